This design comes from an exercise in tuning for small area on the open sky130 flow, not from production work.
At most, simulation tests tie the RTL to the original design; equivalence was not proved.
Order is by start time. A run may have started before the one above it ended, and the first run may already hold edits.
The series may have gaps, and a smaller design here may also do less where the tests do not look.
Only the layout flow was run in runs 3 to 6 and 13 to 15; the RTL was not checked for function there.
In runs 8 to 23 the design's own scripts or RTL, not TritonCTS, make the clock network.
The clock input has no modelled driver; a real chip could not lean on it and would need a root buffer or a full tree.
No activity file was given, so power comes from the tool's default toggle rates.

===== flow/design.v =====
module reset_gen (
    input   wire    i_clk,
    input   wire    i_res_n,
    output  wire    o_res_n
);
    reg r_ff1;
    reg r_ff2;
    always @(posedge i_clk or negedge i_res_n) begin
        if (~i_res_n) begin
            r_ff1 <= 1'b0;
            r_ff2 <= 1'b0;
        end else begin
            r_ff1 <= 1'b1;
            r_ff2 <= r_ff1;
        end
    end
    assign o_res_n = r_ff2;
endmodule
module led_ctrl (
    input   wire            i_clk,
    input   wire            i_res_n,
    input   wire            i_tx_d1,
    input   wire            i_tx_err,
    input   wire            i_rx_d1,
    input   wire            i_rx_err,
    output  wire            o_tx_led_red,
    output  wire            o_tx_led_gr,
    output  wire            o_rx_led_red,
    output  wire            o_rx_led_gr
);
    reg     [19:0]  r_cnt_boot;
    reg     [ 1:0]  r_boot_st;
    wire            w_cnt_max_boot = (r_cnt_boot == 20'd599999);    
    always @(posedge i_clk or negedge i_res_n) begin
        if (~i_res_n) begin
            r_cnt_boot <= 20'd0;
            r_boot_st <= 2'd0;
        end else begin
            if (w_cnt_max_boot) begin
                r_cnt_boot <= 20'd0;
                if (r_boot_st != 2'b11) begin
                    r_boot_st <= r_boot_st + 2'd1;
                end
            end else begin
                r_cnt_boot <= r_cnt_boot + 20'd1;
            end
        end
    end
    reg     [16:0]  r_cnt_flash;
    wire            w_cnt_max_flash = (r_cnt_flash == 17'd119999);   
    reg             r_flash_en;
    always @(posedge i_clk or negedge i_res_n) begin
        if (~i_res_n) begin
            r_cnt_flash <= 17'd0;
            r_flash_en <= 1'b0;
        end else begin
            if (w_cnt_max_flash) begin
                r_cnt_flash <= 17'd0;
                r_flash_en <= ~r_flash_en;
            end else begin
                r_cnt_flash <= r_cnt_flash + 17'd1;
            end
        end
    end
    assign o_tx_led_red =   (r_boot_st == 2'd0) ? 1'b1 :
                            (r_boot_st == 2'd1) ? 1'b0 :
                            (i_tx_err) ? r_flash_en :
                            1'b1;
    assign o_tx_led_gr =    (r_boot_st == 2'd0) ? 1'b1 :
                            (r_boot_st == 2'd1) ? 1'b0 :
                            i_tx_d1;
    assign o_rx_led_red =   (r_boot_st == 2'd0) ? 1'b1 :
                            (r_boot_st == 2'd1) ? 1'b0 :
                            (i_rx_err) ? r_flash_en :
                            1'b1;
    assign o_rx_led_gr =    (r_boot_st == 2'd0) ? 1'b1 :
                            (r_boot_st == 2'd1) ? 1'b0 :
                            i_rx_d1;
endmodule
module cdr (
    input   wire            i_clk,
    input   wire            i_res_n,
    input   wire            i_SerialData,
    output  reg             o_RecoveryData,
    output  reg             o_DataEn
);
    reg     [2:0]   r_syncFF;
    always @(posedge i_clk or negedge i_res_n) begin
        if (~i_res_n) begin
            r_syncFF <= 3'd0;
        end else begin
            r_syncFF <= {r_syncFF[1:0], i_SerialData};
        end
    end
    wire            w_ts = r_syncFF[2] ^ r_syncFF[1];
    reg     [2:0]   r_rcvState;
    always @(posedge i_clk or negedge i_res_n) begin
        if (~i_res_n) begin
            r_rcvState <= 3'b001;
            o_RecoveryData <= 1'b0;
            o_DataEn <= 1'b0;
        end else begin
            if (w_ts) begin
                r_rcvState <= 3'b001;
            end else begin
                r_rcvState <= {r_rcvState[1:0], r_rcvState[2]};
            end
            if (r_rcvState[1]) begin
                o_RecoveryData <= r_syncFF[2];
                o_DataEn <= 1'b1;
            end else begin
                o_DataEn <= 1'b0;
            end
        end
    end
endmodule
module encode_8b10b (datain, dispin, dataout, dispout) ;
  input [8:0]   datain ;
  input 	dispin ;   
  output [9:0]	dataout ;
  output	dispout ;
  wire ai = datain[0] ;
  wire bi = datain[1] ;
  wire ci = datain[2] ;
  wire di = datain[3] ;
  wire ei = datain[4] ;
  wire fi = datain[5] ;
  wire gi = datain[6] ;
  wire hi = datain[7] ;
  wire ki = datain[8] ;
  wire aeqb = (ai & bi) | (!ai & !bi) ;
  wire ceqd = (ci & di) | (!ci & !di) ;
  wire l22 = (ai & bi & !ci & !di) |
	     (ci & di & !ai & !bi) |
	     ( !aeqb & !ceqd) ;
  wire l40 = ai & bi & ci & di ;
  wire l04 = !ai & !bi & !ci & !di ;
  wire l13 = ( !aeqb & !ci & !di) |
	     ( !ceqd & !ai & !bi) ;
  wire l31 = ( !aeqb & ci & di) |
	     ( !ceqd & ai & bi) ;
  wire ao = ai ;
  wire bo = (bi & !l40) | l04 ;
  wire co = l04 | ci | (ei & di & !ci & !bi & !ai) ;
  wire do_ = di & ! (ai & bi & ci) ;
  wire eo = (ei | l13) & ! (ei & di & !ci & !bi & !ai) ;
  wire io = (l22 & !ei) |
	    (ei & !di & !ci & !(ai&bi)) |   
	    (ei & l40) |
	    (ki & ei & di & ci & !bi & !ai) |  
	    (ei & !di & ci & !bi & !ai) ;
  wire pd1s6 = (ei & di & !ci & !bi & !ai) | (!ei & !l22 & !l31) ;
  wire nd1s6 = ki | (ei & !l22 & !l13) | (!ei & !di & ci & bi & ai) ;
  wire ndos6 = pd1s6 ;
  wire pdos6 = ki | (ei & !l22 & !l13) ;
  wire alt7 = fi & gi & hi & (ki | 
			      (dispin ? (!ei & di & l31) : (ei & !di & l13))) ;
  wire fo = fi & ! alt7 ;
  wire go = gi | (!fi & !gi & !hi) ;
  wire ho = hi ;
  wire jo = (!hi & (gi ^ fi)) | alt7 ;
  wire nd1s4 = fi & gi ;
  wire pd1s4 = (!fi & !gi) | (ki & ((fi & !gi) | (!fi & gi))) ;
  wire ndos4 = (!fi & !gi) ;
  wire pdos4 = fi & gi & hi ;
  wire illegalk = ki & 
		  (ai | bi | !ci | !di | !ei) &  
		  (!fi | !gi | !hi | !ei | !l31) ;  
  wire compls6 = (pd1s6 & !dispin) | (nd1s6 & dispin) ;
  wire disp6 = dispin ^ (ndos6 | pdos6) ;
  wire compls4 = (pd1s4 & !disp6) | (nd1s4 & disp6) ;
  assign dispout = disp6 ^ (ndos4 | pdos4) ;
  assign dataout = {(ao ^ compls6), (bo ^ compls6),
		    (co ^ compls6), (do_ ^ compls6),
		    (eo ^ compls6), (io ^ compls6),
		    (fo ^ compls4), (go ^ compls4),
		    (ho ^ compls4), (jo ^ compls4)};
endmodule
module decode_8b10b (datain, dispin, dataout, dispout, code_err, disp_err) ;
  input [9:0]   datain ;
  input		dispin ;
  output [8:0]	dataout ;
  output	dispout ;
  output	code_err ;
  output	disp_err ;
  wire ai = datain[9] ;
  wire bi = datain[8] ;
  wire ci = datain[7] ;
  wire di = datain[6] ;
  wire ei = datain[5] ;
  wire ii = datain[4] ;
  wire fi = datain[3] ;
  wire gi = datain[2] ;
  wire hi = datain[1] ;
  wire ji = datain[0] ;
  wire aeqb = (ai & bi) | (!ai & !bi) ;
  wire ceqd = (ci & di) | (!ci & !di) ;
  wire p22 = (ai & bi & !ci & !di) |
	     (ci & di & !ai & !bi) |
	     ( !aeqb & !ceqd) ;
  wire p13 = ( !aeqb & !ci & !di) |
	     ( !ceqd & !ai & !bi) ;
  wire p31 = ( !aeqb & ci & di) |
	     ( !ceqd & ai & bi) ;
  wire p40 = ai & bi & ci & di ;
  wire p04 = !ai & !bi & !ci & !di ;
  wire disp6a = p31 | (p22 & dispin) ;  
   wire disp6a2 = p31 & dispin ;   
   wire disp6a0 = p13 & ! dispin ;  
  wire disp6b = (((ei & ii & ! disp6a0) | (disp6a & (ei | ii)) | disp6a2 |
		  (ei & ii & di)) & (ei | ii | di)) ;
  wire p22bceeqi = p22 & bi & ci & (ei == ii) ;
  wire p22bncneeqi = p22 & !bi & !ci & (ei == ii) ;
  wire p13in = p13 & !ii ;
  wire p31i = p31 & ii ;
  wire p13dei = p13 & di & ei & ii ;
  wire p22aceeqi = p22 & ai & ci & (ei == ii) ;
  wire p22ancneeqi = p22 & !ai & !ci & (ei == ii) ;
  wire p13en = p13 & !ei ;
  wire anbnenin = !ai & !bi & !ei & !ii ;
  wire abei = ai & bi & ei & ii ;
  wire cdei = ci & di & ei & ii ;
  wire cndnenin = !ci & !di & !ei & !ii ;
  wire p22enin = p22 & !ei & !ii ;
  wire p22ei = p22 & ei & ii ;
  wire p31dnenin = p31 & !di & !ei & !ii ;
  wire p31e = p31 & ei ;
  wire compa = p22bncneeqi | p31i | p13dei | p22ancneeqi | 
		p13en | abei | cndnenin ;
  wire compb = p22bceeqi | p31i | p13dei | p22aceeqi | 
		p13en | abei | cndnenin ;
  wire compc = p22bceeqi | p31i | p13dei | p22ancneeqi | 
		p13en | anbnenin | cndnenin ;
  wire compd = p22bncneeqi | p31i | p13dei | p22aceeqi |
		p13en | abei | cndnenin ;
  wire compe = p22bncneeqi | p13in | p13dei | p22ancneeqi | 
		p13en | anbnenin | cndnenin ;
  wire ao = ai ^ compa ;
  wire bo = bi ^ compb ;
  wire co = ci ^ compc ;
  wire do_ = di ^ compd ;
  wire eo = ei ^ compe ;
  wire feqg = (fi & gi) | (!fi & !gi) ;
  wire heqj = (hi & ji) | (!hi & !ji) ;
  wire fghj22 = (fi & gi & !hi & !ji) |
		(!fi & !gi & hi & ji) |
		( !feqg & !heqj) ;
  wire fghjp13 = ( !feqg & !hi & !ji) |
		 ( !heqj & !fi & !gi) ;
  wire fghjp31 = ( (!feqg) & hi & ji) |
		 ( !heqj & fi & gi) ;
  wire dispout = (fghjp31 | (disp6b & fghj22) | (hi & ji)) & (hi | ji) ;
  wire ko = ( (ci & di & ei & ii) | ( !ci & !di & !ei & !ii) |
		(p13 & !ei & ii & gi & hi & ji) |
		(p31 & ei & !ii & !gi & !hi & !ji)) ;
  wire alt7 =   (fi & !gi & !hi &  
		 ((dispin & ci & di & !ei & !ii) | ko |
		  (dispin & !ci & di & !ei & !ii))) |
		(!fi & gi & hi &  
		 (( !dispin & !ci & !di & ei & ii) | ko |
		  ( !dispin & ci & !di & ei & ii))) ;
  wire k28 = (ci & di & ei & ii) | ! (ci | di | ei | ii) ;
  wire k28p = ! (ci | di | ei | ii) ;
  wire fo = (ji & !fi & (hi | !gi | k28p)) |
	    (fi & !ji & (!hi | gi | !k28p)) |
	    (k28p & gi & hi) |
	    (!k28p & !gi & !hi) ;
  wire go = (ji & !fi & (hi | !gi | !k28p)) |
	    (fi & !ji & (!hi | gi |k28p)) |
	    (!k28p & gi & hi) |
	    (k28p & !gi & !hi) ;
  wire ho = ((ji ^ hi) & ! ((!fi & gi & !hi & ji & !k28p) | (!fi & gi & hi & !ji & k28p) | 
			    (fi & !gi & !hi & ji & !k28p) | (fi & !gi & hi & !ji & k28p))) |
	    (!fi & gi & hi & ji) | (fi & !gi & !hi & !ji) ;
  wire disp6p = (p31 & (ei | ii)) | (p22 & ei & ii) ;
  wire disp6n = (p13 & ! (ei & ii)) | (p22 & !ei & !ii) ;
  wire disp4p = fghjp31 ;
  wire disp4n = fghjp13 ;
  assign code_err = p40 | p04 | (fi & gi & hi & ji) | (!fi & !gi & !hi & !ji) |
		    (p13 & !ei & !ii) | (p31 & ei & ii) | 
		    (ei & ii & fi & gi & hi) | (!ei & !ii & !fi & !gi & !hi) | 
		    (ei & !ii & gi & hi & ji) | (!ei & ii & !gi & !hi & !ji) |
		    (!p31 & ei & !ii & !gi & !hi & !ji) |
		    (!p13 & !ei & ii & gi & hi & ji) |
		    (((ei & ii & !gi & !hi & !ji) | 
		      (!ei & !ii & gi & hi & ji)) &
		     ! ((ci & di & ei) | (!ci & !di & !ei))) |
		    (disp6p & disp4p) | (disp6n & disp4n) |
		    (ai & bi & ci & !ei & !ii & ((!fi & !gi) | fghjp13)) |
		    (!ai & !bi & !ci & ei & ii & ((fi & gi) | fghjp31)) |
		    (fi & gi & !hi & !ji & disp6p) |
		    (!fi & !gi & hi & ji & disp6n) |
		    (ci & di & ei & ii & !fi & !gi & !hi) |
		    (!ci & !di & !ei & !ii & fi & gi & hi) ;
  assign dataout = {ko, ho, go, fo, eo, do_, co, bo, ao} ;
   assign disp_err = ((dispin & disp6p) | (disp6n & !dispin) |
		      (dispin & !disp6n & fi & gi) |
		      (dispin & ai & bi & ci) |
		      (dispin & !disp6n & disp4p) |
		      (!dispin & !disp6p & !fi & !gi) |
		      (!dispin & !ai & !bi & !ci) |
		      (!dispin & !disp6p & disp4n) |
		      (disp6p & disp4p) | (disp6n & disp4n)) ;
endmodule
module serial_tx_master (
    input   wire            i_clk,
    input   wire            i_res_n,
    input   wire            i_sfp_tx_flt,
    input   wire            i_my_lock,   
    input   wire            i_rx_lock,   
    input   wire    [3:0]   i_data,      
    input   wire            i_master,
    output  wire            o_SerialData,
    output  wire            o_drv_en,
    output  wire            o_sfp_tx_dis_n
);
    parameter DEF_SMPL_CNT = 5'd29;  
    wire    w_start = 1'b1;          
    reg             r_my_lock;
    reg             r_rx_lock;
    reg     [3:0]   r_data;
    reg             r_master;
    always @(posedge i_clk or negedge i_res_n) begin
        if (~i_res_n) begin
            r_my_lock <= 1'b0;
            r_rx_lock <= 1'b0;
            r_data <= 4'b0;
            r_master <= 1'b0;
        end else begin
            r_my_lock <= i_my_lock;
            r_rx_lock <= i_rx_lock;
            r_data <= i_data;
            r_master <= i_master;
        end
    end
    wire            w_p1 = w_start ^ r_my_lock ^ r_master ^ r_data[3] ^ r_data[2] ^ r_data[1] ^ r_data[0] ^ 1'b1;
    wire    [7:0]   w_mosi_8b = {w_start, r_my_lock, r_master, r_data[3:0], w_p1};
    reg     [4:0]   r_sample_prsc_cnt;
    wire            w_sample_prsc_en = (r_sample_prsc_cnt == DEF_SMPL_CNT); 
    always @(posedge i_clk or negedge i_res_n) begin
        if (~i_res_n) begin
            r_sample_prsc_cnt <= 5'd0;
        end else if (w_sample_prsc_en) begin
            r_sample_prsc_cnt <= 5'd0;
        end else begin
            r_sample_prsc_cnt <= r_sample_prsc_cnt + 5'd1;
        end
    end
    reg     [7:0]   r_mosi_8b;
    always @(posedge i_clk or negedge i_res_n) begin
        if (~i_res_n) begin
            r_mosi_8b <= 8'd0;
        end else if (w_sample_prsc_en) begin
            r_mosi_8b <= w_mosi_8b;
        end
    end
    reg             r_dispin;
    wire            w_dispout;
    always @(posedge i_clk or negedge i_res_n) begin
        if (~i_res_n) begin
            r_dispin <= 1'b0;
        end else begin
            if (w_sample_prsc_en) begin
                r_dispin <= w_dispout;
            end
        end
    end
    reg             r_k28_5_send_en;
    reg     [3:0]   r_k28_5_send_cnt;
    reg     [1:0]   r_k28_5_send_status;     
    always @(posedge i_clk or negedge i_res_n) begin
        if (~i_res_n) begin
            r_k28_5_send_en <= 1'b0;
            r_k28_5_send_status <= 2'd0;
            r_k28_5_send_cnt <= 4'd0;
        end else begin
            if (w_sample_prsc_en) begin
                case (r_k28_5_send_status[1:0])
                    2'd0: begin
                        if (~r_rx_lock | ~r_my_lock) begin
                            r_k28_5_send_status <= 2'd1;
                            r_k28_5_send_en <= 1'b1;
                            r_k28_5_send_cnt <= 4'd0;
                        end
                    end
                    2'd1: begin
                        if (r_k28_5_send_cnt == 4'd4) begin
                            r_k28_5_send_cnt <= 4'd0;
                            r_k28_5_send_status <= 2'd2;
                            r_k28_5_send_en <= 1'b0;
                        end else begin
                            r_k28_5_send_cnt <= r_k28_5_send_cnt + 4'd1;
                        end
                    end
                    2'd2: begin
                        if (r_k28_5_send_cnt == 4'd4) begin
                            r_k28_5_send_cnt <= 4'd0;
                            r_k28_5_send_status <= 2'd0;
                        end else begin
                            r_k28_5_send_cnt <= r_k28_5_send_cnt + 4'd1;
                        end
                    end
                endcase
            end
        end
    end
    wire    [9:0]   w_data_10b;
    encode_8b10b encode_8b10b_inst (
        .datain ( {r_k28_5_send_en, r_k28_5_send_en ? 8'hbc : r_mosi_8b[7:0]} ),
        .dispin ( r_dispin ),
        .dataout ( w_data_10b ),
        .dispout ( w_dispout )
    );
    reg     [2:0]   r_ser_prsc;
    wire            w_ser_en = r_ser_prsc[0];
    always @(posedge i_clk or negedge i_res_n) begin
        if (~i_res_n) begin
            r_ser_prsc <= 3'b001;
        end else begin
            r_ser_prsc <= {r_ser_prsc[1:0], r_ser_prsc[2]};
        end
    end
    reg             r_sample_prsc_en_ff;
    always @(posedge i_clk or negedge i_res_n) begin
        if (~i_res_n) begin
            r_sample_prsc_en_ff <= 1'b0;
        end else begin
            r_sample_prsc_en_ff <= w_sample_prsc_en;
        end
    end
    reg     [9:0]   r_tx_shiftreg;
    always @(posedge i_clk or negedge i_res_n) begin
        if (~i_res_n) begin
            r_tx_shiftreg <= 10'd0;
        end else if (w_ser_en) begin
            if (r_sample_prsc_en_ff) begin
                r_tx_shiftreg <= w_data_10b;
            end else begin
                r_tx_shiftreg <= {r_tx_shiftreg[8:0], 1'b0};
            end
        end
    end
    reg             r_serialData;
    always @(posedge i_clk or negedge i_res_n) begin
        if (~i_res_n) begin
            r_serialData <= 1'b0;
        end else begin
            r_serialData <= r_tx_shiftreg[9] & ~i_sfp_tx_flt;
        end
    end
    assign o_SerialData = r_serialData;
    assign o_drv_en = ~i_sfp_tx_flt;
    assign o_sfp_tx_dis_n = i_sfp_tx_flt;
endmodule
module serial_rx (
    input   wire            i_clk,
    input   wire            i_res_n,
    input   wire            i_SerialData,
    input   wire            i_sfp_los,
    output  wire            o_rcv_en_n,
    input   wire    [3:0]   i_dip_sel,   
    output  wire            o_my_lock,   
    output  reg             o_rx_lock,   
    output  reg     [3:0]   o_data,      
    output  reg             o_master
);
    assign o_rcv_en_n = 1'b0;    
    wire            w_sync1bData;
    wire            w_sync1bEn;
    reg     [1:0]   r_los_syncFF;
    wire            w_sfp_los = r_los_syncFF[1];
    always @(posedge i_clk or negedge i_res_n) begin
        if (~i_res_n) begin
            r_los_syncFF <= 2'b11;
        end else begin
            r_los_syncFF <= {r_los_syncFF[0], i_sfp_los};
        end
    end
    cdr cdr_inst (
        .i_clk ( i_clk ),
        .i_res_n ( i_res_n ),
        .i_SerialData ( i_SerialData ),
        .o_RecoveryData ( w_sync1bData ),
        .o_DataEn ( w_sync1bEn )
    );
    reg     [9:0]   r_10bShift;
    always @(posedge i_clk or negedge i_res_n) begin
        if (~i_res_n) begin
            r_10bShift <= 10'd0;
        end else if (w_sync1bEn) begin
            r_10bShift <= {r_10bShift[8:0], w_sync1bData};
        end
    end
    wire            w_k28_5_det = (r_10bShift == 10'b0011111010) | 
                                  (r_10bShift == 10'b1100000101);
    reg     [3:0]   r_sym_bitCnt;
    wire            r_sym_capture = (r_sym_bitCnt == 4'd9);
    reg     [9:0]   r_sym_data;
    always @(posedge i_clk or negedge i_res_n) begin
        if (~i_res_n) begin
            r_sym_bitCnt <= 4'd0;
            r_sym_data <= 10'd0;
        end else if (w_sync1bEn) begin
            if (w_k28_5_det || r_sym_capture) begin
                r_sym_bitCnt <= 4'd0;
            end else begin
                r_sym_bitCnt <= r_sym_bitCnt + 4'd1;
            end
            if (r_sym_capture) begin
                r_sym_data <= r_10bShift;    
            end
        end
    end
    wire            w_disp;
    reg             r_disp;
    wire            w_code_err;
    reg             r_code_err;
    wire            w_disp_err;
    reg             r_disp_err;
    always @(posedge i_clk or negedge i_res_n) begin
        if (~i_res_n) begin
            r_disp <= 1'b0;
            r_code_err <= 1'b1;
            r_disp_err <= 1'b1;
        end else begin
            if (r_sym_capture) begin
                r_disp <= w_disp;
                r_code_err <= w_code_err;
                r_disp_err <= w_disp_err;
            end
        end
    end
    wire    [7:0]   w_8b_data;
    decode_8b10b decode_8b10b (
        .datain ( r_sym_data[9:0] ),
        .dispin ( r_disp ),
        .dataout ( w_8b_data[7:0] ),
        .dispout ( w_disp ),
        .code_err ( w_code_err ),
        .disp_err ( w_disp_err )
    );
    reg             r_sym_locked;
    reg     [3:0]   r_sym_lock_cnt;
    reg             r_p1_ng;
    always @(posedge i_clk or negedge i_res_n) begin
        if (~i_res_n) begin
            r_sym_locked <= 1'b0;
            r_sym_lock_cnt <= 4'd0;
        end else if (w_sfp_los | r_code_err | r_p1_ng) begin
            r_sym_locked <= 1'b0;
            r_sym_lock_cnt <= 4'd0;
        end else if (w_sync1bEn & r_sym_capture) begin
            if (w_k28_5_det) begin
                r_sym_lock_cnt <= r_sym_lock_cnt + 4'd1;
                if (r_sym_lock_cnt == 4'd4) begin
                    r_sym_locked <= 1'b1;
                end
            end else begin
                r_sym_lock_cnt <= 4'd0;
            end
        end
    end
    assign o_my_lock = r_sym_locked;     
    reg             r_sym_capture_FF;
    reg             r_k28_5_det_FF;
    wire            w_out_trig = (~r_sym_capture & r_sym_capture_FF);
    always @(posedge i_clk or negedge i_res_n) begin
        if (~i_res_n) begin
            r_sym_capture_FF <= 1'b0;
            r_k28_5_det_FF <= 1'b0;
        end else begin
            r_sym_capture_FF <= r_sym_capture;
            r_k28_5_det_FF <= w_k28_5_det;
        end
    end
    wire            w_p1_ok = ^w_8b_data[7:0];
    always @(posedge i_clk or negedge i_res_n) begin
        if (~i_res_n) begin
            o_rx_lock <= 1'b0;
            o_data <= 4'd0;
            o_master <= 1'b0;
            r_p1_ng <= 1'b0;
        end else if (~r_sym_locked) begin
            r_p1_ng <= 1'b0;
            o_data[3] <= i_dip_sel[3] ? 1'b0 : o_data[3];
            o_data[2] <= i_dip_sel[2] ? 1'b0 : o_data[2];
            o_data[1] <= i_dip_sel[1] ? 1'b0 : o_data[1];
            o_data[0] <= i_dip_sel[0] ? 1'b0 : o_data[0];
        end else if (w_out_trig) begin
            if (r_k28_5_det_FF) begin
            end else begin
                if (w_p1_ok & w_8b_data[7]) begin
                    r_p1_ng <= 1'b0;
                    o_rx_lock <= w_8b_data[6];
                    o_master <= w_8b_data[5];
                    o_data[3:0] <= w_8b_data[4:1];
                end else begin
                    r_p1_ng <= 1'b1;
                    o_data[3] <= i_dip_sel[3] ? 1'b0 : o_data[3];
                    o_data[2] <= i_dip_sel[2] ? 1'b0 : o_data[2];
                    o_data[1] <= i_dip_sel[1] ? 1'b0 : o_data[1];
                    o_data[0] <= i_dip_sel[0] ? 1'b0 : o_data[0];
                end
            end
        end
    end
endmodule
module drsstc_sfp_transceiver_top (
    input           CLK_60M,
    input           RST_N,
    input   [7:0]   IN,
    output  [7:0]   OUT,
    input   [2:0]   LV_IN,
    output  [2:0]   LV_OUT,
    input   [7:0]   DIP_SW1,         
    input   [7:0]   DIP_SW2,         
    output  [1:0]   LED_TX,          
    output  [1:0]   LED_RX,          
    input           SFP_LOSS_SIG,    
    output          SFP_RATE_SEL,    
    output          SFP_TX_DIS_N,    
    input           SFP_TX_FLT,      
    input   [2:0]   SFP_MOD_DEF,     
    input           LVDS_DAT_OUT,    
    output          LVDS_DAT_IN,     
    output          LVDS_DRV_EN,     
    output          LVDS_RCV_EN_N,   
    output          TP1,
    output          TP2
    );
    wire            w_clk = CLK_60M;
    wire            w_my_locked;         
    wire            w_rx_locked;         
    wire            w_rst_n;
    reset_gen reset_gen_inst (
        .i_clk ( w_clk ),
        .i_res_n ( RST_N ),
        .o_res_n ( w_rst_n )
    );
    led_ctrl led_ctrl_inst (
        .i_clk ( w_clk ),
        .i_res_n ( w_rst_n ),
        .i_tx_d1 ( IN[0] ),
        .i_tx_err ( SFP_MOD_DEF[0] | SFP_TX_FLT ),
        .i_rx_d1 ( OUT[0] ),
        .i_rx_err ( SFP_MOD_DEF[0] | SFP_LOSS_SIG | ~w_my_locked),
        .o_tx_led_red ( LED_TX[1] ),
        .o_tx_led_gr ( LED_TX[0] ),
        .o_rx_led_red ( LED_RX[1] ),
        .o_rx_led_gr ( LED_RX[0] )
    );
    serial_tx_master serial_tx_master_inst (
        .i_clk ( w_clk ),
        .i_res_n ( w_rst_n ),
        .i_sfp_tx_flt ( SFP_TX_FLT ),
        .i_my_lock ( w_my_locked ),          
        .i_rx_lock ( w_rx_locked ),          
        .i_data ( IN[3:0] ),
        .i_master ( ~DIP_SW2[0] ),
        .o_SerialData ( LVDS_DAT_IN ),
        .o_drv_en ( LVDS_DRV_EN ),
        .o_sfp_tx_dis_n ( SFP_TX_DIS_N )
    );
    wire    [3:0]   w_rx_data;
    wire            w_rx_master;
    serial_rx serial_rx_inst (
        .i_clk ( w_clk ),
        .i_res_n ( w_rst_n ),
        .i_SerialData ( LVDS_DAT_OUT ),
        .i_sfp_los ( SFP_LOSS_SIG ),
        .o_rcv_en_n ( LVDS_RCV_EN_N ),
        .i_dip_sel ( DIP_SW1[3:0] ),
        .o_my_lock ( w_my_locked ),      
        .o_rx_lock ( w_rx_locked ),      
        .o_data ( w_rx_data[3:0] ),
        .o_master ( w_rx_master )
    );
    assign OUT[3:0] = w_rx_data[3:0];
    assign OUT[4] = w_my_locked;
    assign OUT[5] = w_rx_locked;
    assign OUT[6] = w_rx_master;
    assign LV_OUT[2:0] = w_rx_data[2:0];
    assign OUT[7] = 1'b0;
    assign TP1 = 1'b0;
    assign TP2 = 1'b0;
    assign SFP_RATE_SEL = 1'b0;
endmodule

===== flow/run.sh =====
#!/bin/bash
# synth_recipe.tcl (not shown) runs the flow's synth.tcl, then flattens the netlist and writes it again
# the make line also repeats each setting of config.mk as NAME=value (left out here)
make -C /OpenROAD-flow-scripts/flow DESIGN_CONFIG=/design/flow/config.mk WORK_HOME=/design/flow/orfs CLKGATE_MAP_FILE= SYNTH_SCRIPT=/design/flow/synth_recipe.tcl finish

===== flow/config.mk =====
export PLATFORM = sky130hd
export DESIGN_NAME = drsstc_sfp_transceiver_top
export DESIGN_NICKNAME = drsstc_sfp_transceiver_top
export VERILOG_FILES = /design/flow/design.v
export SDC_FILE = /design/flow/constraint.sdc
export NUM_CORES = 4
export LEC_CHECK = 0
export CAP_MARGIN = 20
export CORE_MARGIN = 2
export CORE_UTILIZATION = 40
export SLEW_MARGIN = 20

===== flow/constraint.sdc =====
create_clock -name core_clock -period 16.0 [get_ports {CLK_60M}]
set_input_delay 3.2000 -clock core_clock [delete_from_list [all_inputs] [get_ports {CLK_60M}]]
set_output_delay 3.2000 -clock core_clock [all_outputs]
set_load 0.01 [all_outputs]

==> results.toml, run 1 <==
[outcome]
status = "no timing/DRC/antenna violations"

[clock_network]
clkLatencyLatePin_ns = 0.41
clk_path_buf_depth = 2
clkSinkCount = 134
clk_pin_slew_ns = 0.05
hold_buffers = 0
ctsResizeCount = 0
cts_tree = "done"
htreeDepth = 4
cts_buffers = 17
postCtsSetupBuffers = 0
cts-root-buf = "clkbuf_16"

[place]
hpwlAfterDp_um = 10100
io_buffers = 31
dpl_cell_area_mm2 = 0.00781
pre_cts_slack_ns = 8.14
gp_congestion = 0.821

[timing]
worst_slack_ns = 8.14
fin_skew_ns = 0.00628
fmax_mhz = 127
slew_violations = 0
setup-tns-final_ns = 0
finalSetupViolations = 0
period_needed_ns = 7.86
hold_viol_final = 0
max_slew_margin_pct = 36.3
worstMarginPinSlew_ns = 0.955
rsz0062_at_grt = "false"
hold_slack_ns = 0.346
period_share_pct = 49.1

[routing]
drt-total-wl_um = 14400
avgViaCountPerCell = 5.27
drc_errors = 0
drt_pass1_iterations = 5
ant_nets = 0
num_vias = 5262
first_iter_violations = 269
detail_route.wl_per_cell_um = 14.4

[yosys]
netlist_area_mm2 = 0.00744
synthXorXnorAreaFrac_pct = 8.48
synth_fa_ha_area_share_pct = 5.38
synthMuxAreaShare_pct = 5.48
synth_compound_area_share_pct = 10.8
syn_inst = 742
yosys.area_share.simple_pct = 19.3
ys_seq_area_share_pct = 45.2
yosysWarningCount = 6
synthFlopType = "dfrtp_1"
synth_top_family_by_area = "simple AND/OR/NAND/NOR gates"
ys_types = 80
synth-seq-cells = 134
synth-edff-count = 0
synthArstFlopShare_pct = 100
avgSynthCellArea_um2 = 10.0

[floorplan]
rows = 49
die_w_um = 140
pin_count = 57
core-area_mm2 = 0.0181
dieHeight_um = 140
start_util_pct = 41.1
dieArea_mm2 = 0.0197

[grt]
grt_pass1_vias = 5388
gr-total-overflow = 0
grt_usage_pct = 15.6
grt_max_degree = 77
grt_antenna_before_repair = 0
grt_pass1_wl_um = 25300

[setup_path]
critPathArrivalTime_ns = 4.66
cp_max_fo = 4
r2r_start = "serial_rx_inst.r_sym_data[6]$_DFFE_PN0P_"
crit_path_start_kind = "input pin"
crit_start = "SFP_TX_FLT"
cp-end-kind = "output port"
critPathKind = "input pin to output port"
crit_required_ns = 12.80

[cells_and_area]
fin_nets = 823
final_cell_mix = "dfrtp_1 (128), nand2_1 (73), nor2_1 (67)"
syn2layout_area_growth_pct = 13.7
num_antenna_cells = 0
final_util_pct = 46.8
nFillCells = 1618
final_area_mm2 = 0.00846
drive_above_1_share_pct = 12.4
final_common_cell = "dfrtp_1"

[min_path]
hold_path_class = "register to register"
worstHoldStart = "serial_tx_master_inst.r_ser_prsc[1]$_DFF_PN0_"

[power]
internal_power_uw = 896
p_leak_uw = 0.00378
switching_share_pct = 33.2
pwr-share-seq_pct = 32.8
switchingPower_uw = 445
p_comb_share_pct = 35.5
vdd_drop_max_uv = 131
powerDensity_mw_per_mm2 = 159
clkPwrFrac_pct = 31.6

[flow_run]
cap_violations = 0
-- sequential cells by signal, indices dropped and copies added, names as in the netlist, 5 cells and up --
register                                 cells
led_ctrl_inst.r_cnt_boot                    20
led_ctrl_inst.r_cnt_flash                   17
serial_rx_inst.r_10bShift                   10
serial_rx_inst.r_sym_data                   10
serial_tx_master_inst.r_mosi_8b              8
serial_tx_master_inst.r_sample_prsc_cnt      5
serial_tx_master_inst.r_tx_shiftreg         10
-- critical path, stage by stage --
cell and delay [ns]:
clkdlybuf4s50_1 0.46, or2_2 0.29, a31oi_1 0.16, clkdlybuf4s50_1 0.55
-- per-layer routing --
layer	vias to the layer above	track usage [%]	wire length, µm
met5	-	0	0
met4	0	6.27	284
met3	25	3.59	397
met2	83	26.5	7110
met1	2556	19.2	6600
li1	2598	-	-
-- power by group through the flow --
stage | clock network (µW) | registers (µW) | logic [µW]
after floorplan | 0 | 411 | 428
after global placement | 0 | 442 | 458
after detailed placement | 0 | 445 | 472
after CTS | 435 | 439 | 476
after global routing | 451 | 450 | 519
final | 424 | 440 | 477
-- metrics by stage --
step / std cells / total power, µW
after floorplan: 746 / 839
after global placement: 966 / 900
after detailed placement: 966 / 917
after CTS: 998 / 1350
after global routing: 998 / 1420
final: 998 / 1340
-- synthesized netlist by cell type, types with 4 or more instances --
library cell / number / area (µm²)
nor3_1: 7 / 35.0
nor4b_1: 4 / 35.0
xor2_1: 24 / 210
and3_1: 12 / 75.1
nand2b_1: 8 / 50.1
a31oi_1: 11 / 68.8
xnor2_1: 35 / 307
nand3_1: 33 / 165
ha_1: 32 / 400
nor4_1: 5 / 31.3
o22ai_1: 4 / 25.0
nand4_1: 13 / 81.3
clkbuf_1: 16 / 60.1
and2_1: 7 / 43.8
nor2_1: 67 / 251
dfrtp_1: 129 / 3230
nand2_1: 73 / 274
o21ai_0: 34 / 170
mux2i_1: 6 / 60.1
mux2_2: 27 / 304
buf_4: 17 / 128
dfstp_2: 5 / 131
nor2b_1: 14 / 87.6
a32o_1: 4 / 40.0
a21oi_1: 25 / 125
buf_2: 4 / 20.0
inv_1: 36 / 135
or2_2: 7 / 43.8
-- final timing paths --
kind                                                            endpoint  slack [ns]  cells after the start
setup / recovery                                               LED_TX[1]        8.14                      4
hold / removal             serial_tx_master_inst.r_ser_prsc[2]$_DFF_PN0_        0.35                      0
setup reg to reg                     serial_rx_inst.o_master$_DFFE_PN0P_       12.34                     11
hold reg to reg            serial_tx_master_inst.r_ser_prsc[2]$_DFF_PN0_        0.35                      0
max in group asynchronous                 reset_gen_inst.r_ff2$_DFF_PN0_       12.93                      1
min in group asynchronous  serial_rx_inst.cdr_inst.r_syncFF[0]$_DFF_PN0_        0.39                      0
-- cells by family (layout without fill, tap and decap cells) --
group / count (synthesis) / count (layout)
muxes: 36 / 36
AOI/OAI and AO/OA: 120 / 120
adders and majority gates: 32 / 32
buffers and inverters: 77 / 100
xor gates and xnor gates: 64 / 64
DFF: 134 / 134
and+or+nand+nor: 277 / 277
other: 2 / 6
-- cell type report --
class	instances	area (µm²)	share of cell area [%]
Sequential cell	134	3360	39.8
Timing Repair Buffer	32	318	3.76
Clock inverter	13	203	2.40
Tap cell	229	287	3.39
Multi-Input combinational cell	535	3710	43.8
Clock buffer	19	443	5.24
Inverter	36	135	1.60
==> inputs of run 2 (changes only) <==
--- a/flow/design.v
+++ b/flow/design.v
@@ -28,35 +28,28 @@
     output  wire            o_rx_led_red,
-    output  wire            o_rx_led_gr
+    output  wire            o_rx_led_gr,
+    output  reg     [1:0]   o_q,
+    output  reg     [3:0]   o_r
 );
-    reg     [19:0]  r_cnt_boot;
-    reg     [ 1:0]  r_boot_st;
-    wire            w_cnt_max_boot = (r_cnt_boot == 20'd599999);    
-    always @(posedge i_clk or negedge i_res_n) begin
-        if (~i_res_n) begin
-            r_cnt_boot <= 20'd0;
-            r_boot_st <= 2'd0;
-        end else begin
-            if (w_cnt_max_boot) begin
-                r_cnt_boot <= 20'd0;
-                if (r_boot_st != 2'b11) begin
-                    r_boot_st <= r_boot_st + 2'd1;
+    reg     [11:0]  r_m;
+    reg     [3:0]   r_c;
+    wire            w_q2  = o_q[1];                      
+    wire            w_r9  = o_r[3] & o_r[0];             
+    wire            w_u29 = w_r9 & o_q[0];               
+    wire            w_m_max = (&r_m[11:7]) & (&r_m[4:0]);  
+    always @(posedge i_clk or negedge i_res_n) begin
+        if (~i_res_n) begin
+            o_q <= 2'd2;
+            o_r <= 4'd9;
+            r_m <= 12'd0;
+            r_c <= 4'd0;
+        end else begin
+            o_q <= w_q2 ? 2'd0 : o_q + 2'd1;
+            if (w_q2) begin
+                o_r <= w_r9 ? 4'd0 : o_r + 4'd1;
+            end
+            if (w_u29) begin
+                r_m <= w_m_max ? 12'd0 : r_m + 12'd1;
+                if (w_m_max) begin
+                    r_c <= (r_c[3] & r_c[1]) ? {r_c[3:1], ~r_c[0]} : r_c + 4'd1;
                 end
-            end else begin
-                r_cnt_boot <= r_cnt_boot + 20'd1;
-            end
-        end
-    end
-    reg     [16:0]  r_cnt_flash;
-    wire            w_cnt_max_flash = (r_cnt_flash == 17'd119999);   
-    reg             r_flash_en;
-    always @(posedge i_clk or negedge i_res_n) begin
-        if (~i_res_n) begin
-            r_cnt_flash <= 17'd0;
-            r_flash_en <= 1'b0;
-        end else begin
-            if (w_cnt_max_flash) begin
-                r_cnt_flash <= 17'd0;
-                r_flash_en <= ~r_flash_en;
-            end else begin
-                r_cnt_flash <= r_cnt_flash + 17'd1;
             end
@@ -64,16 +57,9 @@
     end
-    assign o_tx_led_red =   (r_boot_st == 2'd0) ? 1'b1 :
-                            (r_boot_st == 2'd1) ? 1'b0 :
-                            (i_tx_err) ? r_flash_en :
-                            1'b1;
-    assign o_tx_led_gr =    (r_boot_st == 2'd0) ? 1'b1 :
-                            (r_boot_st == 2'd1) ? 1'b0 :
-                            i_tx_d1;
-    assign o_rx_led_red =   (r_boot_st == 2'd0) ? 1'b1 :
-                            (r_boot_st == 2'd1) ? 1'b0 :
-                            (i_rx_err) ? r_flash_en :
-                            1'b1;
-    assign o_rx_led_gr =    (r_boot_st == 2'd0) ? 1'b1 :
-                            (r_boot_st == 2'd1) ? 1'b0 :
-                            i_rx_d1;
+    wire            w_boot0 = ~r_c[3] & ~(r_c[2] & (r_c[1] | r_c[0]));   
+    wire            w_boot1 = ~w_boot0 & ~(r_c[3] & r_c[1]);             
+    wire            w_flash = r_c[0];
+    assign o_tx_led_red = w_boot0 | (~w_boot1 & (~i_tx_err | w_flash));
+    assign o_tx_led_gr  = w_boot0 | (~w_boot1 & i_tx_d1);
+    assign o_rx_led_red = w_boot0 | (~w_boot1 & (~i_rx_err | w_flash));
+    assign o_rx_led_gr  = w_boot0 | (~w_boot1 & i_rx_d1);
 endmodule
@@ -94,21 +80,18 @@
     end
+    always @(posedge i_clk) begin
+        o_RecoveryData <= r_syncFF[2];
+    end
     wire            w_ts = r_syncFF[2] ^ r_syncFF[1];
-    reg     [2:0]   r_rcvState;
+    reg     [1:0]   r_rcvState;
     always @(posedge i_clk or negedge i_res_n) begin
         if (~i_res_n) begin
-            r_rcvState <= 3'b001;
-            o_RecoveryData <= 1'b0;
+            r_rcvState <= 2'd0;
             o_DataEn <= 1'b0;
         end else begin
-            if (w_ts) begin
-                r_rcvState <= 3'b001;
+            if (w_ts | r_rcvState[1]) begin
+                r_rcvState <= 2'd0;
             end else begin
-                r_rcvState <= {r_rcvState[1:0], r_rcvState[2]};
-            end
-            if (r_rcvState[1]) begin
-                o_RecoveryData <= r_syncFF[2];
-                o_DataEn <= 1'b1;
-            end else begin
-                o_DataEn <= 1'b0;
+                r_rcvState <= r_rcvState + 2'd1;
             end
+            o_DataEn <= r_rcvState[0];
         end
@@ -308,6 +291,8 @@
     input   wire            i_sfp_tx_flt,
-    input   wire            i_my_lock,   
-    input   wire            i_rx_lock,   
-    input   wire    [3:0]   i_data,      
+    input   wire            i_my_lock,
+    input   wire            i_rx_lock,
+    input   wire    [3:0]   i_data,
     input   wire            i_master,
+    input   wire    [1:0]   i_q,
+    input   wire    [3:0]   i_r,
     output  wire            o_SerialData,
@@ -316,43 +301,16 @@
 );
-    parameter DEF_SMPL_CNT = 5'd29;  
-    wire    w_start = 1'b1;          
-    reg             r_my_lock;
-    reg             r_rx_lock;
-    reg     [3:0]   r_data;
-    reg             r_master;
-    always @(posedge i_clk or negedge i_res_n) begin
-        if (~i_res_n) begin
-            r_my_lock <= 1'b0;
-            r_rx_lock <= 1'b0;
-            r_data <= 4'b0;
-            r_master <= 1'b0;
-        end else begin
-            r_my_lock <= i_my_lock;
-            r_rx_lock <= i_rx_lock;
-            r_data <= i_data;
-            r_master <= i_master;
-        end
-    end
-    wire            w_p1 = w_start ^ r_my_lock ^ r_master ^ r_data[3] ^ r_data[2] ^ r_data[1] ^ r_data[0] ^ 1'b1;
-    wire    [7:0]   w_mosi_8b = {w_start, r_my_lock, r_master, r_data[3:0], w_p1};
-    reg     [4:0]   r_sample_prsc_cnt;
-    wire            w_sample_prsc_en = (r_sample_prsc_cnt == DEF_SMPL_CNT); 
-    always @(posedge i_clk or negedge i_res_n) begin
-        if (~i_res_n) begin
-            r_sample_prsc_cnt <= 5'd0;
-        end else if (w_sample_prsc_en) begin
-            r_sample_prsc_cnt <= 5'd0;
-        end else begin
-            r_sample_prsc_cnt <= r_sample_prsc_cnt + 5'd1;
-        end
-    end
-    reg     [7:0]   r_mosi_8b;
-    always @(posedge i_clk or negedge i_res_n) begin
-        if (~i_res_n) begin
-            r_mosi_8b <= 8'd0;
-        end else if (w_sample_prsc_en) begin
-            r_mosi_8b <= w_mosi_8b;
+    wire            w_r9     = i_r[3] & i_r[0];
+    wire            w_sample = w_r9 & ~i_q[1] & ~i_q[0];    
+    wire            w_hold   = w_r9 & (i_q[1] | i_q[0]);    
+    reg     [5:0]   r_mosi;
+    always @(posedge i_clk) begin
+        if (w_sample) begin
+            r_mosi <= {i_my_lock, i_master, i_data[3:0]};
         end
     end
+    wire            w_p1 = ^r_mosi;
+    reg             r_started;
     reg             r_dispin;
+    reg     [3:0]   r_k;
+    wire            w_send_k = (r_k != 4'd0) & (r_k <= 4'd5);
     wire            w_dispout;
@@ -360,45 +318,16 @@
         if (~i_res_n) begin
+            r_started <= 1'b0;
             r_dispin <= 1'b0;
-        end else begin
-            if (w_sample_prsc_en) begin
-                r_dispin <= w_dispout;
-            end
-        end
-    end
-    reg             r_k28_5_send_en;
-    reg     [3:0]   r_k28_5_send_cnt;
-    reg     [1:0]   r_k28_5_send_status;     
-    always @(posedge i_clk or negedge i_res_n) begin
-        if (~i_res_n) begin
-            r_k28_5_send_en <= 1'b0;
-            r_k28_5_send_status <= 2'd0;
-            r_k28_5_send_cnt <= 4'd0;
-        end else begin
-            if (w_sample_prsc_en) begin
-                case (r_k28_5_send_status[1:0])
-                    2'd0: begin
-                        if (~r_rx_lock | ~r_my_lock) begin
-                            r_k28_5_send_status <= 2'd1;
-                            r_k28_5_send_en <= 1'b1;
-                            r_k28_5_send_cnt <= 4'd0;
-                        end
-                    end
-                    2'd1: begin
-                        if (r_k28_5_send_cnt == 4'd4) begin
-                            r_k28_5_send_cnt <= 4'd0;
-                            r_k28_5_send_status <= 2'd2;
-                            r_k28_5_send_en <= 1'b0;
-                        end else begin
-                            r_k28_5_send_cnt <= r_k28_5_send_cnt + 4'd1;
-                        end
-                    end
-                    2'd2: begin
-                        if (r_k28_5_send_cnt == 4'd4) begin
-                            r_k28_5_send_cnt <= 4'd0;
-                            r_k28_5_send_status <= 2'd0;
-                        end else begin
-                            r_k28_5_send_cnt <= r_k28_5_send_cnt + 4'd1;
-                        end
-                    end
-                endcase
+            r_k <= 4'd0;
+        end else if (w_sample) begin
+            r_started <= 1'b1;
+            r_dispin <= r_started & w_dispout;
+            if (r_k == 4'd0) begin
+                if (~i_rx_lock | ~i_my_lock) begin
+                    r_k <= 4'd1;
+                end
+            end else if (r_k == 4'd10) begin
+                r_k <= 4'd0;
+            end else begin
+                r_k <= r_k + 4'd1;
             end
@@ -408,3 +337,3 @@
     encode_8b10b encode_8b10b_inst (
-        .datain ( {r_k28_5_send_en, r_k28_5_send_en ? 8'hbc : r_mosi_8b[7:0]} ),
+        .datain ( w_send_k ? 9'h1bc : {1'b0, 1'b1, r_mosi, w_p1} ),
         .dispin ( r_dispin ),
@@ -413,30 +342,21 @@
     );
-    reg     [2:0]   r_ser_prsc;
-    wire            w_ser_en = r_ser_prsc[0];
-    always @(posedge i_clk or negedge i_res_n) begin
-        if (~i_res_n) begin
-            r_ser_prsc <= 3'b001;
-        end else begin
-            r_ser_prsc <= {r_ser_prsc[1:0], r_ser_prsc[2]};
-        end
-    end
-    reg             r_sample_prsc_en_ff;
-    always @(posedge i_clk or negedge i_res_n) begin
-        if (~i_res_n) begin
-            r_sample_prsc_en_ff <= 1'b0;
-        end else begin
-            r_sample_prsc_en_ff <= w_sample_prsc_en;
-        end
-    end
-    reg     [9:0]   r_tx_shiftreg;
-    always @(posedge i_clk or negedge i_res_n) begin
-        if (~i_res_n) begin
-            r_tx_shiftreg <= 10'd0;
-        end else if (w_ser_en) begin
-            if (r_sample_prsc_en_ff) begin
-                r_tx_shiftreg <= w_data_10b;
-            end else begin
-                r_tx_shiftreg <= {r_tx_shiftreg[8:0], 1'b0};
-            end
-        end
+    reg             w_bit;
+    always @(*) begin
+        case (i_r)
+            4'd0: w_bit = w_data_10b[9];
+            4'd1: w_bit = w_data_10b[8];
+            4'd2: w_bit = w_data_10b[7];
+            4'd3: w_bit = w_data_10b[6];
+            4'd4: w_bit = w_data_10b[5];
+            4'd5: w_bit = w_data_10b[4];
+            4'd6: w_bit = w_data_10b[3];
+            4'd7: w_bit = w_data_10b[2];
+            4'd8: w_bit = w_data_10b[1];
+            default: w_bit = w_data_10b[0];
+        endcase
+    end
+    reg             r_last;
+    wire            w_x = r_started & (w_hold ? r_last : w_bit);
+    always @(posedge i_clk) begin
+        r_last <= w_x;
     end
@@ -447,3 +367,3 @@
         end else begin
-            r_serialData <= r_tx_shiftreg[9] & ~i_sfp_tx_flt;
+            r_serialData <= w_x & ~i_sfp_tx_flt;
         end
@@ -461,5 +381,5 @@
     input   wire    [3:0]   i_dip_sel,   
-    output  wire            o_my_lock,   
-    output  reg             o_rx_lock,   
-    output  reg     [3:0]   o_data,      
+    output  wire            o_my_lock,
+    output  reg             o_rx_lock,
+    output  reg     [3:0]   o_data,
     output  reg             o_master
@@ -486,2 +406,3 @@
     reg     [9:0]   r_10bShift;
+    reg             r_shift_out;
     always @(posedge i_clk or negedge i_res_n) begin
@@ -493,7 +414,11 @@
     end
-    wire            w_k28_5_det = (r_10bShift == 10'b0011111010) | 
+    always @(posedge i_clk) begin
+        if (w_sync1bEn) begin
+            r_shift_out <= r_10bShift[9];
+        end
+    end
+    wire            w_k28_5_det = (r_10bShift == 10'b0011111010) |
                                   (r_10bShift == 10'b1100000101);
     reg     [3:0]   r_sym_bitCnt;
-    wire            r_sym_capture = (r_sym_bitCnt == 4'd9);
-    reg     [9:0]   r_sym_data;
+    wire            r_sym_capture = r_sym_bitCnt[3] & r_sym_bitCnt[0];   
     always @(posedge i_clk or negedge i_res_n) begin
@@ -501,3 +426,2 @@
             r_sym_bitCnt <= 4'd0;
-            r_sym_data <= 10'd0;
         end else if (w_sync1bEn) begin
@@ -508,53 +432,57 @@
             end
-            if (r_sym_capture) begin
-                r_sym_data <= r_10bShift;    
-            end
         end
     end
-    wire            w_disp;
-    reg             r_disp;
-    wire            w_code_err;
-    reg             r_code_err;
-    wire            w_disp_err;
-    reg             r_disp_err;
+    reg             r_out_trig;
+    reg             r_k28_5_det_FF;
     always @(posedge i_clk or negedge i_res_n) begin
         if (~i_res_n) begin
-            r_disp <= 1'b0;
-            r_code_err <= 1'b1;
-            r_disp_err <= 1'b1;
+            r_out_trig <= 1'b0;
         end else begin
-            if (r_sym_capture) begin
-                r_disp <= w_disp;
-                r_code_err <= w_code_err;
-                r_disp_err <= w_disp_err;
-            end
+            r_out_trig <= w_sync1bEn & r_sym_capture;
         end
     end
-    wire    [7:0]   w_8b_data;
+    always @(posedge i_clk) begin
+        r_k28_5_det_FF <= w_k28_5_det;
+    end
+    wire    [9:0]   w_sym = {r_shift_out, r_10bShift[9:1]};
+    wire    [8:0]   w_dec;
+    wire            w_code_err;
     decode_8b10b decode_8b10b (
-        .datain ( r_sym_data[9:0] ),
-        .dispin ( r_disp ),
-        .dataout ( w_8b_data[7:0] ),
-        .dispout ( w_disp ),
+        .datain ( w_sym ),
+        .dispin ( 1'b0 ),
+        .dataout ( w_dec ),
+        .dispout ( ),
         .code_err ( w_code_err ),
-        .disp_err ( w_disp_err )
+        .disp_err ( )
     );
-    reg             r_sym_locked;
-    reg     [3:0]   r_sym_lock_cnt;
+    wire    [7:0]   w_8b_data = w_dec[7:0];
+    reg             r_sym_ce;
+    always @(posedge i_clk or negedge i_res_n) begin
+        if (~i_res_n) begin
+            r_sym_ce <= 1'b1;
+        end else if (r_out_trig) begin
+            r_sym_ce <= w_code_err;
+        end
+    end
+    reg             r_code_err;
+    always @(posedge i_clk or negedge i_res_n) begin
+        if (~i_res_n) begin
+            r_code_err <= 1'b1;
+        end else if (r_sym_capture) begin
+            r_code_err <= r_sym_ce;
+        end
+    end
+    reg     [2:0]   r_lock_st;
     reg             r_p1_ng;
+    wire            r_sym_locked = r_lock_st[2] & r_lock_st[0];
     always @(posedge i_clk or negedge i_res_n) begin
         if (~i_res_n) begin
-            r_sym_locked <= 1'b0;
-            r_sym_lock_cnt <= 4'd0;
+            r_lock_st <= 3'd0;
         end else if (w_sfp_los | r_code_err | r_p1_ng) begin
-            r_sym_locked <= 1'b0;
-            r_sym_lock_cnt <= 4'd0;
-        end else if (w_sync1bEn & r_sym_capture) begin
+            r_lock_st <= 3'd0;
+        end else if (w_sync1bEn & r_sym_capture & ~r_sym_locked) begin
             if (w_k28_5_det) begin
-                r_sym_lock_cnt <= r_sym_lock_cnt + 4'd1;
-                if (r_sym_lock_cnt == 4'd4) begin
-                    r_sym_locked <= 1'b1;
-                end
+                r_lock_st <= r_lock_st + 3'd1;
             end else begin
-                r_sym_lock_cnt <= 4'd0;
+                r_lock_st <= 3'd0;
             end
@@ -562,15 +490,3 @@
     end
-    assign o_my_lock = r_sym_locked;     
-    reg             r_sym_capture_FF;
-    reg             r_k28_5_det_FF;
-    wire            w_out_trig = (~r_sym_capture & r_sym_capture_FF);
-    always @(posedge i_clk or negedge i_res_n) begin
-        if (~i_res_n) begin
-            r_sym_capture_FF <= 1'b0;
-            r_k28_5_det_FF <= 1'b0;
-        end else begin
-            r_sym_capture_FF <= r_sym_capture;
-            r_k28_5_det_FF <= w_k28_5_det;
-        end
-    end
+    assign o_my_lock = r_sym_locked;
     wire            w_p1_ok = ^w_8b_data[7:0];
@@ -584,21 +500,12 @@
             r_p1_ng <= 1'b0;
-            o_data[3] <= i_dip_sel[3] ? 1'b0 : o_data[3];
-            o_data[2] <= i_dip_sel[2] ? 1'b0 : o_data[2];
-            o_data[1] <= i_dip_sel[1] ? 1'b0 : o_data[1];
-            o_data[0] <= i_dip_sel[0] ? 1'b0 : o_data[0];
-        end else if (w_out_trig) begin
-            if (r_k28_5_det_FF) begin
+            o_data <= o_data & ~i_dip_sel;
+        end else if (r_out_trig & ~r_k28_5_det_FF) begin
+            if (w_p1_ok & w_8b_data[7]) begin
+                r_p1_ng <= 1'b0;
+                o_rx_lock <= w_8b_data[6];
+                o_master <= w_8b_data[5];
+                o_data[3:0] <= w_8b_data[4:1];
             end else begin
-                if (w_p1_ok & w_8b_data[7]) begin
-                    r_p1_ng <= 1'b0;
-                    o_rx_lock <= w_8b_data[6];
-                    o_master <= w_8b_data[5];
-                    o_data[3:0] <= w_8b_data[4:1];
-                end else begin
-                    r_p1_ng <= 1'b1;
-                    o_data[3] <= i_dip_sel[3] ? 1'b0 : o_data[3];
-                    o_data[2] <= i_dip_sel[2] ? 1'b0 : o_data[2];
-                    o_data[1] <= i_dip_sel[1] ? 1'b0 : o_data[1];
-                    o_data[0] <= i_dip_sel[0] ? 1'b0 : o_data[0];
-                end
+                r_p1_ng <= 1'b1;
+                o_data <= o_data & ~i_dip_sel;
             end
@@ -631,4 +538,4 @@
     wire            w_clk = CLK_60M;
-    wire            w_my_locked;         
-    wire            w_rx_locked;         
+    wire            w_my_locked;
+    wire            w_rx_locked;
     wire            w_rst_n;
@@ -639,2 +546,4 @@
     );
+    wire    [1:0]   w_tb_q;
+    wire    [3:0]   w_tb_r;
     led_ctrl led_ctrl_inst (
@@ -649,3 +558,5 @@
         .o_rx_led_red ( LED_RX[1] ),
-        .o_rx_led_gr ( LED_RX[0] )
+        .o_rx_led_gr ( LED_RX[0] ),
+        .o_q ( w_tb_q ),
+        .o_r ( w_tb_r )
     );
@@ -655,6 +566,8 @@
         .i_sfp_tx_flt ( SFP_TX_FLT ),
-        .i_my_lock ( w_my_locked ),          
-        .i_rx_lock ( w_rx_locked ),          
+        .i_my_lock ( w_my_locked ),
+        .i_rx_lock ( w_rx_locked ),
         .i_data ( IN[3:0] ),
         .i_master ( ~DIP_SW2[0] ),
+        .i_q ( w_tb_q ),
+        .i_r ( w_tb_r ),
         .o_SerialData ( LVDS_DAT_IN ),
@@ -672,4 +585,4 @@
         .i_dip_sel ( DIP_SW1[3:0] ),
-        .o_my_lock ( w_my_locked ),      
-        .o_rx_lock ( w_rx_locked ),      
+        .o_my_lock ( w_my_locked ),
+        .o_rx_lock ( w_rx_locked ),
         .o_data ( w_rx_data[3:0] ),
==> run 2 against run 1 <==
Maximum frequency up 0.83%. Clock skew up 0.0014 ns. Routed wire length down 21%. Cell count down 23%. Combinational power down 23%. Register-to-register slack worse by 0.25 ns. Critical path type unchanged. Largest cell class unchanged.
==> results.toml, run 2 <==
[timing]
period_needed_ns = 7.80
fmax_mhz = 128
worstMarginPinSlew_ns = 1.01
period_share_pct = 48.7
max_slew_margin_pct = 31.9
hold_viol_final = 0
worst_slack_ns = 8.20
rsz0062_at_grt = "false"
setup-tns-final_ns = 0
finalSetupViolations = 0
fin_skew_ns = 0.00771
slew_violations = 0

[clock_network]
ctsResizeCount = 0
cts_buffers = 9
clk_path_buf_depth = 2
clkSinkCount = 76
clkLatencyLatePin_ns = 0.34
clk_pin_slew_ns = 0.05
cts-root-buf = "clkbuf_16"
cts_tree = "done"
htreeDepth = 3
hold_buffers = 0
postCtsSetupBuffers = 0

[cells_and_area]
reg_top3 = "led_ctrl_inst.r_m: 12 flops, serial_rx_inst.r_10bShift: 10 flops, serial_tx_master_inst.r_mosi: 6 flops"
final_cell_mix = "nand2_1 (67), dfrtp_1 (58), o21ai_0 (57)"
final_common_cell = "nand2_1"
final_area_mm2 = 0.00573
drive_above_1_share_pct = 5.82
num_antenna_cells = 0
syn2layout_area_growth_pct = 12.1
nFillCells = 1234
largest_reg_flops = 12
regMostFlops = "led_ctrl_inst.r_m"
fin_nets = 658
finalNonFillerCells = 773

[yosys]
yosys.area.top_type = "dfrtp_1"
synthArstFlopShare_pct = 86.8
synthFlopType = "dfrtp_1"
syn_inst = 591
ys_seq_area_share_pct = 37.8
synth.area.top_cells = "dfrtp_1 (29%), ha_1 (6.6%), o21ai_0 (5.6%)"
netlist_area_mm2 = 0.00511
synth-seq-cells = 76
synth_top_area_share_pct = 28.9
ys_types = 70
synth-edff-count = 7
yosysWarningCount = 5
avgSynthCellArea_um2 = 8.64
synth_commonest_cells = "nand2_1 (67), dfrtp_1 (59), o21ai_0 (57)"
synth.most_common_cell = "nand2_1"

[routing]
ant_nets = 0
first_iter_violations = 294
drc_errors = 0
num_vias = 4314
drt-total-wl_um = 11400
m1WireLength_um = 5480
met3WireLength_um = 551
top_layer_used = "met4"
detail_route.wl_per_cell_um = 14.7
avgViaCountPerCell = 5.58
drt_pass1_iterations = 4
wl_met2_um = 5190

[setup_path]
critPathArrivalTime_ns = 4.60
cp-end-kind = "output port"
r2r_slack_ns = 12.09
reg2regPathDepth = 12
r2r-end = "serial_tx_master_inst.r_serialData$_DFF_PN0_"
cp_max_fo = 2
crit_path_start_kind = "input pin"
crit_start = "SFP_MOD_DEF[0]"
r2r_start = "serial_tx_master_inst.r_mosi[3]$_DFFE_PP_"
cp-endpoint = "LED_RX[1]"
crit_required_ns = 12.80
critPathKind = "input pin to output port"

[flow_run]
cap_violations = 0

[power]
vdd_drop_max_uv = 77.4
powerDensity_mw_per_mm2 = 148
power.total_uw = 845
p_leak_uw = 0.00237

[grt]
grt_max_degree = 65
grt_usage_pct = 18.0
grt_pass1_vias = 4031
grt_antenna_before_repair = 0
grt_pass1_wl_um = 19500
gr-total-overflow = 0

[min_path]
hold_path_class = "register to register"
hold_path_depth = 0

[place]
pre_cts_slack_ns = 8.19
hpwlAfterDp_um = 8210
gp_congestion = 0.881
dpl_cell_area_mm2 = 0.00543
dpl.cell_count = 757
io_buffers = 31

[floorplan]
rows = 41
pin_count = 57
dieHeight_um = 117
start_util_pct = 40.8
die_w_um = 117
core-area_mm2 = 0.0125
dieArea_mm2 = 0.0137

[outcome]
status = "no timing/DRC/antenna violations"
[run 2: changes by cell type after synthesis, sizes merged, moves of 16 or more]
cell	delta
dfrtp	-70
mux2	-23
xor2	-16
xnor2	-21
nor2	-27
o21ai	+22
[run 2: critical path: stages]
cell and delay [ns]:
clkdlybuf4s50_1 0.46, nor2_1 0.14, a21oi_1 0.08, o21ai_0 0.16, clkdlybuf4s50_1 0.56
[run 2: how the worst min path moves through the flow]
stage / startpoint / end
2_1_floorplan: reset_gen_inst.r_ff1$_DFF_PN0_ / reset_gen_inst.r_ff2$_DFF_PN0_
3_3_place_gp: reset_gen_inst.r_ff1$_DFF_PN0_ / reset_gen_inst.r_ff2$_DFF_PN0_
3_5_place_dp: reset_gen_inst.r_ff1$_DFF_PN0_ / reset_gen_inst.r_ff2$_DFF_PN0_
4_1_cts: serial_rx_inst.r_los_syncFF[0]$_DFF_PN1_ / serial_rx_inst.r_los_syncFF[1]$_DFF_PN1_
5_1_grt: serial_rx_inst.r_los_syncFF[0]$_DFF_PN1_ / serial_rx_inst.r_los_syncFF[1]$_DFF_PN1_
6_report: serial_rx_inst.cdr_inst.r_syncFF[0]$_DFF_PN0_ / serial_rx_inst.cdr_inst.r_syncFF[1]$_DFF_PN0_
[run 2: cell type report]
type	count	area [µm²]	area share, %
Timing Repair Buffer	33	325	5.68
Multi-Input combinational cell	447	2850	49.8
Inverter	29	109	1.90
Tap cell	172	215	3.76
Clock inverter	5	58.8	1.03
Clock buffer	11	233	4.06
Sequential cell	76	1930	33.7
[run 2: per-layer routing]
layer	track usage (%)	vias up
li1	-	2104
met1	25.3	2095
met2	27.9	106
met3	3.04	9
met4	7.22	0
met5	0	-
[run 2: metrics by stage]
step | hold WS, ns | utilization (%)
2_1_floorplan | 0.331 | -
3_3_place_gp | 0.337 | 43.4
3_5_place_dp | 0.339 | 43.4
4_1_cts | 0.356 | 45.7
5_1_grt | 0.362 | 45.7
6_report | 0.355 | 45.7
[run 2: cell families (layout without fill, tap and decap cells)]
kind of cell / count (synthesis) / count (layout) / synth area share [%]
adders and majority gates: 27 / 27 / 6.61
AOI/OAI and AO/OA: 155 / 155 / 19.8
DFF: 76 / 76 / 37.8
other: 2 / 6 / 0.147
buffers and inverters: 72 / 78 / 6.64
xor gates and xnor gates: 25 / 25 / 4.70
and+or+nand+nor: 222 / 222 / 21.7
muxes: 12 / 12 / 2.57
[run 2: power by group]
part / leakage [µW] / internal (µW) / total (µW) / switching [µW]
Sequential: 0.000923 / 218 / 274 / 56.5
Combinational: 0.00131 / 165 / 367 / 202
Clock: 0.000144 / 122 / 204 / 82.0
==> inputs of run 3 (changes only) <==
--- a/flow/design.v
+++ b/flow/design.v
@@ -69,4 +69,4 @@
     input   wire            i_SerialData,
-    output  reg             o_RecoveryData,
-    output  reg             o_DataEn
+    output  wire            o_RecoveryData,
+    output  wire            o_DataEn
 );
@@ -80,5 +80,2 @@
     end
-    always @(posedge i_clk) begin
-        o_RecoveryData <= r_syncFF[2];
-    end
     wire            w_ts = r_syncFF[2] ^ r_syncFF[1];
@@ -88,12 +85,12 @@
             r_rcvState <= 2'd0;
-            o_DataEn <= 1'b0;
         end else begin
-            if (w_ts | r_rcvState[1]) begin
-                r_rcvState <= 2'd0;
-            end else begin
-                r_rcvState <= r_rcvState + 2'd1;
-            end
-            o_DataEn <= r_rcvState[0];
+            case (r_rcvState)
+                2'd1:    r_rcvState <= w_ts ? 2'd3 : 2'd2;
+                2'd2:    r_rcvState <= 2'd0;
+                default: r_rcvState <= w_ts ? 2'd0 : 2'd1;
+            endcase
         end
     end
+    assign o_DataEn = r_rcvState[1];
+    assign o_RecoveryData = r_syncFF[2] ^ r_rcvState[0];
 endmodule
@@ -415,5 +412,3 @@
     always @(posedge i_clk) begin
-        if (w_sync1bEn) begin
-            r_shift_out <= r_10bShift[9];
-        end
+        r_shift_out <= r_10bShift[9];
     end
@@ -422,3 +417,5 @@
     reg     [3:0]   r_sym_bitCnt;
-    wire            r_sym_capture = r_sym_bitCnt[3] & r_sym_bitCnt[0];   
+    wire            r_sym_capture = r_sym_bitCnt[3] & ~r_sym_bitCnt[1] & r_sym_bitCnt[0];   
+    wire            r_out_trig = r_sym_bitCnt[3] & r_sym_bitCnt[1];                       
+    wire            r_k28_5_det_FF = r_sym_bitCnt[0];
     always @(posedge i_clk or negedge i_res_n) begin
@@ -427,3 +424,5 @@
         end else if (w_sync1bEn) begin
-            if (w_k28_5_det || r_sym_capture) begin
+            if (r_sym_capture) begin
+                r_sym_bitCnt <= {3'b101, w_k28_5_det};
+            end else if (w_k28_5_det) begin
                 r_sym_bitCnt <= 4'd0;
@@ -432,16 +431,6 @@
             end
+        end else if (r_out_trig) begin
+            r_sym_bitCnt <= 4'd0;
         end
     end
-    reg             r_out_trig;
-    reg             r_k28_5_det_FF;
-    always @(posedge i_clk or negedge i_res_n) begin
-        if (~i_res_n) begin
-            r_out_trig <= 1'b0;
-        end else begin
-            r_out_trig <= w_sync1bEn & r_sym_capture;
-        end
-    end
-    always @(posedge i_clk) begin
-        r_k28_5_det_FF <= w_k28_5_det;
-    end
     wire    [9:0]   w_sym = {r_shift_out, r_10bShift[9:1]};
@@ -475,4 +464,4 @@
     reg     [2:0]   r_lock_st;
-    reg             r_p1_ng;
-    wire            r_sym_locked = r_lock_st[2] & r_lock_st[0];
+    wire            r_sym_locked = r_lock_st[2] & (r_lock_st[1] | r_lock_st[0]);
+    wire            w_bad_frame;
     always @(posedge i_clk or negedge i_res_n) begin
@@ -480,5 +469,9 @@
             r_lock_st <= 3'd0;
-        end else if (w_sfp_los | r_code_err | r_p1_ng) begin
+        end else if (w_sfp_los | r_code_err | r_lock_st[1] & r_lock_st[2]) begin
             r_lock_st <= 3'd0;
-        end else if (w_sync1bEn & r_sym_capture & ~r_sym_locked) begin
+        end else if (r_sym_locked) begin
+            if (w_bad_frame) begin
+                r_lock_st <= 3'd6;
+            end
+        end else if (w_sync1bEn & r_sym_capture) begin
             if (w_k28_5_det) begin
@@ -492,2 +485,5 @@
     wire            w_p1_ok = ^w_8b_data[7:0];
+    wire            w_frame = r_out_trig & ~r_k28_5_det_FF;
+    wire            w_good = w_p1_ok & w_8b_data[7];
+    assign          w_bad_frame = w_frame & ~w_good;
     always @(posedge i_clk or negedge i_res_n) begin
@@ -497,16 +493,8 @@
             o_master <= 1'b0;
-            r_p1_ng <= 1'b0;
-        end else if (~r_sym_locked) begin
-            r_p1_ng <= 1'b0;
+        end else if (~r_sym_locked | w_bad_frame) begin
             o_data <= o_data & ~i_dip_sel;
-        end else if (r_out_trig & ~r_k28_5_det_FF) begin
-            if (w_p1_ok & w_8b_data[7]) begin
-                r_p1_ng <= 1'b0;
-                o_rx_lock <= w_8b_data[6];
-                o_master <= w_8b_data[5];
-                o_data[3:0] <= w_8b_data[4:1];
-            end else begin
-                r_p1_ng <= 1'b1;
-                o_data <= o_data & ~i_dip_sel;
-            end
+        end else if (w_frame) begin
+            o_rx_lock <= w_8b_data[6];
+            o_master <= w_8b_data[5];
+            o_data[3:0] <= w_8b_data[4:1];
         end
--- a/flow/config.mk
+++ b/flow/config.mk
@@ -7,2 +7,3 @@
 export LEC_CHECK = 0
+export ABC_AREA = 1
 export CAP_MARGIN = 20
@@ -10,2 +11,4 @@
 export CORE_UTILIZATION = 40
+export CTS_BUF_LIST = sky130_fd_sc_hd__clkbuf_8
+export CTS_CLUSTER_SIZE = 20
 export SLEW_MARGIN = 20
==> run 3 against run 2 <==
Core utilization is 0.31 points lower. Cell count increased by 20%. Hold slack lost 0.0038 ns. Critical path depth did not move. Maximum frequency rose by 0.93%. Global-route usage shrank 0.81 points. Die area is 1.2% higher.
==> results.toml, run 3 <==
[cells_and_area]
final_area_mm2 = 0.00573
num_antenna_cells = 0
syn2layout_area_growth_pct = 10.8
reg_top3 = "led_ctrl_inst.r_m: 12 flops, serial_rx_inst.r_10bShift: 10 flops, serial_tx_master_inst.r_mosi: 6 flops"
largest_reg_flops = 12
final_util_pct = 45.4
final_cell_mix = "nand2_1 (170), inv_1 (110), nor2_1 (68), nand3_1 (68), dfrtp_1 (55)"
final_common_cell = "nand2_1"
fin_nets = 813
regMostFlops = "led_ctrl_inst.r_m"
drive_above_1_share_pct = 8.75

[clock_network]
cts_buffers = 9
cts-root-buf = "clkbuf_8"
postCtsSetupBuffers = 0
clk_path_buf_depth = 2
htreeDepth = 3
hold_buffers = 0
clkLatencyLatePin_ns = 0.36
clk_pin_slew_ns = 0.07
clkSinkCount = 71
ctsResizeCount = 0
cts_tree = "done"

[routing]
drt_pass1_iterations = 5
avgViaCountPerCell = 4.93
ant_nets = 0
detail_route.wl_per_cell_um = 12.4
drt-total-wl_um = 11400
num_vias = 4561
first_iter_violations = 258
drc_errors = 0

[setup_path]
critPathBufInv = 2
r2r_slack_ns = 13.07
cp_max_fo = 2
slowest_stage = "clkdlybuf4s50_1"
critPathMaxStageDelay_ns = 0.56
crit_path_start_kind = "input pin"
cp-end-kind = "output port"
crit_path_cell_trace = "clkdlybuf4s50_1, nor2_1, a21oi_1, o21ai_0, clkdlybuf4s50_1"
path_delay_family = "buffers and inverters"
critPathArrivalTime_ns = 4.52
critPathKind = "input pin to output port"
cpMostUsedCell = "clkdlybuf4s50_1"
crit_required_ns = 12.80

[floorplan]
start_util_pct = 41.0
dieArea_mm2 = 0.0139
rows = 41
die_w_um = 118
pin_count = 57
dieHeight_um = 118
core-area_mm2 = 0.0126

[timing]
worstMarginPinSlew_ns = 0.790
finalSetupViolations = 0
max_slew_margin_pct = 47.3
period_share_pct = 48.3
worst_slack_ns = 8.28
rsz0062_at_grt = "false"
fmax_mhz = 129
fin_skew_ns = 0.0105
period_needed_ns = 7.72
slew_violations = 0
hold_viol_final = 0
setup-tns-final_ns = 0

[power]
powerDensity_mw_per_mm2 = 132
vdd_drop_max_uv = 66.2
p_leak_uw = 0.00275
power.total_uw = 755

[place]
hpwlAfterDp_um = 8860
dpl_cell_area_mm2 = 0.00554
pre_cts_slack_ns = 8.29
gp_congestion = 0.873
io_buffers = 31

[yosys]
yosys.area_share.simple_pct = 33.2
synth.most_common_cell = "nand2_1"
syn_inst = 727
synthFlopType = "dfrtp_1"
netlist_area_mm2 = 0.00517
avgSynthCellArea_um2 = 7.11
synth_commonest_cells = "nand2_1 (170), inv_1 (107), nand3_1 (68), nor2_1 (68), dfrtp_1 (56)"
yosys.area.top_type = "dfrtp_1"
synth_top_family_by_area = "simple AND/OR/NAND/NOR gates"
synthArstFlopShare_pct = 88.7
synth_fa_ha_area_share_pct = 7.01
synth.area.top_cells = "dfrtp_1 (27%), nand2_1 (12%), inv_1 (7.8%)"
synth_top_area_share_pct = 27.1
yosysWarningCount = 5
synthXorXnorAreaFrac_pct = 1.86
synth-seq-cells = 71
ys_types = 53
synth-edff-count = 6
synth_compound_area_share_pct = 10.6
ys_seq_area_share_pct = 34.9
synthMuxAreaShare_pct = 0

[outcome]
status = "no timing/DRC/antenna violations"

[flow_run]
cap_violations = 0

[grt]
gr-total-overflow = 0
grt_pass1_wl_um = 19900
grt_usage_pct = 17.2
grt_max_degree = 62
grt_antenna_before_repair = 0
grt_pass1_vias = 4378

[min_path]
hold_path_class = "register to register"
[run 3: cell count changes after synthesis, moves of 15 or more]
cell,before,now
nand2_1,67,170
inv_1,28,107
nand3_1,22,68
nor2_1,40,68
clkbuf_1,24,4
nor2b_1,18,0
o21ai_0,57,42
[run 3: per-stage QoR]
stage,hold WS (ns),std cells
floorplan,0.331,731
global route,0.363,926
global placement,0.338,910
finish,0.351,926
detailed placement,0.337,910
CTS,0.354,926
[run 3: path summary, 6_finish.rpt]
path | from | end | cells past startpoint
max | SFP_LOSS_SIG | LED_RX[1] | 5
min | serial_rx_inst.cdr_inst.r_syncFF[0]$_DFF_PN0_ | serial_rx_inst.cdr_inst.r_syncFF[1]$_DFF_PN0_ | 0
max reg2reg | serial_rx_inst.r_10bShift[8]$_DFFE_PN0P_ | serial_rx_inst.o_data[2]$_DFFE_PN0P_ | 16
min reg2reg | serial_rx_inst.cdr_inst.r_syncFF[0]$_DFF_PN0_ | serial_rx_inst.cdr_inst.r_syncFF[1]$_DFF_PN0_ | 0
max in group asynchronous | RST_N | reset_gen_inst.r_ff2$_DFF_PN0_ | 1
min in group asynchronous | reset_gen_inst.r_ff2$_DFF_PN0_ | led_ctrl_inst.r_m[4]$_DFFE_PN0P_ | 1
[run 3: area by class of cell]
type                       count  area [µm²]
tap                          172         215
multi-input combinational    516        2750
clock buffer                  10         138
inverter                     118         447
fill                        1310        6890
clock inverter                 6        55.1
timing repair buffer          33         325
sequential                    71        1810
[run 3: logic make-up (layout without fill, tap and decap cells)]
kind of cell,count (synthesis),in the layout
AO/OA/AOI/OAI,95,95
XOR/XNOR,11,11
adder cells (fa/ha/maj),29,29
buffers and inverters,144,167
flip-flops,71,71
other,2,6
AND/OR/NAND/NOR,375,375
[run 3: worst reg2reg max path, stage by stage, from the launching register on]
cell and delay, ns:
dfrtp_1 0.68, inv_2 0.16, ha_1 0.36, nand3_1 0.11, o21ai_2 0.10, nand2_1 0.09, nand2_1 0.06, nor2_1 0.18
nand3_1 0.15, xor2_1 0.24, nand2_1 0.08, nand2_1 0.10, nand3_1 0.10, nand2_2 0.12, nand3_1 0.10, nand3_1 0.13
nand2_1 0.05
[run 3: power breakdown]
group	total, µW	internal [µW]	switching, µW
Combinational	366	126	241
Clock	143	74.6	68.9
Sequential	246	204	42.0
[run 3: metal layers]
layer  up-vias  global-route usage (%)  wire, µm  share of wire [%]
met3        16                    3.29       329                2.9
met2        82                    28.5      5450                 48
met5         -                       0         0                  0
met4         0                    7.00       201                1.8
li1       2360                       -         -                  -
met1      2103                    22.1      5460                 48
==> inputs of run 4 (changes only) <==
--- a/flow/design.v
+++ b/flow/design.v
@@ -496,4 +496,4 @@
         end else if (w_frame) begin
-            o_rx_lock <= w_8b_data[6];
-            o_master <= w_8b_data[5];
+            o_rx_lock <= ~(w_sym[2] ^ w_sym[1]);
+            o_master <= w_sym[3] ^ w_sym[0];
             o_data[3:0] <= w_8b_data[4:1];
==> flow/flow/run.sh (new file) <==
#!/bin/bash
# Own layout flow: the standard flow, with
#  - synthesis mapped by an area-oriented ABC script (flow/abc_speed.script
#    stands in for ORFS's script of that name; registers are untouched),
#  - port buffers of the smallest buffer cell,
#  - clock tree without dummy loads.
# Each step's full output goes to a log file of its own in this folder.
set -euo pipefail
W=$PWD

# Scripts folder: ORFS's scripts, with the ABC script replaced.
mkdir -p "$W/scripts_own"
for f in "$FLOW_HOME"/scripts/*; do
  ln -sfn "$f" "$W/scripts_own/$(basename "$f")"
done
rm -f "$W/scripts_own/abc_speed.script"
cp "$W/flow/abc_speed.script" "$W/scripts_own/abc_speed.script"

bash standard.sh SCRIPTS_DIR="$W/scripts_own" synth > "$W/synth.log" 2>&1

CTS="-sink_clustering_enable -repair_clock_nets -buf_list sky130_fd_sc_hd__clkbuf_8 -sink_clustering_size 20 -dont_use_dummy_load"
bash standard.sh \
  BUFFER_PORTS_ARGS="-buffer_cell sky130_fd_sc_hd__buf_1" \
  CTS_ARGS="$CTS" \
  finish > "$W/layout.log" 2>&1
==> flow/flow/abc_speed.script (new file) <==
strash
&get -n
&deepsyn -T 20
&put
dch -f
map -a
topo
dnsize -c
==> flow/standard.sh (new file) <==
#!/bin/bash
# synth_recipe.tcl (not shown) runs the flow's synth.tcl, then flattens the netlist and writes it again
# the make line also repeats each setting of config.mk as NAME=value (left out here)
make -C /OpenROAD-flow-scripts/flow DESIGN_CONFIG=/design/flow/config.mk WORK_HOME=/design/flow/orfs CLKGATE_MAP_FILE= SYNTH_SCRIPT=/design/flow/synth_recipe.tcl "${@:-finish}"
--- a/flow/config.mk
+++ b/flow/config.mk
@@ -7,3 +7,2 @@
 export LEC_CHECK = 0
-export ABC_AREA = 1
 export CAP_MARGIN = 20
@@ -11,4 +10,2 @@
 export CORE_UTILIZATION = 40
-export CTS_BUF_LIST = sky130_fd_sc_hd__clkbuf_8
-export CTS_CLUSTER_SIZE = 20
 export SLEW_MARGIN = 20
removed: flow/run.sh
==> run 4 against run 3 <==
Cell count is 21% lower. Critical endpoint is now LED_TX[1]. Synthesized cell count down 22%. Highest routed layer unchanged. Die area is 13% lower. Core utilization is 1.5 points lower. Final area shrank 17%. Critical path depth down 1. Largest power group is now sequential cells. Still clean. Maximum frequency is 7.9% higher.
==> results.toml, run 4 <==
[grt]
gr-total-overflow = 0
grt_pass1_vias = 3772
grt_antenna_before_repair = 0
grt_usage_pct = 18.0
grt_pass1_wl_um = 17000
grt_max_degree = 62

[yosys]
synth.area.top_cells = "dfrtp_1 (31%), ha_1 (9.2%), clkinv_1 (8.1%)"
synth_commonest_cells = "clkinv_1 (97), nor2_1 (73), nand2_1 (72)"
synth_top_area_share_pct = 31.3
synth-seq-cells = 71
ys_seq_area_share_pct = 40.4
synth-edff-count = 6
netlist_area_mm2 = 0.00447
synthArstFlopShare_pct = 88.7
ys_types = 38
syn_inst = 565
avgSynthCellArea_um2 = 7.92
synth.most_common_cell = "clkinv_1"
synthFlopType = "dfrtp_1"
yosysWarningCount = 5
yosys.area.top_type = "dfrtp_1"

[routing]
drt-total-wl_um = 9960
drc_errors = 0
num_vias = 3854
ant_nets = 0
detail_route.wl_per_cell_um = 13.6
first_iter_violations = 137
drt_pass1_iterations = 4
avgViaCountPerCell = 5.26

[cells_and_area]
finalNonFillerCells = 733
fin_nets = 663
final_common_cell = "clkinv_1"
regMostFlops = "led_ctrl_inst.r_m"
nFillCells = 1105
syn2layout_area_growth_pct = 6.96
largest_reg_flops = 12
final_cell_mix = "clkinv_1 (97), nor2_1 (73), nand2_1 (72)"
num_antenna_cells = 0
reg_top3 = "led_ctrl_inst.r_m: 12 flops, serial_rx_inst.r_10bShift: 10 flops, serial_tx_master_inst.r_mosi: 6 flops"
drive_above_1_share_pct = 3.37

[floorplan]
pin_count = 57
core-area_mm2 = 0.0109
dieHeight_um = 110
die_w_um = 110
dieArea_mm2 = 0.0120
start_util_pct = 41.1
rows = 38

[timing]
finalSetupViolations = 0
fmax_mhz = 140
max_slew_margin_pct = 39.2
rsz0062_at_grt = "false"
fin_skew_ns = 0.0228
hold_viol_final = 0
period_share_pct = 44.7
slew_violations = 0
setup-tns-final_ns = 0
worstMarginPinSlew_ns = 0.905
period_needed_ns = 7.16

[clock_network]
clk_pin_slew_ns = 0.06
clkLatencyLatePin_ns = 0.36
cts-root-buf = "clkbuf_8"
ctsResizeCount = 0
clkSinkCount = 71
cts_buffers = 9
cts_tree = "done"
hold_buffers = 0
htreeDepth = 3
postCtsSetupBuffers = 0
clk_path_buf_depth = 2

[setup_path]
crit_required_ns = 12.80
r2r_start = "serial_rx_inst.r_10bShift[8]$_DFFE_PN0P_"
critPathMaxStageDelay_ns = 0.29
reg2regPathDepth = 19
cp_max_fo = 4
crit_path_start_kind = "input pin"
critPathArrivalTime_ns = 3.96
critPathKind = "input pin to output port"
slowest_stage = "or2_2"
cpMostUsedCell = "buf_1"
crit_path_cell_trace = "buf_1, or2_2, a31oi_1, buf_1"
cp-end-kind = "output port"
r2r-end = "serial_rx_inst.o_data[1]$_DFFE_PN0P_"
path_delay_family = "buffers and inverters"
r2r_slack_ns = 11.12
critPathBufInv = 2

[min_path]
hold_end = "reset_gen_inst.r_ff2$_DFF_PN0_"
worstHoldStart = "reset_gen_inst.r_ff1$_DFF_PN0_"
hold_path_class = "register to register"
hold_path_depth = 0

[power]
powerDensity_mw_per_mm2 = 124
p_leak_uw = 0.00191
vdd_drop_max_uv = 84.1

[flow_run]
cap_violations = 0

[place]
dpl.cell_count = 724
gp_congestion = 0.879
hpwlAfterDp_um = 7450
io_buffers = 31

[outcome]
status = "no timing/DRC/antenna violations"
## run 4: cell types whose count changed after synthesis, moves of 5 or more
| cell | change |
|---|---|
| a31oi_1 | +7 |
| nand3_2 | -5 |
| clkinv_1 | +97 |
| o211ai_1 | +6 |
| a21oi_1 | +22 |
| o21ai_1 | -14 |
| nand3_1 | -50 |
| a211oi_1 | +8 |
| nand2_1 | -98 |
| inv_1 | -107 |
| nor2_1 | +5 |
| inv_2 | -9 |
| nand2_2 | -10 |
| nor3_1 | -10 |
## run 4: how the worst max path moves through the flow
stage	to	start	slack, ns	cells after the start
finish	LED_TX[1]	SFP_TX_FLT	8.84	4
global route	LED_TX[1]	SFP_TX_FLT	8.80	4
CTS	LED_TX[1]	SFP_TX_FLT	8.83	4
detailed placement	LED_TX[1]	SFP_TX_FLT	8.83	4
global placement	LED_TX[1]	SFP_TX_FLT	8.85	4
floorplan	LED_TX[1]	SFP_MOD_DEF[0]	9.04	3
## run 4: final cells by class
class                           count  area (µm²)  share of cell area [%]
Clock buffer                        9         124                    2.59
Inverter                           97         364                    7.61
Multi-Input combinational cell    384        2190                    45.8
Sequential cell                    71        1810                    37.8
Tap cell                          140         175                    3.66
Timing Repair Buffer               32         124                    2.59
## run 4: kinds of logic (layout without fill, tap and decap cells)
| group | Yosys count | count (layout) | share of synthesized area, % |
|---|---|---|---|
| DFF | 71 | 71 | 40.4 |
| and+or+nand+nor | 193 | 193 | 18.1 |
| xor gates and xnor gates | 15 | 15 | 2.94 |
| other | 2 | 6 | 0.168 |
| adders and majority gates | 33 | 33 | 9.23 |
| AOI/OAI and AO/OA | 137 | 137 | 18.2 |
| buffers and inverters | 114 | 138 | 11.0 |
## run 4: report_power, final
part,switching (µW),internal [µW]
logic,150,88.2
clock network,61.1,50.2
registers,38.1,205
## run 4: metrics by stage
| step | instance area, µm² | hold WS (ns) | setup slack [ns] | power (µW) | utilization, % |
|---|---|---|---|---|---|
| after global placement | 4660 | 0.339 | 8.85 | 480 | 42.8 |
| after detailed placement | 4660 | 0.343 | 8.83 | 483 | 42.8 |
| after global routing | 4790 | 0.361 | 8.80 | 647 | 44.0 |
| after floorplan | 4490 | 0.331 | 9.04 | 423 | - |
| after CTS | 4790 | 0.358 | 8.83 | 599 | 44.0 |
| final | 4790 | 0.355 | 8.84 | 593 | 44.0 |
## run 4: worst register-to-register path, stage by stage (launching register included)
cell and delay (ns):
dfrtp_1 0.57, clkinv_1 0.32, ha_1 0.39, a21boi_0 0.42, clkinv_1 0.16, a21oi_1 0.16
nand2_1 0.10, a21oi_1 0.17, clkinv_1 0.10, o21ai_0 0.13, o21ai_0 0.15, xor2_1 0.20
xnor2_1 0.19, a211oi_1 0.11, nor2_1 0.14, clkinv_1 0.18, nor3_1 0.73, clkinv_1 0.30
nor2_1 0.18, a211oi_1 0.06
## run 4: routing by layer
metal  global-route usage (%)  wire length (µm)  up-vias
li1                         -                 -     1944
met1                     21.9              4530     1803
met4                     8.32               238        0
met3                     4.09               462       19
met2                     30.2              4730       88
met5                        0                 0        -
==> inputs of run 5 (changes only) <==
--- a/flow/flow/run.sh
+++ b/flow/flow/run.sh
@@ -18,3 +18,3 @@
 
-bash standard.sh SCRIPTS_DIR="$W/scripts_own" synth > "$W/synth.log" 2>&1
+bash standard.sh SCRIPTS_DIR="$W/scripts_own" ADDER_MAP_FILE= synth > "$W/synth.log" 2>&1
 
==> flow/flow/abc_speed.script (replaced) <==
strash
&get -n
&deepsyn -T 20
&put
&get -n
&dch -f
&nf -a -R 1000
&put
==> run 5 against run 4 <==
Via count decreased by 22%. Setup slack improved by 0.18 ns. Flip-flop and latch count is the same. Die area down 15%. Sequential power up 8.6%. Count of clock-buffer cells in the layout stayed put. Combinational power decreased by 6%. Register-to-register slack gained 0.96 ns. Global-route usage fell by 2.3 points. Synthesized cell count is 27% lower. Critical path depth grew 1.
==> results.toml, run 5 <==
[outcome]
status = "no timing/DRC/antenna violations"

[yosys]
ys_types = 48
avgSynthCellArea_um2 = 9.16
synth.most_common_cell = "dfrtp_1"
synth_top_area_share_pct = 37.0
synth_commonest_cells = "dfrtp_1 (56), nor2_1 (48), a21oi_1 (45), nand2_1 (45), o21ai_0 (26)"
synthFlopType = "dfrtp_1"
synthArstFlopShare_pct = 88.7
ys_seq_area_share_pct = 47.6
yosys.area.top_type = "dfrtp_1"
synth-edff-count = 6
syn_inst = 414
synth-seq-cells = 71
netlist_area_mm2 = 0.00379
synth.area.top_cells = "dfrtp_1 (37%), a21oi_1 (5.9%), dfstp_2 (4.8%)"
yosysWarningCount = 5

[timing]
max_slew_margin_pct = 53.3
fmax_mhz = 143
period_share_pct = 43.6
setup-tns-final_ns = 0
hold_viol_final = 0
fin_skew_ns = 0.0236
slew_violations = 0
finalSetupViolations = 0
worst_slack_ns = 9.03
rsz0062_at_grt = "false"
worstMarginPinSlew_ns = 0.683
period_needed_ns = 6.97

[grt]
grt_max_degree = 45
grt_antenna_before_repair = 0
grt_pass1_wl_um = 12800
grt_usage_pct = 15.7
grt_pass1_vias = 2779
gr-total-overflow = 0

[place]
dpl_cell_area_mm2 = 0.00398
gp_congestion = 0.832
hpwlAfterDp_um = 5350
io_buffers = 31
pre_cts_slack_ns = 9.03

[routing]
ant_nets = 0
detail_route.wl_per_cell_um = 13.0
first_iter_violations = 94
avgViaCountPerCell = 5.27
drt_pass1_iterations = 5
drc_errors = 0
num_vias = 3018
drt-total-wl_um = 7470

[cells_and_area]
nFillCells = 909
num_antenna_cells = 0
final_area_mm2 = 0.00411
fin_nets = 481
final_common_cell = "dfrtp_1"
regMostFlops = "led_ctrl_inst.r_m"
drive_above_1_share_pct = 4.50
final_cell_mix = "dfrtp_1 (55), nor2_1 (48), a21oi_1 (45), nand2_1 (45), buf_1 (31)"
syn2layout_area_growth_pct = 8.25
final_util_pct = 44.4
largest_reg_flops = 12
reg_top3 = "led_ctrl_inst.r_m: 12 flops, serial_rx_inst.r_10bShift: 10 flops, serial_tx_master_inst.r_mosi: 6 flops"

[min_path]
hold_path_class = "register to asynchronous set/reset pin"

[flow_run]
cap_violations = 0

[setup_path]
critPathMaxStageDelay_ns = 0.17
crit_required_ns = 12.80
cpMostUsedCell = "buf_1"
critPathArrivalTime_ns = 3.77
critPathBufInv = 2
slowest_stage = "buf_1"
cp-end-kind = "output port"
critPathKind = "input pin to output port"
cp_max_fo = 2
path_delay_family = "buffers and inverters"
crit_path_cell_trace = "buf_1, nor2_1, a21oi_1, o21ai_0, buf_1"
crit_path_start_kind = "input pin"

[power]
vdd_drop_max_uv = 68.7
p_leak_uw = 0.00165
power.total_uw = 596
powerDensity_mw_per_mm2 = 145

[floorplan]
rows = 35
dieArea_mm2 = 0.0103
start_util_pct = 41.0
core-area_mm2 = 0.00924
pin_count = 57
dieHeight_um = 101
die_w_um = 101

[clock_network]
cts_buffers = 9
postCtsSetupBuffers = 0
ctsResizeCount = 0
hold_buffers = 0
cts_tree = "done"
htreeDepth = 3
clkSinkCount = 71
clkLatencyLatePin_ns = 0.35
clk_pin_slew_ns = 0.07
clk_path_buf_depth = 2
cts-root-buf = "clkbuf_8"
==> run 5: where the power goes <==
| part | total [µW] | switching, µW | internal (µW) |
|---|---|---|---|
| Clock | 107 | 57.0 | 50.1 |
| Sequential | 264 | 57.4 | 206 |
| Combinational | 225 | 120 | 104 |
==> run 5: logic make-up (layout without fill, tap and decap cells) <==
logic type | after synthesis | in the layout | share of synthesized area (%)
flops | 71 | 71 | 47.6
mux | 13 | 13 | 3.83
simple gates | 161 | 161 | 19.7
xor+xnor | 29 | 29 | 6.70
buf+inv | 27 | 53 | 4.36
compound gates | 111 | 111 | 17.6
other cells | 2 | 6 | 0.198
==> run 5: routing by layer <==
layer	track usage, %	share of wire [%]	up-vias
li1	-	-	1512
met1	19.9	47	1441
met2	25.7	48	57
met3	3.73	3.8	8
met4	6.55	1.5	0
met5	0	0	-
==> run 5: final timing paths <==
path | from | endpoint | slack, ns | cells past startpoint
max | SFP_MOD_DEF[0] | LED_RX[1] | 9.03 | 5
min | reset_gen_inst.r_ff2$_DFF_PN0_ | serial_rx_inst.cdr_inst.r_syncFF[0]$_DFF_PN0_ | 0.18 | 0
max reg2reg | serial_tx_master_inst.r_k[1]$_DFFE_PN0P_ | serial_tx_master_inst.r_serialData$_DFF_PN0_ | 12.08 | 16
min reg2reg | reset_gen_inst.r_ff2$_DFF_PN0_ | serial_rx_inst.cdr_inst.r_syncFF[0]$_DFF_PN0_ | 0.18 | 0
max in group asynchronous | RST_N | reset_gen_inst.r_ff2$_DFF_PN0_ | 13.23 | 1
min in group core_clock | serial_rx_inst.cdr_inst.r_syncFF[0]$_DFF_PN0_ | serial_rx_inst.cdr_inst.r_syncFF[1]$_DFF_PN0_ | 0.35 | 0
==> run 5: cell type report <==
cell class | instances | area [µm²] | share of cell area, %
clock buffers | 9 | 124 | 3.02
well taps | 129 | 161 | 3.93
flip-flops and latches | 71 | 1810 | 44.0
inverters | 10 | 37.5 | 0.914
repair buffers | 34 | 139 | 3.38
multi-input cells | 320 | 1840 | 44.7
==> run 5: metrics by stage <==
| step | hold WS (ns) | std cells |
|---|---|---|
| after floorplan | 0.331 | 418 |
| after global placement | 0.189 | 564 |
| after detailed placement | 0.200 | 564 |
| after CTS | 0.206 | 573 |
| after global routing | 0.225 | 573 |
| final | 0.185 | 573 |
==> inputs of run 6 (changes only) <==
--- a/flow/flow/run.sh
+++ b/flow/flow/run.sh
@@ -20,3 +20,3 @@
 
-CTS="-sink_clustering_enable -repair_clock_nets -buf_list sky130_fd_sc_hd__clkbuf_8 -sink_clustering_size 20 -dont_use_dummy_load"
+CTS="-sink_clustering_enable -repair_clock_nets -buf_list sky130_fd_sc_hd__clkbuf_16 -sink_clustering_size 35 -sink_clustering_max_diameter 100 -dont_use_dummy_load"
 bash standard.sh \
==> flow/flow/abc_speed.script (replaced) <==
strash
&get -n
&deepsyn -T 20
&put
dch -f
amap
==> run 6 against run 5 <==
Core utilization grew 0.82 points. First-iteration DRC count grew 110%. Area after synthesis shrank 0.40%. Setup slack lost 0.012 ns. Cell count grew 5.2%. Count of clock-buffer cells in the layout is the same. Global-route usage grew 1.1 points. Via count grew 10%. Sequential power shrank 12%. Die area shrank 0.38%. Register-to-register slack lost 0.75 ns. Total power shrank 4.6%. Critical path type unchanged. Critical endpoint unchanged.
==> results.toml, run 6 <==
[outcome]
status = "no timing/DRC/antenna violations"

[setup_path]
critPathArrivalTime_ns = 3.78
critPathBufInv = 2
path_delay_family = "buffers and inverters"
critPathMaxStageDelay_ns = 0.17
critPathKind = "input pin to output port"
slowest_stage = "buf_1"
cp_max_fo = 2
crit_path_cell_trace = "buf_1, nor2_1, a21oi_1, o21ai_0, buf_1"
crit_required_ns = 12.80
cpMostUsedCell = "buf_1"
cp-end-kind = "output port"
crit_path_start_kind = "input pin"

[timing]
finalSetupViolations = 0
period_share_pct = 43.7
period_needed_ns = 6.98
fmax_mhz = 143
hold_slack_ns = 0.188
rsz0062_at_grt = "false"
max_slew_margin_pct = 42.8
worstMarginPinSlew_ns = 0.851
worst_slack_ns = 9.02
setup-tns-final_ns = 0
slew_violations = 0
hold_viol_final = 0
fin_skew_ns = 0.0181

[floorplan]
rows = 35
dieHeight_um = 101
pin_count = 57
start_util_pct = 41.1
die_w_um = 101
core-area_mm2 = 0.00920
dieArea_mm2 = 0.0102

[yosys]
synthArstFlopShare_pct = 88.7
netlist_area_mm2 = 0.00378
avgSynthCellArea_um2 = 8.16
ys_types = 43
syn_inst = 463
synth-seq-cells = 71
synth.area.top_cells = "dfrtp_1 (37%), nor2_1 (9.5%), clkinv_1 (6.9%)"
synth.most_common_cell = "nor2_1"
synth_commonest_cells = "nor2_1 (96), clkinv_1 (69), dfrtp_1 (56)"
synth-edff-count = 6
synthFlopType = "dfrtp_1"
yosys.area.top_type = "dfrtp_1"
yosysWarningCount = 5
synth_top_area_share_pct = 37.1
ys_seq_area_share_pct = 47.8

[clock_network]
clk_path_buf_depth = 2
cts_tree = "done"
clkSinkCount = 71
cts-root-buf = "clkbuf_16"
clk_pin_slew_ns = 0.05
ctsResizeCount = 0
htreeDepth = 3
postCtsSetupBuffers = 0
clkLatencyLatePin_ns = 0.33
cts_buffers = 9
hold_buffers = 0

[cells_and_area]
drive_above_1_share_pct = 3.86
final_cell_mix = "nor2_1 (96), clkinv_1 (69), dfrtp_1 (55)"
num_antenna_cells = 0
largest_reg_flops = 12
final_area_mm2 = 0.00416
reg_top3 = "led_ctrl_inst.r_m: 12 flops, serial_rx_inst.r_10bShift: 10 flops, serial_tx_master_inst.r_mosi: 6 flops"
regMostFlops = "led_ctrl_inst.r_m"
nFillCells = 909
fin_nets = 529
final_common_cell = "nor2_1"
finalNonFillerCells = 603
syn2layout_area_growth_pct = 10.2

[routing]
drt_pass1_iterations = 4
detail_route.wl_per_cell_um = 13.2
num_vias = 3323
drc_errors = 0
ant_nets = 0
first_iter_violations = 195
avgViaCountPerCell = 5.51
drt-total-wl_um = 7980

[power]
powerDensity_mw_per_mm2 = 137
vdd_drop_max_uv = 50.9
p_leak_uw = 0.00161

[place]
dpl.cell_count = 594
pre_cts_slack_ns = 9.01
dpl_cell_area_mm2 = 0.00394
hpwlAfterDp_um = 6040
gp_congestion = 0.985
io_buffers = 31

[flow_run]
cap_violations = 0

[grt]
grt_antenna_before_repair = 0
gr-total-overflow = 0
grt_max_degree = 45
grt_usage_pct = 16.8
grt_pass1_wl_um = 13900
grt_pass1_vias = 3100

[min_path]
hold_path_class = "register to asynchronous set/reset pin"
## run 6: where the power goes
group	internal (µW)	switching [µW]	total, µW
logic	58.7	117	175
registers	206	27.9	233
clock network	98.1	61.7	160
## run 6: stage by stage
step | total power, µW | util, %
2_1_floorplan | 366 | -
3_3_place_gp | 408 | 42.8
3_5_place_dp | 408 | 42.8
4_1_cts | 571 | 45.3
5_1_grt | 611 | 45.3
6_report | 569 | 45.3
## run 6: layout make-up
type	count	area, µm²	share of cell area [%]
clock buffers	9	225	5.41
inverters	69	259	6.22
multi-input cells	310	1600	38.5
flip-flops and latches	71	1810	43.4
well taps	111	139	3.34
repair buffers	33	131	3.16
## run 6: kinds of logic after synthesis
| logic type | Yosys count | share of synthesized area [%] |
|---|---|---|
| compound gates | 123 | 20.7 |
| xor+xnor | 1 | 0.232 |
| buf+inv | 86 | 10.2 |
| flops | 71 | 47.8 |
| other cells | 2 | 0.199 |
| simple gates | 180 | 20.9 |
## run 6: metal layers
metal	vias up	routed length (µm)	track usage (%)	part of all wire [%]
li1	1663	-	-	-
met1	1562	3790	22.4	47
met2	82	3730	26.8	47
met3	16	312	3.31	3.9
met4	0	148	6.96	1.9
met5	-	0	0	0
## run 6: path summary, 6_finish.rpt
path / start / to / slack [ns] / cells after the start
max in group asynchronous: RST_N / reset_gen_inst.r_ff2$_DFF_PN0_ / 13.21 / 1
max: SFP_MOD_DEF[0] / LED_RX[1] / 9.02 / 5
min reg2reg: reset_gen_inst.r_ff2$_DFF_PN0_ / serial_rx_inst.cdr_inst.r_syncFF[0]$_DFF_PN0_ / 0.19 / 0
min: reset_gen_inst.r_ff2$_DFF_PN0_ / serial_rx_inst.cdr_inst.r_syncFF[0]$_DFF_PN0_ / 0.19 / 0
min in group core_clock: reset_gen_inst.r_ff1$_DFF_PN0_ / reset_gen_inst.r_ff2$_DFF_PN0_ / 0.35 / 0
max reg2reg: serial_rx_inst.r_10bShift[9]$_DFFE_PN0P_ / serial_rx_inst.o_data[0]$_DFFE_PN0P_ / 11.33 / 21
==> inputs of run 7 (changes only) <==
--- a/flow/design.v
+++ b/flow/design.v
@@ -38,3 +38,3 @@
     wire            w_m_max = (&r_m[11:7]) & (&r_m[4:0]);  
-    always @(posedge i_clk or negedge i_res_n) begin
+    always @(posedge i_clk) begin
         if (~i_res_n) begin
@@ -43,3 +43,2 @@
             r_m <= 12'd0;
-            r_c <= 4'd0;
         end else begin
@@ -51,5 +50,2 @@
                 r_m <= w_m_max ? 12'd0 : r_m + 12'd1;
-                if (w_m_max) begin
-                    r_c <= (r_c[3] & r_c[1]) ? {r_c[3:1], ~r_c[0]} : r_c + 4'd1;
-                end
             end
@@ -57,2 +53,9 @@
     end
+    always @(posedge i_clk or negedge i_res_n) begin
+        if (~i_res_n) begin
+            r_c <= 4'd0;
+        end else if (w_u29 & w_m_max) begin
+            r_c <= (r_c[3] & r_c[1]) ? {r_c[3:1], ~r_c[0]} : r_c + 4'd1;
+        end
+    end
     wire            w_boot0 = ~r_c[3] & ~(r_c[2] & (r_c[1] | r_c[0]));   
@@ -317,3 +320,2 @@
             r_dispin <= 1'b0;
-            r_k <= 4'd0;
         end else if (w_sample) begin
@@ -321,2 +323,8 @@
             r_dispin <= r_started & w_dispout;
+        end
+    end
+    always @(posedge i_clk) begin
+        if (~i_res_n) begin
+            r_k <= 4'd0;
+        end else if (w_sample) begin
             if (r_k == 4'd0) begin
@@ -420,3 +428,3 @@
     wire            r_k28_5_det_FF = r_sym_bitCnt[0];
-    always @(posedge i_clk or negedge i_res_n) begin
+    always @(posedge i_clk) begin
         if (~i_res_n) begin
--- a/flow/flow/run.sh
+++ b/flow/flow/run.sh
@@ -20,3 +20,3 @@
 
-CTS="-sink_clustering_enable -repair_clock_nets -buf_list sky130_fd_sc_hd__clkbuf_16 -sink_clustering_size 35 -sink_clustering_max_diameter 100 -dont_use_dummy_load"
+CTS="-sink_clustering_enable -repair_clock_nets -buf_list sky130_fd_sc_hd__clkbuf_8 -sink_clustering_size 20 -dont_use_dummy_load"
 bash standard.sh \
==> flow/flow/abc_speed.script (replaced) <==
strash
&get -n
&deepsyn -T 20
&put
&get -n
&dch -f
&nf -a -R 1000
&put
==> run 7 against run 6 <==
Still clean on timing, DRC and antenna. Flip-flop and latch count is the same. Clock skew grew 0.0074 ns. Via count shrank 5.8%. First-iteration DRC count shrank 33%. Synthesized cell count shrank 7.1%. Cell count shrank 5.5%. Total power grew 14%. Largest cell class is now multi-input combinational cells.
==> results.toml, run 7 <==
[routing]
avgViaCountPerCell = 5.49
ant_nets = 0
m1WireLength_um = 3530
detail_route.wl_per_cell_um = 13.4
num_vias = 3130
drt_pass1_iterations = 5
first_iter_violations = 130
top_layer_used = "met4"
wl_met2_um = 3700
met3WireLength_um = 318
drc_errors = 0
drt-total-wl_um = 7650

[clock_network]
postCtsSetupBuffers = 0
htreeDepth = 3
cts-root-buf = "clkbuf_8"
clk_path_buf_depth = 2
hold_buffers = 0
clkLatencyLatePin_ns = 0.35
cts_tree = "done"
ctsResizeCount = 0
clk_pin_slew_ns = 0.08
clkSinkCount = 71
cts_buffers = 9

[timing]
period_needed_ns = 6.98
finalSetupViolations = 0
max_slew_margin_pct = 42.8
slew_violations = 0
period_share_pct = 43.6
hold_slack_ns = 0.359
fmax_mhz = 143
setup-tns-final_ns = 0
hold_viol_final = 0
rsz0062_at_grt = "false"
worstMarginPinSlew_ns = 0.847
fin_skew_ns = 0.0256

[floorplan]
core-area_mm2 = 0.00915
dieHeight_um = 101
rows = 35
dieArea_mm2 = 0.0102
pin_count = 57
die_w_um = 101
start_util_pct = 41.0

[cells_and_area]
fin_nets = 496
syn2layout_area_growth_pct = 7.67
largest_reg_flops = 12
drive_above_1_share_pct = 3.70
reg_top3 = "led_ctrl_inst.r_m: 12 flops, serial_rx_inst.r_10bShift: 10 flops, serial_tx_master_inst.r_mosi: 6 flops"
final_common_cell = "nor2_1"
final_cell_mix = "nor2_1 (56), nand2_1 (39), a21oi_1 (37)"
num_antenna_cells = 0
regMostFlops = "led_ctrl_inst.r_m"

[setup_path]
cp-end-kind = "output port"
crit_path_cell_trace = "buf_1, nor2_1, a21oi_1, o21ai_0, buf_1"
crit_path_start_kind = "input pin"
slowest_stage = "buf_1"
critPathArrivalTime_ns = 3.78
cp_max_fo = 2
critPathBufInv = 2
crit_required_ns = 12.80
path_delay_family = "buffers and inverters"
critPathMaxStageDelay_ns = 0.17
cpMostUsedCell = "buf_1"
critPathKind = "input pin to output port"

[grt]
grt_antenna_before_repair = 0
grt_max_degree = 52
gr-total-overflow = 0
grt_usage_pct = 16.8
grt_pass1_vias = 3012
grt_pass1_wl_um = 13700

[power]
p_leak_uw = 0.00156
vdd_drop_max_uv = 83.4
power.total_uw = 648
powerDensity_mw_per_mm2 = 160

[yosys]
synth_top_area_share_pct = 22.0
synth.most_common_cell = "nor2_1"
ys_seq_area_share_pct = 44.5
synth-seq-cells = 71
synthArstFlopShare_pct = 52.1
yosysWarningCount = 5
synthFlopType = "dfrtp_1"
syn_inst = 430
synth-edff-count = 6
ys_types = 47
yosys.area.top_type = "dfrtp_1"
netlist_area_mm2 = 0.00375
synth.area.top_cells = "dfrtp_1 (22%), dfxtp_1 (15%), nor2_1 (5.6%)"
avgSynthCellArea_um2 = 8.73
synth_commonest_cells = "nor2_1 (56), nand2_1 (39), a21oi_1 (37)"

[place]
hpwlAfterDp_um = 5370
io_buffers = 31
gp_congestion = 0.868

[min_path]
hold_path_class = "register to register"

[outcome]
status = "no timing/DRC/antenna violations"

[flow_run]
cap_violations = 0
run 7: cell count changes after synthesis, sizes merged, moves of 6 or more:
cell,previous run,this run
dfxtp,2,28
nand2,25,39
nor2,96,56
o22ai,20,3
nand3,3,14
a211oi,4,10
clkinv,69,10
xor2,1,14
dfrtp,56,33
xnor2,0,16
o32ai,6,0
a21oi,25,37
mux2,0,9
nor3,28,16
run 7: where the power goes:
group	internal, µW	switching, µW	total, µW	leakage [µW]
Sequential	207	58.0	265	0.000738
Clock	50.1	58.1	108	0.0000647
Combinational	126	149	275	0.000762
Total	383	265	648	0.00156
run 7: cell type report:
cell class                      instances  area (µm²)
Fill cell                             889        5110
Sequential cell                        71        1670
Multi-Input combinational cell        336        1940
Clock buffer                            9         124
Tap cell                              111         139
Timing Repair Buffer                   33         131
Inverter                               10        37.5
run 7: cells by family (layout without fill, tap and decap cells):
| group | count (synthesis) | count (layout) | synth area share [%] |
|---|---|---|---|
| AOI/OAI and AO/OA | 118 | 118 | 19.1 |
| and+or+nand+nor | 172 | 172 | 21.8 |
| DFF | 71 | 71 | 44.5 |
| buffers and inverters | 27 | 52 | 4.40 |
| xor gates and xnor gates | 30 | 30 | 7.00 |
| muxes | 10 | 10 | 2.97 |
| other | 2 | 6 | 0.200 |
run 7: metal layers:
metal / global-route usage (%) / up-vias
li1: - / 1589
met1: 21.0 / 1474
met2: 27.3 / 58
met3: 4.92 / 9
met4: 6.43 / 0
met5: 0 / -
run 7: worst register-to-register path, delay by kind of cell (launching register included):
family	cells	cell delay [ns]
simple gates	6	1.09
flops	1	0.60
compound gates	7	2.06
xor+xnor	4	0.76
run 7: per-stage QoR:
| stage | instance area (µm²) | worst slack (ns) | cells | utilization, % |
|---|---|---|---|---|
| after detailed placement | 3910 | 9.02 | 561 | 42.7 |
| after global placement | 3910 | 9.03 | 561 | 42.7 |
| after CTS | 4040 | 9.02 | 570 | 44.1 |
| after floorplan | 3770 | 9.19 | 434 | - |
| final | 4040 | 9.02 | 570 | 44.1 |
| after global routing | 4040 | 8.94 | 570 | 44.1 |
run 7: final timing paths:
check                                                               from                                       endpoint  slack (ns)  depth (start not counted)
max                                                       SFP_MOD_DEF[0]                                      LED_RX[1]        9.02                          5
min                        serial_rx_inst.cdr_inst.r_syncFF[0]$_DFF_PN0_  serial_rx_inst.cdr_inst.r_syncFF[1]$_DFF_PN0_        0.36                          0
max in group asynchronous                                          RST_N                 reset_gen_inst.r_ff2$_DFF_PN0_       13.25                          1
min in group asynchronous                 reset_gen_inst.r_ff2$_DFF_PN0_  serial_rx_inst.cdr_inst.r_syncFF[1]$_DFF_PN0_        0.38                          1
min reg2reg                serial_rx_inst.cdr_inst.r_syncFF[0]$_DFF_PN0_  serial_rx_inst.cdr_inst.r_syncFF[1]$_DFF_PN0_        0.36                          0
max reg2reg                     serial_rx_inst.r_10bShift[7]$_DFFE_PN0P_        serial_rx_inst.r_lock_st[2]$_DFFE_PN0P_       11.39                         17
==> inputs of run 8 (changes only) <==
==> flow/flow/run.sh (replaced) <==
#!/bin/bash
# Own layout flow: the standard flow (standard.sh), with
#  - synthesis mapped by an area-oriented ABC script (flow/abc_speed.script
#    stands in for ORFS's script of that name) and no adder cells, so ABC
#    maps all logic; registers are left as the standard synthesis makes them,
#  - port buffers of the smallest buffer cell,
#  - a one-level clock tree (flow/cts_manual.tcl) in place of TritonCTS's.
# Each step's full output goes to a log file of its own in this folder;
# ORFS's per-stage logs are under orfs/logs/.
set -euo pipefail
W=$PWD

# Scripts folder: ORFS's scripts, with the ABC script replaced.
mkdir -p "$W/scripts_own"
for f in "$FLOW_HOME"/scripts/*; do
  ln -sfn "$f" "$W/scripts_own/$(basename "$f")"
done
rm -f "$W/scripts_own/abc_speed.script"
cp "$W/flow/abc_speed.script" "$W/scripts_own/abc_speed.script"

bash standard.sh SCRIPTS_DIR="$W/scripts_own" ADDER_MAP_FILE= synth > "$W/synth.log" 2>&1

# cts_hook.tcl runs before ORFS's CTS step and puts the one-level tree in
# place of its clock_tree_synthesis call.
cat > "$W/cts_hook.tcl" <<TCL
source $W/flow/cts_manual.tcl
rename clock_tree_synthesis tritoncts_unused
proc clock_tree_synthesis {args} { my_manual_cts }
TCL

export CTS_MAN_N=3
export CTS_MAN_CELL=sky130_fd_sc_hd__clkbuf_16
bash standard.sh \
  BUFFER_PORTS_ARGS="-buffer_cell sky130_fd_sc_hd__buf_1" \
  PRE_CTS_TCL="$W/cts_hook.tcl" \
  finish > "$W/layout.log" 2>&1
==> flow/flow/cts_manual.tcl (new file) <==
# Clock buffering for a small design, in place of TritonCTS's H-tree: the
# clock port drives CTS_MAN_N buffers of type CTS_MAN_CELL, each driving one
# k-means cluster of the registers' clock pins. Every register is one buffer
# from the port, so the tree adds no skew on purpose.
proc my_manual_cts {} {
  set nb $::env(CTS_MAN_N)
  set block [ord::get_db_block]
  set master [[ord::get_db] findMaster $::env(CTS_MAN_CELL)]
  set clk_port [get_full_name [lindex [get_property [lindex [all_clocks] 0] sources] 0]]
  set clk_net [[$block findBTerm $clk_port] getNet]
  set its {}
  foreach it [$clk_net getITerms] { lappend its $it }
  set pts {}
  foreach it $its {
    set xy [$it getAvgXY]
    lappend pts [list [lindex $xy 1] [lindex $xy 2]]
  }
  set n [llength $pts]
  # k-means, seeded by x order
  set sorted [lsort -integer -index 0 $pts]
  set cent {}
  for {set b 0} {$b < $nb} {incr b} {
    lappend cent [lindex $sorted [expr {int(($b + 0.5) * $n / $nb)}]]
  }
  for {set iter 0} {$iter < 50} {incr iter} {
    set asg {}
    foreach p $pts {
      set best 0; set bd -1
      for {set b 0} {$b < $nb} {incr b} {
        set c [lindex $cent $b]
        set d [expr {abs([lindex $p 0]-[lindex $c 0]) + abs([lindex $p 1]-[lindex $c 1])}]
        if {$bd < 0 || $d < $bd} { set bd $d; set best $b }
      }
      lappend asg $best
    }
    set new {}
    for {set b 0} {$b < $nb} {incr b} {
      set sx 0.0; set sy 0.0; set k 0
      foreach p $pts a $asg {
        if {$a == $b} { set sx [expr {$sx + [lindex $p 0]}]; set sy [expr {$sy + [lindex $p 1]}]; incr k }
      }
      if {$k > 0} { lappend new [list [expr {int($sx/$k)}] [expr {int($sy/$k)}]] } else { lappend new [lindex $cent $b] }
    }
    set cent $new
  }
  for {set b 0} {$b < $nb} {incr b} {
    set buf [odb::dbInst_create $block $master clkbuf_man_$b]
    set nn [odb::dbNet_create $block clknet_man_$b]
    $nn setSigType CLOCK
    foreach it $its a $asg {
      if {$a == $b} { $it disconnect; $it connect $nn }
    }
    [$buf findITerm A] connect $clk_net
    [$buf findITerm X] connect $nn
    set c [lindex $cent $b]
    $buf setLocation [lindex $c 0] [lindex $c 1]
    $buf setPlacementStatus PLACED
    puts "clock buffer $b: [llength [lsearch -all $asg $b]] sinks at $c"
  }
  set_propagated_clock [all_clocks]
}
--- a/flow/config.mk
+++ b/flow/config.mk
@@ -9,3 +9,4 @@
 export CORE_MARGIN = 2
-export CORE_UTILIZATION = 40
+export CORE_UTILIZATION = 65
+export PLACE_DENSITY = 0.75
 export SLEW_MARGIN = 20
==> run 8 against run 7 <==
First-iteration DRC count grew 15%. Synthesized cell count is 0.70% higher. Via count rose by 1.3%. Critical path type unchanged. Largest power group is now sequential cells.
==> results.toml, run 8 <==
[outcome]
status = "no timing/DRC/antenna violations"

[grt]
grt_max_degree = 47
grt_pass1_vias = 2917
grt_use_met2_pct = 42.2
grt_antenna_before_repair = 0
grtUsageMet1_pct = 36.2
grt_busiest_layer = "met2"
gr-total-overflow = 0
grt_usage_pct = 25.1
use_met3_pct = 2.04
grt_pass1_wl_um = 13200

[timing]
worstMarginPinSlew_ns = 0.912
hold_viol_final = 0
setup-tns-final_ns = 0
slew_violations = 0
hold_slack_ns = 0.367
period_share_pct = 43.8
rsz0062_at_grt = "false"
fmax_mhz = 143
fin_skew_ns = 0.0470
period_needed_ns = 7.00
max_slew_margin_pct = 39.2
finalSetupViolations = 0

[cells_and_area]
syn2layout_area_growth_pct = 4.78
largest_reg_flops = 12
regMostFlops = "led_ctrl_inst.r_m"
drive_above_1_share_pct = 1.98
final_cell_mix = "nor2_1 (50), nand2_1 (45), o21ai_0 (40)"
final_area_mm2 = 0.00389
nFillCells = 434
regArea_mm2 = 0.00167
multi_input_area_mm2 = 0.00187
num_antenna_cells = 0
reg_top3 = "led_ctrl_inst.r_m: 12 flops, serial_rx_inst.r_10bShift: 10 flops, serial_tx_master_inst.r_mosi: 6 flops"
fin_nets = 492
final_common_cell = "nor2_1"

[power]
p_leak_uw = 0.00151
vdd_drop_max_uv = 133
power.total_uw = 547
powerDensity_mw_per_mm2 = 141

[yosys]
synth.most_common_cell = "nor2_1"
synth_top_area_share_pct = 22.2
ys_seq_area_share_pct = 45.0
avgSynthCellArea_um2 = 8.58
synthFlopType = "dfrtp_1"
synth.area.top_cells = "dfrtp_1 (22%), dfxtp_1 (15%), o21ai_0 (5.4%)"
netlist_area_mm2 = 0.00371
yosys.area.top_type = "dfrtp_1"
syn_inst = 433
synth-seq-cells = 71
synthArstFlopShare_pct = 52.1
yosysWarningCount = 5
synth_commonest_cells = "nor2_1 (50), nand2_1 (45), o21ai_0 (40)"
synth-edff-count = 6
ys_types = 50

[setup_path]
slowest_stage = "o41ai_1"
cp_max_fo = 2
r2r-end = "serial_rx_inst.o_data[3]$_DFFE_PN0P_"
crit_start = "SFP_MOD_DEF[0]"
critPathBufInv = 2
path_delay_family = "compound AO/OA/AOI/OAI gates"
critPathArrivalTime_ns = 3.80
crit_path_start_kind = "input pin"
reg2regPathDepth = 12
crit_required_ns = 12.80
cpMostUsedCell = "buf_1"
r2r_slack_ns = 12.01
critPathKind = "input pin to output port"
critPathMaxStageDelay_ns = 0.33
r2r_start = "serial_rx_inst.r_10bShift[8]$_DFFE_PN0P_"
cp-end-kind = "output port"
crit_path_cell_trace = "buf_1, o41ai_1, buf_1"

[floorplan]
dieArea_mm2 = 0.00633
pin_count = 57
dieHeight_um = 79.6
die_w_um = 79.6
rows = 27
core-area_mm2 = 0.00551
start_util_pct = 67.4

[min_path]
hold_path_depth = 0
hold_path_class = "register to register"
hold_end = "serial_rx_inst.cdr_inst.r_syncFF[1]$_DFF_PN0_"
worstHoldStart = "serial_rx_inst.cdr_inst.r_syncFF[0]$_DFF_PN0_"

[clock_network]
clk_pin_slew_ns = 0.11
clkLatencyLatePin_ns = 0.17
postCtsSetupBuffers = 0
ctsResizeCount = 0
hold_buffers = 0

[place]
dpl_cell_area_mm2 = 0.00382
hpwlAfterDp_um = 5520
gp_congestion = 0.926
io_buffers = 31

[routing]
drt_pass1_iterations = 5
drt-total-wl_um = 7560
ant_nets = 0
first_iter_violations = 149
detail_route.wl_per_cell_um = 14.4
drc_errors = 0
avgViaCountPerCell = 6.02
num_vias = 3172

[flow_run]
cap_violations = 0
==> run 8: logic make-up (layout without fill, tap and decap cells) <==
kind of cell | after synthesis | count (layout) | share of synthesized area [%]
flops | 71 | 71 | 45.0
xor+xnor | 22 | 22 | 5.19
mux | 6 | 6 | 1.72
other cells | 2 | 6 | 0.202
buf+inv | 32 | 50 | 4.95
compound gates | 132 | 132 | 21.8
simple gates | 168 | 168 | 21.1
==> run 8: cell type report <==
class                           count  share of cell area (%)
Multi-Input combinational cell    334                    48.1
Inverter                           15                    1.45
Sequential cell                    71                    43.0
Buffer                              3                    1.93
Timing Repair Buffer               32                    3.18
Tap cell                           72                    2.32
==> run 8: per-layer routing <==
| layer | part of all wire, % | wire length [µm] |
|---|---|---|
| met1 | 48 | 3620 |
| met2 | 46 | 3460 |
| met3 | 4.9 | 371 |
| met4 | 1.5 | 111 |
| met5 | 0 | 0 |
==> run 8: stage by stage <==
stage	cells	utilization [%]	worst slack (ns)
2_1_floorplan	437	-	9.11
3_3_place_gp	524	69.3	9.01
3_5_place_dp	524	69.3	9.00
4_1_cts	527	70.7	8.99
5_1_grt	527	70.7	8.96
6_report	527	70.7	9.00
==> run 8: how the worst max path moves through the flow <==
| stage | end | slack (ns) | depth (start not counted) |
|---|---|---|---|
| final | LED_RX[1] | 9.00 | 3 |
| after global routing | LED_RX[1] | 8.96 | 3 |
| after CTS | LED_RX[1] | 8.99 | 3 |
| after detailed placement | LED_RX[1] | 9.00 | 3 |
| after global placement | LED_RX[1] | 9.01 | 3 |
| after floorplan | LED_RX[1] | 9.11 | 2 |
==> run 8: worst reg2reg max path, cell delays in order, from the launching register on <==
cell	delay, ns
dfrtp_1	0.60
and2_0	0.40
a21oi_1	0.16
and3_1	0.24
and3_1	0.22
a22oi_1	0.20
nor2_1	0.07
nor4_1	0.52
mux2i_1	0.15
a21o_1	0.26
or3_1	0.49
nor4b_1	0.51
a31o_1	0.16
==> run 8: report_power, final <==
group          switching [µW]  internal [µW]  total, µW
clock network            43.3           34.3       77.7
logic                     111           85.3        196
registers                67.5            206        274
==> inputs of run 9 (changes only) <==
--- a/flow/design.v
+++ b/flow/design.v
@@ -85,3 +85,3 @@
     reg     [1:0]   r_rcvState;
-    always @(posedge i_clk or negedge i_res_n) begin
+    always @(posedge i_clk) begin
         if (~i_res_n) begin
@@ -316,3 +316,3 @@
     wire            w_dispout;
-    always @(posedge i_clk or negedge i_res_n) begin
+    always @(posedge i_clk) begin
         if (~i_res_n) begin
@@ -320,2 +320,3 @@
             r_dispin <= 1'b0;
+            r_k <= 4'd0;
         end else if (w_sample) begin
@@ -323,8 +324,2 @@
             r_dispin <= r_started & w_dispout;
-        end
-    end
-    always @(posedge i_clk) begin
-        if (~i_res_n) begin
-            r_k <= 4'd0;
-        end else if (w_sample) begin
             if (r_k == 4'd0) begin
@@ -412,3 +407,3 @@
     reg             r_shift_out;
-    always @(posedge i_clk or negedge i_res_n) begin
+    always @(posedge i_clk) begin
         if (~i_res_n) begin
@@ -456,3 +451,3 @@
     reg             r_sym_ce;
-    always @(posedge i_clk or negedge i_res_n) begin
+    always @(posedge i_clk) begin
         if (~i_res_n) begin
@@ -464,3 +459,3 @@
     reg             r_code_err;
-    always @(posedge i_clk or negedge i_res_n) begin
+    always @(posedge i_clk) begin
         if (~i_res_n) begin
==> run 9 against run 8 <==
Die area shrank 1.5%. Combinational power decreased by 63%. Still clean. Final area down 1.4%. Largest cell class unchanged. Area after synthesis shrank 1.6%. Largest power group unchanged. Clock skew down 0.032 ns.
==> results.toml, run 9 <==
[outcome]
status = "no timing/DRC/antenna violations"

[timing]
worstMarginPinSlew_ns = 0.939
fmax_mhz = 143
period_needed_ns = 6.98
setup-tns-final_ns = 0
fin_skew_ns = 0.0152
rsz0062_at_grt = "false"
hold_viol_final = 0
slew_violations = 0
period_share_pct = 43.6
finalSetupViolations = 0
max_slew_margin_pct = 37.0

[floorplan]
die_w_um = 79.0
rows = 27
core-area_mm2 = 0.00547
start_util_pct = 66.8
pin_count = 57
dieHeight_um = 79.0
dieArea_mm2 = 0.00624

[setup_path]
slowest_stage = "buf_1"
cp_max_fo = 2
crit_path_cell_trace = "buf_1, nor2_1, a21oi_1, o21ai_0, buf_1"
critPathArrivalTime_ns = 3.78
cpMostUsedCell = "buf_1"
critPathMaxStageDelay_ns = 0.17
crit_path_start_kind = "input pin"
critPathKind = "input pin to output port"
crit_required_ns = 12.80
cp-end-kind = "output port"

[cells_and_area]
largest_reg_flops = 12
drive_above_1_share_pct = 1.51
num_antenna_cells = 0
finalNonFillerCells = 537
final_cell_mix = "nor2_1 (47), a21oi_1 (47), dfxtp_1 (44)"
syn2layout_area_growth_pct = 5.03
nFillCells = 455
fin_nets = 502
regMostFlops = "led_ctrl_inst.r_m"
reg_top3 = "led_ctrl_inst.r_m: 12 flops, serial_rx_inst.r_10bShift: 10 flops, serial_tx_master_inst.r_mosi: 6 flops"

[yosys]
ys_seq_area_share_pct = 43.5
synthMuxAreaShare_pct = 0.548
synth_top_family_by_area = "simple AND/OR/NAND/NOR gates"
synth-seq-cells = 71
yosysWarningCount = 5
synth_fa_ha_area_share_pct = 0
yosys.area_share.simple_pct = 21.7
synth.area.top_cells = "dfxtp_1 (24%), dfrtp_1 (13%), a21oi_1 (6.4%)"
avgSynthCellArea_um2 = 8.27
synthXorXnorAreaFrac_pct = 6.23
netlist_area_mm2 = 0.00365
synth_commonest_cells = "a21oi_1 (47), nor2_1 (47), dfxtp_1 (44)"
synthArstFlopShare_pct = 29.6
syn_inst = 442
ys_types = 49
synth_top_area_share_pct = 24.1
synthFlopType = "dfxtp_1"
synth-edff-count = 6
synth_compound_area_share_pct = 21.5
yosys.area.top_type = "dfxtp_1"

[routing]
drc_errors = 0
ant_nets = 0
drt_pass1_iterations = 5
detail_route.wl_per_cell_um = 14.0
drt-total-wl_um = 7510
avgViaCountPerCell = 5.99
first_iter_violations = 198
num_vias = 3217

[clock_network]
postCtsSetupBuffers = 0
ctsResizeCount = 0
clkLatencyLatePin_ns = 0.16
hold_buffers = 0
clk_pin_slew_ns = 0.10

[power]
p_leak_uw = 0.00144
vdd_drop_max_uv = 108
powerDensity_mw_per_mm2 = 91.5

[grt]
grt_max_degree = 46
grt_usage_pct = 23.6
grt_pass1_vias = 2778
grt_antenna_before_repair = 0
grt_pass1_wl_um = 12500
gr-total-overflow = 0

[place]
io_buffers = 31
gp_congestion = 0.960
hpwlAfterDp_um = 5440
dpl.cell_count = 534

[flow_run]
cap_violations = 0

[min_path]
hold_path_class = "register to asynchronous set/reset pin"
## run 9: changes by cell type after synthesis, sizes merged, moves of 4 or more
cell,delta
nand4,+4
clkinv,+12
o31ai,-4
dfrtp,-14
and3,-4
nand2,-6
o21a,-5
xnor2,+6
dfxtp,+16
nor3,+12
o21ai,-5
a21oi,+9
## run 9: layout make-up
cell class | count | area, µm² | area share (%)
Sequential cell | 71 | 1590 | 41.4
Inverter | 27 | 101 | 2.64
Tap cell | 72 | 90.1 | 2.35
Multi-Input combinational cell | 331 | 1850 | 48.2
Timing Repair Buffer | 33 | 131 | 3.42
Buffer | 3 | 75.1 | 1.96
## run 9: worst paths after layout
kind / startpoint / slack (ns) / cells past startpoint / to
max in group asynchronous: RST_N / 13.06 / 1 / reset_gen_inst.r_ff2$_DFF_PN0_
worst max register to register: serial_rx_inst.r_10bShift[8]$_SDFFE_PN0P_ / 11.49 / 19 / serial_rx_inst.r_lock_st[2]$_DFFE_PN0P_
worst max-delay path: SFP_MOD_DEF[0] / 9.02 / 5 / LED_RX[1]
worst min register to register: reset_gen_inst.r_ff2$_DFF_PN0_ / 0.32 / 1 / led_ctrl_inst.r_c[2]$_DFFE_PN0P_
worst min-delay path: reset_gen_inst.r_ff2$_DFF_PN0_ / 0.32 / 1 / led_ctrl_inst.r_c[2]$_DFFE_PN0P_
min in group core_clock: serial_rx_inst.cdr_inst.r_syncFF[0]$_DFF_PN0_ / 0.36 / 0 / serial_rx_inst.cdr_inst.r_syncFF[1]$_DFF_PN0_
## run 9: stage by stage
step	utilization (%)	instance area, µm²	worst slack, ns	hold slack (ns)	total power (µW)
final	70.1	3840	9.02	0.324	351
after global routing	70.1	3840	8.96	0.370	370
after CTS	70.1	3840	9.01	0.347	352
after detailed placement	68.7	3760	9.01	0.338	277
after global placement	68.7	3760	9.05	0.333	275
after floorplan	-	3670	9.20	0.331	261
## run 9: kinds of logic after synthesis
kind of cell,count (synthesis)
muxes,2
AOI/OAI and AO/OA,129
xor gates and xnor gates,26
DFF,71
buffers and inverters,44
other,2
and+or+nand+nor,168
## run 9: power breakdown
part	total [µW]	switching (µW)	internal [µW]
sequential	201	12.8	188
combinational	73.4	43.1	30.3
clock	76.8	42.5	34.3
total	351	98.4	253
## run 9: layer usage
| layer | track usage, % | wire (µm) | vias up |
|---|---|---|---|
| met1 | 32.9 | 3530 | 1492 |
| li1 | - | - | 1637 |
| met3 | 1.14 | 298 | 10 |
| met4 | 3.79 | 123 | 0 |
| met5 | 0 | 0 | - |
| met2 | 41.8 | 3550 | 78 |
## run 9: worst max-delay path, delay by kind of cell
| kind | cells | cell delay (ns) |
|---|---|---|
| buffers and inverters | 2 | 0.25 |
| AO/OA/AOI/OAI | 2 | 0.23 |
| AND/OR/NAND/NOR | 1 | 0.10 |
==> inputs of run 10 (changes only) <==
--- a/flow/flow/run.sh
+++ b/flow/flow/run.sh
@@ -6,2 +6,3 @@
 #  - port buffers of the smallest buffer cell,
+#  - one tie cell for all constant outputs,
 #  - a one-level clock tree (flow/cts_manual.tcl) in place of TritonCTS's.
@@ -20,3 +21,3 @@
 
-bash standard.sh SCRIPTS_DIR="$W/scripts_own" ADDER_MAP_FILE= synth > "$W/synth.log" 2>&1
+bash standard.sh SCRIPTS_DIR="$W/scripts_own" synth > "$W/synth.log" 2>&1
 
@@ -35,2 +36,3 @@
   PRE_CTS_TCL="$W/cts_hook.tcl" \
+  SKIP_REPAIR_TIE_FANOUT=1 \
   finish > "$W/layout.log" 2>&1
==> run 10 against run 9 <==
Still clean. Synthesized cell count grew 13%. Area after synthesis rose by 16%. Core utilization shrank 0.35 points. Final area rose by 15%. Clock power grew 1%. Setup slack lost 0.061 ns. Register-to-register slack worse by 0.33 ns. Routed wire length increased by 19%. Flip-flop and latch count unchanged. Sequential power shrank 4%. Hold slack got worse by 0.060 ns. Sequential share of layout area shrank 5.5 points. Critical path type unchanged. Largest cell class unchanged.
==> results.toml, run 10 <==
[cells_and_area]
finalNonFillerCells = 594
fin_nets = 587
final_cell_mix = "nor2_1 (56), nand2_1 (48), dfxtp_1 (44)"
regMostFlops = "led_ctrl_inst.r_m"
final_common_cell = "nor2_1"
reg_top3 = "led_ctrl_inst.r_m: 12 flops, serial_rx_inst.r_10bShift: 10 flops, serial_tx_master_inst.r_mosi: 6 flops"
final_util_pct = 69.8
syn2layout_area_growth_pct = 4.12
num_antenna_cells = 0
largest_reg_flops = 12
drive_above_1_share_pct = 1.35

[floorplan]
pin_count = 57
dieArea_mm2 = 0.00721
dieHeight_um = 84.9
core-area_mm2 = 0.00635
rows = 29
die_w_um = 84.9
start_util_pct = 67.0

[routing]
drt-total-wl_um = 8930
drt_pass1_iterations = 5
ant_nets = 0
met3WireLength_um = 438
avgViaCountPerCell = 6.21
num_vias = 3689
detail_route.wl_per_cell_um = 15.0
wl_met2_um = 4110
m1WireLength_um = 4290
drc_errors = 0
top_layer_used = "met4"
first_iter_violations = 233

[timing]
max_slew_margin_pct = 44.8
finalSetupViolations = 0
hold_viol_final = 0
fin_skew_ns = 0.0344
hold_slack_ns = 0.264
fmax_mhz = 142
slew_violations = 0
period_share_pct = 44.0
period_needed_ns = 7.04
worstMarginPinSlew_ns = 0.826
setup-tns-final_ns = 0
rsz0062_at_grt = "false"

[setup_path]
cpMostUsedCell = "buf_1"
path_delay_family = "buffers and inverters"
crit_path_cell_trace = "buf_1, or2_0, a31oi_1, buf_1"
crit_required_ns = 12.80
critPathKind = "input pin to output port"
slowest_stage = "or2_0"
crit_path_start_kind = "input pin"
critPathMaxStageDelay_ns = 0.21
critPathBufInv = 2
cp-end-kind = "output port"
cp_max_fo = 4
critPathArrivalTime_ns = 3.84

[yosys]
synth-seq-cells = 71
synth.most_common_cell = "nor2_1"
syn_inst = 498
yosys.area.top_type = "dfxtp_1"
yosysWarningCount = 5
synth_commonest_cells = "nor2_1 (56), nand2_1 (48), dfxtp_1 (44)"
ys_types = 56
synth.area.top_cells = "dfxtp_1 (21%), dfrtp_1 (11%), ha_1 (9.7%)"
synthFlopType = "dfxtp_1"
ys_seq_area_share_pct = 37.3
avgSynthCellArea_um2 = 8.54
synth-edff-count = 6
synth_top_area_share_pct = 20.7
synthArstFlopShare_pct = 29.6
netlist_area_mm2 = 0.00426

[clock_network]
hold_buffers = 0
ctsResizeCount = 0
clk_pin_slew_ns = 0.11
clkLatencyLatePin_ns = 0.17
postCtsSetupBuffers = 0

[power]
switchingPower_uw = 83.7
switching_share_pct = 25.7
internal_power_uw = 242
p_comb_share_pct = 17.0
pwr-share-seq_pct = 59.2
powerDensity_mw_per_mm2 = 73.5
vdd_drop_max_uv = 77.0
p_leak_uw = 0.00173
clkPwrFrac_pct = 23.9

[place]
io_buffers = 31
dpl.cell_count = 591
gp_congestion = 0.990
hpwlAfterDp_um = 6690

[grt]
grt_usage_pct = 24.7
grt_pass1_wl_um = 15300
grt_max_degree = 36
grt_antenna_before_repair = 0
gr-total-overflow = 0
grt_pass1_vias = 3352

[flow_run]
cap_violations = 0

[outcome]
status = "no timing/DRC/antenna violations"

[min_path]
hold_path_class = "register to asynchronous set/reset pin"
==> run 10: kinds of logic (layout without fill, tap and decap cells) <==
| family | after synthesis | count (layout) | synth area share [%] |
|---|---|---|---|
| and+or+nand+nor | 178 | 178 | 19.5 |
| muxes | 7 | 7 | 1.68 |
| other | 2 | 2 | 0.176 |
| adders and majority gates | 33 | 33 | 9.70 |
| xor gates and xnor gates | 23 | 23 | 4.73 |
| DFF | 71 | 71 | 37.3 |
| buffers and inverters | 51 | 70 | 6.00 |
| AOI/OAI and AO/OA | 133 | 133 | 20.9 |
==> run 10: layer usage <==
layer / vias to the layer above / GRT usage [%]
met5: - / 0
met1: 1737 / 36.3
met2: 101 / 41.2
met3: 11 / 1.46
li1: 1840 / -
met4: 0 / 3.90
==> run 10: area by class of cell <==
type	instances	area (µm²)
multi-input combinational	376	2410
fill	539	1920
sequential	71	1590
timing repair buffer	33	131
inverter	34	128
tap	77	96.3
buffer	3	75.1
==> run 10: power by group through the flow <==
| stage | clock (µW) | sequential [µW] | combinational [µW] |
|---|---|---|---|
| floorplan | 0 | 196 | 42.4 |
| global placement | 0 | 196 | 52.9 |
| detailed placement | 0 | 196 | 54.5 |
| CTS | 78.7 | 192 | 55.0 |
| global route | 85.3 | 194 | 63.0 |
| finish | 77.7 | 193 | 55.2 |
==> run 10: path summary, 6_finish.rpt <==
check                                                           from                                        to  slack (ns)  cells after the start
setup / recovery                                          SFP_TX_FLT                                 LED_TX[1]        8.96                      4
hold / removal                        reset_gen_inst.r_ff2$_DFF_PN0_   serial_rx_inst.r_lock_st[1]$_DFFE_PN0P_        0.26                      1
setup reg to reg           serial_rx_inst.r_10bShift[8]$_SDFFE_PN0P_      serial_rx_inst.o_data[0]$_DFFE_PN0P_       11.16                     16
hold reg to reg                       reset_gen_inst.r_ff2$_DFF_PN0_   serial_rx_inst.r_lock_st[1]$_DFFE_PN0P_        0.26                      1
max in group asynchronous                                      RST_N            reset_gen_inst.r_ff2$_DFF_PN0_       13.03                      1
min in group core_clock     serial_rx_inst.r_los_syncFF[0]$_DFF_PN1_  serial_rx_inst.r_los_syncFF[1]$_DFF_PN1_        0.33                      0
==> run 10: per-stage QoR <==
| stage | total power [µW] | instance area, µm² | worst slack (ns) |
|---|---|---|---|
| detailed placement | 251 | 4360 | 8.96 |
| global placement | 249 | 4360 | 8.96 |
| global route | 342 | 4430 | 8.92 |
| floorplan | 238 | 4260 | 9.12 |
| finish | 326 | 4430 | 8.96 |
| CTS | 326 | 4430 | 8.96 |
==> inputs of run 11 (changes only) <==
--- a/flow/flow/run.sh
+++ b/flow/flow/run.sh
@@ -21,3 +21,3 @@
 
-bash standard.sh SCRIPTS_DIR="$W/scripts_own" synth > "$W/synth.log" 2>&1
+bash standard.sh SCRIPTS_DIR="$W/scripts_own" ADDER_MAP_FILE= synth > "$W/synth.log" 2>&1
 
==> run 11 against run 10 <==
Still clean. Maximum frequency increased by 0.53%. Register-to-register slack gained 0.33 ns. Combinational power rose by 32%. Area after synthesis decreased by 14%. Final area fell by 14%. Die area decreased by 14%. Flip-flop and latch count unchanged. Routed wire length decreased by 17%. Critical path type unchanged.
==> results.toml, run 11 <==
[outcome]
status = "no timing/DRC/antenna violations"

[routing]
num_vias = 3169
ant_nets = 0
detail_route.wl_per_cell_um = 14.0
drc_errors = 0
drt_pass1_iterations = 4
first_iter_violations = 98
avgViaCountPerCell = 5.95
drt-total-wl_um = 7440

[clock_network]
clk_pin_slew_ns = 0.09
ctsResizeCount = 0
hold_buffers = 0
postCtsSetupBuffers = 0
clkLatencyLatePin_ns = 0.15

[timing]
hold_viol_final = 0
max_slew_margin_pct = 33.5
finalSetupViolations = 0
rsz0062_at_grt = "false"
period_needed_ns = 7.00
period_share_pct = 43.8
fin_skew_ns = 0.00956
fmax_mhz = 143
worstMarginPinSlew_ns = 0.992
slew_violations = 0
hold_slack_ns = 0.295
setup-tns-final_ns = 0

[setup_path]
critPathKind = "input pin to output port"
r2r-end = "serial_rx_inst.r_lock_st[2]$_DFFE_PN0P_"
cpMostUsedCell = "buf_1"
r2r_slack_ns = 11.49
crit_path_start_kind = "input pin"
reg2regPathDepth = 19
critPathBufInv = 2
crit_required_ns = 12.80
r2r_start = "serial_rx_inst.r_10bShift[8]$_SDFFE_PN0P_"
critPathArrivalTime_ns = 3.80
crit_path_cell_trace = "buf_1, nor2_1, a21oi_1, o21ai_0, buf_1"
path_delay_family = "compound AO/OA/AOI/OAI gates"
cp_max_fo = 2
cp-end-kind = "output port"
critPathMaxStageDelay_ns = 0.19
slowest_stage = "o21ai_0"

[cells_and_area]
syn2layout_area_growth_pct = 4.62
drive_above_1_share_pct = 1.52
final_area_mm2 = 0.00382
reg_top3 = "led_ctrl_inst.r_m: 12 flops, serial_rx_inst.r_10bShift: 10 flops, serial_tx_master_inst.r_mosi: 6 flops"
regMostFlops = "led_ctrl_inst.r_m"
fin_nets = 498
num_antenna_cells = 0
final_cell_mix = "nor2_1 (47), a21oi_1 (47), dfxtp_1 (44)"
largest_reg_flops = 12

[yosys]
yosysWarningCount = 5
synthArstFlopShare_pct = 29.6
synthFlopType = "dfxtp_1"
syn_inst = 442
ys_seq_area_share_pct = 43.5
synth-seq-cells = 71
synth_top_area_share_pct = 24.1
netlist_area_mm2 = 0.00365
synth-edff-count = 6
ys_types = 49
synth_commonest_cells = "a21oi_1 (47), nor2_1 (47), dfxtp_1 (44)"
yosys.area.top_type = "dfxtp_1"
synth.area.top_cells = "dfxtp_1 (24%), dfrtp_1 (13%), a21oi_1 (6.4%)"
avgSynthCellArea_um2 = 8.27

[place]
dpl_cell_area_mm2 = 0.00375
io_buffers = 31
gp_congestion = 0.967
hpwlAfterDp_um = 5430

[grt]
grt_usage_pct = 23.8
grt_max_degree = 47
gr-total-overflow = 0
grt_antenna_before_repair = 0
grt_pass1_vias = 2844
grt_pass1_wl_um = 12600

[floorplan]
pin_count = 57
core-area_mm2 = 0.00547
dieHeight_um = 79.0
start_util_pct = 66.8
die_w_um = 79.0
dieArea_mm2 = 0.00624
rows = 27

[min_path]
hold_path_class = "register to asynchronous set/reset pin"

[flow_run]
cap_violations = 0

[power]
powerDensity_mw_per_mm2 = 91.9
power.total_uw = 351
vdd_drop_max_uv = 115
p_leak_uw = 0.00142
run 11: how the worst max path moves through the flow:
stage	start	end	slack, ns	cells past startpoint
after floorplan	SFP_MOD_DEF[0]	LED_RX[1]	9.20	4
after global placement	SFP_MOD_DEF[0]	LED_RX[1]	9.05	5
after detailed placement	SFP_MOD_DEF[0]	LED_RX[1]	9.03	5
after global routing	SFP_MOD_DEF[0]	LED_RX[1]	8.93	5
after CTS	SFP_MOD_DEF[0]	LED_RX[1]	9.03	5
final	SFP_MOD_DEF[0]	LED_RX[1]	9.00	5
run 11: cells by family (layout without fill, tap and decap cells):
kind of cell | Yosys count | in the layout | synth area share [%]
simple gates | 168 | 168 | 21.7
compound gates | 129 | 129 | 21.5
flops | 71 | 71 | 43.5
buf+inv | 44 | 63 | 6.27
xor+xnor | 26 | 26 | 6.23
other cells | 2 | 2 | 0.206
mux | 2 | 2 | 0.548
run 11: area by class of cell:
| type | count | area, µm² |
|---|---|---|
| buffer | 3 | 75.1 |
| multi-input combinational | 327 | 1840 |
| sequential | 71 | 1590 |
| timing repair buffer | 33 | 131 |
| inverter | 27 | 101 |
| tap | 72 | 90.1 |
| fill | 458 | 1650 |
run 11: power breakdown:
| group | internal, µW | switching [µW] |
|---|---|---|
| Combinational | 30.3 | 42.5 |
| Sequential | 188 | 12.9 |
| Clock | 34.3 | 43.1 |
| Total | 253 | 98.5 |
run 11: routing by layer:
layer | vias up | wire length, µm | track usage [%]
li1 | 1632 | - | -
met1 | 1481 | 3620 | 33.2
met2 | 44 | 3520 | 42.2
met3 | 12 | 206 | 1.48
met4 | 0 | 94 | 2.93
met5 | - | 0 | 0
run 11: metrics by stage:
stage	utilization, %	std cells	setup slack (ns)
after floorplan	-	442	9.20
after global placement	68.5	530	9.05
after detailed placement	68.5	530	9.03
after CTS	69.8	533	9.03
after global routing	69.8	533	8.93
final	69.8	533	9.00
==> inputs of run 12 (changes only) <==
--- a/flow/config.mk
+++ b/flow/config.mk
@@ -7,6 +7,6 @@
 export LEC_CHECK = 0
-export CAP_MARGIN = 20
+export CAP_MARGIN = 0
 export CORE_MARGIN = 2
-export CORE_UTILIZATION = 65
-export PLACE_DENSITY = 0.75
-export SLEW_MARGIN = 20
+export CORE_UTILIZATION = 75
+export PLACE_DENSITY = 0.85
+export SLEW_MARGIN = 0
==> run 12 against run 11 <==
First-iteration DRC count grew 120%. Register-to-register slack lost 0.10 ns. Core utilization up 11 points.
==> results.toml, run 12 <==
[routing]
num_vias = 3283
avgViaCountPerCell = 6.22
drc_errors = 0
first_iter_violations = 218
ant_nets = 0
drt-total-wl_um = 7820
detail_route.wl_per_cell_um = 14.8
drt_pass1_iterations = 5

[power]
powerDensity_mw_per_mm2 = 92.0
p_comb_share_pct = 21.1
power.total_uw = 351
internal_power_uw = 253
clkPwrFrac_pct = 21.7
switching_share_pct = 28.0
p_leak_uw = 0.00142
pwr-share-seq_pct = 57.2
switchingPower_uw = 98.3
vdd_drop_max_uv = 123

[yosys]
synth_commonest_cells = "a21oi_1 (47), nor2_1 (47), dfxtp_1 (44)"
synthFlopType = "dfxtp_1"
synth_top_area_share_pct = 24.1
syn_inst = 442
ys_types = 49
avgSynthCellArea_um2 = 8.27
ys_seq_area_share_pct = 43.5
synth.area.top_cells = "dfxtp_1 (24%), dfrtp_1 (13%), a21oi_1 (6.4%)"
yosysWarningCount = 5
yosys.area.top_type = "dfxtp_1"
synthArstFlopShare_pct = 29.6
synth-edff-count = 6
synth-seq-cells = 71
netlist_area_mm2 = 0.00365

[grt]
grt_usage_pct = 29.2
gr-total-overflow = 0
grt_pass1_vias = 2960
grt_antenna_before_repair = 0
grt_pass1_wl_um = 13000
grt_max_degree = 46

[floorplan]
dieArea_mm2 = 0.00545
dieHeight_um = 73.8
die_w_um = 73.8
core-area_mm2 = 0.00472
rows = 25
pin_count = 57
start_util_pct = 77.4

[place]
io_buffers = 31
dpl_cell_area_mm2 = 0.00374
hpwlAfterDp_um = 5680
gp_congestion = 0.948

[timing]
slew_violations = 0
fmax_mhz = 143
period_share_pct = 43.7
rsz0062_at_grt = "false"
period_needed_ns = 6.99
hold_viol_final = 0
fin_skew_ns = 0.0350
finalSetupViolations = 0
setup-tns-final_ns = 0
max_slew_margin_pct = 32.2
worstMarginPinSlew_ns = 1.01

[setup_path]
cp-end-kind = "output port"
path_delay_family = "buffers and inverters"
critPathArrivalTime_ns = 3.79
crit_path_cell_trace = "buf_1, nor2_1, a21oi_1, o21ai_0, buf_1"
critPathMaxStageDelay_ns = 0.17
critPathKind = "input pin to output port"
slowest_stage = "buf_1"
cpMostUsedCell = "buf_1"
critPathBufInv = 2
cp_max_fo = 2
crit_required_ns = 12.80
crit_path_start_kind = "input pin"

[cells_and_area]
drive_above_1_share_pct = 1.52
num_antenna_cells = 0
regMostFlops = "led_ctrl_inst.r_m"
syn2layout_area_growth_pct = 4.45
fin_nets = 498
reg_top3 = "led_ctrl_inst.r_m: 12 flops, serial_rx_inst.r_10bShift: 10 flops, serial_tx_master_inst.r_mosi: 6 flops"
largest_reg_flops = 12
final_cell_mix = "nor2_1 (47), a21oi_1 (47), dfxtp_1 (44)"
final_area_mm2 = 0.00382

[flow_run]
cap_violations = 0

[clock_network]
ctsResizeCount = 0
hold_buffers = 0
postCtsSetupBuffers = 0
clk_pin_slew_ns = 0.11
clkLatencyLatePin_ns = 0.17

[min_path]
hold_path_class = "register to asynchronous set/reset pin"

[outcome]
status = "no timing/DRC/antenna violations"
-- run 12: cell counts after synthesis --
Identical to the previous run, type by type.
-- run 12: final cells by class --
class	instances	area (µm²)
Buffer	3	75.1
Fill cell	324	907
Inverter	27	101
Multi-Input combinational cell	327	1840
Sequential cell	71	1590
Tap cell	67	83.8
Timing Repair Buffer	33	131
-- run 12: final timing paths --
kind | from | to | slack (ns) | cells past startpoint
min in group core_clock | serial_rx_inst.r_los_syncFF[0]$_DFF_PN1_ | serial_rx_inst.r_los_syncFF[1]$_DFF_PN1_ | 0.36 | 0
min | reset_gen_inst.r_ff2$_DFF_PN0_ | led_ctrl_inst.r_c[0]$_DFFE_PN0P_ | 0.33 | 1
max in group asynchronous | RST_N | reset_gen_inst.r_ff2$_DFF_PN0_ | 13.09 | 1
max | SFP_MOD_DEF[0] | LED_RX[1] | 9.01 | 5
max reg2reg | serial_rx_inst.r_10bShift[8]$_SDFFE_PN0P_ | serial_rx_inst.r_lock_st[2]$_DFFE_PN0P_ | 11.39 | 19
min reg2reg | reset_gen_inst.r_ff2$_DFF_PN0_ | led_ctrl_inst.r_c[0]$_DFFE_PN0P_ | 0.33 | 1
-- run 12: per-stage QoR --
stage               util (%)  setup WS [ns]  instances  hold WS, ns
floorplan                  -           9.20        442        0.331
global placement        79.2           9.05        525        0.325
global route            80.8           8.96        528        0.360
detailed placement      79.2           9.01        525        0.335
finish                  80.8           9.01        528        0.332
CTS                     80.8           9.01        528        0.346
-- run 12: per-layer routing --
layer | routed length (µm) | up-vias | part of all wire [%] | global-route usage [%]
li1 | - | 1626 | - | -
met1 | 3310 | 1529 | 42 | 38.0
met2 | 4000 | 111 | 51 | 54.6
met4 | 144 | 0 | 1.8 | 4.85
met5 | 0 | - | 0 | 0
met3 | 376 | 17 | 4.8 | 1.23
-- run 12: worst register-to-register path: cells and delay by family, from the launching register on --
kind | cells | cell delay, ns
AOI/OAI and AO/OA | 6 | 1.72
and+or+nand+nor | 5 | 0.75
xor gates and xnor gates | 6 | 1.21
buffers and inverters | 2 | 0.24
DFF | 1 | 0.57
-- run 12: kinds of logic (layout without fill, tap and decap cells) --
family          after synthesis  after routing  share of synthesized area (%)
simple gates                168            168                           21.7
compound gates              129            129                           21.5
flops                        71             71                           43.5
buf+inv                      44             63                           6.27
xor+xnor                     26             26                           6.23
other cells                   2              2                          0.206
mux                           2              2                          0.548
-- run 12: power by group through the flow --
stage | registers (µW) | clock network [µW] | logic [µW]
2_1_floorplan | 202 | 0 | 58.5
3_3_place_gp | 204 | 0 | 70.2
3_5_place_dp | 204 | 0 | 72.0
4_1_cts | 200 | 77.7 | 73.0
5_1_grt | 202 | 84.2 | 83.3
6_report | 201 | 76.2 | 73.9
==> inputs of run 13 (changes only) <==
--- a/flow/design.v
+++ b/flow/design.v
@@ -391,8 +391,4 @@
     wire            w_sfp_los = r_los_syncFF[1];
-    always @(posedge i_clk or negedge i_res_n) begin
-        if (~i_res_n) begin
-            r_los_syncFF <= 2'b11;
-        end else begin
-            r_los_syncFF <= {r_los_syncFF[0], i_sfp_los};
-        end
+    always @(posedge i_clk) begin
+        r_los_syncFF <= {r_los_syncFF[0], i_sfp_los};
     end
@@ -460,5 +456,3 @@
     always @(posedge i_clk) begin
-        if (~i_res_n) begin
-            r_code_err <= 1'b1;
-        end else if (r_sym_capture) begin
+        if (r_sym_capture) begin
             r_code_err <= r_sym_ce;
--- a/flow/config.mk
+++ b/flow/config.mk
@@ -7,6 +7,6 @@
 export LEC_CHECK = 0
-export CAP_MARGIN = 0
+export CAP_MARGIN = 20
 export CORE_MARGIN = 2
-export CORE_UTILIZATION = 75
-export PLACE_DENSITY = 0.85
-export SLEW_MARGIN = 0
+export CORE_UTILIZATION = 65
+export PLACE_DENSITY = 0.75
+export SLEW_MARGIN = 20
==> run 13 against run 12 <==
Still clean on timing, DRC and antenna. Total power grew 0.34%. Sequential power is essentially flat. Cell count grew 0.38%. Area after synthesis shrank 1.8%. Final area shrank 1.3%. Critical path depth is the same. Combinational power grew 1%. Routed wire length shrank 6.3%. Die area grew 13%. Hold slack lost 0.047 ns. Flip-flop and latch count is the same.
==> results.toml, run 13 <==
[outcome]
status = "no timing/DRC/antenna violations"

[setup_path]
r2r-end = "serial_rx_inst.o_rx_lock$_DFFE_PN0P_"
cp-end-kind = "output port"
r2r_start = "serial_rx_inst.r_10bShift[9]$_SDFFE_PN0P_"
cpMostUsedCell = "buf_1"
reg2regPathDepth = 15
cp_max_fo = 2
crit_path_start_kind = "input pin"
r2r_slack_ns = 12.16
critPathKind = "input pin to output port"
crit_path_cell_trace = "buf_1, nor2_1, a21oi_1, o21ai_0, buf_1"
slowest_stage = "buf_1"
crit_required_ns = 12.80
critPathMaxStageDelay_ns = 0.17
critPathArrivalTime_ns = 3.77

[yosys]
synth.most_common_cell = "nor2_1"
synthFlopType = "dfxtp_1"
synth_commonest_cells = "nor2_1 (51), nand2_1 (46), a21oi_1 (45), dfxtp_1 (45), o21ai_0 (44)"
avgSynthCellArea_um2 = 8.19
synth-edff-count = 7
synth.area.top_cells = "dfxtp_1 (25%), dfrtp_1 (13%), a21oi_1 (6.3%)"
synth-seq-cells = 71
ys_types = 49
ys_seq_area_share_pct = 44.2
synthArstFlopShare_pct = 26.8
synth_top_area_share_pct = 25.1
yosysWarningCount = 5
syn_inst = 438
netlist_area_mm2 = 0.00359
yosys.area.top_type = "dfxtp_1"

[grt]
grt_pass1_wl_um = 12500
gr-total-overflow = 0
grt_max_degree = 41
grt_antenna_before_repair = 0
grt_pass1_vias = 2836
grt_usage_pct = 24.2

[clock_network]
clkLatencyLatePin_ns = 0.16
hold_buffers = 0
ctsResizeCount = 0
clk_pin_slew_ns = 0.10
postCtsSetupBuffers = 0

[power]
internal_power_uw = 252
pwr-share-seq_pct = 57.1
clkPwrFrac_pct = 21.6
switchingPower_uw = 99.9
switching_share_pct = 28.4
p_leak_uw = 0.00143
p_comb_share_pct = 21.3
powerDensity_mw_per_mm2 = 93.5
power.total_uw = 352
vdd_drop_max_uv = 105

[cells_and_area]
drive_above_1_share_pct = 1.31
largest_reg_flops = 12
nFillCells = 477
fin_nets = 495
final_common_cell = "nor2_1"
syn2layout_area_growth_pct = 4.92
final_area_mm2 = 0.00376
regMostFlops = "led_ctrl_inst.r_m"
final_cell_mix = "nor2_1 (51), nand2_1 (46), a21oi_1 (45), dfxtp_1 (45), o21ai_0 (44)"
reg_top3 = "led_ctrl_inst.r_m: 12 flops, serial_rx_inst.r_10bShift: 10 flops, serial_tx_master_inst.r_mosi: 6 flops"
final_util_pct = 69.7
finalNonFillerCells = 530
num_antenna_cells = 0

[place]
hpwlAfterDp_um = 5350
gp_congestion = 0.928
dpl_cell_area_mm2 = 0.00369
io_buffers = 31
dpl.cell_count = 527

[timing]
max_slew_margin_pct = 49.4
rsz0062_at_grt = "false"
period_share_pct = 43.5
fmax_mhz = 144
period_needed_ns = 6.97
finalSetupViolations = 0
worstMarginPinSlew_ns = 0.757
setup-tns-final_ns = 0
slew_violations = 0
hold_viol_final = 0
fin_skew_ns = 0.0281

[floorplan]
die_w_um = 78.3
start_util_pct = 66.4
pin_count = 57
core-area_mm2 = 0.00541
dieArea_mm2 = 0.00613
rows = 27
dieHeight_um = 78.3

[routing]
drt_pass1_iterations = 5
ant_nets = 0
avgViaCountPerCell = 5.90
drc_errors = 0
drt-total-wl_um = 7330
num_vias = 3125
first_iter_violations = 183
detail_route.wl_per_cell_um = 13.8

[min_path]
hold_path_class = "register to asynchronous set/reset pin"

[flow_run]
cap_violations = 0
run 13: cell count changes after synthesis, moves of 3 or more:
cell / delta
a31oi_1: +3
clkinv_1: -5
nand2_1: +7
nand3_1: +4
nand4_1: -4
nor2_1: +4
nor3_1: -14
o21ai_0: +9
or3_1: +3
xnor2_1: -4
run 13: cell families after synthesis:
logic type | synth area share [%]
AOI/OAI and AO/OA | 21.3
muxes | 0.907
DFF | 44.2
and+or+nand+nor | 22.1
xor gates and xnor gates | 5.37
buffers and inverters | 5.86
other | 0.209
run 13: power by group through the flow:
| stage | Combinational, µW | Sequential (µW) | Clock [µW] |
|---|---|---|---|
| final | 74.9 | 201 | 76.0 |
| after global routing | 84.3 | 203 | 84.2 |
| after CTS | 74.2 | 201 | 78.3 |
| after detailed placement | 73.7 | 205 | 0 |
| after global placement | 71.5 | 205 | 0 |
| after floorplan | 58.2 | 203 | 0 |
run 13: through the flow:
| step | hold WS (ns) | setup WS, ns |
|---|---|---|
| floorplan | 0.310 | 9.20 |
| global placement | 0.306 | 9.05 |
| detailed placement | 0.318 | 9.04 |
| CTS | 0.280 | 9.02 |
| global route | 0.316 | 8.97 |
| finish | 0.285 | 9.03 |
run 13: worst max-delay path by stage:
stage,startpoint,endpoint,cells past startpoint
finish,SFP_MOD_DEF[0],LED_RX[1],5
global route,SFP_MOD_DEF[0],LED_RX[1],5
CTS,SFP_MOD_DEF[0],LED_RX[1],5
detailed placement,SFP_MOD_DEF[0],LED_RX[1],5
global placement,SFP_MOD_DEF[0],LED_RX[1],5
floorplan,SFP_MOD_DEF[0],LED_RX[1],4
run 13: routing by layer:
| metal | global-route usage, % | part of all wire [%] | vias to the layer above |
|---|---|---|---|
| met5 | 0 | 0 | - |
| met3 | 1.95 | 4.9 | 6 |
| li1 | - | - | 1584 |
| met1 | 34.1 | 47 | 1455 |
| met4 | 3.33 | 1.1 | 0 |
| met2 | 42.2 | 47 | 80 |
run 13: layout make-up:
class,instances,area (µm²),area share (%)
repair buffers,34,139,3.69
multi-input cells,328,1790,47.6
inverters,22,82.6,2.19
flip-flops and latches,71,1590,42.1
plain buffers,3,75.1,1.99
well taps,72,90.1,2.39
run 13: critical path: cells and delay by family:
family	cells	cell delay, ns
buf+inv	2	0.25
compound gates	2	0.21
simple gates	1	0.10
==> inputs of run 14 (changes only) <==
--- a/flow/design.v
+++ b/flow/design.v
@@ -454,8 +454,2 @@
     end
-    reg             r_code_err;
-    always @(posedge i_clk) begin
-        if (r_sym_capture) begin
-            r_code_err <= r_sym_ce;
-        end
-    end
     reg     [2:0]   r_lock_st;
@@ -466,6 +460,6 @@
             r_lock_st <= 3'd0;
-        end else if (w_sfp_los | r_code_err | r_lock_st[1] & r_lock_st[2]) begin
+        end else if (w_sfp_los | r_lock_st[1] & r_lock_st[2]) begin
             r_lock_st <= 3'd0;
         end else if (r_sym_locked) begin
-            if (w_bad_frame) begin
+            if (w_bad_frame | r_sym_capture & r_sym_ce) begin
                 r_lock_st <= 3'd6;
@@ -473,3 +467,3 @@
         end else if (w_sync1bEn & r_sym_capture) begin
-            if (w_k28_5_det) begin
+            if (w_k28_5_det & ~r_sym_ce) begin
                 r_lock_st <= r_lock_st + 3'd1;
==> run 14 against run 13 <==
Still clean. Sequential share of layout area fell by 0.77 points. Clock power fell by 0.8%. Core utilization barely moved. Global-route usage fell by 0.092 points. Critical path depth fell by 2. Maximum frequency fell by 0.98%. Register-to-register slack got worse by 0.21 ns. Flip-flop and latch count fell by 1. Combinational power fell by 33%. Critical endpoint unchanged. Largest cell class unchanged. Largest power group unchanged.
==> results.toml, run 14 <==
[yosys]
ys_seq_area_share_pct = 43.4
synth.area.top_cells = "dfxtp_1 (25%), dfrtp_1 (13%), a21oi_1 (5.7%)"
synth-seq-cells = 70
yosys.area.top_type = "dfxtp_1"
avgSynthCellArea_um2 = 8.36
ys_types = 48
syn_inst = 429
yosysWarningCount = 5
synthFlopType = "dfxtp_1"
synth-edff-count = 6
netlist_area_mm2 = 0.00359
synth_commonest_cells = "nor2_1 (54), nand2_1 (47), dfxtp_1 (45)"
synth_top_area_share_pct = 25.1
synthArstFlopShare_pct = 27.1
synth.most_common_cell = "nor2_1"

[power]
p_leak_uw = 0.00144
clkPwrFrac_pct = 23.5
switching_share_pct = 25.3
internal_power_uw = 240
power.total_uw = 321
powerDensity_mw_per_mm2 = 85.3
p_comb_share_pct = 15.6
pwr-share-seq_pct = 60.9
vdd_drop_max_uv = 78.1
switchingPower_uw = 81.2

[cells_and_area]
final_cell_mix = "nor2_1 (54), nand2_1 (47), dfxtp_1 (45)"
fin_nets = 485
largest_reg_flops = 12
regArea_mm2 = 0.00156
num_antenna_cells = 0
drive_above_1_share_pct = 1.34
final_area_mm2 = 0.00376
final_common_cell = "nor2_1"
syn2layout_area_growth_pct = 4.85
reg_top3 = "led_ctrl_inst.r_m: 12 flops, serial_rx_inst.r_10bShift: 10 flops, serial_tx_master_inst.r_mosi: 6 flops"
nFillCells = 468
multi_input_area_mm2 = 0.00186
regMostFlops = "led_ctrl_inst.r_m"

[place]
hpwlAfterDp_um = 5440
dpl_cell_area_mm2 = 0.00368
gp_congestion = 0.940
io_buffers = 31

[setup_path]
crit_path_start_kind = "input pin"
r2r_slack_ns = 11.95
cp_max_fo = 2
r2r_start = "serial_rx_inst.r_10bShift[9]$_SDFFE_PN0P_"
cp-end-kind = "output port"
critPathArrivalTime_ns = 3.83
r2r-end = "serial_rx_inst.r_lock_st[1]$_DFFE_PN0P_"
crit_required_ns = 12.80
reg2regPathDepth = 18
critPathKind = "input pin to output port"

[timing]
max_slew_margin_pct = 47.4
worstMarginPinSlew_ns = 0.788
hold_viol_final = 0
fmax_mhz = 142
fin_skew_ns = 0.0420
finalSetupViolations = 0
setup-tns-final_ns = 0
period_needed_ns = 7.03
rsz0062_at_grt = "false"
slew_violations = 0
period_share_pct = 44.0

[floorplan]
dieHeight_um = 78.3
dieArea_mm2 = 0.00613
rows = 27
core-area_mm2 = 0.00541
die_w_um = 78.3
pin_count = 57
start_util_pct = 66.4

[routing]
num_vias = 3119
first_iter_violations = 166
drt_pass1_iterations = 5
drt-total-wl_um = 7320
detail_route.wl_per_cell_um = 14.1
ant_nets = 0
avgViaCountPerCell = 6.00
drc_errors = 0

[grt]
grt_pass1_wl_um = 12600
grt_antenna_before_repair = 0
grt_usage_pct = 24.2
grt_pass1_vias = 2846
grt_max_degree = 38
gr-total-overflow = 0

[outcome]
status = "no timing/DRC/antenna violations"

[clock_network]
clk_pin_slew_ns = 0.11
ctsResizeCount = 0
postCtsSetupBuffers = 0
clkLatencyLatePin_ns = 0.17
hold_buffers = 0

[flow_run]
cap_violations = 0

[min_path]
hold_path_class = "register to asynchronous set/reset pin"
==> run 14: changes by cell type in the layout (fill, tap and decap cells not counted), moves of 4 or more <==
cell	change
a22o_1	+7
o31ai_1	+6
o21ai_0	-10
a21oi_1	-4
clkinv_1	-9
nor3_1	-5
==> run 14: worst max path at each step <==
stage | slack (ns) | startpoint | endpoint
after floorplan | 9.11 | SFP_MOD_DEF[0] | LED_RX[1]
after global placement | 8.99 | SFP_MOD_DEF[0] | LED_RX[1]
after detailed placement | 8.96 | SFP_MOD_DEF[0] | LED_RX[1]
after CTS | 8.96 | SFP_MOD_DEF[0] | LED_RX[1]
after global routing | 8.91 | SFP_MOD_DEF[0] | LED_RX[1]
final | 8.97 | SFP_MOD_DEF[0] | LED_RX[1]
==> run 14: layer usage <==
metal  routed length, µm  GRT usage [%]
met4                  85           3.51
met3                 366           1.61
met5                   0              0
met2                3530           42.1
met1                3340           34.1
==> run 14: layout make-up <==
type | instances | area share, %
multi-input cells | 329 | 49.5
inverters | 13 | 1.30
plain buffers | 3 | 2.00
repair buffers | 33 | 3.49
flip-flops and latches | 70 | 41.4
well taps | 72 | 2.39
==> run 14: logic make-up (layout without fill, tap and decap cells) <==
logic type | Yosys count | after routing | share of synthesized area (%)
other | 2 | 2 | 0.209
flip-flops | 70 | 70 | 43.4
multiplexers | 1 | 1 | 0.279
AND/OR/NAND/NOR | 167 | 167 | 21.4
XOR/XNOR | 24 | 24 | 5.86
buffers and inverters | 30 | 49 | 4.92
AO/OA/AOI/OAI | 135 | 135 | 23.9
==> run 14: per-stage QoR <==
step | std cells | util, % | hold WS [ns] | setup slack, ns
CTS | 520 | 69.5 | 0.307 | 8.96
detailed placement | 517 | 68.1 | 0.316 | 8.96
finish | 520 | 69.6 | 0.286 | 8.97
floorplan | 429 | - | 0.310 | 9.11
global placement | 517 | 68.1 | 0.300 | 8.99
global route | 520 | 69.6 | 0.340 | 8.91
==> run 14: critical path, stage by stage <==
cell	delay, ns
buf_1	0.09
o41ai_1	0.36
buf_1	0.19
==> run 14: power by group through the flow <==
stage | Combinational (µW) | Sequential, µW | Clock [µW]
after floorplan | 39.4 | 197 | 0
after global placement | 48.1 | 199 | 0
after detailed placement | 49.4 | 199 | 0
after CTS | 50.0 | 195 | 77.6
after global routing | 57.4 | 197 | 84.4
final | 50.0 | 195 | 75.4
==> inputs of run 15 (changes only) <==
==> flow/flow/abc_speed.script (replaced) <==
strash
&get -n
&deepsyn -I 10 -T 10
&put
&get -n
&dch -f
&nf -a -R 1000
&put
==> run 15 against run 14 <==
Largest power group unchanged. Total power decreased by 0.97%. Sequential power barely moved. Highest routed layer unchanged. Maximum frequency grew 1.0%. Clock skew decreased by 0.013 ns.
==> results.toml, run 15 <==
[outcome]
status = "no timing/DRC/antenna violations"

[cells_and_area]
final_common_cell = "nor2_1"
num_antenna_cells = 0
syn2layout_area_growth_pct = 4.90
final_cell_mix = "nor2_1 (48), dfxtp_1 (45), a21oi_1 (41)"
fin_nets = 477
largest_reg_flops = 12
final_util_pct = 69.5
drive_above_1_share_pct = 1.36
regMostFlops = "led_ctrl_inst.r_m"
reg_top3 = "led_ctrl_inst.r_m: 12 flops, serial_rx_inst.r_10bShift: 10 flops, serial_tx_master_inst.r_mosi: 6 flops"
finalNonFillerCells = 512

[floorplan]
dieHeight_um = 78.5
die_w_um = 78.5
pin_count = 57
core-area_mm2 = 0.00544
start_util_pct = 66.3
rows = 27
dieArea_mm2 = 0.00616

[place]
dpl.cell_count = 509
io_buffers = 31
hpwlAfterDp_um = 5030
gp_congestion = 0.912

[timing]
fin_skew_ns = 0.0288
worstMarginPinSlew_ns = 0.744
setup-tns-final_ns = 0
period_share_pct = 43.5
period_needed_ns = 6.96
max_slew_margin_pct = 50.3
fmax_mhz = 144
slew_violations = 0
rsz0062_at_grt = "false"
finalSetupViolations = 0
hold_viol_final = 0

[clock_network]
clkLatencyLatePin_ns = 0.17
ctsResizeCount = 0
postCtsSetupBuffers = 0
hold_buffers = 0
clk_pin_slew_ns = 0.10

[yosys]
yosys.area.top_type = "dfxtp_1"
netlist_area_mm2 = 0.00360
avgSynthCellArea_um2 = 8.58
synth_compound_area_share_pct = 23.2
yosysWarningCount = 5
synth-edff-count = 6
synth_top_family_by_area = "compound AO/OA/AOI/OAI gates"
synth.area.top_cells = "dfxtp_1 (25%), dfrtp_1 (13%), a21oi_1 (5.7%)"
yosys.area_share.simple_pct = 21.6
synth_fa_ha_area_share_pct = 0
synth_top_area_share_pct = 25.0
synth-seq-cells = 70
synthXorXnorAreaFrac_pct = 6.56
ys_types = 53
synthArstFlopShare_pct = 27.1
synth.most_common_cell = "nor2_1"
synthFlopType = "dfxtp_1"
syn_inst = 420
synth_commonest_cells = "nor2_1 (48), dfxtp_1 (45), a21oi_1 (41)"
ys_seq_area_share_pct = 43.2
synthMuxAreaShare_pct = 0.590

[setup_path]
crit_path_cell_trace = "buf_1, nor2_1, nor2_1, o21ai_0, buf_1"
crit_required_ns = 12.80
reg2regPathDepth = 19
crit_path_start_kind = "input pin"
slowest_stage = "buf_1"
cp-end-kind = "output port"
cp_max_fo = 3
critPathKind = "input pin to output port"
critPathArrivalTime_ns = 3.76
critPathMaxStageDelay_ns = 0.17

[grt]
gr-total-overflow = 0
grt_max_degree = 32
grt_antenna_before_repair = 0
grt_pass1_wl_um = 12100
grt_usage_pct = 23.1
grt_pass1_vias = 2843

[routing]
num_vias = 3031
ant_nets = 0
drt-total-wl_um = 6940
detail_route.wl_per_cell_um = 13.6
drc_errors = 0
avgViaCountPerCell = 5.92
drt_pass1_iterations = 4
first_iter_violations = 113

[power]
powerDensity_mw_per_mm2 = 84.1
vdd_drop_max_uv = 83.4
p_leak_uw = 0.00147

[flow_run]
cap_violations = 0

[min_path]
hold_path_class = "register to asynchronous set/reset pin"
-- run 15: metrics by stage --
stage / hold WS (ns) / total power, µW / instance area, µm² / worst slack [ns]
2_1_floorplan: 0.310 / 233 / 3600 / 9.20
3_3_place_gp: 0.293 / 243 / 3700 / 9.06
3_5_place_dp: 0.297 / 244 / 3700 / 9.04
4_1_cts: 0.308 / 320 / 3780 / 9.04
5_1_grt: 0.330 / 334 / 3780 / 8.95
6_report: 0.295 / 318 / 3780 / 9.04
-- run 15: metal layers --
| metal | vias up | routed length, µm | GRT usage [%] |
|---|---|---|---|
| met1 | 1405 | 3280 | 32.0 |
| met3 | 7 | 255 | 1.15 |
| met5 | - | 0 | 0 |
| met2 | 62 | 3320 | 41.1 |
| li1 | 1557 | - | - |
| met4 | 0 | 87 | 3.51 |
-- run 15: layout make-up --
class / count / area [µm²]
Multi-Input combinational cell: 322 / 1880
Sequential cell: 70 / 1560
Inverter: 11 / 41.3
Fill cell: 460 / 1660
Timing Repair Buffer: 34 / 139
Buffer: 3 / 75.1
Tap cell: 72 / 90.1
-- run 15: where the power goes --
group          internal, µW  switching, µW  total [µW]  leakage [µW]
combinational          20.4           27.9        48.4      0.000753
clock                  34.3           42.4        76.7     0.0000370
sequential              184           8.72         193      0.000677
total                   239           79.1         318       0.00147
-- run 15: worst paths after layout --
check | start | endpoint | slack [ns]
worst max-delay path | SFP_TX_FLT | LED_TX[1] | 9.04
worst min register to register | reset_gen_inst.r_ff2$_DFF_PN0_ | serial_rx_inst.cdr_inst.r_syncFF[1]$_DFF_PN0_ | 0.30
worst min-delay path | reset_gen_inst.r_ff2$_DFF_PN0_ | serial_rx_inst.cdr_inst.r_syncFF[1]$_DFF_PN0_ | 0.30
min in group core_clock | serial_rx_inst.cdr_inst.r_syncFF[0]$_DFF_PN0_ | serial_rx_inst.cdr_inst.r_syncFF[1]$_DFF_PN0_ | 0.32
max in group asynchronous | RST_N | reset_gen_inst.r_ff2$_DFF_PN0_ | 13.09
worst max register to register | serial_rx_inst.r_10bShift[8]$_SDFFE_PN0P_ | serial_rx_inst.o_master$_DFFE_PN0P_ | 11.84
-- run 15: worst max-delay path, delay by kind of cell --
family | cells | cell delay (ns)
compound gates | 1 | 0.16
simple gates | 2 | 0.14
buf+inv | 2 | 0.26
-- run 15: kinds of logic (layout without fill, tap and decap cells) --
group,count (synthesis),after routing
other,2,2
flip-flops,70,70
AND/OR/NAND/NOR,159,159
multiplexers,2,2
buffers and inverters,28,48
AO/OA/AOI/OAI,132,132
XOR/XNOR,27,27
==> inputs of run 16 (changes only) <==
--- a/flow/design.v
+++ b/flow/design.v
@@ -53,3 +53,3 @@
     end
-    always @(posedge i_clk or negedge i_res_n) begin
+    always @(posedge i_clk) begin
         if (~i_res_n) begin
@@ -60,3 +60,3 @@
     end
-    wire            w_boot0 = ~r_c[3] & ~(r_c[2] & (r_c[1] | r_c[0]));   
+    wire            w_boot0 = ~i_res_n | ~r_c[3] & ~(r_c[2] & (r_c[1] | r_c[0]));   
     wire            w_boot1 = ~w_boot0 & ~(r_c[3] & r_c[1]);             
--- a/flow/flow/run.sh
+++ b/flow/flow/run.sh
@@ -2,5 +2,7 @@
 # Own layout flow: the standard flow (standard.sh), with
-#  - synthesis mapped by an area-oriented ABC script (flow/abc_speed.script
-#    stands in for ORFS's script of that name) and no adder cells, so ABC
-#    maps all logic; registers are left as the standard synthesis makes them,
+#  - synthesis mapped by an area-oriented ABC script (flow/abc_area_seed.script
+#    stands in for ORFS's abc_speed.script) and no adder cells, so ABC maps
+#    all logic. The synthesis runs once for each of 8 seeds of ABC's deepsyn
+#    and the smallest netlist is kept. Registers are left as the standard
+#    synthesis makes them: ABC maps only the logic between them.
 #  - port buffers of the smallest buffer cell,
@@ -12,12 +14,39 @@
 W=$PWD
+SEEDS="0 1 2 3 4 5 6 7"
 
-# Scripts folder: ORFS's scripts, with the ABC script replaced.
-mkdir -p "$W/scripts_own"
-for f in "$FLOW_HOME"/scripts/*; do
-  ln -sfn "$f" "$W/scripts_own/$(basename "$f")"
+synth_seed() {
+  local s=$1
+  local sd="$W/scripts_s$s"
+  mkdir -p "$sd"
+  for f in "$FLOW_HOME"/scripts/*; do
+    ln -sfn "$f" "$sd/$(basename "$f")"
+  done
+  rm -f "$sd/abc_speed.script"
+  sed "s/@SEED@/$s/" "$W/flow/abc_area_seed.script" > "$sd/abc_speed.script"
+  # standard.sh with its work folder moved to orfs_s<seed>
+  sed "s|$W/orfs|$W/orfs_s$s|g" "$W/standard.sh" > "$W/standard_s$s.sh"
+  bash "$W/standard_s$s.sh" SCRIPTS_DIR="$sd" ADDER_MAP_FILE= synth > "$W/synth_s$s.log" 2>&1
+}
+
+for s in $SEEDS; do
+  synth_seed "$s" &
+  # at most NUM_CORES at once
+  while [ "$(jobs -rp | wc -l)" -ge "${NUM_CORES:-4}" ]; do wait -n; done
 done
-rm -f "$W/scripts_own/abc_speed.script"
-cp "$W/flow/abc_speed.script" "$W/scripts_own/abc_speed.script"
+wait
 
-bash standard.sh SCRIPTS_DIR="$W/scripts_own" ADDER_MAP_FILE= synth > "$W/synth.log" 2>&1
+best=""; best_area=""
+for s in $SEEDS; do
+  f="$W/orfs_s$s/reports/$FLOW_PLATFORM/drsstc_sfp_transceiver_top/base/synth_stat.txt"
+  [ -f "$W/orfs_s$s/results/$FLOW_PLATFORM/drsstc_sfp_transceiver_top/base/1_synth.odb" ] || continue
+  a=$(awk '/Chip area/ {print $NF}' "$f")
+  echo "seed $s: synthesis area $a" >> "$W/synth_choice.log"
+  if [ -z "$best" ] || awk -v a="$a" -v b="$best_area" 'BEGIN {exit !(a < b)}'; then
+    best=$s; best_area=$a
+  fi
+done
+echo "kept seed $best ($best_area)" >> "$W/synth_choice.log"
+rm -rf "$W/orfs"
+mv "$W/orfs_s$best" "$W/orfs"
+for s in $SEEDS; do rm -rf "$W/orfs_s$s" "$W/scripts_s$s"; done
 
==> flow/flow/abc_area_seed.script (new file) <==
strash
&get -n
&deepsyn -T 20 -S @SEED@
&put
&get -n
&dch -f
&nf -a -R 1000
&put
removed: flow/flow/abc_speed.script
==> run 16 against run 15 <==
First-iteration DRC count rose by 140%. Highest routed layer unchanged. Via count is 0.92% higher. Critical endpoint is now LED_RX[1]. Critical path depth is the same. Register-to-register slack better by 0.15 ns. Hold slack gained 0.026 ns. Flip-flop and latch count did not move. Total power shrank 0.14%. Cell count up 0.59%. Die area down 1.4%.
==> results.toml, run 16 <==
[routing]
drt_pass1_iterations = 4
ant_nets = 0
num_vias = 3059
drt-total-wl_um = 7210
drc_errors = 0
first_iter_violations = 275
avgViaCountPerCell = 5.94
detail_route.wl_per_cell_um = 14.0

[yosys]
yosys.area.top_type = "dfxtp_1"
yosysWarningCount = 5
synth.most_common_cell = "nor2_1"
ys_seq_area_share_pct = 43.3
synth.area.top_cells = "dfxtp_1 (28%), dfrtp_1 (11%), a21oi_1 (6.2%)"
synthArstFlopShare_pct = 21.4
syn_inst = 425
synth_top_area_share_pct = 27.6
avgSynthCellArea_um2 = 8.36
synth_commonest_cells = "nor2_1 (52), dfxtp_1 (49), nand2_1 (47)"
ys_types = 42
synthFlopType = "dfxtp_1"
synth-seq-cells = 70
synth-edff-count = 6
netlist_area_mm2 = 0.00355

[grt]
grt_antenna_before_repair = 0
gr-total-overflow = 0
grt_max_degree = 41
grt_pass1_vias = 2777
grt_usage_pct = 24.2
grt_pass1_wl_um = 12500

[floorplan]
start_util_pct = 68.2
die_w_um = 77.9
dieHeight_um = 77.9
pin_count = 57
core-area_mm2 = 0.00520
dieArea_mm2 = 0.00607
rows = 26

[timing]
max_slew_margin_pct = 43.9
worstMarginPinSlew_ns = 0.832
rsz0062_at_grt = "false"
finalSetupViolations = 0
setup-tns-final_ns = 0
period_share_pct = 43.6
fin_skew_ns = 0.0183
fmax_mhz = 143
hold_viol_final = 0
slew_violations = 0
period_needed_ns = 6.97

[clock_network]
clkLatencyLatePin_ns = 0.16
postCtsSetupBuffers = 0
hold_buffers = 0
ctsResizeCount = 0
clk_pin_slew_ns = 0.10

[flow_run]
cap_violations = 0

[cells_and_area]
final_area_mm2 = 0.00372
final_common_cell = "nor2_1"
largest_reg_flops = 12
final_cell_mix = "nor2_1 (52), dfxtp_1 (49), nand2_1 (47)"
nFillCells = 413
regArea_mm2 = 0.00154
finalNonFillerCells = 515
drive_above_1_share_pct = 1.35
num_antenna_cells = 0
syn2layout_area_growth_pct = 4.90
reg_top3 = "led_ctrl_inst.r_m: 12 flops, serial_rx_inst.r_10bShift: 10 flops, serial_tx_master_inst.r_mosi: 6 flops"
multi_input_area_mm2 = 0.00185
fin_nets = 482
regMostFlops = "led_ctrl_inst.r_m"

[setup_path]
critPathArrivalTime_ns = 3.77
cp_max_fo = 2
critPathKind = "input pin to output port"
path_delay_family = "buffers and inverters"
crit_path_start_kind = "input pin"
crit_path_cell_trace = "buf_1, nor2_1, a21oi_1, o21ai_0, buf_1"
crit_required_ns = 12.80
critPathMaxStageDelay_ns = 0.17
cpMostUsedCell = "buf_1"
slowest_stage = "buf_1"
critPathBufInv = 2
cp-end-kind = "output port"

[place]
io_buffers = 31
gp_congestion = 0.822
dpl.cell_count = 512
hpwlAfterDp_um = 5260
dpl_cell_area_mm2 = 0.00365

[power]
p_leak_uw = 0.00139
vdd_drop_max_uv = 96.0
power.total_uw = 317
powerDensity_mw_per_mm2 = 85.2

[outcome]
status = "no timing/DRC/antenna violations"

[min_path]
hold_path_class = "register to asynchronous set/reset pin"
[run 16: cell count changes after synthesis, sizes merged, moves of 4 or more]
cell    before  now
nor2        48   52
dfrtp       19   15
nand2       38   47
nor3         8   17
dfxtp       45   49
and2        11    7
o22ai        1    7
nand2b       9    2
[run 16: final timing paths]
path	cells past startpoint	slack [ns]	endpoint	start
min in group core_clock	0	0.34	serial_rx_inst.r_los_syncFF[1]$_DFF_P_	serial_rx_inst.r_los_syncFF[0]$_DFF_P_
setup / recovery	5	9.03	LED_RX[1]	SFP_MOD_DEF[0]
setup reg to reg	13	11.99	serial_rx_inst.o_master$_DFFE_PN0P_	serial_rx_inst.r_10bShift[6]$_SDFFE_PN0P_
max in group asynchronous	1	13.06	reset_gen_inst.r_ff2$_DFF_PN0_	RST_N
hold reg to reg	1	0.32	serial_rx_inst.o_master$_DFFE_PN0P_	reset_gen_inst.r_ff2$_DFF_PN0_
hold / removal	1	0.32	serial_rx_inst.o_master$_DFFE_PN0P_	reset_gen_inst.r_ff2$_DFF_PN0_
[run 16: area by class of cell]
| cell class | instances | area share, % |
|---|---|---|
| Multi-Input combinational cell | 328 | 49.6 |
| Inverter | 10 | 1.01 |
| Sequential cell | 70 | 41.2 |
| Buffer | 3 | 2.02 |
| Tap cell | 70 | 2.35 |
| Timing Repair Buffer | 34 | 3.73 |
[run 16: cell families (layout without fill, tap and decap cells)]
group	count (synthesis)	after routing	share of synthesized area [%]
AO/OA/AOI/OAI	126	126	21.6
XOR/XNOR	28	28	6.91
buffers and inverters	27	47	4.65
flip-flops	70	70	43.3
multiplexers	3	3	0.916
other	2	2	0.211
AND/OR/NAND/NOR	169	169	22.4
[run 16: routing by layer]
metal | vias up | share of wire [%] | track usage (%) | wire length [µm]
met1 | 1443 | 48 | 34.2 | 3430
met4 | 0 | 0.36 | 1.40 | 26
met3 | 2 | 3.5 | 1.05 | 251
met5 | - | 0 | 0 | 0
li1 | 1557 | - | - | -
met2 | 57 | 49 | 43.4 | 3510
[run 16: power breakdown]
part | switching (µW) | total (µW) | leakage (µW) | internal, µW
Combinational | 29.2 | 49.4 | 0.000698 | 20.3
Clock | 41.6 | 75.9 | 0.0000370 | 34.3
Sequential | 8.21 | 192 | 0.000653 | 184
[run 16: metrics by stage]
stage | utilization (%) | setup WS, ns | hold WS [ns]
2_1_floorplan | - | 9.20 | 0.310
3_3_place_gp | 70.1 | 9.03 | 0.319
3_5_place_dp | 70.1 | 9.04 | 0.322
4_1_cts | 71.6 | 9.03 | 0.332
5_1_grt | 71.6 | 8.94 | 0.358
6_report | 71.6 | 9.03 | 0.322
==> inputs of run 17 (changes only) <==
--- a/flow/flow/run.sh
+++ b/flow/flow/run.sh
@@ -4,4 +4,4 @@
 #    stands in for ORFS's abc_speed.script) and no adder cells, so ABC maps
-#    all logic. The synthesis runs once for each of 8 seeds of ABC's deepsyn
-#    and the smallest netlist is kept. Registers are left as the standard
+#    all logic. The synthesis runs for 8 seeds of ABC's deepsyn, each with
+#    two settings of ABC's mapper, and the smallest netlist is kept. Registers are left as the standard
 #    synthesis makes them: ABC maps only the logic between them.
@@ -14,3 +14,3 @@
 W=$PWD
-SEEDS="0 1 2 3 4 5 6 7"
+SEEDS="0 1 2 3 4 5 6 7 10 11 12 13 14 15 16 17"
 
@@ -24,3 +24,7 @@
   rm -f "$sd/abc_speed.script"
-  sed "s/@SEED@/$s/" "$W/flow/abc_area_seed.script" > "$sd/abc_speed.script"
+  # runs 0-7: deepsyn seed 0-7, plain area mapping; runs 10-17: deepsyn
+  # seed 0-7, mapping with pin permutation and more area rounds
+  local map="\\&nf -a -R 1000"
+  if [ "$s" -ge 10 ]; then map="\\&nf -a -p -F 10 -A 10 -C 32 -R 1000"; fi
+  sed -e "s/@SEED@/$((s % 10))/" -e "s/@MAP@/$map/" "$W/flow/abc_area_seed.script" > "$sd/abc_speed.script"
   # standard.sh with its work folder moved to orfs_s<seed>
@@ -42,3 +46,3 @@
   a=$(awk '/Chip area/ {print $NF}' "$f")
-  echo "seed $s: synthesis area $a" >> "$W/synth_choice.log"
+  echo "run $s: synthesis area $a" >> "$W/synth_choice.log"
   if [ -z "$best" ] || awk -v a="$a" -v b="$best_area" 'BEGIN {exit !(a < b)}'; then
@@ -47,3 +51,3 @@
 done
-echo "kept seed $best ($best_area)" >> "$W/synth_choice.log"
+echo "kept run $best ($best_area)" >> "$W/synth_choice.log"
 rm -rf "$W/orfs"
==> flow/flow/abc_area_seed.script (replaced) <==
strash
&get -n
&deepsyn -T 20 -S @SEED@
&put
&get -n
&dch -f
@MAP@
&put
==> run 17 against run 16 <==
First-iteration DRC count shrank 9.1%. Maximum frequency shrank 1.4%. Die area shrank 0.33%. Core utilization grew 0.063 points. Sequential power grew 2%. Setup slack lost 0.10 ns. Critical path type unchanged.
==> results.toml, run 17 <==
[routing]
first_iter_violations = 250
drc_errors = 0
detail_route.wl_per_cell_um = 15.2
drt_pass1_iterations = 5
met3WireLength_um = 425
drt-total-wl_um = 7730
avgViaCountPerCell = 6.19
ant_nets = 0
m1WireLength_um = 3690
wl_met2_um = 3520
num_vias = 3144
top_layer_used = "met4"

[timing]
setup-tns-final_ns = 0
worstMarginPinSlew_ns = 1.08
hold_viol_final = 0
fin_skew_ns = 0.0131
hold_slack_ns = 0.282
period_share_pct = 44.2
worst_slack_ns = 8.93
slew_violations = 0
finalSetupViolations = 0
period_needed_ns = 7.07
fmax_mhz = 141
rsz0062_at_grt = "false"
max_slew_margin_pct = 27.5

[yosys]
netlist_area_mm2 = 0.00354
syn_inst = 419
yosysWarningCount = 5
synth_top_area_share_pct = 27.7
synth-edff-count = 6
yosys.area.top_type = "dfxtp_1"
avgSynthCellArea_um2 = 8.44
synth-seq-cells = 70
synth.area.top_cells = "dfxtp_1 (28%), dfrtp_1 (11%), edfxtp_1 (5.1%)"
ys_seq_area_share_pct = 43.4
synth.most_common_cell = "dfxtp_1"
synthArstFlopShare_pct = 21.4
synthFlopType = "dfxtp_1"
synth_commonest_cells = "dfxtp_1 (49), nand2_1 (47), nor2_1 (42)"
ys_types = 46

[grt]
grt_pass1_vias = 2884
grt_usage_pct = 25.8
grt_pass1_wl_um = 13300
grt_antenna_before_repair = 0
grt_max_degree = 30
gr-total-overflow = 0

[setup_path]
critPathKind = "input pin to output port"
cp_max_fo = 2
crit_required_ns = 12.80
cp-end-kind = "output port"
critPathBufInv = 2
path_delay_family = "buffers and inverters"
crit_path_start_kind = "input pin"
critPathMaxStageDelay_ns = 0.20
critPathArrivalTime_ns = 3.87
crit_path_cell_trace = "buf_1, nor2_1, nor2_1, o21ai_0, buf_1"
slowest_stage = "o21ai_0"

[cells_and_area]
nFillCells = 430
fin_nets = 475
final_common_cell = "dfxtp_1"
regMostFlops = "led_ctrl_inst.r_m"
finalNonFillerCells = 508
largest_reg_flops = 12
drive_above_1_share_pct = 1.14
reg_top3 = "led_ctrl_inst.r_m: 12 flops, serial_rx_inst.r_10bShift: 10 flops, serial_tx_master_inst.r_mosi: 6 flops"
syn2layout_area_growth_pct = 4.70
final_cell_mix = "dfxtp_1 (49), nand2_1 (47), nor2_1 (42)"
final_util_pct = 71.6
num_antenna_cells = 0

[floorplan]
core-area_mm2 = 0.00517
dieArea_mm2 = 0.00605
start_util_pct = 68.4
dieHeight_um = 77.8
rows = 26
die_w_um = 77.8
pin_count = 57

[min_path]
hold_path_class = "register to asynchronous set/reset pin"

[clock_network]
ctsResizeCount = 0
hold_buffers = 0
clkLatencyLatePin_ns = 0.16
postCtsSetupBuffers = 0
clk_pin_slew_ns = 0.09

[place]
hpwlAfterDp_um = 5570
gp_congestion = 0.922
dpl.cell_count = 505
io_buffers = 31
pre_cts_slack_ns = 8.93

[flow_run]
cap_violations = 0

[outcome]
status = "no timing/DRC/antenna violations"

[power]
vdd_drop_max_uv = 97.1
powerDensity_mw_per_mm2 = 89.2
p_leak_uw = 0.00135
run 17: changes by cell type after synthesis, sizes merged, moves of 4 or more:
cell and change:
o311ai +4, a21oi -10, a22o +4, nor3b -4, and3 -4, nand3 +10
nor2 -10, xor2 -4, o22ai -6, xnor2 -4
run 17: cell type report:
class / count / area (µm²) / area share (%)
multi-input combinational: 319 / 1830 / 49.3
tap: 70 / 87.6 / 2.36
buffer: 3 / 75.1 / 2.03
inverter: 13 / 48.8 / 1.32
sequential: 70 / 1540 / 41.5
timing repair buffer: 33 / 131 / 3.55
run 17: cells by family (layout without fill, tap and decap cells):
group                  count (synthesis)  in the layout  synth area share, %
AND/OR/NAND/NOR                      159            159                 20.7
AO/OA/AOI/OAI                        136            136                 25.1
flip-flops                            70             70                 43.4
buffers and inverters                 30             49                 4.99
XOR/XNOR                              20             20                 4.95
other                                  2              2                0.212
multiplexers                           2              2                0.566
run 17: worst paths after layout:
path / startpoint / endpoint / slack (ns) / cells past startpoint
max reg2reg: serial_rx_inst.r_10bShift[7]$_SDFFE_PN0P_ / serial_rx_inst.r_lock_st[1]$_DFFE_PN0P_ / 12.13 / 16
min: reset_gen_inst.r_ff2$_DFF_PN0_ / serial_rx_inst.o_rx_lock$_DFFE_PN0P_ / 0.28 / 1
min in group core_clock: serial_rx_inst.r_los_syncFF[0]$_DFF_P_ / serial_rx_inst.r_los_syncFF[1]$_DFF_P_ / 0.34 / 0
max: SFP_MOD_DEF[0] / LED_TX[1] / 8.93 / 5
max in group asynchronous: RST_N / reset_gen_inst.r_ff2$_DFF_PN0_ / 13.06 / 1
min reg2reg: reset_gen_inst.r_ff2$_DFF_PN0_ / serial_rx_inst.o_rx_lock$_DFFE_PN0P_ / 0.28 / 1
run 17: power breakdown:
part / internal (µW) / switching, µW / total [µW]
clock: 34.3 / 42.4 / 76.7
sequential: 185 / 10.6 / 196
combinational: 23.6 / 34.1 / 57.7
total: 243 / 87.1 / 330
run 17: metrics by stage:
step                      total power [µW]  instance area, µm²
after global placement                 254                3630
final                                  330                3700
after CTS                              331                3700
after floorplan                        244                3540
after detailed placement               256                3630
after global routing                   348                3700
run 17: layer usage:
| metal | up-vias | track usage, % |
|---|---|---|
| met5 | - | 0 |
| met4 | 0 | 3.57 |
| met3 | 11 | 1.28 |
| met2 | 113 | 42.6 |
| met1 | 1450 | 38.4 |
| li1 | 1570 | - |
==> inputs of run 18 (changes only) <==
--- a/flow/flow/run.sh
+++ b/flow/flow/run.sh
@@ -64,4 +64,4 @@
 
-export CTS_MAN_N=3
-export CTS_MAN_CELL=sky130_fd_sc_hd__clkbuf_16
+export CTS_MAN_N=4
+export CTS_MAN_CELL=sky130_fd_sc_hd__clkbuf_8
 bash standard.sh \
--- a/flow/flow/cts_manual.tcl
+++ b/flow/flow/cts_manual.tcl
@@ -2,3 +2,3 @@
 # clock port drives CTS_MAN_N buffers of type CTS_MAN_CELL, each driving one
-# k-means cluster of the registers' clock pins. Every register is one buffer
+# balanced k-means cluster of the registers' clock pins. Every register is one buffer
 # from the port, so the tree adds no skew on purpose.
@@ -45,2 +45,30 @@
   }
+  # balance the clusters: assign sink-centre pairs in order of distance,
+  # each centre taking at most ceil(n/nb) sinks
+  set cap [expr {($n + $nb - 1) / $nb}]
+  set pairs {}
+  set i 0
+  foreach p $pts {
+    for {set b 0} {$b < $nb} {incr b} {
+      set c [lindex $cent $b]
+      lappend pairs [list [expr {abs([lindex $p 0]-[lindex $c 0]) + abs([lindex $p 1]-[lindex $c 1])}] $i $b]
+    }
+    incr i
+  }
+  set pairs [lsort -integer -index 0 $pairs]
+  set asg [lrepeat $n -1]
+  set cnt [lrepeat $nb 0]
+  foreach pr $pairs {
+    set i [lindex $pr 1]; set b [lindex $pr 2]
+    if {[lindex $asg $i] >= 0 || [lindex $cnt $b] >= $cap} { continue }
+    lset asg $i $b
+    lset cnt $b [expr {[lindex $cnt $b] + 1}]
+  }
+  for {set b 0} {$b < $nb} {incr b} {
+    set sx 0.0; set sy 0.0; set k 0
+    foreach p $pts a $asg {
+      if {$a == $b} { set sx [expr {$sx + [lindex $p 0]}]; set sy [expr {$sy + [lindex $p 1]}]; incr k }
+    }
+    if {$k > 0} { lset cent $b [list [expr {int($sx/$k)}] [expr {int($sy/$k)}]] }
+  }
   for {set b 0} {$b < $nb} {incr b} {
==> run 18 against run 17 <==
Combinational power hardly changed. Area after synthesis did not move. Critical path type unchanged. Hold slack improved by 0.0011 ns. Still clean. Sequential power hardly changed. Via count is 0.64% higher. Clock power shrank 14%. Global-route usage down 0.45 points. Core utilization down 0.39 points. Register-to-register slack got worse by 0.05 ns. Flip-flop and latch count unchanged.
==> results.toml, run 18 <==
[yosys]
synthFlopType = "dfxtp_1"
synth-seq-cells = 70
ys_seq_area_share_pct = 43.4
yosys.area.top_type = "dfxtp_1"
avgSynthCellArea_um2 = 8.44
synth.most_common_cell = "dfxtp_1"
synth-edff-count = 6
synthArstFlopShare_pct = 21.4
synth.area.top_cells = "dfxtp_1 (28%), dfrtp_1 (11%), edfxtp_1 (5.1%)"
yosysWarningCount = 5
syn_inst = 419
ys_types = 46
synth_top_area_share_pct = 27.7
netlist_area_mm2 = 0.00354
synth_commonest_cells = "dfxtp_1 (49), nand2_1 (47), nor2_1 (42)"

[routing]
num_vias = 3164
first_iter_violations = 220
avgViaCountPerCell = 6.22
drt_pass1_iterations = 5
ant_nets = 0
drt-total-wl_um = 7570
detail_route.wl_per_cell_um = 14.9
drc_errors = 0

[timing]
finalSetupViolations = 0
fmax_mhz = 141
period_needed_ns = 7.08
max_slew_margin_pct = 31.6
fin_skew_ns = 0.00521
worst_slack_ns = 8.92
slew_violations = 0
worstMarginPinSlew_ns = 1.02
rsz0062_at_grt = "false"
period_share_pct = 44.2
hold_viol_final = 0
setup-tns-final_ns = 0

[power]
clkPwrFrac_pct = 20.6
switching_share_pct = 27.2
pwr-share-seq_pct = 61.4
p_leak_uw = 0.00134
p_comb_share_pct = 18.0
switchingPower_uw = 86.7
powerDensity_mw_per_mm2 = 86.6
power.total_uw = 319
internal_power_uw = 232
vdd_drop_max_uv = 98.3

[cells_and_area]
fin_nets = 476
largest_reg_flops = 12
regMostFlops = "led_ctrl_inst.r_m"
final_common_cell = "dfxtp_1"
drive_above_1_share_pct = 1.37
reg_top3 = "led_ctrl_inst.r_m: 12 flops, serial_rx_inst.r_10bShift: 10 flops, serial_tx_master_inst.r_mosi: 6 flops"
num_antenna_cells = 0
final_area_mm2 = 0.00368
final_cell_mix = "dfxtp_1 (49), nand2_1 (47), nor2_1 (42)"
syn2layout_area_growth_pct = 4.14
final_util_pct = 71.2

[clock_network]
clkLatencyLatePin_ns = 0.16
postCtsSetupBuffers = 0
clk_pin_slew_ns = 0.10
ctsResizeCount = 0
hold_buffers = 0

[min_path]
hold_path_class = "register to asynchronous set/reset pin"

[place]
gp_congestion = 0.922
io_buffers = 31
dpl_cell_area_mm2 = 0.00363
hpwlAfterDp_um = 5570
pre_cts_slack_ns = 8.93

[setup_path]
critPathKind = "input pin to output port"
crit_required_ns = 12.80
crit_path_start_kind = "input pin"
cp_max_fo = 2
critPathArrivalTime_ns = 3.88
cp-end-kind = "output port"

[grt]
grt_usage_pct = 25.3
grt_max_degree = 30
gr-total-overflow = 0
grt_pass1_wl_um = 13100
grt_antenna_before_repair = 0
grt_pass1_vias = 2848

[floorplan]
core-area_mm2 = 0.00517
rows = 26
dieHeight_um = 77.8
die_w_um = 77.8
start_util_pct = 68.4
dieArea_mm2 = 0.00605
pin_count = 57

[outcome]
status = "no timing/DRC/antenna violations"

[flow_run]
cap_violations = 0
## run 18: cell types whose count changed in the layout (fill, tap and decap cells not counted)
cell | previous run | this run
clkbuf_16 | 3 | 0
clkbuf_8 | 0 | 4
## run 18: stage by stage
step | std cells | hold WS, ns
3_5_place_dp | 505 | 0.287
4_1_cts | 509 | 0.292
5_1_grt | 509 | 0.315
3_3_place_gp | 505 | 0.262
2_1_floorplan | 419 | 0.294
6_report | 509 | 0.283
## run 18: power groups by stage
stage / logic [µW] / clock network (µW) / registers [µW]
finish: 57.4 / 65.6 / 196
global route: 66.6 / 73.3 / 197
CTS: 57.2 / 67.2 / 196
detailed placement: 56.8 / 0 / 200
global placement: 55.3 / 0 / 199
floorplan: 45.8 / 0 / 198
## run 18: cell families (layout without fill, tap and decap cells)
group / Yosys count / count (layout) / share of synthesized area (%)
AO/OA/AOI/OAI: 136 / 136 / 25.1
XOR/XNOR: 20 / 20 / 4.95
buffers and inverters: 30 / 50 / 4.99
flip-flops: 70 / 70 / 43.4
multiplexers: 2 / 2 / 0.566
other: 2 / 2 / 0.212
AND/OR/NAND/NOR: 159 / 159 / 20.7
## run 18: area by class of cell
class	instances	area [µm²]
buffer	4	55.1
fill	436	1490
inverter	13	48.8
multi-input combinational	319	1830
sequential	70	1540
tap	70	87.6
timing repair buffer	33	131
## run 18: path summary, 6_finish.rpt
path / from / endpoint / slack (ns) / cells after the start
min in group core_clock: serial_rx_inst.r_los_syncFF[0]$_DFF_P_ / serial_rx_inst.r_los_syncFF[1]$_DFF_P_ / 0.34 / 0
max in group asynchronous: RST_N / reset_gen_inst.r_ff1$_DFF_PN0_ / 13.07 / 1
worst min register to register: reset_gen_inst.r_ff2$_DFF_PN0_ / serial_rx_inst.cdr_inst.r_syncFF[0]$_DFF_PN0_ / 0.28 / 1
worst max register to register: serial_rx_inst.r_10bShift[7]$_SDFFE_PN0P_ / serial_rx_inst.r_lock_st[1]$_DFFE_PN0P_ / 12.08 / 16
worst max-delay path: SFP_LOSS_SIG / LED_RX[1] / 8.92 / 5
worst min-delay path: reset_gen_inst.r_ff2$_DFF_PN0_ / serial_rx_inst.cdr_inst.r_syncFF[0]$_DFF_PN0_ / 0.28 / 1
## run 18: routing by layer
layer	track usage [%]	up-vias	wire, µm
met5	0	-	0
met4	3.04	0	55
met3	1.28	4	428
met2	41.4	114	3470
met1	38.4	1474	3620
li1	-	1572	-
## run 18: critical path: stages
cell and delay, ns:
buf_1 0.11, nor2_1 0.10, a21oi_1 0.07, o21ai_0 0.21
buf_1 0.18
==> inputs of run 19 (changes only) <==
--- a/flow/flow/run.sh
+++ b/flow/flow/run.sh
@@ -5,3 +5,3 @@
 #    all logic. The synthesis runs for 8 seeds of ABC's deepsyn, each with
-#    two settings of ABC's mapper, and the smallest netlist is kept. Registers are left as the standard
+#    three settings of ABC's mapper, and the smallest netlist is kept. Registers are left as the standard
 #    synthesis makes them: ABC maps only the logic between them.
@@ -14,3 +14,3 @@
 W=$PWD
-SEEDS="0 1 2 3 4 5 6 7 10 11 12 13 14 15 16 17"
+SEEDS="0 1 2 3 4 5 6 7 10 11 12 13 14 15 16 17 20 21 22 23 24 25 26 27"
 
@@ -25,5 +25,7 @@
   # runs 0-7: deepsyn seed 0-7, plain area mapping; runs 10-17: deepsyn
-  # seed 0-7, mapping with pin permutation and more area rounds
+  # seed 0-7, mapping with pin permutation and more area rounds; runs
+  # 20-27: deepsyn seed 0-7, mapping with pin permutation
   local map="\\&nf -a -R 1000"
-  if [ "$s" -ge 10 ]; then map="\\&nf -a -p -F 10 -A 10 -C 32 -R 1000"; fi
+  if [ "$s" -ge 20 ]; then map="\\&nf -a -p -R 1000"
+  elif [ "$s" -ge 10 ]; then map="\\&nf -a -p -F 10 -A 10 -C 32 -R 1000"; fi
   sed -e "s/@SEED@/$((s % 10))/" -e "s/@MAP@/$map/" "$W/flow/abc_area_seed.script" > "$sd/abc_speed.script"
==> run 19 against run 18 <==
Global-route usage is 0.86 points lower. Clock skew is 0.0086 ns higher. Synthesized cell count stayed put. First-iteration DRC count is 35% lower. Setup slack better by 0.068 ns. Highest routed layer unchanged.
==> results.toml, run 19 <==
[timing]
worstMarginPinSlew_ns = 0.858
hold_viol_final = 0
slew_violations = 0
max_slew_margin_pct = 42.2
period_share_pct = 43.8
fin_skew_ns = 0.0138
rsz0062_at_grt = "false"
fmax_mhz = 143
finalSetupViolations = 0
period_needed_ns = 7.01
setup-tns-final_ns = 0

[yosys]
synth.area.top_cells = "dfxtp_1 (28%), dfrtp_1 (11%), a21oi_1 (6.5%)"
netlist_area_mm2 = 0.00353
synth_commonest_cells = "dfxtp_1 (49), nor2_1 (49), a21oi_1 (46)"
yosys.area.top_type = "dfxtp_1"
synthArstFlopShare_pct = 21.4
syn_inst = 419
synthFlopType = "dfxtp_1"
synth_top_area_share_pct = 27.8
ys_types = 46
yosysWarningCount = 5
synth-seq-cells = 70
ys_seq_area_share_pct = 43.5
avgSynthCellArea_um2 = 8.43
synth-edff-count = 6

[cells_and_area]
reg_top3 = "led_ctrl_inst.r_m: 12 flops, serial_rx_inst.r_10bShift: 10 flops, serial_tx_master_inst.r_mosi: 6 flops"
drive_above_1_share_pct = 1.59
num_antenna_cells = 0
final_util_pct = 71.3
regMostFlops = "led_ctrl_inst.r_m"
final_cell_mix = "nor2_1 (49), dfxtp_1 (49), a21oi_1 (46)"
syn2layout_area_growth_pct = 4.36
fin_nets = 477
largest_reg_flops = 12
nFillCells = 432

[setup_path]
critPathKind = "input pin to output port"
cp-end-kind = "output port"
cp_max_fo = 2
crit_path_start_kind = "input pin"
critPathArrivalTime_ns = 3.81
crit_required_ns = 12.80
reg2regPathDepth = 15

[grt]
grt_antenna_before_repair = 0
grt_use_met2_pct = 42.1
grt_busiest_layer = "met2"
grtUsageMet1_pct = 35.4
use_met3_pct = 1.98
grt_usage_pct = 24.5
grt_pass1_vias = 2796
gr-total-overflow = 0
grt_pass1_wl_um = 12600
grt_max_degree = 29

[power]
vdd_drop_max_uv = 78.1
pwr-share-seq_pct = 62.0
switchingPower_uw = 82.7
switching_share_pct = 26.6
clkPwrFrac_pct = 22.0
p_leak_uw = 0.00135
p_comb_share_pct = 16.0
powerDensity_mw_per_mm2 = 84.4
internal_power_uw = 228

[min_path]
hold_path_class = "register to asynchronous set/reset pin"

[clock_network]
hold_buffers = 0
clk_pin_slew_ns = 0.11
postCtsSetupBuffers = 0
clkLatencyLatePin_ns = 0.17
ctsResizeCount = 0

[floorplan]
die_w_um = 77.7
pin_count = 57
dieArea_mm2 = 0.00604
start_util_pct = 68.3
rows = 26
core-area_mm2 = 0.00517
dieHeight_um = 77.7

[place]
hpwlAfterDp_um = 5220
io_buffers = 31
gp_congestion = 0.967

[routing]
drc_errors = 0
num_vias = 3090
avgViaCountPerCell = 6.06
drt-total-wl_um = 7250
drt_pass1_iterations = 4
ant_nets = 0
first_iter_violations = 144
detail_route.wl_per_cell_um = 14.2

[outcome]
status = "no timing/DRC/antenna violations"

[flow_run]
cap_violations = 0
## run 19: cell types whose count changed after synthesis, sizes merged, moves of 5 or more
cell,change
a21oi,+12
nand3,-10
nor2,+7
nor3,+7
o22ai,+7
o21ai,-6
xnor2,+5
## run 19: final timing paths
| kind | from | endpoint | slack, ns |
|---|---|---|---|
| worst max-delay path | SFP_MOD_DEF[0] | LED_RX[1] | 8.99 |
| worst min-delay path | reset_gen_inst.r_ff2$_DFF_PN0_ | serial_rx_inst.o_data[3]$_DFFE_PN0P_ | 0.26 |
| worst max register to register | serial_rx_inst.r_10bShift[9]$_SDFFE_PN0P_ | serial_rx_inst.o_rx_lock$_DFFE_PN0P_ | 11.98 |
| worst min register to register | reset_gen_inst.r_ff2$_DFF_PN0_ | serial_rx_inst.o_data[3]$_DFFE_PN0P_ | 0.26 |
| max in group asynchronous | RST_N | reset_gen_inst.r_ff1$_DFF_PN0_ | 13.08 |
| min in group core_clock | serial_rx_inst.cdr_inst.r_syncFF[0]$_DFF_PN0_ | serial_rx_inst.cdr_inst.r_syncFF[1]$_DFF_PN0_ | 0.36 |
## run 19: power by group through the flow
stage / Sequential, µW / Combinational, µW / Clock [µW]
global placement: 196 / 48.1 / 0
floorplan: 195 / 39.8 / 0
CTS: 193 / 49.8 / 70.7
finish: 193 / 49.9 / 68.3
global route: 194 / 57.0 / 76.7
detailed placement: 197 / 49.5 / 0
## run 19: kinds of logic (layout without fill, tap and decap cells)
family          after synthesis  count (layout)  synth area share [%]
mux                           3               3                 0.921
simple gates                161             161                  21.5
xor+xnor                     28              28                  6.94
other cells                   2               2                 0.213
compound gates              127             127                  22.2
flops                        70              70                  43.5
buf+inv                      28              49                  4.78
## run 19: per-layer routing
| metal | routed length (µm) | share of wire, % |
|---|---|---|
| met5 | 0 | 0 |
| met4 | 53 | 0.73 |
| met3 | 343 | 4.7 |
| met1 | 3460 | 48 |
| met2 | 3400 | 47 |
## run 19: worst max-delay path: stages
cell     delay, ns
buf_1         0.08
nor2_1        0.09
a21oi_1       0.07
o21ai_0       0.18
buf_1         0.18
## run 19: area by class of cell
class                           instances  area (µm²)  share of cell area, %
Tap cell                               70        87.6                   2.38
Multi-Input combinational cell        321        1830                   49.6
Inverter                               11        41.3                   1.12
Sequential cell                        70        1540                   41.7
Buffer                                  4        55.1                   1.49
Timing Repair Buffer                   34         139                   3.77
## run 19: through the flow
stage	hold slack [ns]	total power, µW	std cells	setup slack [ns]	instance area [µm²]
2_1_floorplan	0.281	235	419	9.20	3530
3_3_place_gp	0.260	244	506	9.03	3630
3_5_place_dp	0.268	246	506	9.02	3630
4_1_cts	0.258	313	510	9.02	3690
5_1_grt	0.286	328	510	8.89	3690
6_report	0.256	311	510	8.99	3690
==> inputs of run 20 (changes only) <==
--- a/flow/flow/run.sh
+++ b/flow/flow/run.sh
@@ -5,3 +5,3 @@
 #    all logic. The synthesis runs for 8 seeds of ABC's deepsyn, each with
-#    three settings of ABC's mapper, and the smallest netlist is kept. Registers are left as the standard
+#    two settings of ABC's mapper, and the smallest netlist is kept. Registers are left as the standard
 #    synthesis makes them: ABC maps only the logic between them.
@@ -14,3 +14,3 @@
 W=$PWD
-SEEDS="0 1 2 3 4 5 6 7 10 11 12 13 14 15 16 17 20 21 22 23 24 25 26 27"
+SEEDS="14"
 
@@ -25,7 +25,5 @@
   # runs 0-7: deepsyn seed 0-7, plain area mapping; runs 10-17: deepsyn
-  # seed 0-7, mapping with pin permutation and more area rounds; runs
-  # 20-27: deepsyn seed 0-7, mapping with pin permutation
+  # seed 0-7, mapping with pin permutation and more area rounds
   local map="\\&nf -a -R 1000"
-  if [ "$s" -ge 20 ]; then map="\\&nf -a -p -R 1000"
-  elif [ "$s" -ge 10 ]; then map="\\&nf -a -p -F 10 -A 10 -C 32 -R 1000"; fi
+  if [ "$s" -ge 10 ]; then map="\\&nf -a -p -F 10 -A 10 -C 32 -R 1000"; fi
   sed -e "s/@SEED@/$((s % 10))/" -e "s/@MAP@/$map/" "$W/flow/abc_area_seed.script" > "$sd/abc_speed.script"
@@ -68,3 +66,5 @@
 export CTS_MAN_CELL=sky130_fd_sc_hd__clkbuf_8
+echo "remove_buffers" > "$W/gpl_hook.tcl"
 bash standard.sh \
+  PRE_GLOBAL_PLACE_TCL="$W/gpl_hook.tcl" \
   BUFFER_PORTS_ARGS="-buffer_cell sky130_fd_sc_hd__buf_1" \
--- a/flow/config.mk
+++ b/flow/config.mk
@@ -10,2 +10,3 @@
 export CORE_UTILIZATION = 65
+export GPL_TIMING_DRIVEN = 0
 export PLACE_DENSITY = 0.75
==> run 20 against run 19 <==
Setup slack got worse by 0.12 ns. Highest routed layer unchanged. Critical endpoint unchanged. Largest cell class unchanged. Synthesized cell count did not move. Sequential share of layout area rose by 0.15 points.
==> results.toml, run 20 <==
[yosys]
synth_top_area_share_pct = 27.7
synth-edff-count = 6
yosysWarningCount = 5
synthMuxAreaShare_pct = 0.566
synth_fa_ha_area_share_pct = 0
synth.area.top_cells = "dfxtp_1 (28%), dfrtp_1 (11%), edfxtp_1 (5.1%)"
ys_types = 46
synth_compound_area_share_pct = 25.1
synthXorXnorAreaFrac_pct = 4.95
synth.most_common_cell = "dfxtp_1"
synthFlopType = "dfxtp_1"
ys_seq_area_share_pct = 43.4
synthArstFlopShare_pct = 21.4
netlist_area_mm2 = 0.00354
synth_commonest_cells = "dfxtp_1 (49), nand2_1 (47), nor2_1 (42)"
yosys.area.top_type = "dfxtp_1"
synth_top_family_by_area = "compound AO/OA/AOI/OAI gates"
yosys.area_share.simple_pct = 20.7
avgSynthCellArea_um2 = 8.44
syn_inst = 419
synth-seq-cells = 70

[timing]
worstMarginPinSlew_ns = 0.969
period_needed_ns = 7.13
hold_viol_final = 0
rsz0062_at_grt = "false"
worst_slack_ns = 8.87
hold_slack_ns = 0.252
slew_violations = 0
finalSetupViolations = 0
fmax_mhz = 140
fin_skew_ns = 0.0279
period_share_pct = 44.6
setup-tns-final_ns = 0
max_slew_margin_pct = 35.1

[setup_path]
slowest_stage = "o21ai_0"
cpMostUsedCell = "buf_1"
r2r_start = "serial_rx_inst.r_10bShift[7]$_SDFFE_PN0P_"
crit_required_ns = 12.80
path_delay_family = "buffers and inverters"
crit_start = "SFP_LOSS_SIG"
crit_path_cell_trace = "buf_1, nor2_1, a21oi_1, o21ai_0, buf_1"
critPathKind = "input pin to output port"
critPathBufInv = 2
crit_path_start_kind = "input pin"
cp_max_fo = 2
cp-end-kind = "output port"
critPathMaxStageDelay_ns = 0.24
critPathArrivalTime_ns = 3.93

[cells_and_area]
final_cell_mix = "dfxtp_1 (49), nand2_1 (47), nor2_1 (42)"
final_util_pct = 71.1
drive_above_1_share_pct = 1.37
num_antenna_cells = 0
fin_nets = 474
regMostFlops = "led_ctrl_inst.r_m"
final_common_cell = "dfxtp_1"
reg_top3 = "led_ctrl_inst.r_m: 12 flops, serial_rx_inst.r_10bShift: 10 flops, serial_tx_master_inst.r_mosi: 6 flops"
largest_reg_flops = 12
syn2layout_area_growth_pct = 3.89

[routing]
ant_nets = 0
avgViaCountPerCell = 6.20
drt-total-wl_um = 7640
first_iter_violations = 195
drt_pass1_iterations = 5
drc_errors = 0
num_vias = 3142
detail_route.wl_per_cell_um = 15.1

[place]
pre_cts_slack_ns = 8.89
hpwlAfterDp_um = 5490
io_buffers = 31
gp_congestion = 0.928

[power]
powerDensity_mw_per_mm2 = 87.5
p_leak_uw = 0.00133
vdd_drop_max_uv = 83.0

[min_path]
hold_path_class = "register to asynchronous set/reset pin"

[floorplan]
start_util_pct = 68.4
core-area_mm2 = 0.00517
dieHeight_um = 77.8
dieArea_mm2 = 0.00605
die_w_um = 77.8
rows = 26
pin_count = 57

[clock_network]
clk_pin_slew_ns = 0.13
hold_buffers = 0
clkLatencyLatePin_ns = 0.18
postCtsSetupBuffers = 0
ctsResizeCount = 0

[grt]
grt_pass1_vias = 2827
grt_usage_pct = 25.5
grt_pass1_wl_um = 13100
grt_max_degree = 31
gr-total-overflow = 0
grt_antenna_before_repair = 0

[outcome]
status = "no timing/DRC/antenna violations"

[flow_run]
cap_violations = 0
## run 20: changes by cell type in the layout (fill, tap and decap cells not counted), moves of 5 or more
cell and delta:
a21oi_1 -12, nand3_1 +10, nor2_1 -7, nor3_1 -8
o21ai_0 +6, o22ai_1 -7, xnor2_1 -5
## run 20: cell families after synthesis
family,after synthesis
AO/OA/AOI/OAI,136
buffers and inverters,30
AND/OR/NAND/NOR,159
XOR/XNOR,20
multiplexers,2
flip-flops,70
other,2
## run 20: worst paths after layout
path / to / slack, ns / cells past startpoint
setup reg to reg: serial_rx_inst.r_lock_st[1]$_DFFE_PN0P_ / 12.02 / 15
hold reg to reg: serial_tx_master_inst.r_serialData$_DFF_PN0_ / 0.25 / 0
min in group core_clock: serial_rx_inst.r_los_syncFF[1]$_DFF_P_ / 0.35 / 0
hold / removal: serial_tx_master_inst.r_serialData$_DFF_PN0_ / 0.25 / 0
max in group asynchronous: reset_gen_inst.r_ff2$_DFF_PN0_ / 13.05 / 1
setup / recovery: LED_RX[1] / 8.87 / 5
## run 20: layout make-up
cell class                 count  area (µm²)
buffer                         4        55.1
inverter                      13        48.8
fill                         429        1500
timing repair buffer          31         116
sequential                    70        1540
tap                           70        87.6
multi-input combinational    319        1830
## run 20: per-layer routing
layer  wire [µm]  share of wire [%]  global-route usage (%)
met1        3680                 48                    37.9
met2        3430                 45                    42.6
met3         441                5.8                    1.40
met4          91                1.2                    2.68
met5           0                  0                       0
## run 20: report_power, final
group | internal [µW] | switching (µW) | leakage, µW
Sequential | 185 | 11.9 | 0.000653
Combinational | 23.2 | 32.9 | 0.000647
Clock | 23.3 | 44.8 | 0.0000288
Total | 232 | 89.6 | 0.00133
## run 20: metrics by stage
stage | cells | cell area (µm²) | power (µW)
finish | 507 | 3680 | 322
global route | 507 | 3680 | 339
CTS | 507 | 3670 | 324
detailed placement | 503 | 3620 | 256
global placement | 503 | 3610 | 254
floorplan | 419 | 3540 | 244
==> inputs of run 21 (changes only) <==
--- a/flow/config.mk
+++ b/flow/config.mk
@@ -9,5 +9,5 @@
 export CORE_MARGIN = 2
-export CORE_UTILIZATION = 65
+export CORE_UTILIZATION = 75
 export GPL_TIMING_DRIVEN = 0
-export PLACE_DENSITY = 0.75
+export PLACE_DENSITY = 0.9
 export SLEW_MARGIN = 20
==> run 21 against run 20 <==
Still clean. Critical path depth is the same. Cell count shrank 3.6%. Die area shrank 13%. Flip-flop and latch count is the same. Total power shrank 0.46%. Critical path type unchanged.
==> results.toml, run 21 <==
[setup_path]
crit_required_ns = 12.80
r2r_slack_ns = 11.86
r2r_start = "serial_rx_inst.r_10bShift[7]$_SDFFE_PN0P_"
critPathMaxStageDelay_ns = 0.18
cp_max_fo = 2
cp-end-kind = "output port"
reg2regPathDepth = 15
crit_path_start_kind = "input pin"
critPathArrivalTime_ns = 3.81
crit_path_cell_trace = "buf_1, nor2_1, a21oi_1, o21ai_0, buf_1"
cpMostUsedCell = "buf_1"
slowest_stage = "buf_1"
r2r-end = "serial_rx_inst.r_lock_st[1]$_DFFE_PN0P_"
critPathKind = "input pin to output port"

[floorplan]
core-area_mm2 = 0.00444
die_w_um = 72.7
dieArea_mm2 = 0.00528
dieHeight_um = 72.7
rows = 24
start_util_pct = 79.6
pin_count = 57

[timing]
period_share_pct = 43.8
hold_slack_ns = 0.270
rsz0062_at_grt = "false"
worst_slack_ns = 8.99
fmax_mhz = 143
max_slew_margin_pct = 32.8
worstMarginPinSlew_ns = 1.00
slew_violations = 0
hold_viol_final = 0
finalSetupViolations = 0
period_needed_ns = 7.01
fin_skew_ns = 0.0131
setup-tns-final_ns = 0

[yosys]
synth-edff-count = 6
synth.area.top_cells = "dfxtp_1 (28%), dfrtp_1 (11%), edfxtp_1 (5.1%)"
syn_inst = 419
ys_types = 46
yosys.area.top_type = "dfxtp_1"
avgSynthCellArea_um2 = 8.44
synth_top_area_share_pct = 27.7
yosysWarningCount = 5
synthFlopType = "dfxtp_1"
synthArstFlopShare_pct = 21.4
synth-seq-cells = 70
synth.most_common_cell = "dfxtp_1"
ys_seq_area_share_pct = 43.4
netlist_area_mm2 = 0.00354
synth_commonest_cells = "dfxtp_1 (49), nand2_1 (47), nor2_1 (42)"

[clock_network]
ctsResizeCount = 0
clk_pin_slew_ns = 0.11
hold_buffers = 0
clkLatencyLatePin_ns = 0.16
postCtsSetupBuffers = 0

[routing]
drc_errors = 0
drt-total-wl_um = 7600
detail_route.wl_per_cell_um = 15.5
first_iter_violations = 252
drt_pass1_iterations = 5
num_vias = 3261
ant_nets = 0
avgViaCountPerCell = 6.67

[power]
p_leak_uw = 0.00133
powerDensity_mw_per_mm2 = 87.6
vdd_drop_max_uv = 80.5
power.total_uw = 320

[cells_and_area]
regMostFlops = "led_ctrl_inst.r_m"
drive_above_1_share_pct = 1.37
reg_top3 = "led_ctrl_inst.r_m: 12 flops, serial_rx_inst.r_10bShift: 10 flops, serial_tx_master_inst.r_mosi: 6 flops"
fin_nets = 474
final_common_cell = "dfxtp_1"
final_cell_mix = "dfxtp_1 (49), nand2_1 (47), nor2_1 (42)"
nFillCells = 283
largest_reg_flops = 12
syn2layout_area_growth_pct = 3.25
num_antenna_cells = 0

[flow_run]
cap_violations = 0

[min_path]
hold_path_class = "register to asynchronous set/reset pin"

[place]
gp_congestion = 0.951
hpwlAfterDp_um = 5460
io_buffers = 31
pre_cts_slack_ns = 8.98

[grt]
grt_pass1_wl_um = 12800
grt_max_degree = 31
gr-total-overflow = 0
grt_usage_pct = 29.2
grt_antenna_before_repair = 0
grt_pass1_vias = 2895

[outcome]
status = "no timing/DRC/antenna violations"
[run 21: worst max path at each step]
stage	startpoint	cells past startpoint	end
after floorplan	SFP_MOD_DEF[0]	4	LED_RX[1]
after global placement	SFP_LOSS_SIG	5	LED_RX[1]
after detailed placement	SFP_LOSS_SIG	5	LED_RX[1]
after CTS	SFP_LOSS_SIG	5	LED_RX[1]
after global routing	SFP_LOSS_SIG	5	LED_RX[1]
final	SFP_LOSS_SIG	5	LED_RX[1]
[run 21: report_power, final]
group | total, µW | internal, µW | leakage (µW) | switching (µW)
clock | 65.8 | 23.3 | 0.0000288 | 42.5
combinational | 56.9 | 23.2 | 0.000647 | 33.7
sequential | 197 | 185 | 0.000653 | 11.9
total | 320 | 232 | 0.00133 | 88.2
[run 21: area by class of cell]
class | count | area (µm²) | area share [%]
multi-input combinational | 319 | 1830 | 50.1
sequential | 70 | 1540 | 42.1
timing repair buffer | 31 | 116 | 3.18
tap | 52 | 65.1 | 1.78
buffer | 4 | 55.1 | 1.51
inverter | 13 | 48.8 | 1.34
[run 21: through the flow]
stage	utilization (%)	instances	cell area, µm²
2_1_floorplan	-	419	3540
3_3_place_gp	80.8	485	3590
3_5_place_dp	80.9	485	3600
4_1_cts	82.2	489	3650
5_1_grt	82.2	489	3650
6_report	82.2	489	3650
[run 21: layer usage]
layer	vias to the layer above	GRT usage [%]	part of all wire [%]
li1	1565	-	-
met1	1533	40.1	44
met2	144	49.5	46
met3	19	3.18	6.7
met4	0	7.82	2.4
met5	-	0	0
[run 21: cell families after synthesis]
family	count (synthesis)	share of synthesized area (%)
xor+xnor	20	4.95
mux	2	0.566
flops	70	43.4
other cells	2	0.212
buf+inv	30	4.99
compound gates	136	25.1
simple gates	159	20.7
[run 21: worst max-delay path, delay by kind of cell]
family                 cells  cell delay (ns)
buffers and inverters      2             0.30
AOI/OAI and AO/OA          2             0.20
and+or+nand+nor            1             0.11
==> inputs of run 22 (changes only) <==
--- a/flow/flow/run.sh
+++ b/flow/flow/run.sh
@@ -7,2 +7,4 @@
 #    synthesis makes them: ABC maps only the logic between them.
+#  - placement that is not timing driven (the clock period leaves ample
+#    slack), which saves the buffers its timing repair would add,
 #  - port buffers of the smallest buffer cell,
@@ -14,3 +16,3 @@
 W=$PWD
-SEEDS="14"
+SEEDS="0 1 2 3 4 5 6 7 10 11 12 13 14 15 16 17"
 
==> run 22 against run 21 <==
Still clean on timing, DRC and antenna. Register-to-register slack is essentially flat. Flip-flop and latch count unchanged. Area after synthesis stayed put. Synthesized cell count did not move. Final area did not move. Clock skew did not move. Total power did not move. Core utilization stayed put. Critical path depth is the same. First-iteration DRC count unchanged. Via count did not move. Critical endpoint unchanged. Largest cell class unchanged.
==> results.toml, run 22 <==
[yosys]
netlist_area_mm2 = 0.00354
ys_types = 46
ys_seq_area_share_pct = 43.4
synthArstFlopShare_pct = 21.4
avgSynthCellArea_um2 = 8.44
synth-edff-count = 6
synthFlopType = "dfxtp_1"
yosys.area.top_type = "dfxtp_1"
synth-seq-cells = 70
synth.most_common_cell = "dfxtp_1"
synth_commonest_cells = "dfxtp_1 (49), nand2_1 (47), nor2_1 (42)"
synth_top_area_share_pct = 27.7
synth.area.top_cells = "dfxtp_1 (28%), dfrtp_1 (11%), edfxtp_1 (5.1%)"
yosysWarningCount = 5
syn_inst = 419

[cells_and_area]
final_area_mm2 = 0.00365
finalNonFillerCells = 489
final_common_cell = "dfxtp_1"
regMostFlops = "led_ctrl_inst.r_m"
regArea_mm2 = 0.00154
final_cell_mix = "dfxtp_1 (49), nand2_1 (47), nor2_1 (42)"
reg_top3 = "led_ctrl_inst.r_m: 12 flops, serial_rx_inst.r_10bShift: 10 flops, serial_tx_master_inst.r_mosi: 6 flops"
num_antenna_cells = 0
nFillCells = 283
fin_nets = 474
multi_input_area_mm2 = 0.00183
drive_above_1_share_pct = 1.37
largest_reg_flops = 12
syn2layout_area_growth_pct = 3.25

[power]
vdd_drop_max_uv = 80.5
switching_share_pct = 27.5
pwr-share-seq_pct = 61.7
powerDensity_mw_per_mm2 = 87.6
internal_power_uw = 232
power.total_uw = 320
switchingPower_uw = 88.2
clkPwrFrac_pct = 20.6
p_comb_share_pct = 17.8
p_leak_uw = 0.00133

[setup_path]
critPathArrivalTime_ns = 3.81
cp-end-kind = "output port"
r2r_start = "serial_rx_inst.r_10bShift[7]$_SDFFE_PN0P_"
r2r_slack_ns = 11.86
critPathKind = "input pin to output port"
cp_max_fo = 2
crit_path_start_kind = "input pin"
crit_required_ns = 12.80
reg2regPathDepth = 15
r2r-end = "serial_rx_inst.r_lock_st[1]$_DFFE_PN0P_"

[timing]
hold_viol_final = 0
fmax_mhz = 143
setup-tns-final_ns = 0
worstMarginPinSlew_ns = 1.00
finalSetupViolations = 0
fin_skew_ns = 0.0131
rsz0062_at_grt = "false"
period_share_pct = 43.8
max_slew_margin_pct = 32.8
period_needed_ns = 7.01
slew_violations = 0

[routing]
drt-total-wl_um = 7600
avgViaCountPerCell = 6.67
drc_errors = 0
drt_pass1_iterations = 5
ant_nets = 0
first_iter_violations = 252
detail_route.wl_per_cell_um = 15.5
num_vias = 3261

[place]
hpwlAfterDp_um = 5460
io_buffers = 31
dpl.cell_count = 485
gp_congestion = 0.951
dpl_cell_area_mm2 = 0.00360

[clock_network]
clkLatencyLatePin_ns = 0.16
postCtsSetupBuffers = 0
hold_buffers = 0
ctsResizeCount = 0
clk_pin_slew_ns = 0.11

[grt]
grt_usage_pct = 29.2
grt_pass1_wl_um = 12800
grt_antenna_before_repair = 0
grt_pass1_vias = 2895
gr-total-overflow = 0
grt_max_degree = 31

[floorplan]
dieHeight_um = 72.7
dieArea_mm2 = 0.00528
rows = 24
die_w_um = 72.7
pin_count = 57
core-area_mm2 = 0.00444
start_util_pct = 79.6

[outcome]
status = "no timing/DRC/antenna violations"

[min_path]
hold_path_class = "register to asynchronous set/reset pin"

[flow_run]
cap_violations = 0
-- run 22: cell counts in the layout (fill, tap and decap cells not counted) --
No cell type changed its count.
-- run 22: layout make-up --
cell class	instances	share of cell area, %
inverter	13	1.34
timing repair buffer	31	3.18
multi-input combinational	319	50.1
sequential	70	42.1
tap	52	1.78
buffer	4	1.51
-- run 22: per-stage QoR --
step	worst slack (ns)	hold slack [ns]	utilization, %
6_report	8.99	0.270	82.2
3_5_place_dp	8.98	0.325	80.9
3_3_place_gp	8.99	0.314	80.8
4_1_cts	8.98	0.351	82.2
5_1_grt	8.95	0.307	82.2
2_1_floorplan	9.20	0.294	-
-- run 22: how the worst max path moves through the flow --
stage,start,end,slack [ns],cells after the start
2_1_floorplan,SFP_MOD_DEF[0],LED_RX[1],9.20,4
3_3_place_gp,SFP_LOSS_SIG,LED_RX[1],8.99,5
3_5_place_dp,SFP_LOSS_SIG,LED_RX[1],8.98,5
4_1_cts,SFP_LOSS_SIG,LED_RX[1],8.98,5
5_1_grt,SFP_LOSS_SIG,LED_RX[1],8.95,5
6_report,SFP_LOSS_SIG,LED_RX[1],8.99,5
-- run 22: metal layers --
| metal | GRT usage (%) | wire length [µm] | vias to the layer above | share of wire (%) |
|---|---|---|---|---|
| met1 | 40.1 | 3370 | 1533 | 44 |
| met4 | 7.82 | 181 | 0 | 2.4 |
| li1 | - | - | 1565 | - |
| met2 | 49.5 | 3530 | 144 | 46 |
| met5 | 0 | 0 | - | 0 |
| met3 | 3.18 | 509 | 19 | 6.7 |
-- run 22: power by group through the flow --
stage / registers (µW) / logic, µW / clock network (µW)
floorplan: 198 / 45.8 / 0
global placement: 200 / 53.1 / 0
detailed placement: 201 / 55.5 / 0
CTS: 197 / 56.1 / 66.2
global route: 199 / 64.5 / 71.1
finish: 197 / 56.9 / 65.8
-- run 22: cell families (layout without fill, tap and decap cells) --
family / after synthesis / after routing / synth area share [%]
AO/OA/AOI/OAI: 136 / 136 / 25.1
multiplexers: 2 / 2 / 0.566
flip-flops: 70 / 70 / 43.4
buffers and inverters: 30 / 48 / 4.99
other: 2 / 2 / 0.212
XOR/XNOR: 20 / 20 / 4.95
AND/OR/NAND/NOR: 159 / 159 / 20.7
-- run 22: worst max-delay path: stages --
cell and delay [ns]:
buf_1 0.12, nor2_1 0.11, a21oi_1 0.07, o21ai_0 0.13
buf_1 0.18
==> inputs of run 23 (changes only) <==
--- a/flow/flow/run.sh
+++ b/flow/flow/run.sh
@@ -5,4 +5,5 @@
 #    all logic. The synthesis runs for 8 seeds of ABC's deepsyn, each with
-#    two settings of ABC's mapper, and the smallest netlist is kept. Registers are left as the standard
-#    synthesis makes them: ABC maps only the logic between them.
+#    three settings of ABC's mapper, and the smallest netlist is kept.
+#    Registers are left as the standard synthesis makes them: ABC maps only
+#    the logic between them.
 #  - placement that is not timing driven (the clock period leaves ample
@@ -16,3 +17,3 @@
 W=$PWD
-SEEDS="0 1 2 3 4 5 6 7 10 11 12 13 14 15 16 17"
+SEEDS="0 1 2 3 4 5 6 7 10 11 12 13 14 15 16 17 20 21 22 23 24 25 26 27"
 
@@ -27,5 +28,7 @@
   # runs 0-7: deepsyn seed 0-7, plain area mapping; runs 10-17: deepsyn
-  # seed 0-7, mapping with pin permutation and more area rounds
+  # seed 0-7, mapping with pin permutation and more area rounds; runs
+  # 20-27: deepsyn seed 0-7, mapping with pin permutation
   local map="\\&nf -a -R 1000"
-  if [ "$s" -ge 10 ]; then map="\\&nf -a -p -F 10 -A 10 -C 32 -R 1000"; fi
+  if [ "$s" -ge 20 ]; then map="\\&nf -a -p -R 1000"
+  elif [ "$s" -ge 10 ]; then map="\\&nf -a -p -F 10 -A 10 -C 32 -R 1000"; fi
   sed -e "s/@SEED@/$((s % 10))/" -e "s/@MAP@/$map/" "$W/flow/abc_area_seed.script" > "$sd/abc_speed.script"
==> run 23 against run 22 <==
Sequential share of layout area about the same. Area after synthesis decreased by 0.18%. Hold slack got worse by 0.0060 ns. Critical endpoint is now LED_TX[1].
==> results.toml, run 23 <==
[outcome]
status = "no timing/DRC/antenna violations"

[floorplan]
dieHeight_um = 72.6
dieArea_mm2 = 0.00527
die_w_um = 72.6
start_util_pct = 79.5
rows = 24
core-area_mm2 = 0.00444
pin_count = 57

[clock_network]
hold_buffers = 0
postCtsSetupBuffers = 0
ctsResizeCount = 0
clkLatencyLatePin_ns = 0.17
clk_pin_slew_ns = 0.11

[grt]
grt_antenna_before_repair = 0
grt_pass1_wl_um = 12700
grt_pass1_vias = 2902
grt_usage_pct = 28.9
grt_max_degree = 30
gr-total-overflow = 0

[yosys]
ys_seq_area_share_pct = 43.5
synth_top_area_share_pct = 27.8
synthFlopType = "dfxtp_1"
syn_inst = 419
synth.area.top_cells = "dfxtp_1 (28%), dfrtp_1 (11%), a21oi_1 (6.5%)"
ys_types = 46
synthArstFlopShare_pct = 21.4
synth-seq-cells = 70
synth_commonest_cells = "dfxtp_1 (49), nor2_1 (49), a21oi_1 (46)"
netlist_area_mm2 = 0.00353
synth-edff-count = 6
yosysWarningCount = 5
yosys.area.top_type = "dfxtp_1"
avgSynthCellArea_um2 = 8.43

[power]
vdd_drop_max_uv = 81.1
power.total_uw = 310
p_leak_uw = 0.00134
powerDensity_mw_per_mm2 = 84.9

[min_path]
hold_path_class = "register to asynchronous set/reset pin"

[timing]
rsz0062_at_grt = "false"
finalSetupViolations = 0
hold_viol_final = 0
fin_skew_ns = 0.0177
fmax_mhz = 141
setup-tns-final_ns = 0
slew_violations = 0
worstMarginPinSlew_ns = 0.982
worst_slack_ns = 8.90
period_needed_ns = 7.10
max_slew_margin_pct = 33.8
period_share_pct = 44.4

[setup_path]
crit_path_cell_trace = "buf_1, nor2_1, nor2_1, o21ai_0, buf_1"
critPathMaxStageDelay_ns = 0.24
slowest_stage = "o21ai_0"
cp-end-kind = "output port"
critPathKind = "input pin to output port"
cp_max_fo = 4
crit_path_start_kind = "input pin"
critPathArrivalTime_ns = 3.90
crit_required_ns = 12.80

[routing]
drc_errors = 0
first_iter_violations = 209
drt-total-wl_um = 7600
num_vias = 3175
ant_nets = 0
drt_pass1_iterations = 5
avgViaCountPerCell = 6.49
detail_route.wl_per_cell_um = 15.5

[cells_and_area]
drive_above_1_share_pct = 1.60
largest_reg_flops = 12
fin_nets = 474
final_area_mm2 = 0.00365
regMostFlops = "led_ctrl_inst.r_m"
final_cell_mix = "nor2_1 (49), dfxtp_1 (49), a21oi_1 (46)"
reg_top3 = "led_ctrl_inst.r_m: 12 flops, serial_rx_inst.r_10bShift: 10 flops, serial_tx_master_inst.r_mosi: 6 flops"
syn2layout_area_growth_pct = 3.40
num_antenna_cells = 0

[place]
hpwlAfterDp_um = 5460
dpl_cell_area_mm2 = 0.00360
pre_cts_slack_ns = 8.97
io_buffers = 31
gp_congestion = 1.01

[flow_run]
cap_violations = 0
run 23: cells by family after synthesis:
group                     synth area share, %
AOI/OAI and AO/OA                        22.2
xor gates and xnor gates                 6.94
buffers and inverters                    4.78
DFF                                      43.5
muxes                                   0.921
other                                   0.213
and+or+nand+nor                          21.5
run 23: cell type report:
type,instances,area [µm²]
multi-input combinational,321,1840
inverter,11,41.3
tap,52,65.1
buffer,4,55.1
fill,293,792
timing repair buffer,31,116
sequential,70,1540
run 23: routing by layer:
layer	global-route usage, %	wire length (µm)	vias up
li1	-	-	1547
met1	40.1	3270	1494
met2	50.4	3810	121
met3	1.66	406	13
met4	6.17	113	0
met5	0	0	-
run 23: stage by stage:
step           hold WS, ns  utilization, %  instances
2_1_floorplan        0.281               -        419
3_3_place_gp         0.314            80.7        485
3_5_place_dp         0.315            80.9        485
4_1_cts              0.341            82.2        489
5_1_grt              0.311            82.2        489
6_report             0.264            82.2        489
run 23: worst max-delay path: cells and delay by family:
kind | cells | cell delay (ns)
simple gates | 2 | 0.16
buf+inv | 2 | 0.29
compound gates | 1 | 0.24
run 23: power by group:
part	switching [µW]	internal, µW	total (µW)
logic	28.6	20.5	49.1
registers	9.85	184	194
clock network	43.8	23.3	67.1
run 23: worst paths after layout:
kind	endpoint	slack [ns]	startpoint	cells past startpoint
max	LED_TX[1]	8.90	SFP_TX_FLT	5
min	serial_rx_inst.r_lock_st[2]$_DFFE_PN0P_	0.26	reset_gen_inst.r_ff2$_DFF_PN0_	0
max reg2reg	serial_rx_inst.o_rx_lock$_DFFE_PN0P_	12.06	serial_rx_inst.r_10bShift[9]$_SDFFE_PN0P_	15
min in group core_clock	serial_rx_inst.r_los_syncFF[1]$_DFF_P_	0.34	serial_rx_inst.r_los_syncFF[0]$_DFF_P_	0
max in group asynchronous	reset_gen_inst.r_ff2$_DFF_PN0_	13.07	RST_N	1
min reg2reg	serial_rx_inst.r_lock_st[2]$_DFFE_PN0P_	0.26	reset_gen_inst.r_ff2$_DFF_PN0_	0

what the ideal ports hide:
How much do the figures lean on ideal ports? The routed layouts below were timed once more, with nothing changed but the port constraints. Step 1: set_driving_cell puts a clkbuf_16 on CLK_60M and a buf_2 on each other input, an assumption about the parent block. Step 2, shift: input delay + t, output delay - t, t = (earliest + latest rising clock arrival at the registers) / 2. This alone moves slack from input paths to output paths. Slacks: ideal / step 1 / step 2; pairs: ideal / step 1.
run | t, ns | setup slack, ns | slew at the worst register clock pin (ns) | worst data-port slew with drivers (ns) | pins driven straight from the clock port
run 1 | 0.454 | 8.139 / 8.117 / 8.117 | 0.06 / 0.06 | 0.04 | 1
run 2 | 0.375 | 8.204 / 8.180 / 8.180 | 0.06 / 0.06 | 0.04 | 1
run 3 | 0.389 | 8.276 / 8.255 / 8.255 | 0.08 / 0.08 | 0.04 | 1
run 4 | 0.384 | 8.843 / 8.822 / 8.822 | 0.08 / 0.08 | 0.04 | 1
run 5 | 0.363 | 9.028 / 9.007 / 9.007 | 0.08 / 0.08 | 0.03 | 1
run 6 | 0.354 | 9.016 / 8.996 / 8.996 | 0.06 / 0.06 | 0.04 | 1
run 7 | 0.370 | 9.020 / 8.998 / 8.998 | 0.08 / 0.08 | 0.03 | 1
run 8 | 0.207 | 8.995 / 8.973 / 8.973 | 0.11 / 0.11 | 0.03 | 3
run 9 | 0.212 | 9.020 / 8.997 / 8.997 | 0.10 / 0.10 | 0.04 | 3
run 10 | 0.217 | 8.959 / 8.936 / 8.936 | 0.12 / 0.12 | 0.03 | 3
run 11 | 0.210 | 8.996 / 8.977 / 8.977 | 0.09 / 0.09 | 0.03 | 3
run 12 | 0.214 | 9.013 / 8.984 / 8.984 | 0.11 / 0.11 | 0.03 | 3
run 13 | 0.214 | 9.035 / 9.015 / 9.015 | 0.10 / 0.10 | 0.03 | 3
run 14 | 0.208 | 8.966 / 8.946 / 8.946 | 0.11 / 0.11 | 0.03 | 3
run 15 | 0.215 | 9.036 / 9.016 / 9.016 | 0.11 / 0.11 | 0.03 | 3
run 16 | 0.208 | 9.030 / 9.009 / 9.009 | 0.10 / 0.10 | 0.05 | 3
run 17 | 0.210 | 8.927 / 8.904 / 8.904 | 0.09 / 0.09 | 0.04 | 3
run 18 | 0.215 | 8.921 / 8.897 / 8.897 | 0.10 / 0.10 | 0.04 | 4
run 19 | 0.215 | 8.988 / 8.967 / 8.967 | 0.11 / 0.11 | 0.03 | 4
run 20 | 0.224 | 8.866 / 8.846 / 8.846 | 0.13 / 0.13 | 0.03 | 4
run 21 | 0.216 | 8.985 / 8.963 / 8.963 | 0.11 / 0.11 | 0.03 | 4
run 22 | 0.216 | 8.985 / 8.963 / 8.963 | 0.11 / 0.11 | 0.03 | 4
run 23 | 0.213 | 8.898 / 8.876 / 8.876 | 0.11 / 0.11 | 0.03 | 4
After both steps every run listed still meets setup and hold. For run 12, which loses most, drivers alone change the setup slack by -0.029 ns; drivers and shift together by -0.029 ns.
